This is an optimization exercise on Yosys and OpenROAD, whose aim is small area, not a production implementation.
RTL that was checked went through simulation tests only; none was proved equivalent to the original.
Order is by start time. A run may have started before the one above it ended, and the first run may already hold edits.
Some runs may be left out. An edit can pass the tests and still lose a function that they never use.
Function not checked in runs 3 to 5: the RTL went through the layout flow alone.
Power figures rest on the tool's default switching activity, not on a simulated workload.

==> flow/design.v <==
`timescale 1ns / 1ps
`timescale 1ns / 1ps
`timescale 1ns / 1ps
module darkriscv
(
    input             CLK,    
    input             RES,    
    input             HLT,    
    input      [31:0] INSTR_DATA,  
    output     [31:0] INSTR_ADDR,  
    input      [31:0] DATA_INPUT,  
    output     [31:0] DATA_OUTPUT,  
    output     [31:0] DATA_ADDR,  
	output     [ 3:0] BYTE_EN,    
    output            WR_EN,     
    output            RD_EN,     
    output [3:0]  DEBUG       
);
    wire [31:0] ALL_ZEROES  = 0;
    wire [31:0] ALL_ONES  = -1;
    reg [31:0] REG_INSTR_DATA;
    reg IS_INSTR_LUI, IS_INSTR_AUIPC, IS_INSTR_JAL, IS_INSTR_JALR, IS_INSTR_BCC, IS_INSTR_LCC, IS_INSTR_SCC, IS_INSTR_MCC, IS_INSTR_RCC, IS_INSTR_MAC;  
    reg [31:0] sign_ext_imm;
    reg [31:0] unsign_ext_imm;
    always@(posedge CLK)
    begin        
        if(!HLT)
        begin
            REG_INSTR_DATA <=  INSTR_DATA;
            IS_INSTR_LUI   <=  INSTR_DATA[6:0]==7'b01101_11;
            IS_INSTR_AUIPC <=  INSTR_DATA[6:0]==7'b00101_11;
            IS_INSTR_JAL   <=  INSTR_DATA[6:0]==7'b11011_11;
            IS_INSTR_JALR  <=  INSTR_DATA[6:0]==7'b11001_11;        
            IS_INSTR_BCC   <=  INSTR_DATA[6:0]==7'b11000_11;
            IS_INSTR_LCC   <=  INSTR_DATA[6:0]==7'b00000_11;
            IS_INSTR_SCC   <=  INSTR_DATA[6:0]==7'b01000_11;
            IS_INSTR_MCC   <=  INSTR_DATA[6:0]==7'b00100_11;
            IS_INSTR_RCC   <=  INSTR_DATA[6:0]==7'b01100_11;
            IS_INSTR_MAC   <=  INSTR_DATA[6:0]==7'b11111_11;
            sign_ext_imm  <=  
                     INSTR_DATA[6:0]==7'b01000_11 ? { INSTR_DATA[31] ? ALL_ONES[31:12]:ALL_ZEROES[31:12], INSTR_DATA[31:25],INSTR_DATA[11:7] } :  
                     INSTR_DATA[6:0]==7'b11000_11 ? { INSTR_DATA[31] ? ALL_ONES[31:13]:ALL_ZEROES[31:13], INSTR_DATA[31],INSTR_DATA[7],INSTR_DATA[30:25],INSTR_DATA[11:8],ALL_ZEROES[0] } :  
                     INSTR_DATA[6:0]==7'b11011_11 ? { INSTR_DATA[31] ? ALL_ONES[31:21]:ALL_ZEROES[31:21], INSTR_DATA[31], INSTR_DATA[19:12], INSTR_DATA[20], INSTR_DATA[30:21], ALL_ZEROES[0] } :  
                     INSTR_DATA[6:0]==7'b01101_11||
                     INSTR_DATA[6:0]==7'b00101_11 ? { INSTR_DATA[31:12], ALL_ZEROES[11:0] } :  
											{ INSTR_DATA[31] ? ALL_ONES[31:12]:ALL_ZEROES[31:12], INSTR_DATA[31:20] };  
            unsign_ext_imm  <=  
                     INSTR_DATA[6:0]==7'b01000_11 ? { ALL_ZEROES[31:12], INSTR_DATA[31:25],INSTR_DATA[11:7] } :  
                     INSTR_DATA[6:0]==7'b11000_11 ? { ALL_ZEROES[31:13], INSTR_DATA[31],INSTR_DATA[7],INSTR_DATA[30:25],INSTR_DATA[11:8],ALL_ZEROES[0] } :  
                     INSTR_DATA[6:0]==7'b11011_11 ? { ALL_ZEROES[31:21], INSTR_DATA[31], INSTR_DATA[19:12], INSTR_DATA[20], INSTR_DATA[30:21], ALL_ZEROES[0] } :  
                     INSTR_DATA[6:0]==7'b01101_11||
                     INSTR_DATA[6:0]==7'b00101_11 ? { INSTR_DATA[31:12], ALL_ZEROES[11:0] } :  
											{ ALL_ZEROES[31:12], INSTR_DATA[31:20] };  
        end
    end
    reg [1:0] flush_instr_pipe;   
        reg [3:0] RESMODE;
        wire [3:0] DPTR   = RES ? RESMODE : REG_INSTR_DATA[10: 7];  
        wire [3:0] S1PTR  = REG_INSTR_DATA[18:15];
        wire [3:0] S2PTR  = REG_INSTR_DATA[23:20];
    wire [6:0] OPCODE = flush_instr_pipe ? 0 : REG_INSTR_DATA[6:0];
    wire [2:0] FCT3   = REG_INSTR_DATA[14:12];
    wire [6:0] FCT7   = REG_INSTR_DATA[31:25];
    wire    OPCODE_LUI = flush_instr_pipe ? 0 : IS_INSTR_LUI;    
    wire  OPCODE_AUIPC = flush_instr_pipe ? 0 : IS_INSTR_AUIPC;  
    wire    OPCODE_JAL = flush_instr_pipe ? 0 : IS_INSTR_JAL;    
    wire   OPCODE_JALR = flush_instr_pipe ? 0 : IS_INSTR_JALR;   
    wire    OPCODE_BCC = flush_instr_pipe ? 0 : IS_INSTR_BCC;  
    wire    OPCODE_LCC = flush_instr_pipe ? 0 : IS_INSTR_LCC;  
    wire    OPCODE_SCC = flush_instr_pipe ? 0 : IS_INSTR_SCC;  
    wire    OPCODE_MCC = flush_instr_pipe ? 0 : IS_INSTR_MCC;  
    wire    OPCODE_RCC = flush_instr_pipe ? 0 : IS_INSTR_RCC;  
    wire    OPCODE_MAC = flush_instr_pipe ? 0 : IS_INSTR_MAC;  
    reg [31:0] NXPC2;        
    reg [31:0] NXPC;         
    reg [31:0] PC;		     
		reg [31:0] RG [0:15];	 
    wire signed   [31:0] S1REG = RG[S1PTR];
	wire signed   [31:0] S2REG = RG[S2PTR];
    wire          [31:0] U1REG = RG[S1PTR];
	wire          [31:0] U2REG = RG[S2PTR];
    wire [31:0] LDATA = FCT3==0||FCT3==4 ? ( DATA_ADDR[1:0]==3 ? { FCT3==0&&DATA_INPUT[31] ? ALL_ONES[31: 8]:ALL_ZEROES[31: 8] , DATA_INPUT[31:24] } :
                                             DATA_ADDR[1:0]==2 ? { FCT3==0&&DATA_INPUT[23] ? ALL_ONES[31: 8]:ALL_ZEROES[31: 8] , DATA_INPUT[23:16] } :
                                             DATA_ADDR[1:0]==1 ? { FCT3==0&&DATA_INPUT[15] ? ALL_ONES[31: 8]:ALL_ZEROES[31: 8] , DATA_INPUT[15: 8] } :
                                                             { FCT3==0&&DATA_INPUT[ 7] ? ALL_ONES[31: 8]:ALL_ZEROES[31: 8] , DATA_INPUT[ 7: 0] } ):
                        FCT3==1||FCT3==5 ? ( DATA_ADDR[1]==1   ? { FCT3==1&&DATA_INPUT[31] ? ALL_ONES[31:16]:ALL_ZEROES[31:16] , DATA_INPUT[31:16] } :
                                                             { FCT3==1&&DATA_INPUT[15] ? ALL_ONES[31:16]:ALL_ZEROES[31:16] , DATA_INPUT[15: 0] } ) :
                                             DATA_INPUT;
    wire [31:0] SDATA = FCT3==0 ? ( DATA_ADDR[1:0]==3 ? { U2REG[ 7: 0], ALL_ZEROES [23:0] } : 
                                    DATA_ADDR[1:0]==2 ? { ALL_ZEROES [31:24], U2REG[ 7:0], ALL_ZEROES[15:0] } : 
                                    DATA_ADDR[1:0]==1 ? { ALL_ZEROES [31:16], U2REG[ 7:0], ALL_ZEROES[7:0] } :
                                                    { ALL_ZEROES [31: 8], U2REG[ 7:0] } ) :
                        FCT3==1 ? ( DATA_ADDR[1]==1   ? { U2REG[15: 0], ALL_ZEROES [15:0] } :
                                                    { ALL_ZEROES [31:16], U2REG[15:0] } ) :
                                    U2REG;
    wire [31:0] CDATA = 0;	 
    wire signed [31:0] S2REGX = IS_INSTR_MCC ? sign_ext_imm : S2REG;
    wire        [31:0] U2REGX = IS_INSTR_MCC ? unsign_ext_imm : U2REG;
    wire [31:0] RMDATA = FCT3==7 ? U1REG&S2REGX :
                         FCT3==6 ? U1REG|S2REGX :
                         FCT3==4 ? U1REG^S2REGX :
                         FCT3==3 ? U1REG<U2REGX?1:0 :  
                         FCT3==2 ? S1REG<S2REGX?1:0 :  
                         FCT3==0 ? (IS_INSTR_RCC&&FCT7[5] ? U1REG-U2REGX : U1REG+S2REGX) :
                         FCT3==1 ? U1REG<<U2REGX[4:0] :                         
                         FCT7[5] ? U1REG>>>U2REGX[4:0] : U1REG>>U2REGX[4:0];  
    wire signed [15:0] K1TMP = S1REG[15:0];
    wire signed [15:0] K2TMP = S2REG[15:0];
    wire signed [31:0] KDATA = K1TMP*K2TMP;
    wire BMUX       = OPCODE_BCC==1 && (
                          FCT3==4 ? S1REG< S2REG :  
                          FCT3==5 ? S1REG>=S2REG :  
                          FCT3==6 ? U1REG< U2REG :  
                          FCT3==7 ? U1REG>=U2REG :  
                          FCT3==0 ? U1REG==U2REG :  
                          FCT3==1 ? U1REG!=U2REG :  
                                    0);
    wire        JREQ = (OPCODE_JAL||OPCODE_JALR||BMUX);
    wire [31:0] JVAL = sign_ext_imm + (OPCODE_JALR ? U1REG : PC);
    always@(posedge CLK)
    begin
        RESMODE <= RESMODE +1;
	    flush_instr_pipe <= RES ? 2 : HLT ? flush_instr_pipe :         
	                       flush_instr_pipe ? flush_instr_pipe-1 :                           
	                       (OPCODE_JAL||OPCODE_JALR||BMUX) ? 2 : 0;   
        RG[DPTR] <=   RES ? (RESMODE[3:0]==2 ? 32'd8192 : 0)  :         
                       HLT ? RG[DPTR] :         
                     !DPTR ? 0 :                 
                     OPCODE_AUIPC ? PC+sign_ext_imm :
                      OPCODE_JAL||
                      OPCODE_JALR ? NXPC :
                       OPCODE_LUI ? sign_ext_imm :
                       OPCODE_LCC ? LDATA :
                  OPCODE_MCC||OPCODE_RCC ? RMDATA:
                       OPCODE_MAC ? RG[DPTR]+KDATA :
                             RG[DPTR];
        NXPC <=   HLT ? NXPC : NXPC2;
	    NXPC2 <=  RES ? 32'd0 : HLT ? NXPC2 :    
	                 JREQ ? JVAL :                     
	                        NXPC2+4;                    
        PC   <=   HLT ? PC : NXPC;  
    end
    assign DATA_OUTPUT = SDATA;  
    assign DATA_ADDR = U1REG + sign_ext_imm;  
    assign RD_EN = OPCODE_LCC;
    assign WR_EN = OPCODE_SCC;
    assign BYTE_EN = FCT3==0||FCT3==4 ? ( DATA_ADDR[1:0]==3 ? 4'b1000 :  
                                     DATA_ADDR[1:0]==2 ? 4'b0100 : 
                                     DATA_ADDR[1:0]==1 ? 4'b0010 :
                                                     4'b0001 ) :
                FCT3==1||FCT3==5 ? ( DATA_ADDR[1]==1   ? 4'b1100 :  
                                                     4'b0011 ) :
                                                     4'b1111;  
    assign INSTR_ADDR = NXPC2;
    assign DEBUG = { RES, |flush_instr_pipe, WR_EN, RD_EN };
endmodule
==> flow/run.sh <==
#!/bin/bash
# synth_recipe.tcl (not shown) runs the flow's synth.tcl, then flattens the netlist and writes it again
# the make line also repeats each setting of config.mk as NAME=value (left out here)
make -C /OpenROAD-flow-scripts/flow DESIGN_CONFIG=/design/flow/config.mk WORK_HOME=/design/flow/orfs CLKGATE_MAP_FILE= SYNTH_SCRIPT=/design/flow/synth_recipe.tcl finish
==> flow/config.mk <==
export PLATFORM = sky130hd
export DESIGN_NAME = darkriscv
export DESIGN_NICKNAME = darkriscv
export VERILOG_FILES = /design/flow/design.v
export SDC_FILE = /design/flow/constraint.sdc
export NUM_CORES = 4
export LEC_CHECK = 0
export CAP_MARGIN = 20
export CORE_MARGIN = 2
export CORE_UTILIZATION = 40
export SLEW_MARGIN = 20
==> flow/constraint.sdc <==
create_clock -name core_clock -period 12.0 [get_ports {CLK}]
set_input_delay 2.4000 -clock core_clock [delete_from_list [all_inputs] [get_ports {CLK}]]
set_output_delay 2.4000 -clock core_clock [all_outputs]
set_load 0.01 [all_outputs]
==> results of run 1 <==
==> cell families after synthesis <==
family          count (synthesis)
xor+xnor                      150
buf+inv                       895
simple gates                 1512
flops                         700
mux                           665
compound gates               1386
fa+ha+maj                     656
==> per-stage QoR <==
stage	hold WS, ps	instances	worst slack [ps]
2_1_floorplan	414	5964	1690
3_3_place_gp	444	8082	665
3_5_place_dp	449	8082	611
4_1_cts	455	8229	1350
5_1_grt	468	8229	904
6_report	440	8232	1240
==> cell type report <==
type / count / area share [%]
Antenna cell: 3 / 0.0105
Clock buffer: 103 / 3.06
Clock inverter: 44 / 0.735
Inverter: 519 / 2.74
Multi-Input combinational cell: 4369 / 55.8
Sequential cell: 700 / 28.9
Tap cell: 2072 / 3.64
Timing Repair Buffer: 422 / 5.15
==> flip-flops by register name (all words and copies together) (netlist names), 2 cells and up, named ones only <==
register	count
RG	512
NXPC2	32
NXPC	32
PC	32
unsign_ext_imm	31
sign_ext_imm	21
REG_INSTR_DATA	16
RESMODE	4
flush_instr_pipe	2
==> cell usage in the layout, fill, tap and decap left out, types with 107 or more instances in the layout <==
cell / synthesis / routed
edfxtp_1: 654 / 654
nand2_1: 570 / 567
inv_1: 504 / 503
nor2_1: 508 / 496
mux4_2: 430 / 430
a21oi_1: 390 / 389
ha_1: 359 / 359
fa_1: 297 / 297
o21ai_0: 287 / 279
buf_4: 19 / 244
mux2i_1: 184 / 181
clkdlybuf4s50_1: 0 / 170
xnor2_1: 107 / 107
==> layer usage <==
| layer | vias up | track usage (%) | part of all wire [%] |
|---|---|---|---|
| li1 | 22400 | - | - |
| met1 | 27600 | 50.7 | 40 |
| met2 | 3955 | 50.5 | 41 |
| met3 | 764 | 11.3 | 13 |
| met4 | 26 | 18.4 | 6.1 |
| met5 | - | 0.595 | 0.096 |
==> final timing paths <==
| kind | slack, ps | start | end |
|---|---|---|---|
| max | 1240 | RES | RG[1][30]$_DFFE_PP_ |
| min | 440 | NXPC[8]$_DFFE_PN_ | PC[8]$_DFFE_PN_ |
| max reg2reg | 1290 | flip-flop | RG[1][30]$_DFFE_PP_ |
| min reg2reg | 440 | NXPC[8]$_DFFE_PN_ | PC[8]$_DFFE_PN_ |
==> summary.md, run 1 <==
| Metric | Value |
|---|---|
| Status | `complete, no violations` |
| DRC | `0` |
| Layout cells sized above 1 | `between 10% and 20%` |
| CTS Hold Buffers Added | `0` |
| CTS tree | `built` |
| Die ar. | `0.162 mm²` |
| Initial DRC Count | `8,747` |
| Post-synthesis simple-gate area fraction | `around a tenth` |
| First-pass GRT wire length | `412 mm` |
| Hold path depth | `0` |
| EDFF count, synth | `654` |
| Routed wire length | `299 mm` |
| # resized after CTS | `0` |
| Worst slew pin tran | `1300 ps` |
| Initial antenna violation count | `30` |
| Synth Instances | `approximately 6,000` |
| Cell depth of the worst flop-to-flop path | `26` |
| Final worst path period share | `approximately nine tenths` |
| Row Count | `146` |
| # clock sinks | `700` |
| Critical path data required time | `12,450 ps` |
| Gr ovfl total | `0` |
| Stages on the worst setup path | `27` |
| Starting density of the core | `about two fifths` |
| CTS Buffer Depth | `3` |
| Remaining antenna violation count | `0` |
| Worst setup path category | `input port to flip-flop` |
| Post-DP Area | `0.0685 mm²` |
| WL per Instance | `around 36 µm` |
| Worst path bufs/invs | `5` |
| Synth unique cells | `89` |
| Max Freq | `between 90 and 100 MHz` |
| HP Class | `flip-flop to flip-flop` |
| Vias in the first global route | `~52,000` |
| Crit-path max cell delay | `between 600 and 700 ps` |
| Yosys warns | `1` |
| Fillers | `14,600` |
| Final setup violation count | `0` |
| 1st-pass router iterations | `6` |
| CP endpoint kind | `flip-flop` |
| Clk latency of the worst-skew pair | `740 ps` |
| Post-synth top area cell | `edfxtp_1` |
| Min Tclk post-route | `between 10,000 and 15,000 ps` |
| Synthesized cell area | `0.0635 mm²` |
| Register area share after synthesis | `32.4%` |
| Synth Area in Compound Gates | `13.9%` |
| Crit-path most repeated cell | `fa_1` |
| Most numerous cell in the Yosys netlist | `edfxtp_1` |
| Crit path launch type | `input port` |
| Die X-Extent | `between 400 and 500 µm` |
| Max stage delay cell, worst path | `a32o_1` |
| Register area | `0.0206 mm²` |
| CTS H-tree depth | `3` |
| Hold Vio Cnt, Final | `0` |
| Critical Path Fanout Max | `42` |
| Core footprint | `0.158 mm²` |
| # port buffers | `172` |
| Post-synth ARST share | `0%` |
| Combinational family with the most area after synthesis | `multiplexers` |
| Vias/cell | `~6.7` |
| Worst EP arrival | `11,210 ps` |
| Setup TNS | `0 ps` |
| Mux cell area share after synthesis | `19.1%` |
| Post-synthesis average cell area | `between 10 and 15 µm²` |
| Total CTS buffers | `80` |
| Design area | `0.0712 mm²` |
| Area occupied by multi-input gates | `0.0397 mm²` |
| Max cap viols | `0` |
| Layout Area Growth over Synthesis | `12.2%` |
| Chip height | `402 µm` |
| Synth Area in XOR/XNOR | `between 2 and 2.5%` |
| Unrepaired setup endpoints after global routing | `false` |
| IO Count | `173` |
| Post-synth top area share | `between 30 and 40%` |
| Final Wtd Congestion | `1.08` |
| Final nets | `roughly 6,800` |
| Postcts setup bufs | `0` |
| Util after Layout | `45.1%` |
| CP delay by family, top | `compound AO/OA/AOI/OAI gates` |
| Synth Area in Adders | `16.4%` |
| Primary FF master, synth | `edfxtp_1` |
| Synth cell count leaders | `edfxtp_1, nand2_1, nor2_1` |
| Max-slew violations | `0` |
| Vias | `54,800` |
| Total Routing Usage GR | `36.3%` |
| Max_slew headroom | `approximately 13%` |
| Flop and latch count out of synthesis | `700` |
| Root Driver | `clkbuf_16` |
| Detailed placement HPWL | `about 220 mm` |
| Largest net degree at the start of global routing | `between 70 and 80` |
| Clock Skew | `62.3 ps` |
| Clk slew on worst S/H paths | `70 ps` |
| Synth area leaders | `edfxtp_1, mux4_2, fa_1` |
Power of run 1 is left out: the tool's default activity adds up to more than one toggle a clock period on the data nets, which glitch-free logic cannot reach.
==> inputs of run 2 (changes only) <==
==> flow/design.v (replaced) <==
`timescale 1ns / 1ps
`timescale 1ns / 1ps
`timescale 1ns / 1ps
module fa(input a, b, c, output s, co);
    assign {co, s} = a + b + c;
endmodule
module ha(input a, b, output s, co);
    assign {co, s} = a + b;
endmodule
module aoi222(input a, b, c, d, e, f, output y);
    assign y = ~((a & b) | (c & d) | (e & f));
endmodule
module nand5(input a, b, c, d, e, output y);
    assign y = ~(a & b & c & d & e);
endmodule
module rdbit(input [14:0] d, input [14:0] s, output y);
    wire [4:0] n;
    genvar i;
    generate for (i = 0; i < 5; i = i + 1) begin : g
        aoi222 u(.a(d[3*i]), .b(s[3*i]), .c(d[3*i+1]), .d(s[3*i+1]), .e(d[3*i+2]), .f(s[3*i+2]), .y(n[i]));
    end endgenerate
    nand5 u5(.a(n[0]), .b(n[1]), .c(n[2]), .d(n[3]), .e(n[4]), .y(y));
endmodule
module benc(input b2, b1, b0, output one, two, neg);
    assign one = b1 ^ b0;
    assign two = (b2 & ~b1 & ~b0) | (~b2 & b1 & b0);
    assign neg = b2 & ~(b1 & b0);
endmodule
module bpp(input x1, x0, one, two, neg, output p);
    assign p = ((one & x1) | (two & x0)) ^ neg;
endmodule
module add32(input [31:0] a, input [31:0] b, input ci, output [31:0] s, output co,
             output [31:0] g, output [31:0] t);
    assign g = a & b;
    assign t = a | b;
    wire [8:0] c;
    assign c[0] = ci;
    genvar k, i;
    generate for (k = 0; k < 8; k = k + 1) begin : blk
        wire [4:0] rc;
        assign rc[0] = c[k];
        for (i = 0; i < 4; i = i + 1) begin : bt
            fa u(.a(a[4*k+i]), .b(b[4*k+i]), .c(rc[i]), .s(s[4*k+i]), .co(rc[i+1]));
        end
        wire [3:0] gg = g[4*k +: 4];
        wire [3:0] tt = t[4*k +: 4];
        wire G = gg[3] | (tt[3] & gg[2]) | (tt[3] & tt[2] & gg[1]) | (tt[3] & tt[2] & tt[1] & gg[0]);
        wire T = &tt;
        assign c[k+1] = G | (T & c[k]);
    end endgenerate
    assign co = c[8];
endmodule
module darkriscv
(
    input             CLK,    
    input             RES,    
    input             HLT,    
    input      [31:0] INSTR_DATA,  
    output     [31:0] INSTR_ADDR,  
    input      [31:0] DATA_INPUT,  
    output     [31:0] DATA_OUTPUT,  
    output     [31:0] DATA_ADDR,  
    output     [ 3:0] BYTE_EN,    
    output            WR_EN,     
    output            RD_EN,     
    output [3:0]  DEBUG
);
    reg [31:7] IR;       
    reg [6:2]  OPC;      
    reg        OPV;      
    always @(posedge CLK)
        if (!HLT) begin
            IR  <= INSTR_DATA[31:7];
            OPC <= INSTR_DATA[6:2];
            OPV <= &INSTR_DATA[1:0];
        end
    reg [1:0]  FLUSH;    
    reg [3:0]  RESMODE;  
    reg [31:0] NXPC2;    
    wire RUN = ~|FLUSH;
    wire IS_LUI   = OPV && OPC == 5'b01101;
    wire IS_AUIPC = OPV && OPC == 5'b00101;
    wire IS_JAL   = OPV && OPC == 5'b11011;
    wire IS_JALR  = OPV && OPC == 5'b11001;
    wire IS_BCC   = OPV && OPC == 5'b11000;
    wire IS_LCC   = OPV && OPC == 5'b00000;
    wire IS_SCC   = OPV && OPC == 5'b01000;
    wire IS_MCC   = OPV && OPC == 5'b00100;
    wire IS_RCC   = OPV && OPC == 5'b01100;
    wire IS_MAC   = OPV && OPC == 5'b11111;
    wire [2:0] FCT3  = IR[14:12];
    wire       F7B5  = IR[30];
    wire [3:0] DPTR  = IR[10:7];
    wire [3:0] S1PTR = IR[18:15];
    wire [3:0] S2PTR = IR[23:20];
    wire [31:0] IMM =
        IS_SCC ? { {20{IR[31]}}, IR[31:25], IR[11:7] } :
        IS_BCC ? { {20{IR[31]}}, IR[7], IR[30:25], IR[11:8], 1'b0 } :
        IS_JAL ? { {12{IR[31]}}, IR[19:12], IR[20], IR[30:21], 1'b0 } :
        (IS_LUI || IS_AUIPC) ? { IR[31:12], 12'd0 } :
                 { {20{IR[31]}}, IR[31:20] };
    reg [31:0] RG [1:15];
    reg [14:0] SEL1, SEL2, SELD;
    integer r;
    always @* begin
        for (r = 1; r < 16; r = r + 1) begin
            SEL1[r-1] = S1PTR == r;
            SEL2[r-1] = S2PTR == r;
            SELD[r-1] = DPTR == r;
        end
    end
    wire [14:0] SEL1H = IS_MAC ? SELD : SEL1;
    wire [31:0] U1REG, U2REG;
    wire [15:0] UDLO;
    genvar b, k;
    generate for (b = 0; b < 32; b = b + 1) begin : rd
        wire [14:0] col;
        for (k = 1; k < 16; k = k + 1) begin : c
            assign col[k-1] = RG[k][b];
        end
        rdbit r1(.d(col), .s(b < 16 ? SEL1 : SEL1H), .y(U1REG[b]));
        rdbit r2(.d(col), .s(SEL2), .y(U2REG[b]));
        if (b < 16) begin : lo
            rdbit r3(.d(col), .s(SELD), .y(UDLO[b]));
        end
    end endgenerate
    wire [31:0] PC = NXPC2 - 32'd8;
    wire [31:0] MS, MC;
    mac16 mac(.a(U1REG[15:0]), .b(U2REG[15:0]), .c({U1REG[31:16], UDLO}), .S(MS), .C(MC));
    wire LINK = IS_JAL || IS_JALR;
    wire [31:0] BX = IS_MCC ? { {20{IR[31] & (FCT3 != 3)}}, IR[31:20] } : U2REG;
    wire SUB = !IS_MAC && !LINK && (IS_BCC || FCT3 == 2 || FCT3 == 3 || (IS_RCC && FCT3 == 0 && F7B5));
    wire [31:0] AA = IS_MAC ? MS : LINK ? PC : U1REG;
    wire [31:0] AB = IS_MAC ? MC : LINK ? 32'd4 : (BX ^ {32{SUB}});
    wire [31:0] ADD, AG, AT;
    wire        ACO;
    add32 alu(.a(AA), .b(AB), .ci(SUB), .s(ADD), .co(ACO), .g(AG), .t(AT));
    wire LTU = ~ACO;
    wire LTS = (U1REG[31] ^ BX[31]) ? U1REG[31] : ADD[31];
    wire EQ  = ~|ADD;
    wire [31:0] LOGIC = FCT3[0] ? AG : FCT3[1] ? AT : (AT & ~AG);
    function [31:0] rev(input [31:0] x);
        integer q;
        for (q = 0; q < 32; q = q + 1) rev[q] = x[31-q];
    endfunction
    wire        SHL = !FCT3[2];
    wire [31:0] SHI = SHL ? rev(U1REG) : U1REG;
    wire [31:0] SHO = SHI >> BX[4:0];
    wire BTAKEN = FCT3 == 4 ? LTS :
                  FCT3 == 5 ? ~LTS :
                  FCT3 == 6 ? LTU :
                  FCT3 == 7 ? ~LTU :
                  FCT3 == 0 ? EQ :
                  FCT3 == 1 ? ~EQ : 1'b0;
    wire JREQ = RUN && (IS_JAL || IS_JALR || (IS_BCC && BTAKEN));
    wire [31:0] ABASE = (IS_JAL || IS_BCC || IS_AUIPC) ? PC : IS_LUI ? 32'd0 : U1REG;
    wire [31:0] ASUM, DG, DT;
    wire        DCO;
    add32 aadd(.a(ABASE), .b(IMM), .ci(1'b0), .s(ASUM), .co(DCO), .g(DG), .t(DT));
    wire [1:0] BA = ASUM[1:0];
    wire [31:0] LDATA = FCT3 == 0 || FCT3 == 4 ?
                            ( BA == 3 ? { {24{FCT3 == 0 && DATA_INPUT[31]}}, DATA_INPUT[31:24] } :
                              BA == 2 ? { {24{FCT3 == 0 && DATA_INPUT[23]}}, DATA_INPUT[23:16] } :
                              BA == 1 ? { {24{FCT3 == 0 && DATA_INPUT[15]}}, DATA_INPUT[15: 8] } :
                                        { {24{FCT3 == 0 && DATA_INPUT[ 7]}}, DATA_INPUT[ 7: 0] } ) :
                        FCT3 == 1 || FCT3 == 5 ?
                            ( BA[1] ? { {16{FCT3 == 1 && DATA_INPUT[31]}}, DATA_INPUT[31:16] } :
                                      { {16{FCT3 == 1 && DATA_INPUT[15]}}, DATA_INPUT[15: 0] } ) :
                        DATA_INPUT;
    wire WRITE = RUN && (IS_AUIPC || IS_JAL || IS_JALR || IS_LUI || IS_LCC || IS_MCC || IS_RCC || IS_MAC);
    wire ALUOP = IS_MCC || IS_RCC;
    wire [31:0] WDATA = (IS_AUIPC || IS_LUI) ? ASUM :
                        IS_LCC ? LDATA :
                        (ALUOP && FCT3 == 1) ? rev(SHO) :
                        (ALUOP && FCT3 == 5) ? SHO :
                        (ALUOP && FCT3 == 2) ? {31'd0, LTS} :
                        (ALUOP && FCT3 == 3) ? {31'd0, LTU} :
                        (ALUOP && FCT3[2]) ? LOGIC :
                        ADD;
    always @(posedge CLK) begin
        RESMODE <= RESMODE + 1;
        FLUSH <= RES ? 2 : HLT ? FLUSH : FLUSH ? FLUSH - 1 : JREQ ? 2 : 0;
        NXPC2 <= RES ? 0 : HLT ? NXPC2 : JREQ ? ASUM : NXPC2 + 4;
    end
    integer i;
    always @(posedge CLK)
        for (i = 1; i < 16; i = i + 1)
            if (RES ? (RESMODE == i) : (!HLT && WRITE && SELD[i-1]))
                RG[i] <= RES ? (i == 2 ? 32'd8192 : 32'd0) : WDATA;
    assign DATA_ADDR = ASUM;
    assign DATA_OUTPUT = { FCT3 == 0 ? U2REG[7:0] : FCT3 == 1 ? U2REG[15:8] : U2REG[31:24],
                           FCT3 == 0 || FCT3 == 1 ? U2REG[7:0] : U2REG[23:16],
                           FCT3 == 0 ? U2REG[7:0] : U2REG[15:8],
                           U2REG[7:0] };
    assign RD_EN = RUN && IS_LCC;
    assign WR_EN = RUN && IS_SCC;
    assign BYTE_EN = FCT3 == 0 || FCT3 == 4 ? ( BA == 3 ? 4'b1000 :
                                                BA == 2 ? 4'b0100 :
                                                BA == 1 ? 4'b0010 :
                                                          4'b0001 ) :
                     FCT3 == 1 || FCT3 == 5 ? ( BA[1] ? 4'b1100 : 4'b0011 ) :
                                              4'b1111;
    assign INSTR_ADDR = NXPC2;
    assign DEBUG = { RES, |FLUSH, WR_EN, RD_EN };
endmodule
module mac16(input [15:0] a, input [15:0] b, input [31:0] c, output [31:0] S, output [31:0] C);
  wire [16:-1] x = {a[15], a, 1'b0};
  wire [16:-1] y = {b, 1'b0};
  wire one0, two0, neg0;
  benc e0(.b2(b[1]), .b1(b[0]), .b0(1'b0), .one(one0), .two(two0), .neg(neg0));
  wire [16:0] p0;
  genvar j0;
  generate for (j0 = 0; j0 < 17; j0 = j0 + 1) begin : g0
    bpp s(.x1(x[j0]), .x0(x[j0-1]), .one(one0), .two(two0), .neg(neg0), .p(p0[j0]));
  end endgenerate
  wire one1, two1, neg1;
  benc e1(.b2(b[3]), .b1(b[2]), .b0(b[1]), .one(one1), .two(two1), .neg(neg1));
  wire [16:0] p1;
  genvar j1;
  generate for (j1 = 0; j1 < 17; j1 = j1 + 1) begin : g1
    bpp s(.x1(x[j1]), .x0(x[j1-1]), .one(one1), .two(two1), .neg(neg1), .p(p1[j1]));
  end endgenerate
  wire one2, two2, neg2;
  benc e2(.b2(b[5]), .b1(b[4]), .b0(b[3]), .one(one2), .two(two2), .neg(neg2));
  wire [16:0] p2;
  genvar j2;
  generate for (j2 = 0; j2 < 17; j2 = j2 + 1) begin : g2
    bpp s(.x1(x[j2]), .x0(x[j2-1]), .one(one2), .two(two2), .neg(neg2), .p(p2[j2]));
  end endgenerate
  wire one3, two3, neg3;
  benc e3(.b2(b[7]), .b1(b[6]), .b0(b[5]), .one(one3), .two(two3), .neg(neg3));
  wire [16:0] p3;
  genvar j3;
  generate for (j3 = 0; j3 < 17; j3 = j3 + 1) begin : g3
    bpp s(.x1(x[j3]), .x0(x[j3-1]), .one(one3), .two(two3), .neg(neg3), .p(p3[j3]));
  end endgenerate
  wire one4, two4, neg4;
  benc e4(.b2(b[9]), .b1(b[8]), .b0(b[7]), .one(one4), .two(two4), .neg(neg4));
  wire [16:0] p4;
  genvar j4;
  generate for (j4 = 0; j4 < 17; j4 = j4 + 1) begin : g4
    bpp s(.x1(x[j4]), .x0(x[j4-1]), .one(one4), .two(two4), .neg(neg4), .p(p4[j4]));
  end endgenerate
  wire one5, two5, neg5;
  benc e5(.b2(b[11]), .b1(b[10]), .b0(b[9]), .one(one5), .two(two5), .neg(neg5));
  wire [16:0] p5;
  genvar j5;
  generate for (j5 = 0; j5 < 17; j5 = j5 + 1) begin : g5
    bpp s(.x1(x[j5]), .x0(x[j5-1]), .one(one5), .two(two5), .neg(neg5), .p(p5[j5]));
  end endgenerate
  wire one6, two6, neg6;
  benc e6(.b2(b[13]), .b1(b[12]), .b0(b[11]), .one(one6), .two(two6), .neg(neg6));
  wire [16:0] p6;
  genvar j6;
  generate for (j6 = 0; j6 < 17; j6 = j6 + 1) begin : g6
    bpp s(.x1(x[j6]), .x0(x[j6-1]), .one(one6), .two(two6), .neg(neg6), .p(p6[j6]));
  end endgenerate
  wire one7, two7, neg7;
  benc e7(.b2(b[15]), .b1(b[14]), .b0(b[13]), .one(one7), .two(two7), .neg(neg7));
  wire [16:0] p7;
  genvar j7;
  generate for (j7 = 0; j7 < 17; j7 = j7 + 1) begin : g7
    bpp s(.x1(x[j7]), .x0(x[j7-1]), .one(one7), .two(two7), .neg(neg7), .p(p7[j7]));
  end endgenerate
  wire t1, t2; ha ut1(.a(p0[14]), .b(p1[12]), .s(t1), .co(t2));
  wire t3, t4; ha ut3(.a(p0[15]), .b(p1[13]), .s(t3), .co(t4));
  wire t5, t6; ha ut5(.a(p0[16]), .b(p1[14]), .s(t5), .co(t6));
  wire t7, t8; ha ut7(.a(p0[16]), .b(p1[15]), .s(t7), .co(t8));
  wire t9, t10; ha ut9(.a(~p0[16]), .b(~p1[16]), .s(t9), .co(t10));
  wire t11, t12; ha ut11(.a(p0[8]), .b(p1[6]), .s(t11), .co(t12));
  wire t13, t14; ha ut13(.a(p0[9]), .b(p1[7]), .s(t13), .co(t14));
  wire t15, t16; fa ut15(.a(p0[10]), .b(p1[8]), .c(p2[6]), .s(t15), .co(t16));
  wire t17, t18; ha ut17(.a(p3[4]), .b(p4[2]), .s(t17), .co(t18));
  wire t19, t20; fa ut19(.a(p0[11]), .b(p1[9]), .c(p2[7]), .s(t19), .co(t20));
  wire t21, t22; ha ut21(.a(p3[5]), .b(p4[3]), .s(t21), .co(t22));
  wire t23, t24; fa ut23(.a(p0[12]), .b(p1[10]), .c(p2[8]), .s(t23), .co(t24));
  wire t25, t26; fa ut25(.a(p3[6]), .b(p4[4]), .c(p5[2]), .s(t25), .co(t26));
  wire t27, t28; ha ut27(.a(p6[0]), .b(neg6), .s(t27), .co(t28));
  wire t29, t30; fa ut29(.a(p0[13]), .b(p1[11]), .c(p2[9]), .s(t29), .co(t30));
  wire t31, t32; fa ut31(.a(p3[7]), .b(p4[5]), .c(p5[3]), .s(t31), .co(t32));
  wire t33, t34; ha ut33(.a(p6[1]), .b(c[13]), .s(t33), .co(t34));
  wire t35, t36; fa ut35(.a(t1), .b(p2[10]), .c(p3[8]), .s(t35), .co(t36));
  wire t37, t38; fa ut37(.a(p4[6]), .b(p5[4]), .c(p6[2]), .s(t37), .co(t38));
  wire t39, t40; fa ut39(.a(p7[0]), .b(neg7), .c(c[14]), .s(t39), .co(t40));
  wire t41, t42; fa ut41(.a(t3), .b(p2[11]), .c(p3[9]), .s(t41), .co(t42));
  wire t43, t44; fa ut43(.a(p4[7]), .b(p5[5]), .c(p6[3]), .s(t43), .co(t44));
  wire t45, t46; fa ut45(.a(p7[1]), .b(c[15]), .c(t2), .s(t45), .co(t46));
  wire t47, t48; fa ut47(.a(t5), .b(p2[12]), .c(p3[10]), .s(t47), .co(t48));
  wire t49, t50; fa ut49(.a(p4[8]), .b(p5[6]), .c(p6[4]), .s(t49), .co(t50));
  wire t51, t52; fa ut51(.a(p7[2]), .b(c[16]), .c(t4), .s(t51), .co(t52));
  wire t53, t54; fa ut53(.a(t7), .b(p2[13]), .c(p3[11]), .s(t53), .co(t54));
  wire t55, t56; fa ut55(.a(p4[9]), .b(p5[7]), .c(p6[5]), .s(t55), .co(t56));
  wire t57, t58; fa ut57(.a(p7[3]), .b(c[17]), .c(t6), .s(t57), .co(t58));
  wire t59, t60; fa ut59(.a(t9), .b(p2[14]), .c(p3[12]), .s(t59), .co(t60));
  wire t61, t62; fa ut61(.a(p4[10]), .b(p5[8]), .c(p6[6]), .s(t61), .co(t62));
  wire t63, t64; fa ut63(.a(p7[4]), .b(c[18]), .c(t8), .s(t63), .co(t64));
  wire t65, t66; fa ut65(.a(p3[13]), .b(p4[11]), .c(p5[9]), .s(t65), .co(t66));
  wire t67, t68; fa ut67(.a(p6[7]), .b(p7[5]), .c(c[19]), .s(t67), .co(t68));
  wire t69, t70; ha ut69(.a(~p2[15]), .b(t10), .s(t69), .co(t70));
  wire t71, t72; fa ut71(.a(~p2[16]), .b(p3[14]), .c(p4[12]), .s(t71), .co(t72));
  wire t73, t74; fa ut73(.a(p5[10]), .b(p6[8]), .c(p7[6]), .s(t73), .co(t74));
  wire t75, t76; ha ut75(.a(c[20]), .b(p2[15]), .s(t75), .co(t76));
  wire t77, t78; fa ut77(.a(p4[13]), .b(p5[11]), .c(p6[9]), .s(t77), .co(t78));
  wire t79, t80; ha ut79(.a(p7[7]), .b(c[21]), .s(t79), .co(t80));
  wire t81, t82; fa ut81(.a(~p3[16]), .b(p4[14]), .c(p5[12]), .s(t81), .co(t82));
  wire t83, t84; ha ut83(.a(p6[10]), .b(p7[8]), .s(t83), .co(t84));
  wire t85, t86; ha ut85(.a(p5[13]), .b(p6[11]), .s(t85), .co(t86));
  wire t87, t88; ha ut87(.a(~p4[16]), .b(p5[14]), .s(t87), .co(t88));
  wire t89, t90; ha ut89(.a(p0[4]), .b(p1[2]), .s(t89), .co(t90));
  wire t91, t92; ha ut91(.a(p0[5]), .b(p1[3]), .s(t91), .co(t92));
  wire t93, t94; fa ut93(.a(p0[6]), .b(p1[4]), .c(p2[2]), .s(t93), .co(t94));
  wire t95, t96; ha ut95(.a(p3[0]), .b(neg3), .s(t95), .co(t96));
  wire t97, t98; fa ut97(.a(p0[7]), .b(p1[5]), .c(p2[3]), .s(t97), .co(t98));
  wire t99, t100; ha ut99(.a(p3[1]), .b(c[7]), .s(t99), .co(t100));
  wire t101, t102; fa ut101(.a(t11), .b(p2[4]), .c(p3[2]), .s(t101), .co(t102));
  wire t103, t104; fa ut103(.a(p4[0]), .b(neg4), .c(c[8]), .s(t103), .co(t104));
  wire t105, t106; fa ut105(.a(t13), .b(p2[5]), .c(p3[3]), .s(t105), .co(t106));
  wire t107, t108; fa ut107(.a(p4[1]), .b(c[9]), .c(t12), .s(t107), .co(t108));
  wire t109, t110; fa ut109(.a(t15), .b(t17), .c(p5[0]), .s(t109), .co(t110));
  wire t111, t112; fa ut111(.a(neg5), .b(c[10]), .c(t14), .s(t111), .co(t112));
  wire t113, t114; fa ut113(.a(t19), .b(t21), .c(p5[1]), .s(t113), .co(t114));
  wire t115, t116; fa ut115(.a(c[11]), .b(t16), .c(t18), .s(t115), .co(t116));
  wire t117, t118; fa ut117(.a(t23), .b(t25), .c(t27), .s(t117), .co(t118));
  wire t119, t120; fa ut119(.a(c[12]), .b(t20), .c(t22), .s(t119), .co(t120));
  wire t121, t122; fa ut121(.a(t29), .b(t31), .c(t33), .s(t121), .co(t122));
  wire t123, t124; fa ut123(.a(t24), .b(t26), .c(t28), .s(t123), .co(t124));
  wire t125, t126; fa ut125(.a(t35), .b(t37), .c(t39), .s(t125), .co(t126));
  wire t127, t128; fa ut127(.a(t30), .b(t32), .c(t34), .s(t127), .co(t128));
  wire t129, t130; fa ut129(.a(t41), .b(t43), .c(t45), .s(t129), .co(t130));
  wire t131, t132; fa ut131(.a(t36), .b(t38), .c(t40), .s(t131), .co(t132));
  wire t133, t134; fa ut133(.a(t47), .b(t49), .c(t51), .s(t133), .co(t134));
  wire t135, t136; fa ut135(.a(t42), .b(t44), .c(t46), .s(t135), .co(t136));
  wire t137, t138; fa ut137(.a(t53), .b(t55), .c(t57), .s(t137), .co(t138));
  wire t139, t140; fa ut139(.a(t48), .b(t50), .c(t52), .s(t139), .co(t140));
  wire t141, t142; fa ut141(.a(t59), .b(t61), .c(t63), .s(t141), .co(t142));
  wire t143, t144; fa ut143(.a(t54), .b(t56), .c(t58), .s(t143), .co(t144));
  wire t145, t146; fa ut145(.a(t65), .b(t67), .c(t69), .s(t145), .co(t146));
  wire t147, t148; fa ut147(.a(t60), .b(t62), .c(t64), .s(t147), .co(t148));
  wire t149, t150; fa ut149(.a(t71), .b(t73), .c(t75), .s(t149), .co(t150));
  wire t151, t152; fa ut151(.a(t66), .b(t68), .c(t70), .s(t151), .co(t152));
  wire t153, t154; fa ut153(.a(t77), .b(t79), .c(~p3[15]), .s(t153), .co(t154));
  wire t155, t156; fa ut155(.a(t72), .b(t74), .c(t76), .s(t155), .co(t156));
  wire t157, t158; fa ut157(.a(t81), .b(t83), .c(c[22]), .s(t157), .co(t158));
  wire t159, t160; fa ut159(.a(p3[15]), .b(t78), .c(t80), .s(t159), .co(t160));
  wire t161, t162; fa ut161(.a(t85), .b(p7[9]), .c(c[23]), .s(t161), .co(t162));
  wire t163, t164; fa ut163(.a(~p4[15]), .b(t82), .c(t84), .s(t163), .co(t164));
  wire t165, t166; fa ut165(.a(t87), .b(p6[12]), .c(p7[10]), .s(t165), .co(t166));
  wire t167, t168; fa ut167(.a(c[24]), .b(p4[15]), .c(t86), .s(t167), .co(t168));
  wire t169, t170; fa ut169(.a(p6[13]), .b(p7[11]), .c(c[25]), .s(t169), .co(t170));
  wire t171, t172; ha ut171(.a(~p5[15]), .b(t88), .s(t171), .co(t172));
  wire t173, t174; fa ut173(.a(~p5[16]), .b(p6[14]), .c(p7[12]), .s(t173), .co(t174));
  wire t175, t176; ha ut175(.a(c[26]), .b(p5[15]), .s(t175), .co(t176));
  wire t177, t178; ha ut177(.a(p7[13]), .b(c[27]), .s(t177), .co(t178));
  wire t179, t180; ha ut179(.a(~p6[16]), .b(p7[14]), .s(t179), .co(t180));
  wire t181, t182; ha ut181(.a(p0[2]), .b(p1[0]), .s(t181), .co(t182));
  wire t183, t184; ha ut183(.a(p0[3]), .b(p1[1]), .s(t183), .co(t184));
  wire t185, t186; fa ut185(.a(t89), .b(p2[0]), .c(neg2), .s(t185), .co(t186));
  wire t187, t188; fa ut187(.a(t91), .b(p2[1]), .c(c[5]), .s(t187), .co(t188));
  wire t189, t190; fa ut189(.a(t93), .b(t95), .c(c[6]), .s(t189), .co(t190));
  wire t191, t192; fa ut191(.a(t97), .b(t99), .c(t94), .s(t191), .co(t192));
  wire t193, t194; fa ut193(.a(t101), .b(t103), .c(t98), .s(t193), .co(t194));
  wire t195, t196; fa ut195(.a(t105), .b(t107), .c(t102), .s(t195), .co(t196));
  wire t197, t198; fa ut197(.a(t109), .b(t111), .c(t106), .s(t197), .co(t198));
  wire t199, t200; fa ut199(.a(t113), .b(t115), .c(t110), .s(t199), .co(t200));
  wire t201, t202; fa ut201(.a(t117), .b(t119), .c(t114), .s(t201), .co(t202));
  wire t203, t204; fa ut203(.a(t121), .b(t123), .c(t118), .s(t203), .co(t204));
  wire t205, t206; fa ut205(.a(t125), .b(t127), .c(t122), .s(t205), .co(t206));
  wire t207, t208; fa ut207(.a(t129), .b(t131), .c(t126), .s(t207), .co(t208));
  wire t209, t210; fa ut209(.a(t133), .b(t135), .c(t130), .s(t209), .co(t210));
  wire t211, t212; fa ut211(.a(t137), .b(t139), .c(t134), .s(t211), .co(t212));
  wire t213, t214; fa ut213(.a(t141), .b(t143), .c(t138), .s(t213), .co(t214));
  wire t215, t216; fa ut215(.a(t145), .b(t147), .c(t142), .s(t215), .co(t216));
  wire t217, t218; fa ut217(.a(t149), .b(t151), .c(t146), .s(t217), .co(t218));
  wire t219, t220; fa ut219(.a(t153), .b(t155), .c(t150), .s(t219), .co(t220));
  wire t221, t222; fa ut221(.a(t157), .b(t159), .c(t154), .s(t221), .co(t222));
  wire t223, t224; fa ut223(.a(t161), .b(t163), .c(t158), .s(t223), .co(t224));
  wire t225, t226; fa ut225(.a(t165), .b(t167), .c(t162), .s(t225), .co(t226));
  wire t227, t228; fa ut227(.a(t169), .b(t171), .c(t166), .s(t227), .co(t228));
  wire t229, t230; fa ut229(.a(t173), .b(t175), .c(t170), .s(t229), .co(t230));
  wire t231, t232; fa ut231(.a(t177), .b(~p6[15]), .c(t174), .s(t231), .co(t232));
  wire t233, t234; fa ut233(.a(t179), .b(c[28]), .c(p6[15]), .s(t233), .co(t234));
  wire t235, t236; ha ut235(.a(c[29]), .b(~p7[15]), .s(t235), .co(t236));
  wire t237, t238; ha ut237(.a(~p7[16]), .b(c[30]), .s(t237), .co(t238));
  wire t239, t240; ha ut239(.a(p0[0]), .b(neg0), .s(t239), .co(t240));
  wire t241, t242; ha ut241(.a(p0[1]), .b(c[1]), .s(t241), .co(t242));
  wire t243, t244; fa ut243(.a(t181), .b(neg1), .c(c[2]), .s(t243), .co(t244));
  wire t245, t246; fa ut245(.a(t183), .b(c[3]), .c(t182), .s(t245), .co(t246));
  wire t247, t248; fa ut247(.a(t185), .b(c[4]), .c(t184), .s(t247), .co(t248));
  wire t249, t250; fa ut249(.a(t187), .b(t90), .c(t186), .s(t249), .co(t250));
  wire t251, t252; fa ut251(.a(t189), .b(t92), .c(t188), .s(t251), .co(t252));
  wire t253, t254; fa ut253(.a(t191), .b(t96), .c(t190), .s(t253), .co(t254));
  wire t255, t256; fa ut255(.a(t193), .b(t100), .c(t192), .s(t255), .co(t256));
  wire t257, t258; fa ut257(.a(t195), .b(t104), .c(t194), .s(t257), .co(t258));
  wire t259, t260; fa ut259(.a(t197), .b(t108), .c(t196), .s(t259), .co(t260));
  wire t261, t262; fa ut261(.a(t199), .b(t112), .c(t198), .s(t261), .co(t262));
  wire t263, t264; fa ut263(.a(t201), .b(t116), .c(t200), .s(t263), .co(t264));
  wire t265, t266; fa ut265(.a(t203), .b(t120), .c(t202), .s(t265), .co(t266));
  wire t267, t268; fa ut267(.a(t205), .b(t124), .c(t204), .s(t267), .co(t268));
  wire t269, t270; fa ut269(.a(t207), .b(t128), .c(t206), .s(t269), .co(t270));
  wire t271, t272; fa ut271(.a(t209), .b(t132), .c(t208), .s(t271), .co(t272));
  wire t273, t274; fa ut273(.a(t211), .b(t136), .c(t210), .s(t273), .co(t274));
  wire t275, t276; fa ut275(.a(t213), .b(t140), .c(t212), .s(t275), .co(t276));
  wire t277, t278; fa ut277(.a(t215), .b(t144), .c(t214), .s(t277), .co(t278));
  wire t279, t280; fa ut279(.a(t217), .b(t148), .c(t216), .s(t279), .co(t280));
  wire t281, t282; fa ut281(.a(t219), .b(t152), .c(t218), .s(t281), .co(t282));
  wire t283, t284; fa ut283(.a(t221), .b(t156), .c(t220), .s(t283), .co(t284));
  wire t285, t286; fa ut285(.a(t223), .b(t160), .c(t222), .s(t285), .co(t286));
  wire t287, t288; fa ut287(.a(t225), .b(t164), .c(t224), .s(t287), .co(t288));
  wire t289, t290; fa ut289(.a(t227), .b(t168), .c(t226), .s(t289), .co(t290));
  wire t291, t292; fa ut291(.a(t229), .b(t172), .c(t228), .s(t291), .co(t292));
  wire t293, t294; fa ut293(.a(t231), .b(t176), .c(t230), .s(t293), .co(t294));
  wire t295, t296; fa ut295(.a(t233), .b(t178), .c(t232), .s(t295), .co(t296));
  wire t297, t298; fa ut297(.a(t235), .b(t180), .c(t234), .s(t297), .co(t298));
  wire t299, t300; fa ut299(.a(t237), .b(p7[15]), .c(t236), .s(t299), .co(t300));
  wire t301, t302; ha ut301(.a(~c[31]), .b(t238), .s(t301), .co(t302));
  assign S[0] = t239;
  assign C[0] = c[0];
  assign S[1] = t241;
  assign C[1] = t240;
  assign S[2] = t243;
  assign C[2] = t242;
  assign S[3] = t245;
  assign C[3] = t244;
  assign S[4] = t247;
  assign C[4] = t246;
  assign S[5] = t249;
  assign C[5] = t248;
  assign S[6] = t251;
  assign C[6] = t250;
  assign S[7] = t253;
  assign C[7] = t252;
  assign S[8] = t255;
  assign C[8] = t254;
  assign S[9] = t257;
  assign C[9] = t256;
  assign S[10] = t259;
  assign C[10] = t258;
  assign S[11] = t261;
  assign C[11] = t260;
  assign S[12] = t263;
  assign C[12] = t262;
  assign S[13] = t265;
  assign C[13] = t264;
  assign S[14] = t267;
  assign C[14] = t266;
  assign S[15] = t269;
  assign C[15] = t268;
  assign S[16] = t271;
  assign C[16] = t270;
  assign S[17] = t273;
  assign C[17] = t272;
  assign S[18] = t275;
  assign C[18] = t274;
  assign S[19] = t277;
  assign C[19] = t276;
  assign S[20] = t279;
  assign C[20] = t278;
  assign S[21] = t281;
  assign C[21] = t280;
  assign S[22] = t283;
  assign C[22] = t282;
  assign S[23] = t285;
  assign C[23] = t284;
  assign S[24] = t287;
  assign C[24] = t286;
  assign S[25] = t289;
  assign C[25] = t288;
  assign S[26] = t291;
  assign C[26] = t290;
  assign S[27] = t293;
  assign C[27] = t292;
  assign S[28] = t295;
  assign C[28] = t294;
  assign S[29] = t297;
  assign C[29] = t296;
  assign S[30] = t299;
  assign C[30] = t298;
  assign S[31] = t301;
  assign C[31] = t300;
endmodule
--- a/flow/config.mk
+++ b/flow/config.mk
@@ -9,3 +9,4 @@
 export CORE_MARGIN = 2
 export CORE_UTILIZATION = 40
 export SLEW_MARGIN = 20
+export SYNTH_HIERARCHICAL = 1
==> run 2 against run 1 <==
Still clean on timing, DRC and antenna. Synthesized cell count down 36%. Clock skew down 13 ps. Synthesized area is 34% lower. Utilization increased by 1.5 points. Design area decreased by 32%. Die area fell by 34%. Sequential cell count shrank 151.
==> summary.md, run 2 <==
| Metric | Value |
|---|---|
| Status | `complete, no violations` |
| Peak supply drop | `about 370 µV` |
| # port buffers | `172` |
| Worst slack, placed | `approximately 610 ps` |
| Most common cell after layout, fill and taps aside | `edfxtp_1` |
| Static leakage | `16.1 nW` |
| Biggest register | `RG` |
| Detailed placement HPWL | `155 mm` |
| Max-slew violations | `0` |
| First-pass GRT wire length | `287 mm` |
| Vias | `39,900` |
| Most frequent cells in the layout | `edfxtp_1, a222oi_1, nand2_1, buf_4, o21ai_0` |
| Max Freq | `86.3 MHz` |
| Routed wire length | `206 mm` |
| Final hold slack | `482 ps` |
| Core footprint | `0.103 mm²` |
| Final Wtd Congestion | `1.05` |
| Max cap viols | `0` |
| WL per Instance | `37.6 µm` |
| Top Registers | `RG (480), NXPC2 (32), IR (25)` |
| Vias/cell | `7.28` |
| Gr ovfl total | `0` |
| Worst setup path category | `flip-flop to flip-flop` |
| Yosys warns | `8` |
| Combinational fraction of design power | `65.6%` |
| Chip height | `327 µm` |
| Layout cells sized above 1 | `17.1%` |
| Critical Path Source | `IR[20]$_DFFE_PN_` |
| Total Power | `0.0125 W` |
| Final setup violation count | `0` |
| Synth Instances | `roughly 3,800` |
| IO Count | `173` |
| Layout Area Growth over Synthesis | `15.5%` |
| WL met2 | `84.0 mm` |
| Row Count | `118` |
| Remaining antenna violation count | `0` |
| CP endpoint kind | `flip-flop` |
| CTS tree | `built` |
| Reg-to-reg slack, setup | `410 ps` |
| Hold Vio Cnt, Final | `0` |
| Worst EP arrival | `12,170 ps` |
| DRC | `0` |
| Switching part of the total power | `48.3%` |
| Postcts setup bufs | `0` |
| Unrepaired setup endpoints after global routing | `false` |
| Clk slew on worst S/H paths | `approximately 60 ps` |
| P per Cell Area | `260 mW/mm²` |
| Post-synthesis average cell area | `10.9 µm²` |
| Critical path data required time | `12,580 ps` |
| Max stage delay cell, worst path | `ha_1` |
| Max_slew headroom | `20.5%` |
| Clk latency of the worst-skew pair | `720 ps` |
| Largest net degree at the start of global routing | `64` |
| Max reg flops | `480` |
| Min Tclk post-route | `~12,000 ps` |
| Starting density of the core | `40.3%` |
| Synthesized cell area | `between 0.04 and 0.05 mm²` |
| Fillers | `9,556` |
| Critical Path Fanout Max | `29` |
| 1st-pass router iterations | `17` |
| Net Switching | `0.00604 W` |
| Final nets | `4,350` |
| HP Class | `flip-flop to flip-flop` |
| Die X-Extent | `about 330 µm` |
| CTS H-tree depth | `2` |
| Critical Path End | `NXPC2[31]$_SDFFE_PP0N_` |
| Cell depth of the worst flop-to-flop path | `35` |
| Register area | `0.0161 mm²` |
| Initial DRC Count | `8,504` |
| Sequential power share | `around 19%` |
| Total Routing Usage GR | `37.5%` |
| Crit path launch type | `flip-flop` |
| Setup TNS | `0 ps` |
| Area occupied by multi-input gates | `0.0245 mm²` |
| R2R Path Start | `IR[20]$_DFFE_PN_` |
| Setup WS post-layout | `around 410 ps` |
| Crit-path max cell delay | `~910 ps` |
| Root Driver | `clkbuf_16` |
| # clock sinks | `about 550` |
| Final worst path period share | `96.6%` |
| M1 WL | `77.0 mm` |
| Pint | `0.00648 W` |
| Clock Skew | `between 40 and 50 ps` |
| Reg-to-Reg End | `NXPC2[31]$_SDFFE_PP0N_` |
| Total CTS buffers | `about 60` |
| Crit-path most repeated cell | `fa_1` |
| Die ar. | `around 0.11 mm²` |
| Top sig layer | `met5` |
| Initial antenna violation count | `16` |
| Metal3 WL | `30.8 mm` |
| CTS Buffer Depth | `3` |
| Clock power frac | `14.9%` |
| Worst slew pin tran | `1180 ps` |
| Vias in the first global route | `36,900` |
## run 2: cell types whose count changed in the layout (fill, tap and decap cells not counted), moves of 136 or more
cell,previous run,this run
a21oi_1,389,155
a222oi_1,1,405
a22oi_2,0,136
edfxtp_1,654,511
ha_1,359,46
inv_1,503,58
mux4_2,430,13
nand2_1,567,262
nor2_1,496,145
## run 2: stage by stage
step	cell area, µm²	std cells	util, %
after floorplan	41800	3828	-
after global placement	46200	5370	44.6
after detailed placement	46200	5370	44.6
after CTS	48100	5480	46.5
after global routing	48200	5480	46.5
final	48200	5487	46.6
## run 2: worst min-delay path by stage
stage,startpoint,end,cells after the start
after CTS,RESMODE[0]$_DFF_P_,RESMODE[0]$_DFF_P_,1
after global routing,FLUSH[1]$_SDFFE_PP1N_,FLUSH[0]$_SDFFE_PP0N_,2
after detailed placement,RESMODE[0]$_DFF_P_,RESMODE[0]$_DFF_P_,1
after floorplan,RESMODE[0]$_DFF_P_,RESMODE[0]$_DFF_P_,1
after global placement,RESMODE[0]$_DFF_P_,RESMODE[0]$_DFF_P_,1
final,RESMODE[0]$_DFF_P_,RESMODE[0]$_DFF_P_,1
## run 2: layer usage
metal  vias up  GRT usage [%]
met3       620           13.6
li1      16200              -
met4         8           21.1
met2      3450           52.7
met1     19700           49.7
met5         -              0
## run 2: layout make-up
cell class | count | area share, %
Clock buffer | 80 | 3.36
Inverter | 62 | 0.483
Antenna cell | 7 | 0.0363
Multi-Input combinational cell | 2953 | 50.9
Timing Repair Buffer | 426 | 7.57
Clock inverter | 30 | 0.683
Tap cell | 1380 | 3.58
Sequential cell | 549 | 33.4
## run 2: power by group through the flow
stage	Sequential, W	Combinational [W]	Clock, W
3_5_place_dp	0.00247	0.00789	0
3_3_place_gp	0.00247	0.00792	0
6_report	0.00243	0.00822	0.00187
2_1_floorplan	0.00245	0.00593	0
5_1_grt	0.00243	0.00873	0.00194
4_1_cts	0.00243	0.00798	0.00188
## run 2: critical path: cells and delay by family (launching register included)
kind,cells,cell delay (ps)
AOI/OAI and AO/OA,11,2370
DFF,1,570
xor gates and xnor gates,1,260
adders and majority gates,9,4580
buffers and inverters,5,1170
and+or+nand+nor,9,2500
## run 2: timing repair
item	in CTS	in global routing
endpoints found under the setup margin	0	18
gates resized for setup	0	5
hold buffers	0	0
==> inputs of run 3 (changes only) <==
--- a/flow/design.v
+++ b/flow/design.v
@@ -143,9 +143,18 @@
         integer q;
         for (q = 0; q < 32; q = q + 1) rev[q] = x[31-q];
     endfunction
-    wire        SHL = !FCT3[2];
-    wire [31:0] SHI = SHL ? rev(U1REG) : U1REG;
-    wire [31:0] SHO = SHI >> BX[4:0];
+    wire        ALUOP = IS_MCC || IS_RCC;
+    wire        SLL = ALUOP && FCT3 == 1;
+    wire        LB  = IS_LCC && FCT3[1:0] == 2'b00;    
+    wire        LH  = IS_LCC && FCT3[1:0] == 2'b01;    
+    wire [1:0]  BA  = ASUM[1:0];
+    wire [31:0] SHI = IS_LCC ? DATA_INPUT : SLL ? rev(U1REG) : U1REG;
+    wire [4:0]  SHN = IS_LCC ? { (LB || LH) && BA[1], LB && BA[0], 3'd0 } : BX[4:0];
+    wire [31:0] SHO = SHI >> SHN;
+    wire        LSGN = !FCT3[2] && (LB ? SHO[7] : SHO[15]);
+    wire [31:0] SHL = { (LB || LH) ? {16{LSGN}} : SHO[31:16],
+                        LB ? {8{LSGN}} : SHO[15:8],
+                        SHO[7:0] };
     wire BTAKEN = FCT3 == 4 ? LTS :
                   FCT3 == 5 ? ~LTS :
                   FCT3 == 6 ? LTU :
@@ -157,26 +166,15 @@
     wire [31:0] ASUM, DG, DT;
     wire        DCO;
     add32 aadd(.a(ABASE), .b(IMM), .ci(1'b0), .s(ASUM), .co(DCO), .g(DG), .t(DT));
-    wire [1:0] BA = ASUM[1:0];
-    wire [31:0] LDATA = FCT3 == 0 || FCT3 == 4 ?
-                            ( BA == 3 ? { {24{FCT3 == 0 && DATA_INPUT[31]}}, DATA_INPUT[31:24] } :
-                              BA == 2 ? { {24{FCT3 == 0 && DATA_INPUT[23]}}, DATA_INPUT[23:16] } :
-                              BA == 1 ? { {24{FCT3 == 0 && DATA_INPUT[15]}}, DATA_INPUT[15: 8] } :
-                                        { {24{FCT3 == 0 && DATA_INPUT[ 7]}}, DATA_INPUT[ 7: 0] } ) :
-                        FCT3 == 1 || FCT3 == 5 ?
-                            ( BA[1] ? { {16{FCT3 == 1 && DATA_INPUT[31]}}, DATA_INPUT[31:16] } :
-                                      { {16{FCT3 == 1 && DATA_INPUT[15]}}, DATA_INPUT[15: 0] } ) :
-                        DATA_INPUT;
     wire WRITE = RUN && (IS_AUIPC || IS_JAL || IS_JALR || IS_LUI || IS_LCC || IS_MCC || IS_RCC || IS_MAC);
-    wire ALUOP = IS_MCC || IS_RCC;
     wire [31:0] WDATA = (IS_AUIPC || IS_LUI) ? ASUM :
-                        IS_LCC ? LDATA :
-                        (ALUOP && FCT3 == 1) ? rev(SHO) :
-                        (ALUOP && FCT3 == 5) ? SHO :
+                        SLL ? rev(SHO) :
+                        (IS_LCC || (ALUOP && FCT3 == 5)) ? SHL :
                         (ALUOP && FCT3 == 2) ? {31'd0, LTS} :
                         (ALUOP && FCT3 == 3) ? {31'd0, LTU} :
                         (ALUOP && FCT3[2]) ? LOGIC :
                         ADD;
+    wire [31:0] WD = RES ? {18'd0, RESMODE == 2, 13'd0} : WDATA;
     always @(posedge CLK) begin
         RESMODE <= RESMODE + 1;
         FLUSH <= RES ? 2 : HLT ? FLUSH : FLUSH ? FLUSH - 1 : JREQ ? 2 : 0;
@@ -186,7 +184,7 @@
     always @(posedge CLK)
         for (i = 1; i < 16; i = i + 1)
             if (RES ? (RESMODE == i) : (!HLT && WRITE && SELD[i-1]))
-                RG[i] <= RES ? (i == 2 ? 32'd8192 : 32'd0) : WDATA;
+                RG[i] <= WD;
     assign DATA_ADDR = ASUM;
     assign DATA_OUTPUT = { FCT3 == 0 ? U2REG[7:0] : FCT3 == 1 ? U2REG[15:8] : U2REG[31:24],
                            FCT3 == 0 || FCT3 == 1 ? U2REG[7:0] : U2REG[23:16],
--- a/flow/config.mk
+++ b/flow/config.mk
@@ -8,5 +8,6 @@
 export CAP_MARGIN = 20
 export CORE_MARGIN = 2
 export CORE_UTILIZATION = 40
+export CTS_BUF_LIST = sky130_fd_sc_hd__clkbuf_4
 export SLEW_MARGIN = 20
 export SYNTH_HIERARCHICAL = 1
==> run 3 against run 2 <==
Still clean on timing, DRC and antenna. Critical path depth rose by 1. Clock power fell by 9%. Worst setup slack improved by 39 ps. Utilization hardly changed. Fmax up 0.34%. Synthesized area down 2.1%. Register-to-register slack gained 40 ps. Cell count up 0.38%. Count of clock-buffer cells in the layout rose by 123. Global-route usage shrank 1.1 points. Clock skew is 140 ps higher. Non-clock buffer count decreased by 6.
==> summary.md, run 3 <==
| Metric | Value |
|---|---|
| Biggest register | `RG` |
| Initial DRC Count | `a little under 9,000` |
| Util after Layout | `a little under half` |
| # port buffers | `172` |
| Most common cell after layout, fill and taps aside | `edfxtp_1` |
| Crit-path max cell delay | `between 600 and 700 ps` |
| Synth Instances | `3,693` |
| Total Routing Usage GR | `36.4%` |
| Sequential power share | `slightly above 20%` |
| Synthesized cell area | `0.0408 mm²` |
| Min Tclk post-route | `11,550 ps` |
| First-pass GRT wire length | `272 mm` |
| Static leakage | `about 16 nW` |
| Final worst path period share | `between 90 and 100%` |
| Max-slew violations | `0` |
| Max stage delay cell, worst path | `fa_1` |
| Top Registers | `RG (480), NXPC2 (32), IR (25)` |
| Critical Path Fanout Max | `55` |
| Clock power frac | `14.5%` |
| Max_slew headroom | `7.95%` |
| Max Freq | `just under 90 MHz` |
| Gr ovfl total | `0` |
| # clock sinks | `549` |
| CTS H-tree depth | `4` |
| Crit path launch type | `flip-flop` |
| Core footprint | `0.101 mm²` |
| Total CTS buffers | `between 100 and 150` |
| Crit-path most repeated cell | `fa_1` |
| Combinational fraction of design power | `about two thirds` |
| Switching part of the total power | `47.3%` |
| Post-synthesis average cell area | `approximately 11 µm²` |
| Status | `complete, no violations` |
| Unrepaired setup endpoints after global routing | `false` |
| Dpl cells | `5,238` |
| Vias | `between 30,000 and 40,000` |
| Die ar. | `0.105 mm²` |
| CTS Buffer Depth | `3` |
| Most frequent cells in the layout | `edfxtp_1, a222oi_1, buf_4, o21ai_0, nand2_1` |
| Starting density of the core | `40.2%` |
| Detailed placement HPWL | `141 mm` |
| Peak supply drop | `205 µV` |
| Max cap viols | `0` |
| Worst setup path category | `flip-flop to flip-flop` |
| Pint | `0.00618 W` |
| Worst EP arrival | `about 12,000 ps` |
| Row Count | `117` |
| Vias in the first global route | `35,800` |
| Yosys warns | `8` |
| Root Driver | `clkbuf_4` |
| Design area | `0.0473 mm²` |
| Initial antenna violation count | `13` |
| 1st-pass router iterations | `13` |
| Layout Area Growth over Synthesis | `15.7%` |
| Setup TNS | `0 ps` |
| Remaining antenna violation count | `0` |
| Final setup violation count | `0` |
| Chip height | `between 300 and 400 µm` |
| Finished Layout Cells | `about 5,500` |
| HP Class | `flip-flop to flip-flop` |
| Final Wtd Congestion | `1.04` |
| CP endpoint kind | `flip-flop` |
| Routed wire length | `between 150 and 200 mm` |
| Clk slew on worst S/H paths | `70 ps` |
| Clk latency of the worst-skew pair | `1160 ps` |
| Hold Vio Cnt, Final | `0` |
| Vias/cell | `a little over 7` |
| Die X-Extent | `323 µm` |
| DRC | `0` |
| Largest net degree at the start of global routing | `61` |
| CTS tree | `built` |
| P per Cell Area | `248 mW/mm²` |
| Critical path data required time | `12,900 ps` |
| IO Count | `173` |
| Net Switching | `between 0.005 and 0.006 W` |
| Worst slew pin tran | `about 1400 ps` |
| Max reg flops | `480` |
| Final nets | `4,331` |
| Fillers | `around 9,400` |
| Layout cells sized above 1 | `20.1%` |
| WL per Instance | `35.4 µm` |
| Post-DP Area | `0.0451 mm²` |
| Clock Skew | `between 150 and 200 ps` |
run 3: path summary, 6_finish.rpt:
kind	endpoint	depth (start not counted)	slack, ps	startpoint
min	FLUSH[0]$_SDFFE_PP0N_	2	480	FLUSH[1]$_SDFFE_PP1N_
max reg2reg	NXPC2[10]$_SDFFE_PP0N_	36	450	IR[22]$_DFFE_PN_
min reg2reg	FLUSH[0]$_SDFFE_PP0N_	2	480	FLUSH[1]$_SDFFE_PP1N_
max	NXPC2[10]$_SDFFE_PP0N_	36	450	IR[22]$_DFFE_PN_
run 3: cell type report:
class | count | area [µm²] | share of cell area (%)
multi-input cells | 2813 | 23600 | 49.9
flip-flops and latches | 549 | 16100 | 34.1
repair buffers | 420 | 3620 | 7.67
well taps | 1368 | 1710 | 3.62
clock buffers | 203 | 1520 | 3.22
inverters | 103 | 387 | 0.818
clock inverters | 42 | 323 | 0.683
diodes | 10 | 25.0 | 0.0530
run 3: worst max-delay path: cells and delay by family, from the launching register on:
kind	cells	cell delay (ps)
fa+ha+maj	9	4230
compound gates	12	2470
mux	1	240
buf+inv	3	830
simple gates	9	2800
xor+xnor	2	220
flops	1	480
run 3: metal layers:
metal / vias up / wire, µm / track usage (%) / share of wire (%)
met4: 10 / 12300 / 18.5 / 6.3
met2: 3252 / 82300 / 53.4 / 42
met5: - / 59 / 0 / 0.030
li1: 15900 / - / - / -
met3: 655 / 26200 / 10.9 / 13
met1: 19200 / 74100 / 48.5 / 38
run 3: power by group through the flow:
| stage | Combinational, W | Sequential [W] | Clock [W] |
|---|---|---|---|
| 2_1_floorplan | 0.00576 | 0.00246 | 0 |
| 3_3_place_gp | 0.00724 | 0.00247 | 0 |
| 5_1_grt | 0.00806 | 0.00243 | 0.00182 |
| 4_1_cts | 0.00730 | 0.00243 | 0.00171 |
| 6_report | 0.00760 | 0.00243 | 0.00170 |
| 3_5_place_dp | 0.00728 | 0.00247 | 0 |
run 3: metrics by stage:
step | power (W) | setup WS [ps] | hold WS (ps)
2_1_floorplan | 0.00822 | 42.5 | 432
3_3_place_gp | 0.00971 | 634 | 448
3_5_place_dp | 0.00975 | 400 | 468
4_1_cts | 0.0114 | 352 | 477
5_1_grt | 0.0123 | 20.3 | 496
6_report | 0.0117 | 452 | 476
run 3: what timing repair did:
item	4_1_cts	5_1_grt
resized for setup	0	18
setup endpoints to repair	0	40
hold buffers	0	0
buffers inserted	0	9
==> inputs of run 4 (changes only) <==
--- a/flow/design.v
+++ b/flow/design.v
@@ -148,8 +148,12 @@
     wire        LB  = IS_LCC && FCT3[1:0] == 2'b00;    
     wire        LH  = IS_LCC && FCT3[1:0] == 2'b01;    
     wire [1:0]  BA  = ASUM[1:0];
-    wire [31:0] SHI = IS_LCC ? DATA_INPUT : SLL ? rev(U1REG) : U1REG;
-    wire [4:0]  SHN = IS_LCC ? { (LB || LH) && BA[1], LB && BA[0], 3'd0 } : BX[4:0];
+    wire        SB  = IS_SCC && FCT3 == 0;             
+    wire        SH  = IS_SCC && FCT3 == 1;             
+    wire        BSH = LB || SB;                        
+    wire        HSH = LH || SH;                        
+    wire [31:0] SHI = IS_LCC ? DATA_INPUT : SLL ? rev(U1REG) : IS_SCC ? rev(U2REG) : U1REG;
+    wire [4:0]  SHN = (IS_LCC || IS_SCC) ? { (BSH || HSH) && BA[1], BSH && BA[0], 3'd0 } : BX[4:0];
     wire [31:0] SHO = SHI >> SHN;
     wire        LSGN = !FCT3[2] && (LB ? SHO[7] : SHO[15]);
     wire [31:0] SHL = { (LB || LH) ? {16{LSGN}} : SHO[31:16],
@@ -186,10 +190,7 @@
             if (RES ? (RESMODE == i) : (!HLT && WRITE && SELD[i-1]))
                 RG[i] <= WD;
     assign DATA_ADDR = ASUM;
-    assign DATA_OUTPUT = { FCT3 == 0 ? U2REG[7:0] : FCT3 == 1 ? U2REG[15:8] : U2REG[31:24],
-                           FCT3 == 0 || FCT3 == 1 ? U2REG[7:0] : U2REG[23:16],
-                           FCT3 == 0 ? U2REG[7:0] : U2REG[15:8],
-                           U2REG[7:0] };
+    assign DATA_OUTPUT = rev(SHO);
     assign RD_EN = RUN && IS_LCC;
     assign WR_EN = RUN && IS_SCC;
     assign BYTE_EN = FCT3 == 0 || FCT3 == 4 ? ( BA == 3 ? 4'b1000 :
==> flow/flow/run.sh (new file) <==
#!/bin/bash
# Own layout flow: the standard ORFS layout (standard.sh) with these changes.
#  - Synthesis maps the logic with an area-oriented ABC script (strash; dch;
#    map -a) instead of the speed script; the rest of synthesis, and so every
#    register, is unchanged. OpenROAD's repair steps fix timing afterwards.
#  - The port buffers that global placement inserts are buf_1 cells.
#  - CTS uses clkbuf_4 and inserts no dummy loads.
#  - After global routing, cells on paths with slack are downsized
#    (ORFS RECOVER_POWER).
# make's full output goes to make.log here; each ORFS step logs to orfs/logs.
set -euo pipefail
WORK=$(pwd)
rm -rf "$WORK/scripts"
cp -r "$FLOW_HOME/scripts" "$WORK/scripts"
cp "$WORK/flow/abc_area.script" "$WORK/scripts/abc_speed.script"
bash "$WORK/standard.sh" SCRIPTS_DIR="$WORK/scripts" \
    "BUFFER_PORTS_ARGS=-buffer_cell sky130_fd_sc_hd__buf_1" \
    "CTS_ARGS=-sink_clustering_enable -repair_clock_nets -dont_use_dummy_load -buf_list sky130_fd_sc_hd__clkbuf_4" \
    RECOVER_POWER=100 \
    finish > "$WORK/make.log" 2>&1
==> flow/flow/abc_area.script (new file) <==
strash
dch -f
map -a
topo
stime -c
==> flow/standard.sh (new file) <==
#!/bin/bash
# synth_recipe.tcl (not shown) runs the flow's synth.tcl, then flattens the netlist and writes it again
# the make line also repeats each setting of config.mk as NAME=value (left out here)
make -C /OpenROAD-flow-scripts/flow DESIGN_CONFIG=/design/flow/config.mk WORK_HOME=/design/flow/orfs CLKGATE_MAP_FILE= SYNTH_SCRIPT=/design/flow/synth_recipe.tcl "${@:-finish}"
--- a/flow/config.mk
+++ b/flow/config.mk
@@ -8,6 +8,4 @@
 export CAP_MARGIN = 20
 export CORE_MARGIN = 2
 export CORE_UTILIZATION = 40
-export CTS_BUF_LIST = sky130_fd_sc_hd__clkbuf_4
 export SLEW_MARGIN = 20
-export SYNTH_HIERARCHICAL = 1
removed: flow/run.sh
==> run 4 against run 3 <==
Now fails the layout checks on capacitance limit, slew limit. Sequential share of layout area grew 0.48 points. Via count grew 11%. Total power shrank 7.8%. Highest routed layer unchanged. Count of clock-buffer cells in the layout shrank 54. Critical path type unchanged. Clock power shrank 24%.
==> summary.md, run 4 <==
| Metric | Value |
|---|---|
| Max stage delay cell, worst path | `o21ai_0` |
| Die ar. | `0.104 mm²` |
| Clk latency of the worst-skew pair | `1140 ps` |
| CTS tree | `built` |
| # clock sinks | `549` |
| Worst slew pin tran | `3660 ps` |
| Util after Layout | `46.5%` |
| Most numerous cell in the Yosys netlist | `clkinv_1` |
| Initial DRC Count | `7,934` |
| Static leakage | `15.9 nW` |
| Synth area leaders | `edfxtp_1, fa_1, clkinv_1` |
| Core footprint | `between 0.1 and 0.15 mm²` |
| Remaining antenna violation count | `0` |
| CTS H-tree depth | `4` |
| Max_slew headroom | `-144%` |
| Top Registers | `RG (480), NXPC2 (32), IR (25)` |
| CTS Buffer Depth | `3` |
| Gr ovfl total | `0` |
| Layout Area Growth over Synthesis | `15.4%` |
| Crit-path max cell delay | `750 ps` |
| Synth Instances | `4,498` |
| Vias in the first global route | `40,400` |
| EDFF count, synth | `a little over 500` |
| CP endpoint kind | `flip-flop` |
| Worst EP arrival | `12,410 ps` |
| Hold Vio Cnt, Final | `0` |
| Total Routing Usage GR | `43.1%` |
| Clk slew on worst S/H paths | `70 ps` |
| Max-slew violations | `627` |
| Primary FF master, synth | `edfxtp_1` |
| IO Count | `173` |
| Post-synthesis average cell area | `8.98 µm²` |
| Chip height | `between 300 and 400 µm` |
| Most common cell after layout, fill and taps aside | `clkinv_1` |
| Critical path data required time | `12,970 ps` |
| Peak supply drop | `approximately 220 µV` |
| Synthesized cell area | `0.0404 mm²` |
| Crit path launch type | `flip-flop` |
| Worst setup path category | `flip-flop to flip-flop` |
| Fillers | `between 9,000 and 10,000` |
| Layout cells sized above 1 | `roughly 11%` |
| Most frequent cells in the layout | `clkinv_1, nand2_1, edfxtp_1, o21ai_0, o22ai_1` |
| Root Driver | `clkbuf_4` |
| Dpl cells | `between 6,000 and 7,000` |
| Starting density of the core | `around 40%` |
| Biggest register | `RG` |
| Row Count | `around 120` |
| Flop and latch count out of synthesis | `approximately 550` |
| Register area | `0.0161 mm²` |
| Clock Skew | `between 100 and 150 ps` |
| Synth unique cells | `49` |
| Post-synth top area cell | `edfxtp_1` |
| # port buffers | `172` |
| Post-DP Area | `0.0456 mm²` |
| Final nets | `5,507` |
| Largest net degree at the start of global routing | `79` |
| WL per Instance | `roughly 35 µm` |
| Max reg flops | `480` |
| HP Class | `flip-flop to flip-flop` |
| Final setup violation count | `0` |
| Vias/cell | `6.69` |
| Post-synth top area share | `between 30% and 40%` |
| First-pass GRT wire length | `311 mm` |
| Total Power | `around 0.011 W` |
| Design area | `around 0.047 mm²` |
| P per Cell Area | `232 mW/mm²` |
| Register area share after synthesis | `about two fifths` |
| DRC | `0` |
| Initial antenna violation count | `20` |
| Yosys warns | `2` |
| Vias | `43,300` |
| Max Freq | `87.4 MHz` |
| Post-synth ARST share | `0%` |
| Violated Checks | `capacitance limit, slew limit` |
| Critical Path Fanout Max | `7` |
| Status | `finished with violations` |
| Area occupied by multi-input gates | `0.0216 mm²` |
| Final worst path period share | `95.4%` |
| Finished Layout Cells | `6,479` |
| Min Tclk post-route | `11,440 ps` |
| Routed wire length | `228 mm` |
| Total CTS buffers | `149` |
| Die X-Extent | `approximately 320 µm` |
| Final Wtd Congestion | `1.10` |
| Detailed placement HPWL | `167 mm` |
| 1st-pass router iterations | `8` |
| Synth cell count leaders | `clkinv_1, nand2_1, edfxtp_1` |
| Max cap viols | `29` |
[run 4: layout make-up]
type,instances,share of cell area (%)
multi-input combinational,3192,46.4
antenna,14,0.0752
tap,1298,3.48
sequential,549,34.6
clock buffer,149,2.40
inverter,722,5.96
timing repair buffer,555,7.12
[run 4: layer usage]
layer | vias up | track usage [%] | share of wire, %
met1 | 20500 | 52.3 | 36
met2 | 3819 | 62.5 | 41
met4 | 16 | 33.7 | 9.6
met3 | 1113 | 15.0 | 14
li1 | 17900 | - | -
met5 | - | 0 | 0.045
[run 4: repair_timing]
action	in CTS	in global routing
setup buffers	0	24
gates resized for setup	0	56
hold buffers	0	0
setup endpoints to repair	0	52
[run 4: cells by family after synthesis]
kind of cell | after synthesis | synth area share [%]
AO/OA/AOI/OAI | 1568 | 25.0
XOR/XNOR | 214 | 4.64
adder cells (fa/ha/maj) | 272 | 11.5
buffers and inverters | 757 | 7.36
flip-flops | 549 | 39.9
multiplexers | 4 | 0.0992
AND/OR/NAND/NOR | 1134 | 11.6
[run 4: where the power goes]
group / internal (W) / switching (W) / total, W / leakage (nW)
logic: 0.00250 / 0.00459 / 0.00710 / 10.2
registers: 0.00240 / 0.0000301 / 0.00243 / 5.00
clock network: 0.000561 / 0.000729 / 0.00129 / 0.686
[run 4: final timing paths]
kind / from / endpoint / slack, ps / cells after the start
worst max-delay path: IR[16]$_DFFE_PN_ / NXPC2[0]$_SDFFE_PP0P_ / 560 / 49
worst min-delay path: FLUSH[1]$_SDFFE_PP1N_ / FLUSH[0]$_SDFFE_PP0N_ / 480 / 2
worst max register to register: IR[16]$_DFFE_PN_ / NXPC2[0]$_SDFFE_PP0P_ / 560 / 49
worst min register to register: FLUSH[1]$_SDFFE_PP1N_ / FLUSH[0]$_SDFFE_PP0N_ / 480 / 2
[run 4: critical path, delay by kind of cell (launching register included)]
| kind | cells | cell delay (ps) |
|---|---|---|
| simple gates | 18 | 2380 |
| compound gates | 12 | 2700 |
| fa+ha+maj | 8 | 3390 |
| flops | 1 | 520 |
| buf+inv | 11 | 2380 |
[run 4: per-stage QoR]
| step | TNS [ps] | hold slack [ps] | setup WS, ps |
|---|---|---|---|
| after floorplan | 0 | 416 | 26.6 |
| after global placement | 0 | 428 | 458 |
| after detailed placement | 0 | 462 | 285 |
| after CTS | 0 | 471 | 334 |
| after global routing | -148 | 496 | -42.2 |
| final | 0 | 476 | 557 |
==> inputs of run 5 (changes only) <==
==> flow/flow/run.sh (replaced) <==
#!/bin/bash
# Own layout flow: the standard ORFS layout (standard.sh, with its
# synthesis unchanged) with these changes.
#  - The port buffers that global placement inserts are buf_1 cells.
#  - CTS uses clkbuf_4 and inserts no dummy loads.
#  - After global routing, cells on paths with slack are downsized
#    (ORFS RECOVER_POWER).
# make's full output goes to make.log here; each ORFS step logs to orfs/logs.
set -euo pipefail
WORK=$(pwd)
bash "$WORK/standard.sh" \
    "BUFFER_PORTS_ARGS=-buffer_cell sky130_fd_sc_hd__buf_1" \
    "CTS_ARGS=-sink_clustering_enable -repair_clock_nets -dont_use_dummy_load -buf_list sky130_fd_sc_hd__clkbuf_4" \
    RECOVER_POWER=100 \
    finish > "$WORK/make.log" 2>&1
--- a/flow/config.mk
+++ b/flow/config.mk
@@ -9,3 +9,4 @@
 export CORE_MARGIN = 2
 export CORE_UTILIZATION = 40
 export SLEW_MARGIN = 20
+export SYNTH_HIERARCHICAL = 1
removed: flow/flow/abc_area.script
==> run 5 against run 4 <==
The layout still fails its checks (capacitance limit, slew limit). Sequential share of layout area grew 0.97 points. Synthesized cell count is 17% lower. Design area down 2.7%. Synthesized area increased by 1.4%. Total power fell by 1.3%. Largest cell class unchanged.
==> summary.md, run 5 <==
| Metric | Value |
|---|---|
| Chip height | `between 300 and 400 µm` |
| Post-DP Area | `~0.044 mm²` |
| Vias | `39,000` |
| Total CTS buffers | `143` |
| Clk latency of the worst-skew pair | `between 1000 and 1500 ps` |
| Peak supply drop | `167 µV` |
| Register area | `approximately 0.016 mm²` |
| Min Tclk post-route | `11,640 ps` |
| Max_slew headroom | `-123%` |
| Post-synthesis average cell area | `between 10 and 15 µm²` |
| Design area | `0.0453 mm²` |
| Worst EP arrival | `11,970 ps` |
| Largest net degree at the start of global routing | `46` |
| Static leakage | `about 15 nW` |
| DRC | `0` |
| Dpl cells | `5,259` |
| Max cap viols | `25` |
| Worst setup path category | `flip-flop to flip-flop` |
| CTS tree | `built` |
| Area occupied by multi-input gates | `~0.024 mm²` |
| Clock Skew | `112 ps` |
| Max Freq | `about 86 MHz` |
| Starting density of the core | `40.3%` |
| Finished Layout Cells | `5,427` |
| Worst slack, placed | `6.16 ps` |
| Fillers | `9,779` |
| HP Class | `flip-flop to flip-flop` |
| Final setup violation count | `0` |
| Detailed placement HPWL | `137 mm` |
| Violated Checks | `capacitance limit, slew limit` |
| Synth Instances | `3,719` |
| Hold path depth | `1` |
| Die X-Extent | `324 µm` |
| Status | `finished with violations` |
| P per Cell Area | `236 mW/mm²` |
| Routed wire length | `190 mm` |
| Biggest register | `RG` |
| CTS H-tree depth | `4` |
| Die ar. | `0.105 mm²` |
| First-pass GRT wire length | `265 mm` |
| Setup TNS | `0 ps` |
| Vias/cell | `between 7 and 8` |
| Max-slew violations | `721` |
| Grt met3 use | `roughly an eighth` |
| IO Count | `173` |
| Most common cell after layout, fill and taps aside | `edfxtp_1` |
| Busiest grt layer | `met2` |
| Initial antenna violation count | `16` |
| Critical Path Fanout Max | `16` |
| # clock sinks | `549` |
| Clk slew on worst S/H paths | `60 ps` |
| Root Driver | `clkbuf_4` |
| Met1 GRT Util | `45.7%` |
| Core footprint | `0.102 mm²` |
| Top Registers | `RG (480), NXPC2 (32), IR (25)` |
| Unrepaired setup endpoints after global routing | `false` |
| CTS Buffer Depth | `3` |
| Final nets | `4,345` |
| WL per Instance | `35.0 µm` |
| Row Count | `approximately 120` |
| Crit path launch type | `flip-flop` |
| Hold path startpoint | `RESMODE[0]$_DFF_P_` |
| Setup WS post-layout | `roughly 360 ps` |
| Total Routing Usage GR | `35.1%` |
| Final worst path period share | `between 90 and 100%` |
| Layout Area Growth over Synthesis | `10.7%` |
| Reg-to-Reg End | `RG[15][12]$_DFFE_PP_` |
| CP endpoint kind | `flip-flop` |
| Gr ovfl total | `0` |
| Vias in the first global route | `between 30,000 and 40,000` |
| Layout cells sized above 1 | `16.8%` |
| # port buffers | `about 170` |
| CTS Hold Buffers Added | `0` |
| Most frequent cells in the layout | `edfxtp_1, a222oi_1, nand2_1, buf_4, o21ai_0` |
| Critical path data required time | `12,320 ps` |
| Max reg flops | `480` |
| Reg-to-reg slack, setup | `around 360 ps` |
| Remaining antenna violation count | `0` |
| Synthesized cell area | `a little over 0.04 mm²` |
| R2R Path Start | `IR[16]$_DFFE_PN_` |
| Cell depth of the worst flop-to-flop path | `25` |
| Final Wtd Congestion | `between 1 and 1.5` |
| Routing usage on met2 | `51.0%` |
| Worst Hold End | `RESMODE[0]$_DFF_P_` |
| Hold Vio Cnt, Final | `0` |
| 1st-pass router iterations | `17` |
| Worst slew pin tran | `3330 ps` |
| Initial DRC Count | `8,822` |
| Total Power | `0.0107 W` |
| Yosys warns | `8` |
## run 5: what timing repair did
item / CTS / global route
resized for setup: 0 / 34
buffers inserted: 0 / 12
endpoints found under the setup margin: 0 / 32
## run 5: layer usage
layer  vias up  part of all wire, %
met5         -                0.089
met4        14                  6.8
met3       651                   14
met2      3244                   42
met1     19000                   37
li1      16000                    -
## run 5: worst max-delay path, stage by stage (launching register included)
cell      delay (ps)
edfxtp_1         550
inv_1            390
nand2_1          200
nor3_1           350
buf_4            370
a222oi_1         170
and3_1           250
nand3_1          530
clkbuf_1         440
buf_4            280
a22oi_1          130
xnor2_1          220
fa_1             480
fa_1             530
fa_1             540
a221o_1          390
or2_0            240
nand2_1           80
o21ai_0          350
a21o_1           340
a41o_1           270
fa_1             520
o21ai_0          410
o21ai_0          470
a31oi_1           80
a211oi_1        2370
## run 5: final cells by class
cell class                      instances  area share, %
Tap cell                             1368           3.78
Inverter                              103          0.853
Clock buffer                          143           2.37
Multi-Input combinational cell       2833           52.1
Sequential cell                       549           35.5
Timing Repair Buffer                  418           5.33
Antenna cell                           13         0.0717
## run 5: through the flow
stage / utilization, % / hold WS, ps
after global placement: 43.6 / 457
after floorplan: - / 432
after CTS: 44.7 / 471
final: 44.6 / 475
after global routing: 44.6 / 485
after detailed placement: 43.6 / 457
## run 5: worst max-delay path by stage
| stage | cells after the start | startpoint | to | slack (ps) |
|---|---|---|---|---|
| 2_1_floorplan | 34 | IR[22]$_DFFE_PN_ | NXPC2[15]$_SDFFE_PP0N_ | 70 |
| 3_3_place_gp | 35 | IR[20]$_DFFE_PN_ | NXPC2[31]$_SDFFE_PP0N_ | 220 |
| 3_5_place_dp | 35 | IR[20]$_DFFE_PN_ | NXPC2[31]$_SDFFE_PP0N_ | 6 |
| 4_1_cts | 35 | IR[20]$_DFFE_PN_ | NXPC2[31]$_SDFFE_PP0N_ | 20 |
| 5_1_grt | 35 | IR[16]$_DFFE_PN_ | NXPC2[31]$_SDFFE_PP0N_ | 20 |
| 6_report | 25 | IR[16]$_DFFE_PN_ | RG[15][12]$_DFFE_PP_ | 360 |
## run 5: power breakdown
| group | leakage, nW | internal, W | total (W) | switching [W] |
|---|---|---|---|---|
| registers | 4.99 | 0.00241 | 0.00244 | 0.0000315 |
| logic | 9.17 | 0.00258 | 0.00700 | 0.00442 |
| clock network | 0.658 | 0.000539 | 0.00124 | 0.000698 |
| total | 14.8 | 0.00553 | 0.0107 | 0.00514 |
==> inputs of run 6 (changes only) <==
--- a/flow/design.v
+++ b/flow/design.v
@@ -26,8 +26,11 @@
     assign two = (b2 & ~b1 & ~b0) | (~b2 & b1 & b0);
     assign neg = b2 & ~(b1 & b0);
 endmodule
-module bpp(input x1, x0, one, two, neg, output p);
-    assign p = ((one & x1) | (two & x0)) ^ neg;
+module bpp(input q1, q0, one, two, output p);
+    assign p = (one & q1) | (two & q0);
+endmodule
+module xor2(input a, b, output y);
+    assign y = a ^ b;
 endmodule
 module add32(input [31:0] a, input [31:0] b, input ci, output [31:0] s, output co,
              output [31:0] g, output [31:0] t);
@@ -208,58 +211,106 @@
   wire one0, two0, neg0;
   benc e0(.b2(b[1]), .b1(b[0]), .b0(1'b0), .one(one0), .two(two0), .neg(neg0));
   wire [16:0] p0;
+  wire [16:-1] q0;
+  assign q0[-1] = neg0;
+  assign q0[16] = q0[15];
   genvar j0;
+  generate for (j0 = 0; j0 < 16; j0 = j0 + 1) begin : x0
+    xor2 s(.a(x[j0]), .b(neg0), .y(q0[j0]));
+  end endgenerate
   generate for (j0 = 0; j0 < 17; j0 = j0 + 1) begin : g0
-    bpp s(.x1(x[j0]), .x0(x[j0-1]), .one(one0), .two(two0), .neg(neg0), .p(p0[j0]));
+    bpp s(.q1(q0[j0]), .q0(q0[j0-1]), .one(one0), .two(two0), .p(p0[j0]));
   end endgenerate
   wire one1, two1, neg1;
   benc e1(.b2(b[3]), .b1(b[2]), .b0(b[1]), .one(one1), .two(two1), .neg(neg1));
   wire [16:0] p1;
+  wire [16:-1] q1;
+  assign q1[-1] = neg1;
+  assign q1[16] = q1[15];
   genvar j1;
+  generate for (j1 = 0; j1 < 16; j1 = j1 + 1) begin : x1
+    xor2 s(.a(x[j1]), .b(neg1), .y(q1[j1]));
+  end endgenerate
   generate for (j1 = 0; j1 < 17; j1 = j1 + 1) begin : g1
-    bpp s(.x1(x[j1]), .x0(x[j1-1]), .one(one1), .two(two1), .neg(neg1), .p(p1[j1]));
+    bpp s(.q1(q1[j1]), .q0(q1[j1-1]), .one(one1), .two(two1), .p(p1[j1]));
   end endgenerate
   wire one2, two2, neg2;
   benc e2(.b2(b[5]), .b1(b[4]), .b0(b[3]), .one(one2), .two(two2), .neg(neg2));
   wire [16:0] p2;
+  wire [16:-1] q2;
+  assign q2[-1] = neg2;
+  assign q2[16] = q2[15];
   genvar j2;
+  generate for (j2 = 0; j2 < 16; j2 = j2 + 1) begin : x2
+    xor2 s(.a(x[j2]), .b(neg2), .y(q2[j2]));
+  end endgenerate
   generate for (j2 = 0; j2 < 17; j2 = j2 + 1) begin : g2
-    bpp s(.x1(x[j2]), .x0(x[j2-1]), .one(one2), .two(two2), .neg(neg2), .p(p2[j2]));
+    bpp s(.q1(q2[j2]), .q0(q2[j2-1]), .one(one2), .two(two2), .p(p2[j2]));
   end endgenerate
   wire one3, two3, neg3;
   benc e3(.b2(b[7]), .b1(b[6]), .b0(b[5]), .one(one3), .two(two3), .neg(neg3));
   wire [16:0] p3;
+  wire [16:-1] q3;
+  assign q3[-1] = neg3;
+  assign q3[16] = q3[15];
   genvar j3;
+  generate for (j3 = 0; j3 < 16; j3 = j3 + 1) begin : x3
+    xor2 s(.a(x[j3]), .b(neg3), .y(q3[j3]));
+  end endgenerate
   generate for (j3 = 0; j3 < 17; j3 = j3 + 1) begin : g3
-    bpp s(.x1(x[j3]), .x0(x[j3-1]), .one(one3), .two(two3), .neg(neg3), .p(p3[j3]));
+    bpp s(.q1(q3[j3]), .q0(q3[j3-1]), .one(one3), .two(two3), .p(p3[j3]));
   end endgenerate
   wire one4, two4, neg4;
   benc e4(.b2(b[9]), .b1(b[8]), .b0(b[7]), .one(one4), .two(two4), .neg(neg4));
   wire [16:0] p4;
+  wire [16:-1] q4;
+  assign q4[-1] = neg4;
+  assign q4[16] = q4[15];
   genvar j4;
+  generate for (j4 = 0; j4 < 16; j4 = j4 + 1) begin : x4
+    xor2 s(.a(x[j4]), .b(neg4), .y(q4[j4]));
+  end endgenerate
   generate for (j4 = 0; j4 < 17; j4 = j4 + 1) begin : g4
-    bpp s(.x1(x[j4]), .x0(x[j4-1]), .one(one4), .two(two4), .neg(neg4), .p(p4[j4]));
+    bpp s(.q1(q4[j4]), .q0(q4[j4-1]), .one(one4), .two(two4), .p(p4[j4]));
   end endgenerate
   wire one5, two5, neg5;
   benc e5(.b2(b[11]), .b1(b[10]), .b0(b[9]), .one(one5), .two(two5), .neg(neg5));
   wire [16:0] p5;
+  wire [16:-1] q5;
+  assign q5[-1] = neg5;
+  assign q5[16] = q5[15];
   genvar j5;
+  generate for (j5 = 0; j5 < 16; j5 = j5 + 1) begin : x5
+    xor2 s(.a(x[j5]), .b(neg5), .y(q5[j5]));
+  end endgenerate
   generate for (j5 = 0; j5 < 17; j5 = j5 + 1) begin : g5
-    bpp s(.x1(x[j5]), .x0(x[j5-1]), .one(one5), .two(two5), .neg(neg5), .p(p5[j5]));
+    bpp s(.q1(q5[j5]), .q0(q5[j5-1]), .one(one5), .two(two5), .p(p5[j5]));
   end endgenerate
   wire one6, two6, neg6;
   benc e6(.b2(b[13]), .b1(b[12]), .b0(b[11]), .one(one6), .two(two6), .neg(neg6));
   wire [16:0] p6;
+  wire [16:-1] q6;
+  assign q6[-1] = neg6;
+  assign q6[16] = q6[15];
   genvar j6;
+  generate for (j6 = 0; j6 < 16; j6 = j6 + 1) begin : x6
+    xor2 s(.a(x[j6]), .b(neg6), .y(q6[j6]));
+  end endgenerate
   generate for (j6 = 0; j6 < 17; j6 = j6 + 1) begin : g6
-    bpp s(.x1(x[j6]), .x0(x[j6-1]), .one(one6), .two(two6), .neg(neg6), .p(p6[j6]));
+    bpp s(.q1(q6[j6]), .q0(q6[j6-1]), .one(one6), .two(two6), .p(p6[j6]));
   end endgenerate
   wire one7, two7, neg7;
   benc e7(.b2(b[15]), .b1(b[14]), .b0(b[13]), .one(one7), .two(two7), .neg(neg7));
   wire [16:0] p7;
+  wire [16:-1] q7;
+  assign q7[-1] = neg7;
+  assign q7[16] = q7[15];
   genvar j7;
+  generate for (j7 = 0; j7 < 16; j7 = j7 + 1) begin : x7
+    xor2 s(.a(x[j7]), .b(neg7), .y(q7[j7]));
+  end endgenerate
   generate for (j7 = 0; j7 < 17; j7 = j7 + 1) begin : g7
-    bpp s(.x1(x[j7]), .x0(x[j7-1]), .one(one7), .two(two7), .neg(neg7), .p(p7[j7]));
+    bpp s(.q1(q7[j7]), .q0(q7[j7-1]), .one(one7), .two(two7), .p(p7[j7]));
   end endgenerate
   wire t1, t2; ha ut1(.a(p0[14]), .b(p1[12]), .s(t1), .co(t2));
   wire t3, t4; ha ut3(.a(p0[15]), .b(p1[13]), .s(t3), .co(t4));
==> flow/flow/run.sh (replaced) <==
#!/bin/bash
# Own layout flow: the standard ORFS layout (standard.sh, with its
# synthesis unchanged) with two changes.
#  - The port buffers that global placement inserts are buf_1 cells.
#  - CTS uses clkbuf_4 and inserts no dummy loads.
# make's full output goes to make.log here; each ORFS step logs to orfs/logs.
set -euo pipefail
WORK=$(pwd)
bash "$WORK/standard.sh" \
    "BUFFER_PORTS_ARGS=-buffer_cell sky130_fd_sc_hd__buf_1" \
    "CTS_ARGS=-sink_clustering_enable -repair_clock_nets -dont_use_dummy_load -buf_list sky130_fd_sc_hd__clkbuf_4" \
    finish > "$WORK/make.log" 2>&1
==> run 6 against run 5 <==
The run now finishes clean. Sequential power about the same. Design area decreased by 1.3%. Synthesized area decreased by 1.4%. Combinational power decreased by 3.9%. Utilization increased by 0.11 points. Synthesized cell count decreased by 0.22%. Sequential share of layout area increased by 0.48 points. Total power decreased by 2.6%. Sequential cell count unchanged. Global-route usage increased by 0.82 points. Largest cell class unchanged.
==> summary.md, run 6 <==
| Metric | Value |
|---|---|
| Status | `complete, no violations` |
| Clk latency of the worst-skew pair | `1090 ps` |
| Final nets | `4,309` |
| DRC | `0` |
| Setup WS post-layout | `378 ps` |
| Biggest register | `RG` |
| # port buffers | `between 150 and 200` |
| Die X-Extent | `322 µm` |
| Most common cell after layout, fill and taps aside | `edfxtp_1` |
| Remaining antenna violation count | `0` |
| Max-slew violations | `0` |
| Vias in the first global route | `36,100` |
| Layout Area Growth over Synthesis | `10.9%` |
| Core footprint | `0.100 mm²` |
| Crit path launch type | `flip-flop` |
| Initial DRC Count | `8,544` |
| Most frequent cells in the layout | `edfxtp_1, a222oi_1, buf_4, nand2_1, nand3_1` |
| Worst slew pin tran | `1320 ps` |
| Final Wtd Congestion | `1.08` |
| Total CTS buffers | `144` |
| Critical path data required time | `roughly 13,000 ps` |
| Root Driver | `clkbuf_4` |
| CTS Buffer Depth | `3` |
| Top Registers | `RG (480), NXPC2 (32), IR (25)` |
| Worst EP arrival | `12,560 ps` |
| P per Cell Area | `233 mW/mm²` |
| Unrepaired setup endpoints after global routing | `false` |
| Final setup violation count | `0` |
| Die ar. | `~0.10 mm²` |
| Layout cells sized above 1 | `about 15%` |
| Initial antenna violation count | `22` |
| Static leakage | `15.6 nW` |
| Fillers | `9,508` |
| # clock sinks | `roughly 550` |
| Max cap viols | `0` |
| WL per Instance | `35.7 µm` |
| Setup TNS | `0 ps` |
| Crit-path most repeated cell | `fa_1` |
| CTS Hold Buffers Added | `0` |
| Vias | `around 39,000` |
| Synth Instances | `3,711` |
| Detailed placement HPWL | `140 mm` |
| Chip height | `322 µm` |
| Yosys warns | `8` |
| Critical Path Fanout Max | `17` |
| Worst slack, placed | `352 ps` |
| Final worst path period share | `a little over nine tenths` |
| Max_slew headroom | `11.6%` |
| Clk slew on worst S/H paths | `approximately 60 ps` |
| Synthesized cell area | `0.0404 mm²` |
| CTS H-tree depth | `4` |
| Total Routing Usage GR | `a little over a third` |
| Hold Vio Cnt, Final | `0` |
| First-pass GRT wire length | `267 mm` |
| CTS tree | `built` |
| Crit-path max cell delay | `810 ps` |
| Max reg flops | `480` |
| Starting density of the core | `roughly two fifths` |
| 1st-pass router iterations | `15` |
| Min Tclk post-route | `11,620 ps` |
| Max stage delay cell, worst path | `nor2_1` |
| Peak supply drop | `289 µV` |
| Worst setup path category | `flip-flop to flip-flop` |
| Clock Skew | `135 ps` |
| Max Freq | `86.0 MHz` |
| Largest net degree at the start of global routing | `68` |
| HP Class | `flip-flop to flip-flop` |
| Routed wire length | `190 mm` |
| Worst path bufs/invs | `5` |
| CP delay by family, top | `adder cells` |
| IO Count | `173` |
| CP endpoint kind | `flip-flop` |
| Post-synthesis average cell area | `10.9 µm²` |
| Vias/cell | `7.30` |
| Row Count | `116` |
| Gr ovfl total | `0` |
==> run 6: timing repair <==
| item | CTS | global route |
|---|---|---|
| buffers inserted | 0 | 6 |
| setup endpoints to repair | 0 | 32 |
| gates resized for setup | 0 | 14 |
| endpoints found under the hold margin | 0 | 0 |
==> run 6: report_power, final <==
part	switching (W)	internal, W	total (W)
clock	0.000711	0.000542	0.00125
sequential	0.0000301	0.00239	0.00242
combinational	0.00424	0.00249	0.00673
==> run 6: stage by stage <==
step	instances	hold WS (ps)	power, W	cell area [µm²]	utilization [%]
after detailed placement	5157	461	0.00900	43500	43.5
after global placement	5157	452	0.00895	43500	43.5
after CTS	5301	475	0.0103	44600	44.6
final	5323	478	0.0104	44700	44.7
after global routing	5312	501	0.0110	44700	44.7
after floorplan	3715	432	0.00759	40400	-
==> run 6: area by class of cell <==
type	instances	area (µm²)	share of cell area, %
multi-input combinational	2817	23200	51.8
sequential	549	16100	36.0
timing repair buffer	397	2350	5.26
tap	1298	1620	3.63
clock buffer	144	1080	2.42
inverter	103	387	0.864
antenna	15	37.5	0.0839
==> run 6: metal layers <==
metal | GRT usage (%) | vias up | wire (µm)
met5 | 0 | - | 154
met4 | 20.4 | 24 | 12000
met3 | 11.5 | 606 | 26400
met2 | 52.7 | 3233 | 81000
met1 | 46.6 | 19000 | 70700
li1 | - | 16000 | -
==> run 6: worst paths after layout <==
path / slack [ps] / from / depth (start not counted) / to
max: 380 / IR[15]$_DFFE_PN_ / 36 / NXPC2[19]$_SDFFE_PP0N_
min reg2reg: 480 / RESMODE[0]$_DFF_P_ / 1 / RESMODE[0]$_DFF_P_
max reg2reg: 380 / IR[15]$_DFFE_PN_ / 36 / NXPC2[19]$_SDFFE_PP0N_
min: 480 / RESMODE[0]$_DFF_P_ / 1 / RESMODE[0]$_DFF_P_
==> run 6: worst reg2reg max path, delay by kind of cell (launching register included) <==
kind	cells	cell delay, ps
buffers and inverters	5	1220
XOR/XNOR	1	250
adder cells (fa/ha/maj)	8	3740
AO/OA/AOI/OAI	12	2860
flip-flops	1	590
AND/OR/NAND/NOR	10	2910
==> inputs of run 7 (changes only) <==
--- a/flow/design.v
+++ b/flow/design.v
@@ -181,7 +181,7 @@
                         (ALUOP && FCT3 == 3) ? {31'd0, LTU} :
                         (ALUOP && FCT3[2]) ? LOGIC :
                         ADD;
-    wire [31:0] WD = RES ? {18'd0, RESMODE == 2, 13'd0} : WDATA;
+    wire [31:0] WD = (WDATA & {32{!RES}}) | {18'd0, RES && RESMODE == 2, 13'd0};
     always @(posedge CLK) begin
         RESMODE <= RESMODE + 1;
         FLUSH <= RES ? 2 : HLT ? FLUSH : FLUSH ? FLUSH - 1 : JREQ ? 2 : 0;
==> flow/flow/run.sh (replaced) <==
#!/bin/bash
# Own layout flow: the standard ORFS layout (standard.sh, with its
# synthesis unchanged) with two changes.
#  - The port buffers that global placement inserts are buf_1 cells.
#  - CTS uses clkbuf_8 in clusters of at most 12 sinks within 80 um, and
#    inserts no dummy loads.
# make's full output goes to make.log here; each ORFS step logs to orfs/logs.
set -euo pipefail
WORK=$(pwd)
bash "$WORK/standard.sh" \
    "BUFFER_PORTS_ARGS=-buffer_cell sky130_fd_sc_hd__buf_1" \
    "CTS_ARGS=-sink_clustering_enable -repair_clock_nets -dont_use_dummy_load -buf_list sky130_fd_sc_hd__clkbuf_8 -sink_clustering_size 12 -sink_clustering_max_diameter 80" \
    finish > "$WORK/make.log" 2>&1
--- a/flow/config.mk
+++ b/flow/config.mk
@@ -7,6 +7,6 @@
 export LEC_CHECK = 0
 export CAP_MARGIN = 20
 export CORE_MARGIN = 2
-export CORE_UTILIZATION = 40
+export CORE_UTILIZATION = 60
 export SLEW_MARGIN = 20
 export SYNTH_HIERARCHICAL = 1
==> run 7 against run 6 <==
Still clean. Sequential power about the same. Critical path depth stayed put. Sequential share of layout area increased by 1.3 points. Count of clock-buffer cells in the layout fell by 92. Worst setup slack worse by 41 ps. Critical path type unchanged.
==> summary.md, run 7 <==
| Metric | Value |
|---|---|
| CTS Buffer Depth | `3` |
| Worst EP arrival | `between 10,000 and 15,000 ps` |
| Critical Path Fanout Max | `32` |
| CTS Hold Buffers Added | `0` |
| Critical Path Source | `IR[17]$_DFFE_PN_` |
| Clk slew on worst S/H paths | `90 ps` |
| Die X-Extent | `262 µm` |
| Switching part of the total power | `between 40% and 50%` |
| Layout Area Growth over Synthesis | `8.20%` |
| Total CTS buffers | `52` |
| Pint | `0.00526 W` |
| Crit path launch type | `flip-flop` |
| Routed wire length | `182 mm` |
| Die ar. | `0.0685 mm²` |
| Synthesized cell area | `0.0399 mm²` |
| Gr ovfl total | `0` |
| Hold Vio Cnt, Final | `0` |
| Core footprint | `0.0657 mm²` |
| Util after Layout | `about two thirds` |
| Sequential power share | `23.4%` |
| Initial antenna violation count | `15` |
| R2R Path Start | `IR[17]$_DFFE_PN_` |
| Synth Instances | `3,656` |
| Top Registers | `RG (480), NXPC2 (32), IR (25)` |
| Critical path data required time | `12,570 ps` |
| Net Switching | `0.00507 W` |
| CTS H-tree depth | `2` |
| Combinational fraction of design power | `66.6%` |
| Vias | `~40,000` |
| Post-synthesis average cell area | `10.9 µm²` |
| IO Count | `173` |
| Final worst path period share | `97.2%` |
| Max reg flops | `between 400 and 500` |
| Setup TNS | `0 ps` |
| WL per Instance | `38.7 µm` |
| Most common cell after layout, fill and taps aside | `edfxtp_1` |
| Final Wtd Congestion | `1.12` |
| Layout cells sized above 1 | `12.0%` |
| First-pass GRT wire length | `256 mm` |
| Peak supply drop | `337 µV` |
| Crit-path most repeated cell | `fa_1` |
| Worst Hold End | `RESMODE[0]$_DFF_P_` |
| P per Cell Area | `239 mW/mm²` |
| Max Freq | `85.7 MHz` |
| Max stage delay cell, worst path | `edfxtp_1` |
| Fillers | `5,077` |
| Min Tclk post-route | `11,660 ps` |
| Biggest register | `RG` |
| DRC | `0` |
| Reg-to-reg slack, setup | `340 ps` |
| Setup WS post-layout | `about 340 ps` |
| Hold path depth | `1` |
| Worst setup path category | `flip-flop to flip-flop` |
| Starting density of the core | `a little over 60%` |
| Vias/cell | `approximately 8.4` |
| Most frequent cells in the layout | `edfxtp_1, a222oi_1, nand2_1, buf_4, o21ai_0` |
| Hold path startpoint | `RESMODE[0]$_DFF_P_` |
| Final hold slack | `501 ps` |
| Largest net degree at the start of global routing | `65` |
| Static leakage | `15.0 nW` |
| Max_slew headroom | `between 10% and 20%` |
| Clk latency of the worst-skew pair | `770 ps` |
| CTS tree | `built` |
| Chip height | `262 µm` |
| Reg-to-Reg End | `NXPC2[29]$_SDFFE_PP0N_` |
| Crit-path max cell delay | `740 ps` |
| Unrepaired setup endpoints after global routing | `false` |
| # port buffers | `172` |
| Cell depth of the worst flop-to-flop path | `36` |
| Worst slew pin tran | `between 1000 and 1500 ps` |
| Max-slew violations | `0` |
| CP endpoint kind | `flip-flop` |
| Vias in the first global route | `36,600` |
| # clock sinks | `549` |
| Worst slack, placed | `148 ps` |
| Remaining antenna violation count | `0` |
| Detailed placement HPWL | `132 mm` |
| Row Count | `94` |
| 1st-pass router iterations | `23` |
| Total Routing Usage GR | `51.8%` |
| Root Driver | `clkbuf_8` |
| Final nets | `a little over 4,000` |
| Status | `complete, no violations` |
| Max cap viols | `0` |
| Final setup violation count | `0` |
| Clock power frac | `10.0%` |
| HP Class | `flip-flop to flip-flop` |
| Yosys warns | `8` |
| Initial DRC Count | `between 10,000 and 15,000` |
| Clock Skew | `141 ps` |
-- run 7: per-stage QoR --
| stage | cell area [µm²] | cells | power (W) |
|---|---|---|---|
| after floorplan | 39900 | 3660 | 0.00755 |
| after CTS | 43000 | 4699 | 0.00995 |
| after global routing | 43100 | 4704 | 0.0106 |
| final | 43200 | 4713 | 0.0103 |
| after detailed placement | 42200 | 4647 | 0.00896 |
| after global placement | 42200 | 4647 | 0.00880 |
-- run 7: per-layer routing --
metal / global-route usage, % / part of all wire [%]
met1: 62.9 / 32
met2: 74.0 / 41
met3: 22.5 / 18
met4: 36.5 / 9.9
met5: 0 / 0.030
-- run 7: worst max-delay path: cells and delay by family, from the launching register on --
family	cells	cell delay [ps]
buffers and inverters	3	770
adders and majority gates	8	3810
DFF	1	740
xor gates and xnor gates	1	370
AOI/OAI and AO/OA	13	2910
muxes	1	220
and+or+nand+nor	10	2630
-- run 7: worst max path at each step --
| stage | end | cells after the start |
|---|---|---|
| floorplan | NXPC2[26]$_SDFFE_PP0N_ | 39 |
| global placement | NXPC2[4]$_SDFFE_PP0N_ | 37 |
| detailed placement | NXPC2[4]$_SDFFE_PP0N_ | 36 |
| CTS | NXPC2[4]$_SDFFE_PP0N_ | 36 |
| global route | NXPC2[29]$_SDFFE_PP0N_ | 39 |
| finish | NXPC2[29]$_SDFFE_PP0N_ | 36 |
-- run 7: what timing repair did --
action                     4_1_cts  5_1_grt
resized for setup                0       11
setup endpoints to repair        0       32
buffers inserted                 0        2
-- run 7: power by group through the flow --
stage	logic (W)	registers, W	clock network [W]
floorplan	0.00512	0.00244	0
global placement	0.00634	0.00246	0
detailed placement	0.00650	0.00246	0
CTS	0.00653	0.00242	0.00101
global route	0.00715	0.00242	0.00107
finish	0.00687	0.00242	0.00103
-- run 7: cell type report --
cell class / instances / area (µm²) / share of cell area, %
clock buffer: 52 / 716 / 1.66
inverter: 102 / 383 / 0.887
multi-input combinational: 2762 / 22700 / 52.5
sequential: 549 / 16100 / 37.3
timing repair buffer: 374 / 2180 / 5.05
tap: 864 / 1080 / 2.51
antenna: 10 / 25.0 / 0.0580
==> inputs of run 8 (changes only) <==
--- a/flow/design.v
+++ b/flow/design.v
@@ -21,6 +21,33 @@
     end endgenerate
     nand5 u5(.a(n[0]), .b(n[1]), .c(n[2]), .d(n[3]), .e(n[4]), .y(y));
 endmodule
+module mx2n(input a, b, s, output y);
+    assign y = ~(s ? b : a);
+endmodule
+module nr2(input a, b, output y);
+    assign y = ~(a | b);
+endmodule
+module nd2(input a, b, output y);
+    assign y = ~(a & b);
+endmodule
+module shr32(input [31:0] xn, input [4:0] n, output [31:0] y);
+    wire [31:0] s [0:5];
+    wire [4:0] nn = ~n;
+    assign s[0] = xn;
+    genvar k, i;
+    generate for (k = 0; k < 5; k = k + 1) begin : st
+        for (i = 0; i < 32; i = i + 1) begin : b
+            if (i + (1 << k) < 32) begin : m
+                mx2n u(.a(s[k][i]), .b(s[k][i + (1 << k)]), .s(n[k]), .y(s[k+1][i]));
+            end else if (k % 2 == 0) begin : z0
+                nr2 u(.a(s[k][i]), .b(n[k]), .y(s[k+1][i]));
+            end else begin : z1
+                nd2 u(.a(s[k][i]), .b(nn[k]), .y(s[k+1][i]));
+            end
+        end
+    end endgenerate
+    assign y = s[5];
+endmodule
 module benc(input b2, b1, b0, output one, two, neg);
     assign one = b1 ^ b0;
     assign two = (b2 & ~b1 & ~b0) | (~b2 & b1 & b0);
@@ -78,7 +105,6 @@
             OPV <= &INSTR_DATA[1:0];
         end
     reg [1:0]  FLUSH;    
-    reg [3:0]  RESMODE;  
     reg [31:0] NXPC2;    
     wire RUN = ~|FLUSH;
     wire IS_LUI   = OPV && OPC == 5'b01101;
@@ -157,7 +183,8 @@
     wire        HSH = LH || SH;                        
     wire [31:0] SHI = IS_LCC ? DATA_INPUT : SLL ? rev(U1REG) : IS_SCC ? rev(U2REG) : U1REG;
     wire [4:0]  SHN = (IS_LCC || IS_SCC) ? { (BSH || HSH) && BA[1], BSH && BA[0], 3'd0 } : BX[4:0];
-    wire [31:0] SHO = SHI >> SHN;
+    wire [31:0] SHO;
+    shr32 shifter(.xn(~SHI), .n(SHN), .y(SHO));
     wire        LSGN = !FCT3[2] && (LB ? SHO[7] : SHO[15]);
     wire [31:0] SHL = { (LB || LH) ? {16{LSGN}} : SHO[31:16],
                         LB ? {8{LSGN}} : SHO[15:8],
@@ -181,17 +208,16 @@
                         (ALUOP && FCT3 == 3) ? {31'd0, LTU} :
                         (ALUOP && FCT3[2]) ? LOGIC :
                         ADD;
-    wire [31:0] WD = (WDATA & {32{!RES}}) | {18'd0, RES && RESMODE == 2, 13'd0};
+    wire [31:0] WD = WDATA & {32{!RES}};
     always @(posedge CLK) begin
-        RESMODE <= RESMODE + 1;
         FLUSH <= RES ? 2 : HLT ? FLUSH : FLUSH ? FLUSH - 1 : JREQ ? 2 : 0;
         NXPC2 <= RES ? 0 : HLT ? NXPC2 : JREQ ? ASUM : NXPC2 + 4;
     end
     integer i;
     always @(posedge CLK)
         for (i = 1; i < 16; i = i + 1)
-            if (RES ? (RESMODE == i) : (!HLT && WRITE && SELD[i-1]))
-                RG[i] <= WD;
+            if (RES || (!HLT && WRITE && SELD[i-1]))
+                RG[i] <= (i == 2) ? (WD | {18'd0, RES, 13'd0}) : WD;
     assign DATA_ADDR = ASUM;
     assign DATA_OUTPUT = rev(SHO);
     assign RD_EN = RUN && IS_LCC;
--- a/flow/config.mk
+++ b/flow/config.mk
@@ -8,5 +8,6 @@
 export CAP_MARGIN = 20
 export CORE_MARGIN = 2
 export CORE_UTILIZATION = 60
+export SETUP_SLACK_MARGIN = 0.1
 export SLEW_MARGIN = 20
 export SYNTH_HIERARCHICAL = 1
==> run 8 against run 7 <==
Fmax rose by 0.60%. Sequential cell count shrank 4. Synthesized cell count is 4.5% lower. Design area fell by 1.3%. Cell count is 2.8% lower. Wire length fell by 5.4%. Clock skew is 30 ps lower. Register-to-register slack improved by 70 ps. Count of clock-buffer cells in the layout is 1 lower. First-iteration DRC count fell by 3.4%. Via count is 5.5% lower.
==> summary.md, run 8 <==
| Metric | Value |
|---|---|
| First-pass GRT wire length | `243 mm` |
| Status | `complete, no violations` |
| Chip height | `roughly 260 µm` |
| Max-slew violations | `0` |
| Worst slack, placed | `415 ps` |
| Remaining antenna violation count | `0` |
| Starting density of the core | `60.7%` |
| # clock sinks | `545` |
| Routed wire length | `about 170 mm` |
| Detailed placement HPWL | `126 mm` |
| Post-DP Area | `0.0418 mm²` |
| Reg-to-Reg End | `RG[15][0]$_DFFE_PP_` |
| Clk slew on worst S/H paths | `100 ps` |
| Design area | `0.0426 mm²` |
| Hold path startpoint | `FLUSH[1]$_SDFFE_PP1N_` |
| CP endpoint kind | `flip-flop` |
| Final setup violation count | `0` |
| Initial antenna violation count | `4` |
| Most frequent cells in the layout | `edfxtp_1, a222oi_1, nand2_1, buf_4, fa_1` |
| Max_slew headroom | `23.9%` |
| CTS H-tree depth | `2` |
| Layout Area Growth over Synthesis | `8.78%` |
| Worst Hold End | `FLUSH[0]$_SDFFE_PP0N_` |
| Top Registers | `RG (480), NXPC2 (32), IR (25)` |
| Crit path launch type | `flip-flop` |
| Vias/cell | `8.17` |
| DRC | `0` |
| Final nets | `4,019` |
| Critical path data required time | `12,520 ps` |
| Max cap viols | `0` |
| Worst EP arrival | `12,110 ps` |
| Final Wtd Congestion | `approximately 1.1` |
| Initial DRC Count | `9,842` |
| CTS Hold Buffers Added | `0` |
| Die ar. | `0.0673 mm²` |
| CTS Buffer Depth | `3` |
| Final worst path period share | `96.6%` |
| Min Tclk post-route | `11,590 ps` |
| Clk latency of the worst-skew pair | `~700 ps` |
| Synth Instances | `3,492` |
| Hold Vio Cnt, Final | `0` |
| R2R Path Start | `IR[20]$_DFFE_PN_` |
| Max Freq | `86.3 MHz` |
| Crit-path max cell delay | `approximately 660 ps` |
| Clock Skew | `110 ps` |
| Root Driver | `clkbuf_8` |
| Yosys warns | `9` |
| Core footprint | `0.0645 mm²` |
| Post-synthesis average cell area | `between 10 and 15 µm²` |
| Hold path depth | `2` |
| Synthesized cell area | `a little under 0.04 mm²` |
| Die X-Extent | `about 260 µm` |
| Layout cells sized above 1 | `11.7%` |
| IO Count | `173` |
| Setup WS post-layout | `slightly above 400 ps` |
| Most common cell after layout, fill and taps aside | `edfxtp_1` |
| Largest net degree at the start of global routing | `between 60 and 70` |
| Gr ovfl total | `0` |
| Unrepaired setup endpoints after global routing | `false` |
| Crit-path most repeated cell | `fa_1` |
| Fillers | `4,944` |
| Max reg flops | `480` |
| # port buffers | `172` |
| Biggest register | `RG` |
| Max stage delay cell, worst path | `nor2_2` |
| Worst setup path category | `flip-flop to flip-flop` |
| Critical Path Fanout Max | `15` |
| Row Count | `93` |
| HP Class | `flip-flop to flip-flop` |
| Setup TNS | `0 ps` |
| Vias | `37,500` |
| Worst slew pin tran | `around 1100 ps` |
| Total Routing Usage GR | `50.0%` |
| Vias in the first global route | `roughly 35,000` |
| Total CTS buffers | `between 50 and 60` |
| Cell depth of the worst flop-to-flop path | `36` |
| WL per Instance | `about 38 µm` |
| Reg-to-reg slack, setup | `a little over 400 ps` |
| 1st-pass router iterations | `19` |
| CTS tree | `built` |
run 8: timing repair:
| item | in CTS | in global routing |
|---|---|---|
| resized for setup | 0 | 12 |
| setup buffers | 0 | 5 |
| endpoints found under the setup margin | 0 | 48 |
run 8: metal layers:
layer,vias up,wire length (µm),global-route usage (%)
met3,961,28700,18.4
met1,17800,56700,62.7
met5,-,36,0
met2,3923,71300,72.8
li1,14800,-,-
met4,2,15800,32.8
run 8: critical path: cells and delay by family (launching register included):
family / cells / cell delay, ps
compound gates: 15 / 3820
flops: 1 / 490
buf+inv: 5 / 840
simple gates: 7 / 2010
fa+ha+maj: 9 / 4200
run 8: worst max-delay path by stage:
| stage | startpoint | slack, ps | cells after the start | to |
|---|---|---|---|---|
| after detailed placement | IR[23]$_DFFE_PN_ | 420 | 34 | NXPC2[15]$_SDFFE_PP0N_ |
| after CTS | IR[23]$_DFFE_PN_ | 400 | 35 | NXPC2[15]$_SDFFE_PP0N_ |
| final | IR[20]$_DFFE_PN_ | 410 | 36 | RG[15][0]$_DFFE_PP_ |
| after global placement | IR[23]$_DFFE_PN_ | 660 | 37 | NXPC2[15]$_SDFFE_PP0N_ |
| after floorplan | IR[21]$_DFFE_PN_ | 210 | 36 | NXPC2[26]$_SDFFE_PP0N_ |
| after global routing | IR[20]$_DFFE_PN_ | 110 | 39 | NXPC2[7]$_SDFFE_PP0N_ |
run 8: final cells by class:
class                      count  area [µm²]  share of cell area, %
multi-input combinational   2668       22100                   52.0
sequential                   545       16000                   37.6
timing repair buffer         401        2420                   5.69
tap                          855        1070                   2.51
clock buffer                  51         702                   1.65
inverter                      59         221                  0.520
antenna                        4        10.0                 0.0235
run 8: stage by stage:
step	utilization, %	hold slack, ps	instances
final	66.1	485	4583
after global routing	66.1	512	4580
after CTS	65.9	476	4573
after detailed placement	64.8	464	4522
after global placement	64.8	443	4522
after floorplan	-	436	3496
Power of run 8 is not shown: the default activity estimate is doubtful for this run.
==> inputs of run 9 (changes only) <==
--- a/flow/design.v
+++ b/flow/design.v
@@ -48,6 +48,9 @@
     end endgenerate
     assign y = s[5];
 endmodule
+module wd5(input [4:0] d, input [4:0] s, output y);
+    assign y = |(d & s);
+endmodule
 module benc(input b2, b1, b0, output one, two, neg);
     assign one = b1 ^ b0;
     assign two = (b2 & ~b1 & ~b0) | (~b2 & b1 & b0);
@@ -201,17 +204,30 @@
     wire        DCO;
     add32 aadd(.a(ABASE), .b(IMM), .ci(1'b0), .s(ASUM), .co(DCO), .g(DG), .t(DT));
     wire WRITE = RUN && (IS_AUIPC || IS_JAL || IS_JALR || IS_LUI || IS_LCC || IS_MCC || IS_RCC || IS_MAC);
-    wire [31:0] WDATA = (IS_AUIPC || IS_LUI) ? ASUM :
-                        SLL ? rev(SHO) :
-                        (IS_LCC || (ALUOP && FCT3 == 5)) ? SHL :
-                        (ALUOP && FCT3 == 2) ? {31'd0, LTS} :
-                        (ALUOP && FCT3 == 3) ? {31'd0, LTU} :
-                        (ALUOP && FCT3[2]) ? LOGIC :
-                        ADD;
-    wire [31:0] WD = WDATA & {32{!RES}};
+    wire [4:0] WSEL = { !RES && (IS_AUIPC || IS_LUI), !RES && SLL, !RES && (IS_LCC || (ALUOP && FCT3 == 5)),
+                        !RES && ALUOP && (FCT3 == 4 || FCT3[2:1] == 2'b11), !RES && (IS_MAC || LINK || (ALUOP && FCT3 == 0)) };
+    wire WSLT = !RES && ALUOP && FCT3[2:1] == 2'b01;
+    wire [31:0] SLLO = rev(SHO);
+    wire [31:0] INC4; wire [32:2] icy;
+    assign icy[2] = 1'b1;
+    assign INC4[1:0] = NXPC2[1:0];
+    genvar ic;
+    generate for (ic = 2; ic < 32; ic = ic + 1) begin : incm
+        ha u(.a(NXPC2[ic]), .b(icy[ic]), .s(INC4[ic]), .co(icy[ic+1]));
+    end endgenerate
+    wire [31:0] WDATA;
+    genvar w;
+    generate for (w = 0; w < 32; w = w + 1) begin : wm
+        if (w == 0) begin : b0
+            assign WDATA[0] = |({ASUM[0], SLLO[0], SHL[0], LOGIC[0], ADD[0]} & WSEL) | (WSLT && (FCT3[0] ? LTU : LTS));
+        end else begin : bn
+            wd5 u(.d({ASUM[w], SLLO[w], SHL[w], LOGIC[w], ADD[w]}), .s(WSEL), .y(WDATA[w]));
+        end
+    end endgenerate
+    wire [31:0] WD = WDATA;
     always @(posedge CLK) begin
         FLUSH <= RES ? 2 : HLT ? FLUSH : FLUSH ? FLUSH - 1 : JREQ ? 2 : 0;
-        NXPC2 <= RES ? 0 : HLT ? NXPC2 : JREQ ? ASUM : NXPC2 + 4;
+        NXPC2 <= RES ? 0 : HLT ? NXPC2 : JREQ ? ASUM : INC4;
     end
     integer i;
     always @(posedge CLK)
==> run 9 against run 8 <==
Still clean. Cell count shrank 3.7%. First-iteration DRC count down 6.9%. Non-clock buffer count decreased by 26. Worst hold slack improved by 7.4 ps. Design area is 1.5% lower. Synthesized area fell by 1.5%.
==> summary.md, run 9 <==
| Metric | Value |
|---|---|
| Status | `complete, no violations` |
| # port buffers | `172` |
| Remaining antenna violation count | `0` |
| Layout cells sized above 1 | `11.3%` |
| Clk slew on worst S/H paths | `100 ps` |
| Chip height | `between 200 and 300 µm` |
| Max_slew headroom | `17.4%` |
| Post-synthesis average cell area | `11.7 µm²` |
| Final nets | `3,882` |
| Total Power | `0.00864 W` |
| HP Class | `flip-flop to flip-flop` |
| Worst slew pin tran | `1230 ps` |
| Most frequent cells in the layout | `edfxtp_1, a222oi_1, buf_4, nand2_1, fa_1` |
| CTS Buffer Depth | `3` |
| Root Driver | `clkbuf_8` |
| Final worst path period share | `roughly 96%` |
| Largest net degree at the start of global routing | `75` |
| Routed wire length | `between 150 and 200 mm` |
| Initial antenna violation count | `9` |
| 1st-pass router iterations | `22` |
| Hold path startpoint | `FLUSH[1]$_SDFFE_PP1N_` |
| Hold Vio Cnt, Final | `0` |
| Vias | `35,600` |
| Most common cell after layout, fill and taps aside | `edfxtp_1` |
| Final Wtd Congestion | `about 1.1` |
| Worst EP arrival | `12,020 ps` |
| Gr ovfl total | `0` |
| Unrepaired setup endpoints after global routing | `false` |
| Layout Area Growth over Synthesis | `8.74%` |
| Critical path data required time | `12,470 ps` |
| Worst slack, placed | `~660 ps` |
| CTS H-tree depth | `2` |
| Crit-path max cell delay | `roughly 600 ps` |
| Max stage delay cell, worst path | `edfxtp_1` |
| Final hold slack | `493 ps` |
| Synth Instances | `about 3,300` |
| Vias/cell | `8.06` |
| Critical Path Fanout Max | `33` |
| Clock Skew | `125 ps` |
| Crit path launch type | `flip-flop` |
| Hold path depth | `2` |
| R2R Path Start | `IR[23]$_DFFE_PN_` |
| Biggest register | `RG` |
| WL per Instance | `between 30 and 40 µm` |
| Synthesized cell area | `between 0.03 and 0.04 mm²` |
| Clk latency of the worst-skew pair | `710 ps` |
| Top Registers | `RG (480), NXPC2 (32), IR (25)` |
| Setup WS post-layout | `450 ps` |
| CP endpoint kind | `flip-flop` |
| P per Cell Area | `approximately 210 mW/mm²` |
| Util after Layout | `66.2%` |
| Crit-path most repeated cell | `fa_1` |
| Min Tclk post-route | `11,550 ps` |
| Yosys warns | `9` |
| Total CTS buffers | `52` |
| Worst Hold End | `FLUSH[0]$_SDFFE_PP0N_` |
| Core footprint | `0.0633 mm²` |
| Peak supply drop | `186 µV` |
| CTS tree | `built` |
| # clock sinks | `545` |
| Reg-to-Reg End | `NXPC2[7]$_SDFFE_PP0N_` |
| Worst setup path category | `flip-flop to flip-flop` |
| Total Routing Usage GR | `around half` |
| Max Freq | `86.6 MHz` |
| Detailed placement HPWL | `122 mm` |
| Vias in the first global route | `33,800` |
| CTS Hold Buffers Added | `0` |
| Fillers | `4,777` |
| Starting density of the core | `60.9%` |
| Final setup violation count | `0` |
| Row Count | `92` |
| Static leakage | `16.2 nW` |
| Die X-Extent | `258 µm` |
| IO Count | `173` |
| First-pass GRT wire length | `236 mm` |
| DRC | `0` |
| Max-slew violations | `0` |
| Setup TNS | `0 ps` |
| Reg-to-reg slack, setup | `around 450 ps` |
| Die ar. | `0.0663 mm²` |
| Initial DRC Count | `9,167` |
| Max reg flops | `480` |
| Cell depth of the worst flop-to-flop path | `36` |
| Max cap viols | `0` |
==> run 9: critical path: cells and delay by family (launching register included) <==
family,cells,cell delay [ps]
adders and majority gates,9,3970
and+or+nand+nor,11,3010
AOI/OAI and AO/OA,11,2640
buffers and inverters,4,850
DFF,1,600
xor gates and xnor gates,1,260
==> run 9: area by class of cell <==
type                       instances  area, µm²  area share, %
sequential                       545      16000           38.2
antenna                            7       17.5         0.0418
tap                              846       1060           2.52
timing repair buffer             375       2280           5.43
multi-input combinational       2484      21500           51.2
clock buffer                      52        716           1.71
inverter                         103        387          0.922
==> run 9: timing repair <==
action / in CTS / in global routing
setup buffers: 0 / 6
resized for setup: 0 / 3
setup endpoints to repair: 0 / 23
==> run 9: worst max-delay path by stage <==
| stage | startpoint | end | slack [ps] | cells past startpoint |
|---|---|---|---|---|
| final | IR[23]$_DFFE_PN_ | NXPC2[7]$_SDFFE_PP0N_ | 450 | 36 |
| after global routing | IR[23]$_DFFE_PN_ | NXPC2[24]$_SDFFE_PP0N_ | 90 | 35 |
| after CTS | IR[22]$_DFFE_PN_ | NXPC2[7]$_SDFFE_PP0N_ | 600 | 35 |
| after detailed placement | IR[22]$_DFFE_PN_ | NXPC2[2]$_SDFFE_PP0N_ | 660 | 35 |
| after global placement | IR[22]$_DFFE_PN_ | NXPC2[4]$_SDFFE_PP0N_ | 920 | 35 |
| after floorplan | IR[21]$_DFFE_PN_ | NXPC2[24]$_SDFFE_PP0N_ | 110 | 36 |
==> run 9: metrics by stage <==
stage	cells	cell area, µm²
2_1_floorplan	3305	38600
3_3_place_gp	4345	41100
3_5_place_dp	4345	41100
4_1_cts	4397	41800
5_1_grt	4406	41900
6_report	4412	41900
==> run 9: layer usage <==
layer  vias to the layer above  track usage (%)  wire (µm)  share of wire [%]
li1                      14100                -          -                  -
met1                     17000             60.8      54900                 33
met2                      3602             73.1      70800                 43
met3                       891             15.4      25200                 15
met4                         6             33.4      15400                9.3
met5                         -            0.214         40              0.024
==> run 9: power by group <==
part           total (W)  switching (W)  internal [W]
clock           0.000996       0.000613      0.000384
combinational    0.00529        0.00325       0.00204
sequential       0.00235       0.000115       0.00224
total            0.00864        0.00397       0.00466
==> inputs of run 10 (changes only) <==
--- a/flow/design.v
+++ b/flow/design.v
@@ -83,6 +83,25 @@
     end endgenerate
     assign co = c[8];
 endmodule
+module add32n(input [31:0] a, input [31:0] b, output [31:0] s);
+    wire [31:0] g = a & b;
+    wire [31:0] t = a | b;
+    wire [8:0] c;
+    assign c[0] = 1'b0;
+    genvar k, i;
+    generate for (k = 0; k < 8; k = k + 1) begin : blk
+        wire [4:0] rc;
+        assign rc[0] = c[k];
+        for (i = 0; i < 4; i = i + 1) begin : bt
+            fa u(.a(a[4*k+i]), .b(b[4*k+i]), .c(rc[i]), .s(s[4*k+i]), .co(rc[i+1]));
+        end
+        wire [3:0] gg = g[4*k +: 4];
+        wire [3:0] tt = t[4*k +: 4];
+        wire G = gg[3] | (tt[3] & gg[2]) | (tt[3] & tt[2] & gg[1]) | (tt[3] & tt[2] & tt[1] & gg[0]);
+        wire T = &tt;
+        assign c[k+1] = G | (T & c[k]);
+    end endgenerate
+endmodule
 module darkriscv
 (
     input             CLK,    
@@ -200,9 +219,8 @@
                   FCT3 == 1 ? ~EQ : 1'b0;
     wire JREQ = RUN && (IS_JAL || IS_JALR || (IS_BCC && BTAKEN));
     wire [31:0] ABASE = (IS_JAL || IS_BCC || IS_AUIPC) ? PC : IS_LUI ? 32'd0 : U1REG;
-    wire [31:0] ASUM, DG, DT;
-    wire        DCO;
-    add32 aadd(.a(ABASE), .b(IMM), .ci(1'b0), .s(ASUM), .co(DCO), .g(DG), .t(DT));
+    wire [31:0] ASUM;
+    add32n aadd(.a(ABASE), .b(IMM), .s(ASUM));
     wire WRITE = RUN && (IS_AUIPC || IS_JAL || IS_JALR || IS_LUI || IS_LCC || IS_MCC || IS_RCC || IS_MAC);
     wire [4:0] WSEL = { !RES && (IS_AUIPC || IS_LUI), !RES && SLL, !RES && (IS_LCC || (ALUOP && FCT3 == 5)),
                         !RES && ALUOP && (FCT3 == 4 || FCT3[2:1] == 2'b11), !RES && (IS_MAC || LINK || (ALUOP && FCT3 == 0)) };
==> run 10 against run 9 <==
Design area decreased by 0.90%. Cell count decreased by 1.2%. Synthesized cell count decreased by 0.61%. First-iteration DRC count decreased by 4.3%. Largest power group unchanged.
==> summary.md, run 10 <==
| Metric | Value |
|---|---|
| CTS tree | `built` |
| Worst path bufs/invs | `4` |
| Post-synth top area cell | `edfxtp_1` |
| Total Routing Usage GR | `48.3%` |
| Most frequent cells in the layout | `edfxtp_1, a222oi_1, nand2_1, fa_1, mux2i_1` |
| Max Freq | `85.8 MHz` |
| Vias | `35,200` |
| Clock power frac | `11.6%` |
| Post-synth ARST share | `0%` |
| Layout Area Growth over Synthesis | `8.32%` |
| Yosys warns | `9` |
| Switching part of the total power | `46.0%` |
| Synth cell count leaders | `edfxtp_1, a222oi_1, nand2_1` |
| Max_slew headroom | `22.0%` |
| Vias in the first global route | `33,400` |
| Starting density of the core | `roughly three fifths` |
| Clk slew on worst S/H paths | `90 ps` |
| Synth Instances | `3,281` |
| Crit path launch type | `flip-flop` |
| Row Count | `92` |
| Dpl cells | `4,287` |
| Setup TNS | `0 ps` |
| Worst setup path category | `flip-flop to flip-flop` |
| Most common cell after layout, fill and taps aside | `edfxtp_1` |
| Flop and latch count out of synthesis | `545` |
| Unrepaired setup endpoints after global routing | `false` |
| HP Class | `flip-flop to flip-flop` |
| Initial antenna violation count | `8` |
| DRC | `0` |
| P per Cell Area | `about 210 mW/mm²` |
| Routed wire length | `164 mm` |
| Sequential power share | `~28%` |
| Static leakage | `16.0 nW` |
| Clk latency of the worst-skew pair | `approximately 720 ps` |
| Max stage delay cell, worst path | `fa_1` |
| Vias/cell | `8.09` |
| CTS H-tree depth | `2` |
| Min Tclk post-route | `11,660 ps` |
| Synth area leaders | `edfxtp_1, a222oi_1, fa_1` |
| Most numerous cell in the Yosys netlist | `edfxtp_1` |
| Register area share after synthesis | `41.8%` |
| Max cap viols | `0` |
| Register area | `0.0160 mm²` |
| EDFF count, synth | `511` |
| Root Driver | `clkbuf_8` |
| Remaining antenna violation count | `0` |
| Clock Skew | `125 ps` |
| # clock sinks | `545` |
| Chip height | `257 µm` |
| Synthesized cell area | `0.0384 mm²` |
| Fillers | `4,787` |
| Combinational fraction of design power | `60.9%` |
| Net Switching | `0.00395 W` |
| Largest net degree at the start of global routing | `74` |
| Final Wtd Congestion | `1.12` |
| Peak supply drop | `between 150 and 200 µV` |
| Area occupied by multi-input gates | `roughly 0.021 mm²` |
| CTS Buffer Depth | `3` |
| # port buffers | `172` |
| Die ar. | `0.0660 mm²` |
| Critical Path Fanout Max | `33` |
| Core footprint | `0.0632 mm²` |
| Worst EP arrival | `12,150 ps` |
| Worst slew pin tran | `1160 ps` |
| Primary FF master, synth | `edfxtp_1` |
| Finished Layout Cells | `4,357` |
| Final worst path period share | `97.2%` |
| Status | `complete, no violations` |
| CTS Hold Buffers Added | `0` |
| CP delay by family, top | `adder cells` |
| Layout cells sized above 1 | `10.5%` |
| Gr ovfl total | `0` |
| Post-synthesis average cell area | `11.7 µm²` |
| Max reg flops | `480` |
| CP endpoint kind | `flip-flop` |
| Initial DRC Count | `just under 9,000` |
| Biggest register | `RG` |
| Pint | `0.00463 W` |
| Post-synth top area share | `about 40%` |
| 1st-pass router iterations | `20` |
| First-pass GRT wire length | `232 mm` |
| Final setup violation count | `0` |
| IO Count | `173` |
| Max-slew violations | `0` |
| Top Registers | `RG (480), NXPC2 (32), IR (25)` |
| Crit-path most repeated cell | `fa_1` |
| Crit-path max cell delay | `between 500 and 600 ps` |
| Die X-Extent | `257 µm` |
| Hold Vio Cnt, Final | `0` |
| Critical path data required time | `12,480 ps` |
| Total CTS buffers | `53` |
| Detailed placement HPWL | `119 mm` |
| Synth unique cells | `97` |
| Final nets | `3,829` |
| Reg-to-reg slack, setup | `340 ps` |
| WL per Instance | `37.6 µm` |
## run 10: cell types whose count changed in the layout (fill, tap and decap cells not counted), sizes merged, moves of 3 or more
cell   change
a21oi      +4
a31oi      +4
and2      -10
buf       -33
inv        -5
nor2      +13
nor3       +4
o21ai      -4
o22ai      +3
o31a       +3
or2       -17
## run 10: kinds of logic after synthesis
family                   after synthesis  synth area share (%)
adder cells (fa/ha/maj)              262                  12.1
other                                  3                0.0294
AND/OR/NAND/NOR                      709                  9.34
flip-flops                           545                  41.8
buffers and inverters                271                  3.46
AO/OA/AOI/OAI                       1116                  24.1
multiplexers                         190                  5.01
XOR/XNOR                             185                  4.22
## run 10: repair_timing
| item | 4_1_cts | 5_1_grt |
|---|---|---|
| gates resized for setup | 0 | 25 |
| setup endpoints to repair | 0 | 48 |
| setup buffers | 0 | 10 |
## run 10: layer usage
metal,GRT usage [%],routed length [µm],vias up
met3,16.8,26000,840
met4,32.9,14900,4
li1,-,-,14000
met2,71.2,69000,3488
met1,60.0,54000,16900
met5,0,31,-
## run 10: cell type report
class,instances,share of cell area [%]
Multi-Input combinational cell,2468,51.5
Sequential cell,545,38.6
Timing Repair Buffer,342,4.76
Tap cell,846,2.55
Clock buffer,53,1.76
Inverter,98,0.885
Antenna cell,5,0.0301
## run 10: power groups by stage
stage	Clock [W]	Combinational, W	Sequential (W)
global route	0.00105	0.00554	0.00237
floorplan	0	0.00425	0.00235
finish	0.000997	0.00522	0.00235
global placement	0	0.00489	0.00237
CTS	0.000990	0.00500	0.00235
detailed placement	0	0.00498	0.00239
## run 10: Yosys stat by module (local to each module, per instance), a selection
| module | times used | flip-flops and latches |
|---|---|---|
| add32 | 1 | 0 |
| add32n | 1 | 0 |
| aoi222 | 400 | 0 |
| bpp | 136 | 0 |
| ha | 62 | 0 |
| mac16 | 1 | 0 |
| nand5 | 80 | 0 |
| nd2 | 10 | 0 |
| nr2 | 21 | 0 |
| shr32 | 1 | 0 |
| wd5 | 31 | 0 |
## run 10: path summary, 6_finish.rpt
| kind | from | end | depth (start not counted) |
|---|---|---|---|
| hold / removal | FLUSH[1]$_SDFFE_PP1N_ | FLUSH[0]$_SDFFE_PP0N_ | 2 |
| hold reg to reg | FLUSH[1]$_SDFFE_PP1N_ | FLUSH[0]$_SDFFE_PP0N_ | 2 |
| setup reg to reg | IR[20]$_DFFE_PN_ | NXPC2[10]$_SDFFE_PP0N_ | 35 |
| setup / recovery | IR[20]$_DFFE_PN_ | NXPC2[10]$_SDFFE_PP0N_ | 35 |
## run 10: worst min-delay path, stage by stage, from the launching register on
cell and delay [ps]:
dfxtp_1 340, nand2_1 60, a21oi_1 50
## run 10: stage by stage
| step | area (µm²) | power, W | setup WS, ps | hold WS (ps) | util, % |
|---|---|---|---|---|---|
| final | 41600 | 0.00857 | 338 | 495 | 65.8 |
| after global routing | 41500 | 0.00896 | 82.3 | 524 | 65.7 |
| after CTS | 41300 | 0.00834 | 231 | 493 | 65.4 |
| after detailed placement | 40600 | 0.00737 | 319 | 483 | 64.2 |
| after global placement | 40600 | 0.00726 | 552 | 459 | 64.2 |
| after floorplan | 38400 | 0.00660 | 106 | 446 | - |
==> inputs of run 11 (changes only) <==
--- a/flow/design.v
+++ b/flow/design.v
@@ -63,9 +63,11 @@
     assign y = a ^ b;
 endmodule
 module add32(input [31:0] a, input [31:0] b, input ci, output [31:0] s, output co,
-             output [31:0] g, output [31:0] t);
-    assign g = a & b;
-    assign t = a | b;
+             output [31:0] gn, output [31:0] tn);
+    wire [31:0] g = a & b;
+    wire [31:0] t = a | b;
+    assign gn = ~(a & b);
+    assign tn = ~(a | b);
     wire [8:0] c;
     assign c[0] = ci;
     genvar k, i;
@@ -185,7 +187,10 @@
     wire [31:0] AB = IS_MAC ? MC : LINK ? 32'd4 : (BX ^ {32{SUB}});
     wire [31:0] ADD, AG, AT;
     wire        ACO;
-    add32 alu(.a(AA), .b(AB), .ci(SUB), .s(ADD), .co(ACO), .g(AG), .t(AT));
+    wire [31:0] AGN, ATN;
+    add32 alu(.a(AA), .b(AB), .ci(SUB), .s(ADD), .co(ACO), .gn(AGN), .tn(ATN));
+    assign AG = ~AGN;
+    assign AT = ~ATN;
     wire LTU = ~ACO;
     wire LTS = (U1REG[31] ^ BX[31]) ? U1REG[31] : ADD[31];
     wire EQ  = ~|ADD;
==> run 11 against run 10 <==
Synthesized area decreased by 0.38%. Worst hold slack got worse by 1.4 ps. Via count increased by 0.28%. Largest cell class unchanged. Sequential power about the same. Still clean on timing, DRC and antenna. Fmax decreased by 0.31%. Critical endpoint is now NXPC2[2]$_SDFFE_PP0N_. Wire length increased by 0.33%. Total power increased by 1.7%. Design area increased by 0.13%. Non-clock buffer count increased by 19. Sequential cell count unchanged. Critical path type unchanged. Clock skew decreased by 34 ps.
==> summary.md, run 11 <==
| Metric | Value |
|---|---|
| Status | `complete, no violations` |
| Critical Path Fanout Max | `33` |
| Remaining antenna violation count | `0` |
| P per Cell Area | `210 mW/mm²` |
| Most numerous cell in the Yosys netlist | `edfxtp_1` |
| Combinational fraction of design power | `between 60% and 70%` |
| Vias/cell | `8.21` |
| CP endpoint kind | `flip-flop` |
| Synth unique cells | `86` |
| First-pass GRT wire length | `234 mm` |
| Final worst path period share | `a little over nine tenths` |
| Crit-path max cell delay | `between 500 and 600 ps` |
| Critical path data required time | `12,590 ps` |
| Clock Skew | `91.0 ps` |
| Finished Layout Cells | `4,305` |
| Final Wtd Congestion | `approximately 1.2` |
| Initial antenna violation count | `13` |
| 1st-pass router iterations | `17` |
| Util after Layout | `about two thirds` |
| Crit path launch type | `flip-flop` |
| Pint | `0.00466 W` |
| Post-synthesis average cell area | `between 10 and 15 µm²` |
| CTS Buffer Depth | `3` |
| Switching part of the total power | `46.6%` |
| Total CTS buffers | `52` |
| Final nets | `3,770` |
| Layout cells sized above 1 | `11.2%` |
| # port buffers | `172` |
| Total Routing Usage GR | `roughly half` |
| Primary FF master, synth | `edfxtp_1` |
| Max_slew headroom | `7.85%` |
| Die ar. | `around 0.066 mm²` |
| Synthesized cell area | `roughly 0.038 mm²` |
| Hold Vio Cnt, Final | `0` |
| Vias in the first global route | `33,400` |
| Final setup violation count | `0` |
| CTS H-tree depth | `2` |
| Vias | `35,300` |
| Dpl cells | `around 4,200` |
| Worst slew pin tran | `1370 ps` |
| Max cap viols | `0` |
| DRC | `0` |
| Clk slew on worst S/H paths | `80 ps` |
| Post-synth top area share | `approximately 40%` |
| Routed wire length | `between 150 and 200 mm` |
| Starting density of the core | `between 60% and 70%` |
| Yosys warns | `9` |
| Crit-path most repeated cell | `fa_1` |
| Largest net degree at the start of global routing | `67` |
| Flop and latch count out of synthesis | `545` |
| Clk latency of the worst-skew pair | `roughly 700 ps` |
| Biggest register | `RG` |
| Static leakage | `16.0 nW` |
| Initial DRC Count | `8,810` |
| Worst EP arrival | `12,290 ps` |
| Clock power frac | `11.3%` |
| Synth area leaders | `edfxtp_1, a222oi_1, fa_1` |
| Unrepaired setup endpoints after global routing | `false` |
| HP Class | `flip-flop to flip-flop` |
| Top Registers | `RG (480), NXPC2 (32), IR (25)` |
| EDFF count, synth | `about 510` |
| Post-synth top area cell | `edfxtp_1` |
| Max-slew violations | `0` |
| Max reg flops | `between 400 and 500` |
| # clock sinks | `545` |
| Max stage delay cell, worst path | `edfxtp_1` |
| Core footprint | `around 0.063 mm²` |
| Most frequent cells in the layout | `edfxtp_1, a222oi_1, mux2i_1, buf_4, fa_1` |
| Peak supply drop | `219 µV` |
| Sequential power share | `a little over a quarter` |
| Detailed placement HPWL | `between 100 and 150 mm` |
| Synth cell count leaders | `edfxtp_1, a222oi_1, mux2i_1` |
| IO Count | `around 170` |
| Chip height | `approximately 260 µm` |
| Root Driver | `clkbuf_8` |
| Min Tclk post-route | `11,700 ps` |
| Row Count | `92` |
| Register area share after synthesis | `41.9%` |
| Layout Area Growth over Synthesis | `8.88%` |
| Most common cell after layout, fill and taps aside | `edfxtp_1` |
| Setup TNS | `0 ps` |
| Post-synth ARST share | `0%` |
| CTS Hold Buffers Added | `0` |
| Gr ovfl total | `0` |
| Max Freq | `85.5 MHz` |
| Synth Instances | `3,198` |
| WL per Instance | `38.2 µm` |
| Die X-Extent | `between 200 and 300 µm` |
| Worst setup path category | `flip-flop to flip-flop` |
| Net Switching | `0.00406 W` |
| CTS tree | `built` |
==> run 11: cell count changes after synthesis, sizes merged, moves of 29 or more <==
| cell | previous run | this run |
|---|---|---|
| o21ai | 143 | 73 |
| nand2 | 193 | 152 |
| inv | 98 | 58 |
| mux2i | 174 | 210 |
| nor2 | 147 | 178 |
| o21bai | 7 | 36 |
==> run 11: Yosys stat by module (local to each module, per instance), excerpt <==
module / cell area (µm²) / cells inside / flip-flops and latches / times used
wd5: 21.3 / 3 / 0 / 31
darkriscv: 22300 / 1521 / 545 / 1
bpp: 8.76 / 1 / 0 / 136
xor2: 8.76 / 1 / 0 / 128
add32: 818 / 147 / 0 / 1
mx2n: 10.0 / 1 / 0 / 129
benc: 41.3 / 5 / 0 / 8
fa: 20.0 / 1 / 0 / 183
add32n: 495 / 86 / 0 / 1
ha: 12.5 / 1 / 0 / 62
mac16: 541 / 80 / 0 / 1
shr32: 7.51 / 2 / 0 / 1
nd2: 3.75 / 1 / 0 / 10
nr2: 3.75 / 1 / 0 / 21
==> run 11: cell type report <==
cell class	instances	area (µm²)
inverter	58	218
antenna	12	30.0
tap	846	1060
multi-input combinational	2431	21500
sequential	545	16000
clock buffer	52	716
timing repair buffer	361	2100
fill	4856	21500
==> run 11: routing by layer <==
| metal | wire [µm] | track usage, % | up-vias |
|---|---|---|---|
| met5 | 106 | 0.439 | - |
| met4 | 15700 | 34.4 | 14 |
| met3 | 26400 | 17.8 | 919 |
| met2 | 69100 | 71.8 | 3743 |
| met1 | 53200 | 59.5 | 16800 |
| li1 | - | - | 13900 |
==> run 11: power groups by stage <==
stage / clock network [W] / logic (W) / registers [W]
2_1_floorplan: 0 / 0.00431 / 0.00234
3_3_place_gp: 0 / 0.00503 / 0.00238
3_5_place_dp: 0 / 0.00514 / 0.00239
4_1_cts: 0.000974 / 0.00516 / 0.00235
5_1_grt: 0.00104 / 0.00572 / 0.00236
6_report: 0.000985 / 0.00538 / 0.00235
==> run 11: kinds of logic after synthesis <==
family	count (synthesis)	synth area share [%]
adders and majority gates	262	12.1
xor gates and xnor gates	186	4.26
other	3	0.0295
DFF	545	41.9
and+or+nand+nor	662	8.40
AOI/OAI and AO/OA	1090	24.3
buffers and inverters	225	2.98
muxes	225	5.94
==> run 11: final timing paths <==
path	cells after the start	start	end	slack [ps]
min reg2reg	2	FLUSH[1]$_SDFFE_PP1N_	FLUSH[0]$_SDFFE_PP0N_	490
max	36	IR[22]$_DFFE_PN_	NXPC2[2]$_SDFFE_PP0N_	300
min	2	FLUSH[1]$_SDFFE_PP1N_	FLUSH[0]$_SDFFE_PP0N_	490
max reg2reg	36	IR[22]$_DFFE_PN_	NXPC2[2]$_SDFFE_PP0N_	300
==> run 11: timing repair <==
action	4_1_cts	5_1_grt
endpoints found under the setup margin	0	48
setup buffers	0	15
resized for setup	0	26
==> run 11: stage by stage <==
step                      setup slack, ps  hold slack, ps  power [W]  instance area, µm²
after floorplan                       330             437    0.00665               38300
after global placement                597             448    0.00740               40600
after detailed placement              517             471    0.00753               40600
after CTS                             494             490    0.00848               41300
after global routing                 93.9             509    0.00912               41600
final                                 303             493    0.00872               41600
==> run 11: critical path: cells and delay by family, from the launching register on <==
family,cells,cell delay [ps]
fa+ha+maj,9,4090
compound gates,12,3040
simple gates,11,2740
buf+inv,3,780
flops,1,580
xor+xnor,1,280

==> static timing again, ports no longer ideal <==
The flow's constraints put no driver on any port. The routed layouts listed below were extracted and timed again, unchanged, in two steps.
Step 1 sets driving cells, clkbuf_16 on the clock port and buf_2 on the other inputs (assumed; they add their load-dependent delay and slew).
Step 2, shift: input delay + t, output delay - t, t = (earliest + latest rising clock arrival at the registers) / 2. This alone moves slack from input paths to output paths.
Slacks: ideal / step 1 / step 2; pairs: ideal / step 1.
run	shift t [ns]	setup WS [ns]	slew at the worst register clock pin (ns)	pins driven straight from the clock port
run 1	0.802	1.245 / 1.295 / 0.506	0.07 / 0.07	1
run 2	0.766	0.413 / 0.413 / 0.413	0.07 / 0.07	1
run 3	1.127	0.452 / 0.452 / 0.452	0.08 / 0.08	1
run 4	1.131	0.557 / 0.503 / 0.557	0.08 / 0.08	1
run 5	1.076	0.357 / 0.357 / 0.357	0.08 / 0.08	1
run 6	1.086	0.378 / 0.378 / 0.378	0.08 / 0.08	1
run 7	0.763	0.337 / 0.337 / 0.337	0.10 / 0.10	1
run 8	0.716	0.406 / 0.406 / 0.406	0.10 / 0.10	1
run 9	0.709	0.450 / 0.450 / 0.450	0.10 / 0.10	1
run 10	0.730	0.338 / 0.338 / 0.338	0.10 / 0.10	1
run 11	0.722	0.303 / 0.303 / 0.303	0.10 / 0.10	1
For run 1, which loses most, drivers alone change the setup slack by +0.050 ns; drivers and shift together by -0.739 ns.
